What follows belongs to an exercise in optimizing a design on an open flow for small area, a short achievable clock period and few clock cycles per item; a production flow would make more cautious choices. At most, simulation tests tie the RTL to the original design; equivalence was not proved. Order is by start time. A run may have started before the one above it ended, and the first run may already hold edits. Not every run is shown, and edits may drop behaviour that the tests do not exercise. Only the layout flow was run in runs 4 to 10, 17, 21 and 22; the RTL was not checked for function there. No driver is modelled on the clock port, so clocking that relies on it looks cheaper here than on a real chip.

==> design.v <==
module ireg (
    input logic clk,
    input logic rst_n,
    input logic write,
    input logic [7:0] data_in,
    input logic [4:0] addr_in,
    output logic [7:0] data_out_1,
    output logic [7:0] data_out_2,
    output logic [7:0] data_out_3,
    output logic [7:0] data_out_4,
    input logic [4:0] addr_out_1,
    input logic [4:0] addr_out_2,
    input logic [4:0] addr_out_3,
    input logic [4:0] addr_out_4
    );
    logic [7:0] registers [0:31];
  assign data_out_1 = registers[addr_out_1];
  assign data_out_2 = registers[addr_out_2];
  assign data_out_3 = registers[addr_out_3];
  assign data_out_4 = registers[addr_out_4];
  always_ff @(posedge clk) begin
    if (!rst_n) begin
      for(int i = 0; i < 32; i++) begin
        registers[i] <= 0;
      end
    end else begin	
      if(write) begin
        registers[addr_in] <= data_in;
      end
    end
  end
endmodule
module rom(
    input logic [3:0] in_addr,
    input logic sel_upper,
    output logic [6:0] out_data
);
    logic [13:0] sel_word;
    always_comb begin
        case(in_addr)
            0: sel_word = 14'b00000110010110;
            1: sel_word = 14'b11110011111111;
            2: sel_word = 14'b00010000000011;
            3: sel_word = 14'b00000010000010;
            4: sel_word = 14'b00010001111101;
            5: sel_word = 14'b00000100000100;
            6: sel_word = 14'b11110000000110;
            7: sel_word = 14'b00000010000010;
            8: sel_word = 14'b00100100101000;
            9: sel_word = 14'b00000110000010;
            10: sel_word = 14'b00100000001001;
            11: sel_word = 14'b00000010000010;
            12: sel_word = 14'b00000010001010;
            13: sel_word = 14'b00001000000000;
            14: sel_word = 14'b00000100001100;
            default: sel_word = 14'b00000010000010;
        endcase 
        if(~sel_upper) begin  
            out_data = sel_word[13:7];
        end else begin
            out_data = sel_word[6:0];
        end
    end
endmodule
module mul(
  input logic [7:0] in_data,
  input logic [6:0] in_coeff,
  output logic [14:0] out_data
);
  assign out_data = in_data * in_coeff;
endmodule
module mac_unit(
  input logic [14:0] in_data,
  input logic clk,
  input logic rst_n,
  input logic en,
  output logic [17:0] out_data
);
  logic [17:0] acc_reg;
  always_ff @(posedge clk) begin
    if(!rst_n) begin
      acc_reg <= 0;
    end else begin
      if(en) begin
        acc_reg <= acc_reg + in_data;
      end
    end
  end
  assign out_data = acc_reg;
endmodule
module ram_mux(
    input logic [17:0] in_data_1,
    input logic [17:0] in_data_2,
    input logic [17:0] in_data_3,
    input logic [17:0] in_data_4,
    input logic [1:0] select,
    output logic [17:0] out_data
);
    always_comb begin
        case(select)
            2'b00 : out_data = in_data_1;
            2'b01 : out_data = in_data_2;
            2'b10 : out_data = in_data_3;
            default : out_data = in_data_4;
        endcase
    end
endmodule
module output_logic(
    input logic clk,
    input logic rst_n,
    input logic [31:0] in_data,
    input logic sel_upper,
    output logic [8:0] out_data
);
    logic [8:0] output_buffer;
    always_comb begin
        if(sel_upper) begin
            out_data = output_buffer;
        end
        else begin
            out_data = in_data[8:0];
        end
    end
    always_ff @(posedge clk) begin
        if(!rst_n) begin
            output_buffer <= 0;
        end
        else begin
            output_buffer <= in_data[17:9];
        end
    end
endmodule
module calc_asmd(
    input logic clk,
    input logic rst_n,
    input logic start,
    input logic read,
    input logic [2:0] in_addr,
    output logic finish,
    output logic mac_en,
    output logic mac_rst_n,
    output logic [4:0] to_ireg_read_addr_1,
    output logic [4:0] to_ireg_read_addr_2,
    output logic [4:0] to_ireg_read_addr_3,
    output logic [4:0] to_ireg_read_addr_4,
    output logic [4:0] to_ireg_write_addr,
    output logic to_ireg_write_en,
    output logic [3:0] to_rom_read_addr,  
    output logic to_rom_sel_second,
    output logic [6:0] to_ram_addr,
    output logic to_ram_write_en,
    output logic [1:0] to_mux_select,
    output logic sel_upper
);
    typedef enum {idle, input_data, calc_collumn, write_collumn, read_first, read_second} state_type;
    state_type current_state, next_state;
    logic [2:0] ram_base_addr,ram_base_addr_next;   
    logic [4:0] input_counter,input_counter_next;   
    logic [2:0] calc_col_counter,calc_col_counter_next;  
    logic [4:0] ireg_read_counter,ireg_read_counter_next;  
    logic [1:0] write_col_counter,write_col_counter_next;  
    logic [1:0] calc_total_counter,calc_total_counter_next;  
    logic [3:0] read_counter, read_counter_next;
    always_ff @(posedge clk) begin
        if (!rst_n) begin
            current_state <= idle;
            ram_base_addr <= 0;
            input_counter <= 0;
            calc_col_counter <= 0;
            ireg_read_counter <= 0;
            write_col_counter <= 0;
            calc_total_counter <= 0;
            read_counter <= 0;
        end else begin	
            current_state <= next_state;
            ram_base_addr <= ram_base_addr_next;
            input_counter <= input_counter_next;
            calc_col_counter <= calc_col_counter_next;
            ireg_read_counter <= ireg_read_counter_next;
            write_col_counter <= write_col_counter_next;
            calc_total_counter <= calc_total_counter_next;
            read_counter <= read_counter_next;
        end
    end
    always_comb begin
        next_state = current_state;
        case(current_state)
            input_data: begin
                if(input_counter == 31) begin
                    next_state = calc_collumn;
                end
            end
            calc_collumn: begin
                if(calc_col_counter == 7) begin
                    next_state = write_collumn;
                end
            end
            write_collumn: begin
                if(write_col_counter == 3) begin
                    if(calc_total_counter == 3) begin
                        next_state = idle;
                    end else begin
                        next_state = calc_collumn;
                    end
                end
            end
            read_first: begin
                next_state = read_second;
            end
            read_second: begin
                next_state = read_first;
                if(read_counter == 0) begin  
                    next_state = idle;
                end
            end 
            default: begin  
                if(start) begin
                    next_state = input_data;
                end else begin
                    if(read) begin
                        next_state = read_first;
                    end
                end
            end
        endcase
    end
    assign to_rom_sel_second = calc_col_counter[0];
    assign to_mux_select = write_col_counter;
    assign to_rom_read_addr = {calc_total_counter,calc_col_counter[2:1]};
    always_comb begin
        finish = 0;
        to_ireg_read_addr_1 = 0;
        to_ireg_read_addr_2 = 0;
        to_ireg_read_addr_3 = 0;
        to_ireg_read_addr_4 = 0;
        to_ireg_write_addr = 0;
        to_ireg_write_en = 0;
        mac_en = 0;
        mac_rst_n = 1;
        to_ram_write_en = 0;
        sel_upper = 0; 
        to_ram_addr = 0; 
        case(current_state)
            input_data: begin
                to_ireg_write_addr = input_counter;
                to_ireg_write_en = 1;
            end
            calc_collumn: begin
                to_ireg_read_addr_1 = ireg_read_counter;
                to_ireg_read_addr_2 = ireg_read_counter +1;
                to_ireg_read_addr_3 = ireg_read_counter +2;
                to_ireg_read_addr_4 = ireg_read_counter +3;
                mac_en = 1;
            end
            write_collumn: begin
                to_ram_addr = {ram_base_addr,calc_total_counter,write_col_counter};
                to_ram_write_en = 1;
                if(write_col_counter == 3) begin
                    mac_rst_n = 0;
                    if(calc_total_counter == 3) begin
                        finish = 1;
                    end
                end
            end
            read_first: begin
                to_ram_addr = {ram_base_addr,read_counter};
            end
            read_second: begin
                to_ram_addr = {ram_base_addr,read_counter};
                sel_upper = 1;
            end  
            default: begin  
              	if(start) begin
                	to_ireg_write_en = 1;
                end else begin
                    if(read == 1) begin
                        to_ram_addr = {in_addr,4'b0000};
                    end
                end
            end
        endcase
    end
    always_comb begin
        ram_base_addr_next = ram_base_addr;
        input_counter_next = input_counter;
        calc_col_counter_next = calc_col_counter;
        ireg_read_counter_next = ireg_read_counter;
        write_col_counter_next = write_col_counter;
        calc_total_counter_next = calc_total_counter;
        read_counter_next = read_counter;
        case(current_state)
        input_data: begin
            input_counter_next = input_counter+1;
            if(input_counter == 31) begin
                calc_col_counter_next = 0;
                ireg_read_counter_next = 0;
            end
        end
        calc_collumn: begin
            calc_col_counter_next = calc_col_counter +1;
            ireg_read_counter_next = ireg_read_counter +4;
            if(calc_col_counter == 7) begin
                write_col_counter_next = 0;
            end
        end
        write_collumn: begin
            write_col_counter_next = write_col_counter +1;
            if(write_col_counter == 3) begin
                calc_col_counter_next = 0;
                calc_total_counter_next = calc_total_counter +1;
            end
        end
        read_first: begin
            read_counter_next = read_counter + 1;
        end
        read_second: begin
        end
        default: begin  
            input_counter_next = 0;
            calc_total_counter_next = 0;
            if(start) begin
                input_counter_next = 1;
                ram_base_addr_next = in_addr;
            end else begin
                if(read) begin
                    ram_base_addr_next = in_addr;
                end
            end
        end
    endcase
    end
endmodule
module result_ram(
    input logic clk,
    input logic [6:0] addr,
    input logic [17:0] din,
    input logic wen,
    output logic [17:0] dout
);
    logic [17:0] mem [0:127];
    always_ff @(posedge clk) begin
        if (wen) begin
            mem[addr] <= din;
            dout <= din;
        end else begin
            dout <= mem[addr];
        end
    end
endmodule
module mm_top(
    input logic clk,
    input logic rst,
    input logic read,
    input logic start,
    input logic [7:0] in_data,
    input logic [2:0] ram_slot,
    output logic finish,
    output logic [8:0] out_data
);
    logic ireg_write_en;
    logic [4:0] ireg_write_addr;
    logic [7:0] ireg_data_out_1;
    logic [7:0] ireg_data_out_2;
    logic [7:0] ireg_data_out_3;
    logic [7:0] ireg_data_out_4;
    logic [4:0] ireg_read_addr_1;
    logic [4:0] ireg_read_addr_2;
    logic [4:0] ireg_read_addr_3;
    logic [4:0] ireg_read_addr_4;
    logic [14:0] mul_output_1;
    logic [14:0] mul_output_2;
    logic [14:0] mul_output_3;
    logic [14:0] mul_output_4;
    logic [17:0] mac_out_1;
    logic [17:0] mac_out_2;
    logic [17:0] mac_out_3;
    logic [17:0] mac_out_4;
    logic mac_rst_n;
    logic mac_en;
    logic [1:0] ram_mux_select;
    logic [17:0] ram_mux_out;
    logic from_asmd_mac_rst_n;
    logic [3:0] rom_read_addr;
    logic [6:0] ram_addr;
    logic ram_write_en;
    logic [31:0] ram_read_data;
    logic [8:0] ram_read_addr; 
    logic read_sel_upper;
    logic [6:0] rom_coeff;
    logic rom_sel_upper;
    logic rst_n;
    assign rst_n = ~rst;
result_ram ram_block(
    .clk(clk),
    .addr(ram_addr),
    .din(ram_mux_out),
    .wen(ram_write_en),
    .dout(ram_read_data[17:0])
);
assign ram_read_data[31:18] = 14'b0;
ireg input_register(
    .clk(clk),
    .rst_n(rst_n),
    .write(ireg_write_en),
    .data_in(in_data),
    .addr_in(ireg_write_addr),
    .data_out_1(ireg_data_out_1),
    .data_out_2(ireg_data_out_2),
    .data_out_3(ireg_data_out_3),
    .data_out_4(ireg_data_out_4),
    .addr_out_1(ireg_read_addr_1),
    .addr_out_2(ireg_read_addr_2),
    .addr_out_3(ireg_read_addr_3),
    .addr_out_4(ireg_read_addr_4)
);
rom rom_1(
    .in_addr(rom_read_addr),
    .sel_upper(rom_sel_upper),
    .out_data(rom_coeff)
);
mul mul_1(
    .in_data(ireg_data_out_1),
    .in_coeff(rom_coeff),
    .out_data(mul_output_1)
);
mul mul_2(
    .in_data(ireg_data_out_2),
    .in_coeff(rom_coeff),
    .out_data(mul_output_2)
);
mul mul_3(
    .in_data(ireg_data_out_3),
    .in_coeff(rom_coeff),
    .out_data(mul_output_3)
);
mul mul_4(
    .in_data(ireg_data_out_4),
    .in_coeff(rom_coeff),
    .out_data(mul_output_4)
);
mac_unit mac_1(
    .clk(clk),
    .rst_n(mac_rst_n),
    .in_data(mul_output_1),
    .out_data(mac_out_1),
    .en(mac_en)
);
mac_unit mac_2(
    .clk(clk),
    .rst_n(mac_rst_n),
    .in_data(mul_output_2),
    .out_data(mac_out_2),
    .en(mac_en)
);
mac_unit mac_3(
    .clk(clk),
    .rst_n(mac_rst_n),
    .in_data(mul_output_3),
    .out_data(mac_out_3),
    .en(mac_en)
);
mac_unit mac_4(
    .clk(clk),
    .rst_n(mac_rst_n),
    .in_data(mul_output_4),
    .out_data(mac_out_4),
    .en(mac_en)
);
assign mac_rst_n = rst_n && from_asmd_mac_rst_n;
ram_mux ram_mux_1(
    .in_data_1(mac_out_1),
    .in_data_2(mac_out_2),
    .in_data_3(mac_out_3),
    .in_data_4(mac_out_4),
    .select(ram_mux_select),
    .out_data(ram_mux_out)
);
output_logic op_logic(
    .clk(clk),
    .rst_n(rst_n),
    .in_data(ram_read_data),
    .sel_upper(read_sel_upper),
    .out_data(out_data)
);
calc_asmd calc_control(
    .clk(clk),
    .rst_n(rst_n),
    .start(start),
    .read(read),
    .in_addr(ram_slot),
    .finish(finish),
    .mac_en(mac_en),
    .mac_rst_n(from_asmd_mac_rst_n),
    .to_ireg_read_addr_1(ireg_read_addr_1),
    .to_ireg_read_addr_2(ireg_read_addr_2),
    .to_ireg_read_addr_3(ireg_read_addr_3),
    .to_ireg_read_addr_4(ireg_read_addr_4),
    .to_ireg_write_addr(ireg_write_addr),
    .to_ireg_write_en(ireg_write_en),
    .to_rom_sel_second(rom_sel_upper),
    .to_rom_read_addr(rom_read_addr),
    .to_ram_addr(ram_addr),
    .to_ram_write_en(ram_write_en),
    .sel_upper(read_sel_upper),
    .to_mux_select(ram_mux_select)
);
endmodule
==> run.sh <==
#!/bin/bash
# synth_recipe.tcl (not shown) runs the flow's synth.tcl, then flattens the netlist and writes it again
# the make line also repeats each setting of config.mk as NAME=value (left out here)
make -C /OpenROAD-flow-scripts/flow DESIGN_CONFIG=/design/flow/config.mk WORK_HOME=/design/flow/orfs CLKGATE_MAP_FILE= SYNTH_SCRIPT=/design/flow/synth_recipe.tcl finish
==> config.mk <==
export PLATFORM = sky130hd
export DESIGN_NAME = mm_top
export DESIGN_NICKNAME = mm_top
export VERILOG_FILES = /design/flow/design.v
export SDC_FILE = /design/flow/constraint.sdc
export NUM_CORES = 4
export LEC_CHECK = 0
export CAP_MARGIN = 20
export CORE_MARGIN = 2
export CORE_UTILIZATION = 40
export SLEW_MARGIN = 20
==> constraint.sdc <==
create_clock -name core_clock -period 10.0 [get_ports {clk}]
set_input_delay 2.0000 -clock core_clock [delete_from_list [all_inputs] [get_ports {clk}]]
set_output_delay 2.0000 -clock core_clock [all_outputs]
set_load 0.01 [all_outputs]
==> summary.txt, run 1 <==
Clock network
  • Clock tree from TritonCTS: done
  • Clock sinks: between 2,000 and 3,000
  • CTS buffer count: 282
  • Root cell of the clock tree: clkbuf_16
  • Hold-fix buffers at CTS: 0
  • Htree depth: 5
  • Clock-pin slew of the registers on the worst-case setup and hold paths: about 0.06 ns
  • Worst-skew pair later-pin latency: slightly below 0.9 ns
  • Post-CTS setup buffer count: 0
  • Number of instances resized during post-cts repair: 0
  • Buffer depth of the longest clock path: 4

Logic synthesis
  • Post-synthesis share of cell area spent on and, or, nand and nor gates: 4.902%
  • Fraction of the mapped netlist area in adder cells: under 10%
  • Portion of synthesized cell area occupied by the leading cell type: around two thirds
  • Number of instances in the synthesized netlist: between 6,000 and 7,000
  • Synthesized flop and latch total: 2,673
  • Largest area contributor in the netlist: edfxtp_1
  • Count of flip-flops with a built-in enable after synthesis: 2,560
  • Top cells by area in the synthesized netlist: edfxtp_1, mux4_2, fa_1
  • Most used flip-flop cell after synthesis: edfxtp_1
  • Share of synthesized flip-flops with an asynchronous set or reset: 0%
  • Share of synthesized area occupied by flip-flops and latches: 69.19%
  • Combinational family with the most area after synthesis: multiplexers
  • Fraction of synthesized area in multiplexers: around 15%
  • Synthesis warning total: 7
  • Summed instance area of the synthesized netlist: around 110,000 sq um
  • Post-synth net total: 6,568
  • Number of library cell types mapped by synthesis: 70
  • Parity-gate share of the synthesized area counting xor and xnor cells: 0.1991%
  • Average footprint of a synthesized cell: 18.42 sq um
  • Compound-gate portion of the synthesized area: between 3 and 4%

Timing
  • Setup TNS: 0 ns
  • Setup Skew: 0.09683 ns
  • Count of final max-slew check failures: 0
  • Worst Tran Pin Value: 1.184 ns
  • Max_slew headroom: 20.21%
  • Final setup violation count: 0
  • RSZ-0062 raised after global routing: false
  • Fmax: 129.6 MHz
  • Final Hold Vio Count: 0
  • Final min period: around 7.7 ns
  • Final Cycle Share: 77.17%

Detailed routing
  • Aggregate routed wire length: 291,100 um
  • Pre-Repair DR Iteration Count: 6
  • Drt initial violations: ~6,500
  • Final routed wire length divided by cell count: 28.06 um
  • Avg Vias per Cell: about 5.7
  • DRC violation count after routing: 0
  • Remaining antenna violation count after routing: 0
  • Via count of the routed design: 58,939

Global routing
  • Total track usage: 19.90%
  • First-pass GRT wire length: roughly 420,000 um
  • Global-route track usage on met3: 3.048%
  • Maximum number of pins on one net before global-route repair: 108
  • Vias in the first global route: 60,224
  • Overall overflow remaining after global route: 0
  • Fraction of met2 tracks used by global routing: about a third
  • Most utilized layer in the global route result: met2
  • Met1 demand-to-capacity share in global routing: around 28%
  • Antenna violations before repair: 8

Worst setup path
  • Buffering stage count on the worst path with inverters included: 4
  • Worst setup path class: flop to flop
  • Cell breakdown of the critical path: nor3_2 -> buf_4 -> nand2_1 -> mux4_2 -> o21ai_0 -> nand2_1 -> nand2b_1 -> fa_1 -> fa_1 -> inv_1 -> fa_1 -> inv_1 -> fa_1 -> inv_1 -> ha_1 -> a21boi_0 -> o2111ai_1 -> a31oi_1 -> nor3_1 -> or3_1
  • Slowest CP cell: o21ai_0
  • Arrival time worst endpoint: roughly 8.4 ns
  • Internal reg-to-reg setup slack: around 2.3 ns
  • Sort of element at the start of the critical path: flop
  • Largest stage delay on the critical path: 0.92 ns
  • Endpoint class of the critical path: flop
  • Top delay family on crit path: adder cells
  • Required arrival time at the worst endpoint: between 10 and 15 ns
  • Cell repeated most along the worst path: fa_1
  • Maximum fanout along the worst path: between 40 and 50

Floorplanning
  • Top-level port count: 25
  • Die W: between 500 and 600 um
  • Die Outline Area: 290,200 sq um
  • Starting utilization of the core area: around 40%
  • Count of standard-cell rows: 196
  • Die boundary height: 538.7 um
  • Floorplan Core Area: 284,700 sq um

Final layout
  • Register with the highest flop count: ram_block.mem
  • Number of flip-flops under the largest register name: 2,304
  • Post-layout util: 45.38%
  • Layout filler cell count: around 24,000
  • Registers with the most flip-flops: ram_block.mem (2304), input_register.registers (256)
  • Net total in the final layout: 6,765
  • Layout overhead on the synthesized area: 12.96%
  • Fraction of layout cells with a size suffix above 1: between 20% and 30%

Hold path
  • Hold Crit Class: flop to flop

Place
  • Final HPWL DP: 173,600 um
  • Total of buffers placed on input and output ports: 24
  • Routability congestion estimate from global placement: about 0.84

Status
  • Result of the run: no timing/DRC/antenna violations

Flow run
  • Max-capacitance violation count: 0
[layout by cell type (no fill, tap or decap), types with 27 or more instances in the layout]
| master | synthesis | routed |
|---|---|---|
| nand2_1 | 174 | 174 |
| clkbuf_16 | 0 | 289 |
| inv_1 | 301 | 301 |
| clkinv_1 | 1 | 49 |
| nand3_1 | 47 | 47 |
| or2_2 | 87 | 87 |
| a211oi_1 | 31 | 31 |
| o21ai_0 | 76 | 76 |
| a21oi_1 | 127 | 127 |
| a21o_1 | 27 | 27 |
| buf_4 | 26 | 210 |
| nor2_2 | 0 | 80 |
| fa_1 | 168 | 168 |
| ha_1 | 176 | 175 |
| clkinv_2 | 0 | 37 |
| edfxtp_1 | 2560 | 2560 |
| mux2i_1 | 127 | 108 |
| and2_1 | 264 | 264 |
| a22o_1 | 36 | 36 |
| nor2_1 | 439 | 343 |
| dfxtp_1 | 113 | 106 |
| a221oi_1 | 28 | 28 |
| clkbuf_1 | 188 | 55 |
| mux4_2 | 718 | 718 |
[cells in the mapped netlist (all sizes together), types with 28 or more instances]
| cell type | n |
|---|---|
| dfxtp | 113 |
| a22o | 36 |
| o21ai | 94 |
| a211oi | 31 |
| edfxtp | 2560 |
| mux2i | 127 |
| inv | 301 |
| buf | 148 |
| nand3 | 47 |
| mux4 | 718 |
| fa | 168 |
| nand2 | 174 |
| a221oi | 28 |
| and2 | 265 |
| a21oi | 127 |
| or2 | 87 |
| nor2 | 439 |
| a31oi | 28 |
| ha | 176 |
| clkbuf | 188 |
[layout make-up]
| type | instances | area [sq um] | share of cell area, % |
|---|---|---|---|
| clock inverters | 140 | 1449 | 1.121 |
| diodes | 3 | 7.507 | 0.005811 |
| inverters | 302 | 1134 | 0.8774 |
| well taps | 3762 | 4707 | 3.643 |
| clock buffers | 347 | 7480 | 5.789 |
| flip-flops and latches | 2673 | 79160 | 61.27 |
| repair buffers | 249 | 2096 | 1.622 |
| multi-input cells | 2898 | 33160 | 25.67 |
[cell families after synthesis]
group,after synthesis
buffers and inverters,638
multiplexers,864
flip-flops,2673
AND/OR/NAND/NOR,1145
XOR/XNOR,26
AO/OA/AOI/OAI,519
adder cells (fa/ha/maj),344
[stage by stage]
stage / worst slack [ns] / hold slack, ns / instance area, sq um / cells
3_5_place_dp: 2.417 / 0.4631 / 120200 / 9883
6_report: 2.283 / 0.4724 / 129200 / 10374
4_1_cts: 2.420 / 0.4716 / 129200 / 10370
3_3_place_gp: 2.496 / 0.4500 / 120200 / 9881
2_1_floorplan: 3.654 / 0.4347 / 114400 / 6209
5_1_grt: 1.903 / 0.4972 / 129200 / 10374
[layer usage]
layer  routed length [um]  up-vias
li1                     -    24890
met1               121200    31437
met2               141800     2201
met3                20500      411
met4                 7625        0
met5                    0        -
[worst paths after layout]
check	from	to	depth (start not counted)
worst max register to register	calc_control.current_state[0]	mac_4.acc_reg[14]	20
worst max-delay path	calc_control.current_state[0]	mac_4.acc_reg[14]	20
worst min-delay path	mac_4.acc_reg[12]	mac_4.acc_reg[12]	2
worst min register to register	mac_4.acc_reg[12]	mac_4.acc_reg[12]	2
[worst register-to-register path: cells and delay by family (launching register included)]
family	cells	cell delay (ns)
adder cells (fa/ha/maj)	5	2.26
AND/OR/NAND/NOR	6	1.70
AO/OA/AOI/OAI	4	1.79
multiplexers	1	0.67
buffers and inverters	4	0.65
flip-flops	1	0.57
Testbench counts, summed over its fixed seeds: cycles 21,696, items 192.
Power of run 1 is not shown: the default activity estimate is doubtful for this run.
==> run 2, diff against run 1 <==
==> design.v (replaced) <==
module mm_top(
    input  logic       clk,
    input  logic       rst,
    input  logic       read,
    input  logic       start,
    input  logic [7:0] in_data,
    input  logic [2:0] ram_slot,
    output logic       finish,
    output logic [8:0] out_data
);
    localparam int W0 = 17, W1 = 17, W2 = 15, W3 = 13;
    localparam int RW = W0 + W1 + W2 + W3;   
    localparam int O1 = W0, O2 = W0 + W1, O3 = W0 + W1 + W2;
    typedef enum logic [1:0] {IDLE = 2'd0, COMP = 2'd1, READ = 2'd2} state_t;
    state_t     state;
    logic [4:0] cnt;         
    logic [2:0] slot_q;      
    logic       fin_q;
    logic [1:0] g;           
    wire idle    = (state == IDLE);
    wire cmd_c   = idle && start;
    wire cmd_r   = idle && !start && read;
    always_ff @(posedge clk) begin
        g <= g + 2'd1;
        if (rst) begin
            state <= IDLE;
            cnt   <= 5'd0;
            fin_q <= 1'b0;
        end else begin
            fin_q <= (state == COMP) && (cnt == 5'd30);
            case (state)
                IDLE: begin
                    cnt <= cmd_c ? 5'd1 : 5'd0;
                    if (cmd_c) state <= COMP;
                    else if (cmd_r) state <= READ;
                end
                COMP: begin
                    cnt <= cnt + 5'd1;
                    if (cnt == 5'd31) state <= IDLE;
                end
                default: begin
                    cnt <= cnt + 5'd1;
                    if (cnt == 5'd31) state <= IDLE;
                end
            endcase
        end
    end
    always_ff @(posedge clk) begin
        if (idle) slot_q <= ram_slot;
    end
    assign finish = fin_q;
    logic [7:0] din_q;
    logic       v1, v2;
    logic [4:0] n1, n2;
    logic [2:0] d1, d2;
    wire in_valid = !rst && (cmd_c || state == COMP);
    wire [4:0] in_n = idle ? 5'd0 : cnt;
    wire [2:0] in_d = idle ? ram_slot : slot_q;
    always_ff @(posedge clk) begin
        din_q <= in_data;
        v1 <= in_valid;
        n1 <= in_n;
        d1 <= in_d;
        v2 <= v1;
        n2 <= n1;
        d2 <= d1;
    end
    function automatic logic [27:0] crow(input logic [2:0] k);
        case (k)
            3'd0: crow = {7'd1,  7'd18, 7'd8,   7'd3};
            3'd1: crow = {7'd10, 7'd40, 7'd125, 7'd22};
            3'd2: crow = {7'd4,  7'd3,  7'd2,   7'd121};
            3'd3: crow = {7'd0,  7'd2,  7'd4,   7'd127};
            3'd4: crow = {7'd2,  7'd16, 7'd120, 7'd8};
            3'd5: crow = {7'd12, 7'd9,  7'd6,   7'd3};
            3'd6: crow = {7'd1,  7'd1,  7'd1,   7'd1};
            default: crow = {7'd2, 7'd2, 7'd2,  7'd2};
        endcase
    endfunction
    wire [2:0] k1 = n1[4:2];
    logic [14:0] p0, p1, p2, p3;
    wire [27:0] cr = crow(k1);
    always_ff @(posedge clk) begin
        p0 <= 15'(din_q) * 15'(cr[6:0]);
        p1 <= 15'(din_q) * 15'(cr[13:7]);
        p2 <= 15'(din_q) * 15'(cr[20:14]);
        p3 <= 15'(din_q) * 15'(cr[27:21]);
    end
    logic [RW-1:0] acc [0:3];
    wire first2 = (n2[4:2] == 3'd0);
    wire last2  = (n2[4:2] == 3'd7);
    wire [RW-1:0] ah = first2 ? '0 : acc[0];
    wire [W0-1:0] s0 = ah[O1-1:0]  + W0'(p0);
    wire [W1-1:0] s1 = ah[O2-1:O1] + W1'(p1);
    wire [W2-1:0] s2 = ah[O3-1:O2] + W2'(p2);
    wire [W3-1:0] s3 = ah[RW-1:O3] + W3'(p3);
    wire [RW-1:0] sum = {s3, s2, s1, s0};
    always_ff @(posedge clk) begin
        acc[0] <= acc[1];
        acc[1] <= acc[2];
        acc[2] <= acc[3];
        acc[3] <= sum;
    end
    wire wr = v2 && last2;
    wire [4:0] u_nx = idle ? 5'd0 : (cnt + 5'd1);
    wire [1:0] ri = u_nx[2:1];
    wire [1:0] rj = u_nx[4:3];
    wire       rh = u_nx[0];
    wire [2:0] rslot = idle ? ram_slot : slot_q;
    logic [8:0] slot_out [0:7];
    for (genvar x = 0; x < 8; x++) begin : g_slot
        logic [RW-1:0] ring0, ring1, ring2, ring3;
        logic [1:0] base;    
        wire we = wr && (d2 == 3'(x));
        always_ff @(posedge clk) begin
            ring0 <= ring1;
            ring1 <= ring2;
            ring2 <= ring3;
            ring3 <= we ? sum : ring0;
            if (we && n2[1:0] == 2'd0) base <= g;
        end
        wire [1:0] pos = base + ri - g;
        logic [RW-1:0] row;
        always_comb begin
            case (pos)
                2'd0: row = ring0;
                2'd1: row = ring1;
                2'd2: row = ring2;
                default: row = ring3;
            endcase
        end
        logic [16:0] word;
        always_comb begin
            case (rj)
                2'd0: word = row[O1-1:0];
                2'd1: word = row[O2-1:O1];
                2'd2: word = 17'(row[O3-1:O2]);
                default: word = 17'(row[RW-1:O3]);
            endcase
        end
        assign slot_out[x] = rh ? {1'b0, word[16:9]} : word[8:0];
    end
    logic [8:0] out_q;
    always_ff @(posedge clk) begin
        out_q <= slot_out[rslot];
    end
    assign out_data = out_q;
endmodule
==> summary.txt, run 2 <==
Worst setup path
  • Top delay family on crit path: XOR/XNOR gates
  • Slowest CP cell: xnor3_4
  • R2r endpoint: out_q[1]
  • Required arrival time at the worst endpoint: 10.71 ns (about the same)
  • Cell repeated most along the worst path: buf_4
  • Launch instance of the worst register-to-register path: cnt[0]
  • Maximum fanout along the worst path: 55 (+12%)
  • Arrival time worst endpoint: 6.91 ns (-1.53 ns)
  • Sort of element at the start of the critical path: flop
  • Largest stage delay on the critical path: 0.97 ns (+0.05 ns)
  • Worst setup path class: flop to flop
  • Worst reg2reg path depth: 14 (-30%)
  • Buffering stage count on the worst path with inverters included: 3 (-1)
  • Internal reg-to-reg setup slack: 3.80 ns (+1.51 ns)
  • Endpoint class of the critical path: flop
  • Cell breakdown of the critical path: inv_2 -> ha_1 -> nor2_1 -> buf_4 -> ha_2 -> xor2_1 -> xnor2_1 -> xnor3_4 -> buf_4 -> mux4_2 -> o31ai_1 -> a211oi_1 -> nor4_1 -> a41oi_1

Logic synthesis
  • Largest area contributor in the netlist: dfxtp_1
  • Most used flip-flop cell after synthesis: dfxtp_1
  • Summed instance area of the synthesized netlist: 79,160 sq um (-31%)
  • Average footprint of a synthesized cell: 11.66 sq um (-37%)
  • Top cells by area in the synthesized netlist: dfxtp_1, mux4_2, nand2_1
  • Number of instances in the synthesized netlist: 6,790 (+9.4%)
  • Share of synthesized area occupied by flip-flops and latches: 59.63% (-9.6 points)
  • Share of synthesized flip-flops with an asynchronous set or reset: 0% (unchanged)
  • Number of library cell types mapped by synthesis: 83 (+19%)
  • Synthesis warning total: 3 (-4)
  • Most frequent cells after synthesis: dfxtp_1, nand2_1, o21ai_0, mux2i_1, a21oi_1
  • Library cell with the highest instance count after synthesis: dfxtp_1
  • Post-synth net total: 7,095 (+8.0%)
  • Synthesized flop and latch total: 2,350 (-12%)
  • Count of flip-flops with a built-in enable after synthesis: 16 (-99%)
  • Portion of synthesized cell area occupied by the leading cell type: 59.03% (-8.2 points)

Clock network
  • Clock tree from TritonCTS: done
  • Worst-skew pair later-pin latency: 0.90 ns (+0.03 ns)
  • Buffer depth of the longest clock path: 3 (-1)
  • Hold-fix buffers at CTS: 0 (unchanged)
  • Clock sinks: 2,350 (-12%)
  • Root cell of the clock tree: clkbuf_16
  • Htree depth: 4 (-1)
  • Clock-pin slew of the registers on the worst-case setup and hold paths: 0.06 ns (about the same)
  • CTS buffer count: 222 (-21%)
  • Post-CTS setup buffer count: 0 (unchanged)
  • Number of instances resized during post-cts repair: 0 (unchanged)

Floorplanning
  • Count of standard-cell rows: 163 (-17%)
  • Top-level port count: 25 (unchanged)
  • Starting utilization of the core area: 40.18% (about the same)
  • Die W: 448.9 um (-17%)
  • Die Outline Area: 201,500 sq um (-31%)
  • Floorplan Core Area: 197,000 sq um (-31%)
  • Die boundary height: 448.9 um (-17%)

Timing
  • Final min period: 6.203 ns (-1.514 ns)
  • Count of final max-slew check failures: 0 (unchanged)
  • RSZ-0062 raised after global routing: false
  • Setup Skew: 0.08531 ns (-0.01151 ns)
  • Setup TNS: 0 ns (unchanged)
  • Max_slew headroom: 20.72% (+0.51 points)
  • Final Cycle Share: 62.03% (-15 points)
  • Fmax: 161.2 MHz (+24%)
  • Final Hold Vio Count: 0 (unchanged)
  • Final setup violation count: 0 (unchanged)
  • Worst Tran Pin Value: 1.178 ns (-0.006012 ns)

Detailed routing
  • Final routed wire length divided by cell count: 25.15 um (-10%)
  • DRC violation count after routing: 0 (unchanged)
  • Remaining antenna violation count after routing: 0 (unchanged)
  • Routed wl met2: 108,000 um (-24%)
  • Routed wl met3: 18,400 um (-10%)
  • Via count of the routed design: 52,262 (-11%)
  • Drt initial violations: 4,683 (-28%)
  • Avg Vias per Cell: 5.412 (-4.7%)
  • Aggregate routed wire length: 242,900 um (-17%)
  • Max layer used: met5
  • Total routed wire length on the met1 layer: 104,100 um (-14%)
  • Pre-Repair DR Iteration Count: 6 (unchanged)

Place
  • Routability congestion estimate from global placement: 0.9131 (+8.9%)
  • Final HPWL DP: 162,000 um (-6.7%)
  • Total of buffers placed on input and output ports: 24 (unchanged)

Status
  • Result of the run: no timing/DRC/antenna violations

Final layout
  • Highest-count cells in the layout ignoring fill and taps: dfxtp_1, nand2_1, o21ai_0
  • Fraction of layout cells with a size suffix above 1: 13.65% (-10 points)
  • Most frequent standard cell in the layout excluding fill and tap cells: dfxtp_1
  • Layout overhead on the synthesized area: 14.61%
  • Net total in the final layout: 7,123 (+5.3%)

Flow run
  • Max-capacitance violation count: 0 (unchanged)

Global routing
  • First-pass GRT wire length: 354,700 um (-16%)
  • Total track usage: 23.69% (+3.8 points)
  • Maximum number of pins on one net before global-route repair: 90 (-17%)
  • Vias in the first global route: 51,695 (-14%)
  • Antenna violations before repair: 18 (+10)
  • Overall overflow remaining after global route: 0 (unchanged)

Hold path
  • Origin of the worst min-delay path: acc[1][39]
  • WHS Endpoint: acc[0][39]
  • Hold Crit Class: flop to flop
  • Worst Hold Depth: 0 (-2)
run 2: layer usage:
| metal | GRT usage (%) | vias to the layer above |
|---|---|---|
| li1 | - | 23662 |
| met1 | 31.96 | 26043 |
| met2 | 36.72 | 2030 |
| met3 | 4.362 | 521 |
| met4 | 11.31 | 6 |
| met5 | 0 | - |
run 2: final cells by class:
cell class / instances / area, sq um
antenna: 6 / 15.01
clock buffer: 321 / 6549
clock inverter: 95 / 1311
fill: 17892 / 106300
inverter: 215 / 807.0
multi-input combinational: 3875 / 30310
sequential: 2350 / 47210
tap: 2640 / 3303
timing repair buffer: 154 / 1221
run 2: how the worst max path moves through the flow:
| stage | cells after the start | start | to |
|---|---|---|---|
| floorplan | 21 | n1[2] | p0[14] |
| global placement | 12 | cnt[0] | out_q[0] |
| detailed placement | 14 | cnt[0] | out_q[1] |
| CTS | 15 | cnt[0] | out_q[4] |
| global route | 20 | n1[3] | p0[14] |
| finish | 14 | cnt[0] | out_q[1] |
run 2: through the flow:
step / util [%] / setup slack (ns) / hold slack, ns / cell area (sq um) / std cells
floorplan: - / 4.958 / 0.3096 / 79160 / 6790
global placement: 42.02 / 4.048 / 0.3097 / 82780 / 9232
detailed placement: 42.05 / 3.964 / 0.3121 / 82850 / 9234
CTS: 46.04 / 3.880 / 0.3020 / 90710 / 9650
global route: 46.04 / 3.469 / 0.2994 / 90710 / 9650
finish: 46.05 / 3.797 / 0.2948 / 90720 / 9656
run 2: logic make-up (layout without fill, tap and decap cells):
logic type / Yosys count / after routing / synth area share (%)
adder cells (fa/ha/maj): 290 / 290 / 5.380
AO/OA/AOI/OAI: 1135 / 1135 / 8.632
XOR/XNOR: 137 / 137 / 1.761
flip-flops: 2350 / 2350 / 59.63
multiplexers: 710 / 710 / 12.72
AND/OR/NAND/NOR: 1603 / 1603 / 9.043
other: 0 / 6 / 0
buffers and inverters: 565 / 785 / 2.831
Testbench counts for the RTL of run 2, summed over its fixed seeds: cycles 12,480, items 192.
Power of run 2 is not shown: the default activity estimate is doubtful for this run.
==> run 3, diff against run 2 <==
--- a/design.v
+++ b/design.v
@@ -88,6 +88,11 @@
     end
-    logic [RW-1:0] acc [0:3];
     wire first2 = (n2[4:2] == 3'd0);
     wire last2  = (n2[4:2] == 3'd7);
-    wire [RW-1:0] ah = first2 ? '0 : acc[0];
+    wire [2:0] hsel = v2 ? d2 : slot_q;
+    logic [RW-1:0] heads [0:7];
+    logic [1:0]    bases [0:7];
+    logic [16:0]   col0s [0:7];
+    wire  [RW-1:0] head = heads[hsel];
+    wire  [1:0]    hbase = bases[hsel];
+    wire [RW-1:0] ah = first2 ? '0 : head;
     wire [W0-1:0] s0 = ah[O1-1:0]  + W0'(p0);
@@ -97,15 +102,7 @@
     wire [RW-1:0] sum = {s3, s2, s1, s0};
-    always_ff @(posedge clk) begin
-        acc[0] <= acc[1];
-        acc[1] <= acc[2];
-        acc[2] <= acc[3];
-        acc[3] <= sum;
-    end
-    wire wr = v2 && last2;
-    wire [4:0] u_nx = idle ? 5'd0 : (cnt + 5'd1);
-    wire [1:0] ri = u_nx[2:1];
-    wire [1:0] rj = u_nx[4:3];
-    wire       rh = u_nx[0];
+    wire [4:0] u_nx = idle ? 5'd0 : (cnt + 5'd1);    
+    wire [1:0] sp_i = u_nx[2:1];
+    wire       sp_h = u_nx[0];
     wire [2:0] rslot = idle ? ram_slot : slot_q;
-    logic [8:0] slot_out [0:7];
+    logic [8:0] sp_out [0:7];
     for (genvar x = 0; x < 8; x++) begin : g_slot
@@ -113,3 +110,3 @@
         logic [1:0] base;    
-        wire we = wr && (d2 == 3'(x));
+        wire we = v2 && (d2 == 3'(x));
         always_ff @(posedge clk) begin
@@ -119,28 +116,46 @@
             ring3 <= we ? sum : ring0;
-            if (we && n2[1:0] == 2'd0) base <= g;
+            if (we && last2 && n2[1:0] == 2'd0) base <= g;
         end
-        wire [1:0] pos = base + ri - g;
-        logic [RW-1:0] row;
+        assign heads[x] = ring0;
+        assign bases[x] = base;
+        wire [1:0] pos = base + sp_i - g;
+        logic [16:0] c0;
         always_comb begin
             case (pos)
-                2'd0: row = ring0;
-                2'd1: row = ring1;
-                2'd2: row = ring2;
-                default: row = ring3;
+                2'd0: c0 = ring0[16:0];
+                2'd1: c0 = ring1[16:0];
+                2'd2: c0 = ring2[16:0];
+                default: c0 = ring3[16:0];
             endcase
         end
-        logic [16:0] word;
-        always_comb begin
-            case (rj)
-                2'd0: word = row[O1-1:0];
-                2'd1: word = row[O2-1:O1];
-                2'd2: word = 17'(row[O3-1:O2]);
-                default: word = 17'(row[RW-1:O3]);
-            endcase
-        end
-        assign slot_out[x] = rh ? {1'b0, word[16:9]} : word[8:0];
+        assign sp_out[x] = sp_h ? {1'b0, c0[16:9]} : c0[8:0];
     end
-    logic [8:0] out_q;
+    wire [5:0] d   = 6'(cnt) + 6'd1;           
+    wire [4:0] m_a = 5'((d + 6'd2) >> 1);
+    wire [4:0] m_b = m_a + 5'd1;
+    wire [1:0] hrow = g - hbase;               
+    wire ok_a = (state == READ) && m_a >= 5'd4 && m_a <= 5'd15 && m_a[1:0] == hrow;
+    wire ok_b = (state == READ) && m_b >= 5'd4 && m_b <= 5'd15 && m_b[1:0] == hrow;
+    wire [4:0] m_f = ok_a ? m_a : m_b;
+    logic [16:0] hcol;
+    always_comb begin
+        case (m_f[3:2])
+            2'd0: hcol = head[O1-1:0];
+            2'd1: hcol = head[O2-1:O1];
+            2'd2: hcol = 17'(head[O3-1:O2]);
+            default: hcol = 17'(head[RW-1:O3]);
+        endcase
+    end
+    logic [16:0] hold0, hold1;
+    logic [7:0]  hi_q;
+    logic [8:0]  out_q;
+    wire  [3:0]  m_nx = u_nx[4:1];
+    wire  [16:0] hold_m = m_nx[0] ? hold1 : hold0;
     always_ff @(posedge clk) begin
-        out_q <= slot_out[rslot];
+        if ((ok_a || ok_b) && !m_f[0]) hold0 <= hcol;
+        if ((ok_a || ok_b) &&  m_f[0]) hold1 <= hcol;
+        hi_q <= hold_m[16:9];
+        if (m_nx < 4'd4) out_q <= sp_out[rslot];
+        else if (!sp_h)  out_q <= hold_m[8:0];
+        else             out_q <= {1'b0, hi_q};
     end
==> summary.txt, run 3 <==
Status
  • Result of the run: no timing/DRC/antenna violations

Logic synthesis
  • Share of synthesized flip-flops with an asynchronous set or reset: 0% (unchanged)
  • Count of flip-flops with a built-in enable after synthesis: 50 (+34)
  • Share of synthesized area occupied by flip-flops and latches: 63.77% (+4.1 points)
  • Largest area contributor in the netlist: dfxtp_1
  • Most used flip-flop cell after synthesis: dfxtp_1
  • Portion of synthesized cell area occupied by the leading cell type: 61.57% (+2.5 points)
  • Most frequent cells after synthesis: dfxtp_1, nand2_1, o21ai_0, nor2_1, ha_1
  • Synthesized flop and latch total: 2,144 (-8.8%)
  • Number of instances in the synthesized netlist: 5,957 (-12%)
  • Summed instance area of the synthesized netlist: 68,090 sq um (-14%)
  • Post-synth net total: 6,267 (-12%)
  • Number of library cell types mapped by synthesis: 87 (+4.8%)
  • Synthesis warning total: 4 (+1)
  • Top cells by area in the synthesized netlist: dfxtp_1, nand2_1, o21ai_0
  • Average footprint of a synthesized cell: 11.43 sq um (-2.0%)
  • Library cell with the highest instance count after synthesis: dfxtp_1

Detailed routing
  • Pre-Repair DR Iteration Count: 5 (-1)
  • Avg Vias per Cell: 5.164 (-4.6%)
  • DRC violation count after routing: 0 (unchanged)
  • Drt initial violations: 4,207 (-10%)
  • Via count of the routed design: 43,249 (-17%)
  • Final routed wire length divided by cell count: 22.06 um (-12%)
  • Remaining antenna violation count after routing: 0 (unchanged)
  • Aggregate routed wire length: 184,700 um (-24%)

Floorplanning
  • Die W: 416.6 um (-7.2%)
  • Starting utilization of the core area: 40.22% (+0.043 points)
  • Die Outline Area: 173,500 sq um (-14%)
  • Die boundary height: 416.6 um (-7.2%)
  • Top-level port count: 25 (unchanged)
  • Floorplan Core Area: 169,300 sq um (-14%)
  • Count of standard-cell rows: 151 (-7.4%)

Timing
  • Final Cycle Share: 64.40% (+2.4 points)
  • Setup Skew: 0.04139 ns (-0.04392 ns)
  • Count of final max-slew check failures: 0 (unchanged)
  • RSZ-0062 raised after global routing: false
  • Final Hold Vio Count: 0 (unchanged)
  • Fmax: 155.3 MHz (-3.7%)
  • Setup TNS: 0 ns (unchanged)
  • Final setup violation count: 0 (unchanged)
  • Max_slew headroom: 17.61% (-3.1 points)
  • Final min period: 6.440 ns (+0.2369 ns)
  • Worst setup margin: 3.560 ns (-0.2369 ns)
  • Worst Tran Pin Value: 1.226 ns (+0.04822 ns)

Final layout
  • Net total in the final layout: 6,301 (-12%)
  • Highest-count cells in the layout ignoring fill and taps: dfxtp_1, nand2_1, o21ai_0
  • Layout filler cell count: 15,422 (-14%)
  • Post-route cell area: 77,480 sq um (-15%)
  • Multi-input logic area: 23,060 sq um (-24%)
  • Combined flip-flop and latch cell area: 43,420 sq um (-8.0%)
  • Post-layout util: 45.77% (-0.28 points)
  • Most frequent standard cell in the layout excluding fill and tap cells: dfxtp_1
  • Layout overhead on the synthesized area: 13.79%
  • Fraction of layout cells with a size suffix above 1: 9.324% (-4.3 points)

Clock network
  • Clock-pin slew of the registers on the worst-case setup and hold paths: 0.07 ns (about the same)
  • CTS buffer count: 201 (-9.5%)
  • Root cell of the clock tree: clkbuf_16
  • Hold-fix buffers at CTS: 0 (unchanged)
  • Clock tree from TritonCTS: done
  • Post-CTS setup buffer count: 0 (unchanged)
  • Worst-skew pair later-pin latency: 0.84 ns (-0.06 ns)
  • Buffer depth of the longest clock path: 3 (unchanged)
  • Number of instances resized during post-cts repair: 0 (unchanged)
  • Clock sinks: 2,144 (-8.8%)
  • Htree depth: 4 (unchanged)

Worst setup path
  • Endpoint class of the critical path: flop
  • Maximum fanout along the worst path: 31 (-44%)
  • Arrival time worst endpoint: 7.09 ns (+0.18 ns)
  • Required arrival time at the worst endpoint: 10.65 ns (-0.06 ns)
  • Worst reg2reg path depth: 17 (+3)
  • Sort of element at the start of the critical path: flop
  • Worst setup path class: flop to flop

Place
  • Final HPWL DP: 121,200 um (-25%)
  • Worst slack, placed: 3.721 ns (-0.2432 ns)
  • Total of buffers placed on input and output ports: 24 (unchanged)
  • Placed Instance Area: 70,810 sq um (-15%)
  • Routability congestion estimate from global placement: 0.9046 (-0.93%)

Global routing
  • Total track usage: 21.18% (-2.5 points)
  • Vias in the first global route: 42,525 (-18%)
  • Overall overflow remaining after global route: 0 (unchanged)
  • Antenna violations before repair: 4 (-14)
  • Maximum number of pins on one net before global-route repair: 96 (+6.7%)
  • First-pass GRT wire length: 276,100 um (-22%)

Flow run
  • Max-capacitance violation count: 0 (unchanged)

Hold path
  • Hold Crit Class: flop to flop
  • Worst Hold Depth: 0 (unchanged)
## run 3: final timing paths
kind	to	startpoint	slack, ns
max	g_slot[6].ring3[30]	v2	3.56
min	g_slot[4].ring0[38]	g_slot[4].ring1[38]	0.30
max reg2reg	g_slot[6].ring3[30]	v2	3.56
min reg2reg	g_slot[4].ring0[38]	g_slot[4].ring1[38]	0.30
## run 3: through the flow
stage	hold slack, ns	std cells
2_1_floorplan	0.3096	5957
3_3_place_gp	0.3096	8006
3_5_place_dp	0.3121	8006
4_1_cts	0.3032	8374
5_1_grt	0.3091	8374
6_report	0.2985	8375
## run 3: logic make-up after synthesis
family	count (synthesis)	synth area share, %
DFF	2144	63.77
and+or+nand+nor	1581	10.12
AOI/OAI and AO/OA	1086	9.531
buffers and inverters	448	2.635
adders and majority gates	295	6.358
muxes	266	5.606
xor gates and xnor gates	137	1.981
## run 3: layer usage
layer / track usage, % / routed length [um]
met5: 0 / 0
met4: 7.959 / 6497
met2: 31.91 / 79670
met1: 30.49 / 85430
met3: 3.439 / 13130
## run 3: critical path: stages, from the launching register on
cell	delay (ns)
dfxtp_1	0.90
mux2i_4	0.90
buf_4	0.61
nand2_1	0.62
a21oi_1	0.30
o32a_1	0.31
nand2_1	0.13
inv_1	0.09
ha_1	0.22
a21o_1	0.15
a21oi_1	0.21
nand2b_1	0.18
a31o_2	0.24
o211a_1	0.29
o21bai_1	0.10
a21oi_1	0.20
xor2_1	0.56
o21ai_0	0.21
## run 3: area by class of cell
cell class | count | area share [%]
flip-flops and latches | 2144 | 56.04
inverters | 168 | 0.8139
repair buffers | 111 | 1.185
clock inverters | 60 | 0.9060
well taps | 2218 | 3.582
diodes | 1 | 0.003230
multi-input cells | 3365 | 29.77
clock buffers | 308 | 7.695
Testbench counts for the RTL of run 3, summed over its fixed seeds: cycles 12,480, items 192.
Power of run 3 is not shown: the default activity estimate is doubtful for this run.
==> run 4, diff against run 3 <==
==> design.v (replaced) <==
module mm_top(
    input  logic       clk,
    input  logic       rst,
    input  logic       read,
    input  logic       start,
    input  logic [7:0] in_data,
    input  logic [2:0] ram_slot,
    output logic       finish,
    output logic [8:0] out_data
);
    localparam int W0 = 17, W1 = 17, W2 = 15, W3 = 13;
    localparam int RW = W0 + W1 + W2 + W3;   
    localparam int O1 = W0, O2 = W0 + W1, O3 = W0 + W1 + W2;
    typedef enum logic [1:0] {IDLE = 2'd0, COMP = 2'd1, READ = 2'd2} state_t;
    state_t     state, state_n;
    logic [4:0] u, u_n;      
    logic [2:0] slot_q;      
    logic       fin_q;
    logic [1:0] g;           
    wire idle  = (state == IDLE);
    wire cmd_c = idle && start;
    wire cmd_r = idle && !start && read;
    always_comb begin
        state_n = state;
        u_n = u + 5'd1;
        case (state)
            IDLE: begin
                u_n = (cmd_c || cmd_r) ? 5'd1 : 5'd0;
                if (cmd_c) state_n = COMP;
                else if (cmd_r) state_n = READ;
            end
            COMP: if (u == 5'd31) state_n = IDLE;
            default: if (u == 5'd0) begin
                state_n = IDLE;
                u_n = 5'd0;
            end
        endcase
        if (rst) begin
            state_n = IDLE;
            u_n = 5'd0;
        end
    end
    always_ff @(posedge clk) begin
        g <= g + 2'd1;
        state <= state_n;
        u <= u_n;
        fin_q <= !rst && (state == COMP) && (u == 5'd30);
        if (idle) slot_q <= ram_slot;
    end
    assign finish = fin_q;
    logic [7:0] din_q;
    logic       v1, v2;
    logic [4:0] n1, n2;
    logic [2:0] d1, d2;
    logic [2:0] hsel;        
    always_ff @(posedge clk) begin
        din_q <= in_data;
        v1 <= !rst && (cmd_c || state == COMP);
        n1 <= u;
        d1 <= idle ? ram_slot : slot_q;
        v2 <= v1;
        n2 <= n1;
        d2 <= d1;
        hsel <= v1 ? d1 : (idle ? ram_slot : slot_q);
    end
    function automatic logic [27:0] crow(input logic [2:0] k);
        case (k)
            3'd0: crow = {7'd1,  7'd18, 7'd8,   7'd3};
            3'd1: crow = {7'd10, 7'd40, 7'd125, 7'd22};
            3'd2: crow = {7'd4,  7'd3,  7'd2,   7'd121};
            3'd3: crow = {7'd0,  7'd2,  7'd4,   7'd127};
            3'd4: crow = {7'd2,  7'd16, 7'd120, 7'd8};
            3'd5: crow = {7'd12, 7'd9,  7'd6,   7'd3};
            3'd6: crow = {7'd1,  7'd1,  7'd1,   7'd1};
            default: crow = {7'd2, 7'd2, 7'd2,  7'd2};
        endcase
    endfunction
    wire [27:0] cr = crow(n1[4:2]);
    logic [14:0] p0, p1, p2, p3;
    always_ff @(posedge clk) begin
        p0 <= 15'(din_q) * 15'(cr[6:0]);
        p1 <= 15'(din_q) * 15'(cr[13:7]);
        p2 <= 15'(din_q) * 15'(cr[20:14]);
        p3 <= 15'(din_q) * 15'(cr[27:21]);
    end
    wire first2 = (n2[4:2] == 3'd0);
    wire last2  = (n2[4:2] == 3'd7);
    logic [RW-1:0] heads [0:7];
    logic [1:0]    bases [0:7];
    logic [8:0]    sp_out [0:7];
    wire  [RW-1:0] head = heads[hsel];
    wire [RW-1:0] ah = first2 ? '0 : head;
    wire [W0-1:0] s0 = ah[O1-1:0]  + W0'(p0);
    wire [W1-1:0] s1 = ah[O2-1:O1] + W1'(p1);
    wire [W2-1:0] s2 = ah[O3-1:O2] + W2'(p2);
    wire [W3-1:0] s3 = ah[RW-1:O3] + W3'(p3);
    wire [RW-1:0] sum = {s3, s2, s1, s0};
    logic sp_use, sp_h;
    always_ff @(posedge clk) begin
        sp_use <= (u_n[4:3] == 2'd0);
        sp_h   <= u_n[0];
    end
    for (genvar x = 0; x < 8; x++) begin : g_slot
        logic [RW-1:0] ring0, ring1, ring2, ring3;
        logic [1:0] base;    
        logic [1:0] pos;     
        wire we = v2 && (d2 == 3'(x));
        always_ff @(posedge clk) begin
            ring0 <= ring1;
            ring1 <= ring2;
            ring2 <= ring3;
            ring3 <= we ? sum : ring0;
            if (we && last2 && n2[1:0] == 2'd0) base <= g;
            pos <= base + u_n[2:1] - g - 2'd1;
        end
        assign heads[x] = ring0;
        assign bases[x] = base;
        logic [16:0] c0;
        always_comb begin
            case (pos)
                2'd0: c0 = ring0[16:0];
                2'd1: c0 = ring1[16:0];
                2'd2: c0 = ring2[16:0];
                default: c0 = ring3[16:0];
            endcase
        end
        assign sp_out[x] = sp_h ? {1'b0, c0[16:9]} : c0[8:0];
    end
    wire [1:0] hrow_n = g + 2'd1 - bases[slot_q];
    wire [5:0] m_a = 6'((6'(u_n) + 6'd2) >> 1);
    wire [5:0] m_b = m_a + 6'd1;
    wire rd_n = (state_n == READ);
    wire ok_a = rd_n && m_a >= 6'd4 && m_a <= 6'd15 && m_a[1:0] == hrow_n;
    wire ok_b = rd_n && m_b >= 6'd4 && m_b <= 6'd15 && m_b[1:0] == hrow_n;
    wire [5:0] m_f = ok_a ? m_a : m_b;
    logic f_en0, f_en1;
    logic [1:0] f_col;
    always_ff @(posedge clk) begin
        f_en0 <= (ok_a || ok_b) && !m_f[0];
        f_en1 <= (ok_a || ok_b) &&  m_f[0];
        f_col <= m_f[3:2];
    end
    logic [16:0] hcol;
    always_comb begin
        case (f_col)
            2'd0: hcol = head[O1-1:0];
            2'd1: hcol = head[O2-1:O1];
            2'd2: hcol = 17'(head[O3-1:O2]);
            default: hcol = 17'(head[RW-1:O3]);
        endcase
    end
    logic [16:0] hold0, hold1;
    logic [7:0]  hi_q;
    logic [8:0]  out_q;
    logic        o_par;
    always_ff @(posedge clk) o_par <= u_n[1];
    wire  [16:0] hold_m = o_par ? hold1 : hold0;
    wire  [2:0]  rslot = idle ? ram_slot : slot_q;
    always_ff @(posedge clk) begin
        if (f_en0) hold0 <= hcol;
        if (f_en1) hold1 <= hcol;
        hi_q <= hold_m[16:9];
        if (sp_use)     out_q <= sp_out[rslot];
        else if (!sp_h) out_q <= hold_m[8:0];
        else            out_q <= {1'b0, hi_q};
    end
    assign out_data = out_q;
endmodule
==> summary.txt, run 4 <==
Status
  • Result of the run: no timing/DRC/antenna violations

Logic synthesis
  • Number of library cell types mapped by synthesis: 87 (unchanged)
  • Synthesized flop and latch total: 2,168 (+1.1%)
  • Average footprint of a synthesized cell: 12.08 sq um (+5.7%)
  • Post-synth net total: 5,977 (-4.6%)
  • Share of synthesized area occupied by flip-flops and latches: 64.02% (+0.25 points)
  • Number of instances in the synthesized netlist: 5,677 (-4.7%)
  • Library cell with the highest instance count after synthesis: dfxtp_1
  • Portion of synthesized cell area occupied by the leading cell type: 61.83% (+0.27 points)
  • Count of flip-flops with a built-in enable after synthesis: 50 (unchanged)
  • Top cells by area in the synthesized netlist: dfxtp_1, mux4_2, nand2_1
  • Synthesis warning total: 4 (unchanged)
  • Summed instance area of the synthesized netlist: 68,570 sq um (+0.71%)
  • Share of synthesized flip-flops with an asynchronous set or reset: 0% (unchanged)
  • Most used flip-flop cell after synthesis: dfxtp_1
  • Most frequent cells after synthesis: dfxtp_1, nand2_1, o21ai_0, nor2_1, ha_1
  • Largest area contributor in the netlist: dfxtp_1

Final layout
  • Layout filler cell count: 15,213 (-1.4%)
  • Highest-count cells in the layout ignoring fill and taps: dfxtp_1, nand2_1, o21ai_0
  • Net total in the final layout: 6,002 (-4.7%)
  • Layout overhead on the synthesized area: 13.33%
  • Post-route cell area: 77,710 sq um (+0.30%)
  • Most frequent standard cell in the layout excluding fill and tap cells: dfxtp_1
  • Multi-input logic area: 23,030 sq um (-0.15%)
  • Fraction of layout cells with a size suffix above 1: 11.32% (+2.0 points)
  • Combined flip-flop and latch cell area: 43,910 sq um (+1.1%)

Detailed routing
  • Via count of the routed design: 40,899 (-5.4%)
  • DRC violation count after routing: 0 (unchanged)
  • Final routed wire length divided by cell count: 21.18 um (-4.0%)
  • Avg Vias per Cell: 5.059 (-2.0%)
  • Drt initial violations: 3,192 (-24%)
  • Remaining antenna violation count after routing: 0 (unchanged)
  • Pre-Repair DR Iteration Count: 6 (+1)
  • Aggregate routed wire length: 171,200 um (-7.3%)

Flow run
  • Max-capacitance violation count: 0 (unchanged)

Clock network
  • Clock-pin slew of the registers on the worst-case setup and hold paths: 0.06 ns (about the same)
  • Number of instances resized during post-cts repair: 0 (unchanged)
  • Clock tree from TritonCTS: done
  • Hold-fix buffers at CTS: 0 (unchanged)
  • CTS buffer count: 197 (-2.0%)
  • Htree depth: 4 (unchanged)
  • Post-CTS setup buffer count: 0 (unchanged)
  • Root cell of the clock tree: clkbuf_16
  • Worst-skew pair later-pin latency: 0.85 ns (about the same)
  • Buffer depth of the longest clock path: 3 (unchanged)
  • Clock sinks: 2,168 (+1.1%)

Floorplanning
  • Floorplan Core Area: 169,800 sq um (+0.33%)
  • Die W: 418.0 um (+0.35%)
  • Starting utilization of the core area: 40.37% (+0.15 points)
  • Die boundary height: 418.0 um (+0.35%)
  • Top-level port count: 25 (unchanged)
  • Count of standard-cell rows: 151 (unchanged)
  • Die Outline Area: 174,800 sq um (+0.70%)

Worst setup path
  • Sort of element at the start of the critical path: flop
  • Setup crit end: g_slot[3].ring3[61]
  • Required arrival time at the worst endpoint: 10.67 ns (+0.02 ns)
  • R2r endpoint: g_slot[3].ring3[61]
  • Worst setup path class: flop to flop
  • Maximum fanout along the worst path: 64 (+110%)
  • Endpoint class of the critical path: flop
  • Worst setup path startpoint: hsel[0]
  • Launch instance of the worst register-to-register path: hsel[0]
  • Worst reg2reg path depth: 16 (-1)
  • Internal reg-to-reg setup slack: 4.01 ns (+0.45 ns)
  • Arrival time worst endpoint: 6.66 ns (-0.43 ns)

Global routing
  • Overall overflow remaining after global route: 0 (unchanged)
  • Antenna violations before repair: 12 (+8)
  • Total track usage: 19.66% (-1.5 points)
  • First-pass GRT wire length: 259,500 um (-6.0%)
  • Vias in the first global route: 40,975 (-3.6%)
  • Maximum number of pins on one net before global-route repair: 93 (-3.1%)

Hold path
  • Hold Crit Class: flop to flop

Place
  • Routability congestion estimate from global placement: 0.8856 (-2.1%)
  • Total of buffers placed on input and output ports: 24 (unchanged)
  • Placed Instance Area: 71,050 sq um (+0.33%)
  • Final HPWL DP: 111,200 um (-8.2%)

Timing
  • Final Cycle Share: 59.89% (-4.5 points)
  • Final min period: 5.989 ns (-0.4504 ns)
  • Count of final max-slew check failures: 0 (unchanged)
  • Final Hold Vio Count: 0 (unchanged)
  • RSZ-0062 raised after global routing: false
  • Setup Skew: 0.05733 ns (+0.01593 ns)
  • Max_slew headroom: 24.25% (+6.6 points)
  • Setup TNS: 0 ns (unchanged)
  • Final setup violation count: 0 (unchanged)
  • Fmax: 167.0 MHz (+7.5%)
  • Worst Tran Pin Value: 1.124 ns (-0.1022 ns)
-- run 4: changes by cell type in the layout (fill, tap and decap cells not counted), sizes merged, moves of 28 or more --
cell   previous run  this run
inv             179       151
nand3           115        52
nand2           917       749
mux4             87       190
mux2i           129       101
-- run 4: per-stage QoR --
step / util (%) / worst slack, ns / hold slack [ns] / cells
global placement: 41.83 / 4.034 / 0.3095 / 7721
finish: 45.75 / 4.011 / 0.3022 / 8084
detailed placement: 41.83 / 3.965 / 0.3121 / 7721
floorplan: - / 5.190 / 0.3096 / 5677
CTS: 45.75 / 3.985 / 0.3039 / 8082
global route: 45.75 / 3.680 / 0.3199 / 8082
-- run 4: routing by layer --
layer	part of all wire (%)	track usage, %	vias to the layer above
met5	0.0076	0	-
met4	2.9	6.278	2
met3	5.5	3.372	286
met2	45	31.11	1087
met1	46	27.37	20051
li1	-	-	19473
-- run 4: final cells by class --
type	count	area share, %
clock inverters	73	1.217
repair buffers	96	1.037
clock buffers	288	7.352
well taps	2218	3.571
inverters	139	0.6714
diodes	2	0.006440
multi-input cells	3100	29.64
flip-flops and latches	2168	56.51
-- run 4: cell families after synthesis --
group | Yosys count | synth area share (%)
buf+inv | 409 | 2.527
xor+xnor | 121 | 1.567
simple gates | 1361 | 8.811
flops | 2168 | 64.02
compound gates | 1003 | 8.541
mux | 330 | 8.355
fa+ha+maj | 285 | 6.175
-- run 4: how the worst min path moves through the flow --
stage / endpoint / from / cells after the start / slack (ns)
2_1_floorplan: g_slot[0].ring0[17] / g_slot[0].ring1[17] / 0 / 0.31
3_3_place_gp: g_slot[7].ring0[56] / g_slot[7].ring1[56] / 0 / 0.31
3_5_place_dp: g_slot[3].ring0[27] / g_slot[3].ring1[27] / 0 / 0.31
4_1_cts: g_slot[1].ring1[33] / g_slot[1].ring2[33] / 0 / 0.30
5_1_grt: g_slot[1].ring1[33] / g_slot[1].ring2[33] / 0 / 0.32
6_report: g_slot[6].ring2[18] / g_slot[6].ring3[18] / 0 / 0.30
-- run 4: worst max-delay path: stages (launching register included) --
cell,delay (ns)
dfxtp_4,0.75
buf_12,0.46
or3_2,0.94
buf_4,0.52
nor2_1,0.07
a21oi_1,0.57
and2_1,0.22
ha_1,0.20
inv_1,0.08
fa_1,0.42
nor2b_1,0.18
o31ai_1,0.13
a21oi_1,0.20
a41oi_1,0.17
a21oi_1,0.21
xor2_1,0.51
o21ai_0,0.14
Power of run 4 is not shown: the default activity estimate is doubtful for this run.
==> run 5, diff against run 4 <==
--- a/design.v
+++ b/design.v
@@ -54,3 +54,4 @@
     logic [2:0] d1, d2;
-    logic [2:0] hsel;        
+    logic [2:0] hs_q;        
+    logic [7:0] we_q;        
     always_ff @(posedge clk) begin
@@ -63,3 +64,4 @@
         d2 <= d1;
-        hsel <= v1 ? d1 : (idle ? ram_slot : slot_q);
+        hs_q <= (!rst && (cmd_c || state == COMP)) ? (idle ? ram_slot : slot_q) : slot_q;
+        for (int x = 0; x < 8; x++) we_q[x] <= v1 && (d1 == 3'(x));
     end
@@ -87,6 +89,8 @@
     wire last2  = (n2[4:2] == 3'd7);
-    logic [RW-1:0] heads [0:7];
+    logic [RW-1:0] nheads [0:7];
     logic [1:0]    bases [0:7];
     logic [8:0]    sp_out [0:7];
-    wire  [RW-1:0] head = heads[hsel];
+    logic [RW-1:0] head_q;
+    always_ff @(posedge clk) head_q <= nheads[hs_q];
+    wire  [RW-1:0] head = head_q;
     wire [RW-1:0] ah = first2 ? '0 : head;
@@ -106,3 +110,3 @@
         logic [1:0] pos;     
-        wire we = v2 && (d2 == 3'(x));
+        wire we = we_q[x];
         always_ff @(posedge clk) begin
@@ -115,3 +119,3 @@
         end
-        assign heads[x] = ring0;
+        assign nheads[x] = ring1;
         assign bases[x] = base;
--- a/config.mk
+++ b/config.mk
@@ -7,2 +7,3 @@
 export LEC_CHECK = 0
+export ABC_CLOCK_PERIOD_IN_PS = 3000
 export CAP_MARGIN = 20
@@ -10,2 +11,3 @@
 export CORE_UTILIZATION = 40
+export SETUP_SLACK_MARGIN = 5
 export SLEW_MARGIN = 20
==> summary.txt, run 5 <==
Logic synthesis
  • Compound-gate portion of the synthesized area: 6.246% (-2.3 points)
  • Summed instance area of the synthesized netlist: 71,090 sq um (+3.7%)
  • Largest area contributor in the netlist: dfxtp_1
  • Most frequent cells after synthesis: dfxtp_1, mux2_2, nand2_1, nor2_1, ha_1
  • Fraction of synthesized area in multiplexers: 13.97% (+5.6 points)
  • Share of synthesized flip-flops with an asynchronous set or reset: 0% (unchanged)
  • Top cells by area in the synthesized netlist: dfxtp_1, mux2_2, mux4_2
  • Post-synth net total: 5,711 (-4.5%)
  • Share of synthesized area occupied by flip-flops and latches: 63.61% (-0.41 points)
  • Combinational family with the most area after synthesis: multiplexers
  • Synthesis warning total: 4 (unchanged)
  • Count of flip-flops with a built-in enable after synthesis: 50 (unchanged)
  • Average footprint of a synthesized cell: 13.15 sq um (+8.9%)
  • Fraction of the mapped netlist area in adder cells: 6.086% (-0.089 points)
  • Number of instances in the synthesized netlist: 5,406 (-4.8%)
  • Portion of synthesized cell area occupied by the leading cell type: 61.50% (-0.33 points)
  • Synthesized flop and latch total: 2,234 (+3.0%)
  • Parity-gate share of the synthesized area counting xor and xnor cells: 1.383% (-0.18 points)
  • Number of library cell types mapped by synthesis: 89 (+2.3%)
  • Most used flip-flop cell after synthesis: dfxtp_1
  • Library cell with the highest instance count after synthesis: dfxtp_1
  • Post-synthesis share of cell area spent on and, or, nand and nor gates: 6.482% (-2.3 points)

Worst setup path
  • Required arrival time at the worst endpoint: 10.78 ns (+0.11 ns)
  • Sort of element at the start of the critical path: flop
  • R2r endpoint: p1[13]
  • Cell repeated most along the worst path: fa_1
  • Worst setup path startpoint: n1[2]
  • Endpoint class of the critical path: flop
  • Worst setup path class: flop to flop
  • Internal reg-to-reg setup slack: 5.14 ns (+1.13 ns)
  • Arrival time worst endpoint: 5.64 ns (-1.02 ns)
  • Cell breakdown of the critical path: clkinvlp_4 -> nor2_4 -> and2_2 -> or2_2 -> fa_1 -> inv_1 -> fa_1 -> fa_1 -> fa_1 -> inv_1 -> ha_2 -> or2_2 -> nor3_2 -> nor2_1 -> a41o_1 -> o41ai_2 -> xnor2_1
  • Top delay family on crit path: adder cells
  • Launch instance of the worst register-to-register path: n1[2]
  • Largest stage delay on the critical path: 0.55 ns (-0.39 ns)
  • Maximum fanout along the worst path: 7 (-89%)
  • Worst reg2reg path depth: 17 (+1)
  • Slowest CP cell: fa_1
  • Buffering stage count on the worst path with inverters included: 3 (unchanged)

Global routing
  • Antenna violations before repair: 11 (-1)
  • Maximum number of pins on one net before global-route repair: 86 (-7.5%)
  • First-pass GRT wire length: 268,900 um (+3.6%)
  • Vias in the first global route: 41,474 (+1.2%)
  • Overall overflow remaining after global route: 0 (unchanged)
  • Total track usage: 19.82% (+0.17 points)

Clock network
  • Clock-pin slew of the registers on the worst-case setup and hold paths: 0.07 ns (about the same)
  • Root cell of the clock tree: clkbuf_16
  • Hold-fix buffers at CTS: 0 (unchanged)
  • Clock sinks: 2,234 (+3.0%)
  • CTS buffer count: 205 (+4.1%)
  • Clock tree from TritonCTS: done
  • Worst-skew pair later-pin latency: 0.86 ns (about the same)
  • Htree depth: 4 (unchanged)
  • Buffer depth of the longest clock path: 3 (unchanged)

Detailed routing
  • Aggregate routed wire length: 179,800 um (+5.0%)
  • DRC violation count after routing: 0 (unchanged)
  • Final routed wire length divided by cell count: 22.46 um (+6.1%)
  • Pre-Repair DR Iteration Count: 5 (-1)
  • Avg Vias per Cell: 5.051 (-0.15%)
  • Remaining antenna violation count after routing: 0 (unchanged)
  • Via count of the routed design: 40,427 (-1.2%)
  • Drt initial violations: 2,826 (-11%)

Floorplanning
  • Die W: 425.6 um (+1.8%)
  • Top-level port count: 25 (unchanged)
  • Floorplan Core Area: 176,300 sq um (+3.8%)
  • Starting utilization of the core area: 40.32% (-0.050 points)
  • Die Outline Area: 181,100 sq um (+3.6%)
  • Count of standard-cell rows: 154 (+2.0%)
  • Die boundary height: 425.6 um (+1.8%)

Timing
  • Max_slew headroom: 22.47% (-1.8 points)
  • RSZ-0062 raised after global routing: false
  • Count of final max-slew check failures: 0 (unchanged)
  • Worst Tran Pin Value: 1.155 ns (+0.03036 ns)
  • Final min period: 4.860 ns (-1.130 ns)
  • Setup Skew: 0.04714 ns (-0.01019 ns)
  • Final setup violation count: 0 (unchanged)
  • Final Hold Vio Count: 0 (unchanged)
  • Setup TNS: 0 ns (unchanged)
  • Fmax: 205.8 MHz (+23%)
  • Final Cycle Share: 48.60% (-11 points)

Hold path
  • Origin of the worst min-delay path: g_slot[2].ring2[53]
  • Hold Crit Class: flop to flop
  • WHS Endpoint: g_slot[2].ring1[53]
  • Worst Hold Depth: 0 (unchanged)

Final layout
  • Highest-count cells in the layout ignoring fill and taps: dfxtp_1, mux2_2, nand2_1
  • Most frequent standard cell in the layout excluding fill and tap cells: dfxtp_1
  • Net total in the final layout: 5,795 (-3.4%)
  • Fraction of layout cells with a size suffix above 1: 19.82% (+8.5 points)
  • Layout overhead on the synthesized area: 14.50%

Flow run
  • Max-capacitance violation count: 0 (unchanged)

Status
  • Result of the run: no timing/DRC/antenna violations

Place
  • Routability congestion estimate from global placement: 0.8550 (-3.5%)
  • Final HPWL DP: 113,800 um (+2.4%)
  • Total of buffers placed on input and output ports: 24 (unchanged)
[run 5: cell types whose count changed in the layout (fill, tap and decap cells not counted), sizes merged, moves of 37 or more]
cell | previous run | this run
dfxtp | 2118 | 2184
and2 | 112 | 149
o21ai | 544 | 143
mux2 | 39 | 431
nand2 | 749 | 301
nor2 | 222 | 292
[run 5: timing repair]
item,4_1_cts,5_1_grt
pin swaps,0,2
resized for setup,15,36
cloned,0,1
setup endpoints to repair,18,15
setup buffers,0,10
[run 5: how the worst max path moves through the flow]
stage | endpoint | slack [ns] | depth (start not counted)
finish | p1[13] | 5.14 | 17
global route | p1[13] | 4.98 | 17
CTS | p1[14] | 5.02 | 18
detailed placement | f_col[0] | 4.38 | 13
global placement | f_col[0] | 4.47 | 13
floorplan | p0[14] | 5.27 | 20
[run 5: metal layers]
| metal | wire (um) | vias up | global-route usage, % |
|---|---|---|---|
| li1 | - | 18944 | - |
| met1 | 80700 | 20176 | 26.26 |
| met2 | 84360 | 1006 | 32.63 |
| met3 | 8608 | 301 | 3.205 |
| met4 | 6103 | 0 | 7.246 |
| met5 | 0 | - | 0 |
[run 5: metrics by stage]
stage          util, %  instances  hold slack, ns  setup WS [ns]  cell area, sq um
3_5_place_dp     41.98       7611          0.3121          4.379             74010
6_report         46.17       8003          0.3021          5.140             81400
5_1_grt          46.17       8001          0.3098          4.976             81400
3_3_place_gp     41.98       7611          0.3096          4.466             74010
4_1_cts          46.03       7988          0.3012          5.017             81160
2_1_floorplan        -       5406          0.3096          5.267             71090
[run 5: kinds of logic (layout without fill, tap and decap cells)]
logic type	Yosys count	in the layout
xor gates and xnor gates	108	108
and+or+nand+nor	979	980
DFF	2234	2234
adders and majority gates	290	290
AOI/OAI and AO/OA	661	661
muxes	722	722
other	0	3
buffers and inverters	412	665
[run 5: cell type report]
| type | instances | area, sq um |
|---|---|---|
| Fill cell | 15607 | 94900 |
| Antenna cell | 3 | 7.507 |
| Clock inverter | 73 | 1020 |
| Clock buffer | 304 | 6092 |
| Tap cell | 2340 | 2928 |
| Sequential cell | 2234 | 45290 |
| Timing Repair Buffer | 113 | 920.9 |
| Multi-Input combinational cell | 2761 | 24480 |
| Inverter | 175 | 669.4 |
Power of run 5 is not shown: the default activity estimate is doubtful for this run.
==> run 6, diff against run 5 <==
--- a/config.mk
+++ b/config.mk
@@ -10,3 +10,5 @@
 export CORE_MARGIN = 2
-export CORE_UTILIZATION = 40
+export CORE_UTILIZATION = 55
+export CTS_BUF_LIST = sky130_fd_sc_hd__clkbuf_4 sky130_fd_sc_hd__clkbuf_8
+export CTS_CLUSTER_SIZE = 30
 export SETUP_SLACK_MARGIN = 5
==> summary.txt, run 6 <==
Status
  • Result of the run: no timing/DRC/antenna violations

Logic synthesis
  • Post-synth net total: 5,711 (unchanged)
  • Portion of synthesized cell area occupied by the leading cell type: 61.50% (unchanged)
  • Number of library cell types mapped by synthesis: 89 (unchanged)
  • Number of instances in the synthesized netlist: 5,406 (unchanged)
  • Share of synthesized flip-flops with an asynchronous set or reset: 0% (unchanged)
  • Largest area contributor in the netlist: dfxtp_1
  • Top cells by area in the synthesized netlist: dfxtp_1, mux2_2, mux4_2
  • Share of synthesized area occupied by flip-flops and latches: 63.61% (unchanged)
  • Library cell with the highest instance count after synthesis: dfxtp_1
  • Summed instance area of the synthesized netlist: 71,090 sq um (unchanged)
  • Most used flip-flop cell after synthesis: dfxtp_1
  • Average footprint of a synthesized cell: 13.15 sq um (unchanged)
  • Count of flip-flops with a built-in enable after synthesis: 50 (unchanged)
  • Synthesis warning total: 4 (unchanged)
  • Synthesized flop and latch total: 2,234 (unchanged)
  • Most frequent cells after synthesis: dfxtp_1, mux2_2, nand2_1, nor2_1, ha_1

Final layout
  • Most frequent standard cell in the layout excluding fill and tap cells: dfxtp_1
  • Non-filler instance count after layout: 7,556 (-5.6%)
  • Fraction of layout cells with a size suffix above 1: 23.43% (+3.6 points)
  • Layout filler cell count: 9,962 (-36%)
  • Combined flip-flop and latch cell area: 45,290 sq um (about the same)
  • Multi-input logic area: 24,440 sq um (-0.14%)
  • Net total in the final layout: 5,941 (+2.5%)
  • Layout overhead on the synthesized area: 13.57%
  • Highest-count cells in the layout ignoring fill and taps: dfxtp_1, clkbuf_8, mux2_2
  • Post-route cell area: 80,740 sq um (-0.82%)

Timing
  • Setup TNS: 0 ns (unchanged)
  • Setup Skew: 0.07541 ns (+0.02827 ns)
  • Count of final max-slew check failures: 0 (unchanged)
  • Worst Tran Pin Value: 1.182 ns (+0.02744 ns)
  • RSZ-0062 raised after global routing: false
  • Final setup violation count: 0 (unchanged)
  • Worst setup margin: 5.216 ns (+0.07582 ns)
  • Final Cycle Share: 47.84% (-0.76 points)
  • Fmax: 209.0 MHz (+1.6%)
  • Max_slew headroom: 20.63% (-1.8 points)
  • Final Hold Vio Count: 0 (unchanged)
  • Final min period: 4.784 ns (-0.07582 ns)

Global routing
  • First-pass GRT wire length: 271,200 um (+0.85%)
  • Vias in the first global route: 42,179 (+1.7%)
  • Maximum number of pins on one net before global-route repair: 62 (-28%)
  • Antenna violations before repair: 10 (-1)
  • Overall overflow remaining after global route: 0 (unchanged)
  • Total track usage: 27.89% (+8.1 points)

Worst setup path
  • Worst setup path class: flop to flop
  • Maximum fanout along the worst path: 51 (+44)
  • Number of logic stages on the critical path including buffering: 13 (-4)
  • Cell breakdown of the critical path: or3_2 -> buf_4 -> and2_1 -> ha_1 -> inv_1 -> fa_1 -> nand2b_1 -> a21oi_1 -> o31ai_1 -> o31ai_1 -> o41ai_1 -> xor2_1 -> o2bb2ai_1
  • R2r endpoint: g_slot[0].ring3[16]
  • Cell repeated most along the worst path: o31ai_1
  • Required arrival time at the worst endpoint: 10.78 ns (about the same)
  • Buffering stage count on the worst path with inverters included: 2 (-1)
  • Endpoint class of the critical path: flop
  • Worst reg2reg path depth: 13 (-4)
  • Top delay family on crit path: compound AO/OA/AOI/OAI gates
  • Launch instance of the worst register-to-register path: n2[4]
  • Internal reg-to-reg setup slack: 5.22 ns (+0.08 ns)
  • Largest stage delay on the critical path: 0.83 ns (+0.28 ns)
  • Slowest CP cell: xor2_1
  • Sort of element at the start of the critical path: flop
  • Arrival time worst endpoint: 5.56 ns (-0.08 ns)

Detailed routing
  • Pre-Repair DR Iteration Count: 6 (+1)
  • Via count of the routed design: 41,425 (+2.5%)
  • Drt initial violations: 2,918 (+3.3%)
  • DRC violation count after routing: 0 (unchanged)
  • Remaining antenna violation count after routing: 0 (unchanged)
  • Avg Vias per Cell: 5.482 (+8.5%)
  • Final routed wire length divided by cell count: 24.22 um (+7.8%)
  • Aggregate routed wire length: 183,000 um (+1.8%)

Place
  • Placed cell count: 6,935 (-8.9%)
  • Total of buffers placed on input and output ports: 24 (unchanged)
  • Routability congestion estimate from global placement: 0.8836 (+3.3%)
  • Final HPWL DP: 115,100 um (+1.1%)
  • Worst slack, placed: 4.360 ns (-0.01886 ns)
  • Placed Instance Area: 73,210 sq um (-1.1%)

Clock network
  • Worst-skew pair later-pin latency: 1.02 ns (+0.16 ns)
  • Htree depth: 5 (+1)
  • Clock-pin slew of the registers on the worst-case setup and hold paths: 0.06 ns (about the same)
  • Buffer depth of the longest clock path: 4 (+1)
  • Clock tree from TritonCTS: done
  • CTS buffer count: 355 (+73%)
  • Hold-fix buffers at CTS: 0 (unchanged)
  • Clock sinks: 2,234 (unchanged)
  • Root cell of the clock tree: clkbuf_8

Hold path
  • Hold Crit Class: flop to flop
  • WHS Endpoint: g_slot[0].ring1[49]
  • Worst Hold Depth: 0 (unchanged)
  • Origin of the worst min-delay path: g_slot[0].ring2[49]

Floorplanning
  • Starting utilization of the core area: 55.61% (+15 points)
  • Count of standard-cell rows: 131 (-15%)
  • Die W: 363.5 um (-15%)
  • Die boundary height: 363.5 um (-15%)
  • Floorplan Core Area: 127,800 sq um (-27%)
  • Die Outline Area: 132,100 sq um (-27%)
  • Top-level port count: 25 (unchanged)

Flow run
  • Max-capacitance violation count: 0 (unchanged)
-- run 6: cell count changes in the layout (fill, tap and decap cells not counted), sizes merged --
cell      previous run  this run
diode                3         8
buf                 88        85
clkbuf             305       558
bufinv              17         7
clkinvlp             8         7
inv                184       177
clkinv              39        33
-- run 6: final cells by class --
| class | instances | share of cell area [%] |
|---|---|---|
| well taps | 1662 | 2.576 |
| diodes | 8 | 0.02480 |
| flip-flops and latches | 2234 | 56.09 |
| inverters | 175 | 0.8183 |
| multi-input cells | 2761 | 30.27 |
| repair buffers | 109 | 1.100 |
| clock inverters | 49 | 0.5641 |
| clock buffers | 558 | 8.551 |
-- run 6: what timing repair did --
item                       4_1_cts  5_1_grt
resized for setup               10       24
buffers inserted                 0        5
hold endpoints to repair         0        0
pin swaps                        0        1
cloned                           0        1
setup endpoints to repair       14       12
-- run 6: metrics by stage --
step | util, % | hold slack (ns)
final | 63.15 | 0.2627
after global routing | 63.14 | 0.2674
after CTS | 63.04 | 0.2636
after detailed placement | 57.26 | 0.3121
after global placement | 57.26 | 0.3095
after floorplan | - | 0.3096
-- run 6: logic make-up after synthesis --
group           count (synthesis)  synth area share, %
flops                        2234                63.61
simple gates                  979                6.482
mux                           722                13.97
compound gates                661                6.246
buf+inv                       412                2.219
fa+ha+maj                     290                6.086
xor+xnor                      108                1.383
-- run 6: worst max path at each step --
stage	endpoint	slack (ns)	startpoint
floorplan	p0[14]	5.27	n1[4]
global placement	f_col[0]	4.48	rst
detailed placement	f_col[0]	4.36	rst
CTS	p0[14]	4.96	n1[4]
global route	p1[13]	5.02	n1[2]
finish	g_slot[0].ring3[16]	5.22	n2[4]
-- run 6: worst reg2reg max path, stage by stage, from the launching register on --
cell and delay (ns):
dfxtp_1 0.30, or3_2 0.72, buf_4 0.45, and2_1 0.28, ha_1 0.21, inv_1 0.09, fa_1 0.21, nand2b_1 0.14
a21oi_1 0.09, o31ai_1 0.38, o31ai_1 0.20, o41ai_1 0.56, xor2_1 0.83, o2bb2ai_1 0.17
-- run 6: routing by layer --
metal / global-route usage [%] / share of wire [%]
met3: 4.276 / 4.3
met5: 0 / 0.0055
met2: 45.54 / 47
met4: 11.58 / 3.9
met1: 37.17 / 45
Power of run 6 is not shown: the default activity estimate is doubtful for this run.
==> run 7, diff against run 6 <==
--- a/design.v
+++ b/design.v
@@ -87,3 +87,2 @@
     end
-    wire first2 = (n2[4:2] == 3'd0);
     wire last2  = (n2[4:2] == 3'd7);
@@ -93,5 +92,5 @@
     logic [RW-1:0] head_q;
-    always_ff @(posedge clk) head_q <= nheads[hs_q];
+    always_ff @(posedge clk) head_q <= (v1 && n1[4:2] == 3'd0) ? '0 : nheads[hs_q];
     wire  [RW-1:0] head = head_q;
-    wire [RW-1:0] ah = first2 ? '0 : head;
+    wire [RW-1:0] ah = head;
     wire [W0-1:0] s0 = ah[O1-1:0]  + W0'(p0);
@@ -101,5 +100,8 @@
     wire [RW-1:0] sum = {s3, s2, s1, s0};
+    wire [4:0] u_p1 = u + 5'd1;
+    wire       rd   = (state == READ);
+    wire [1:0] i_n  = (rd && !rst) ? u_p1[2:1] : 2'd0;
     logic sp_use, sp_h;
     always_ff @(posedge clk) begin
-        sp_use <= (u_n[4:3] == 2'd0);
+        sp_use <= !(rd && !rst && u_p1[4:3] != 2'd0);
         sp_h   <= u_n[0];
@@ -117,3 +119,3 @@
             if (we && last2 && n2[1:0] == 2'd0) base <= g;
-            pos <= base + u_n[2:1] - g - 2'd1;
+            pos <= base + i_n - g - 2'd1;
         end
@@ -133,5 +135,5 @@
     wire [1:0] hrow_n = g + 2'd1 - bases[slot_q];
-    wire [5:0] m_a = 6'((6'(u_n) + 6'd2) >> 1);
+    wire [5:0] m_a = 6'((6'(u) + 6'd3) >> 1);
     wire [5:0] m_b = m_a + 6'd1;
-    wire rd_n = (state_n == READ);
+    wire rd_n = rd;
     wire ok_a = rd_n && m_a >= 6'd4 && m_a <= 6'd15 && m_a[1:0] == hrow_n;
@@ -159,3 +161,3 @@
     logic        o_par;
-    always_ff @(posedge clk) o_par <= u_n[1];
+    always_ff @(posedge clk) o_par <= u_p1[1];
     wire  [16:0] hold_m = o_par ? hold1 : hold0;
==> flow/run.sh (new file) <==
#!/bin/bash
set -euo pipefail
bash standard.sh SETUP_SLACK_MARGIN=6.4 finish > standard_flow.log 2>&1
==> standard.sh (new file) <==
#!/bin/bash
# synth_recipe.tcl (not shown) runs the flow's synth.tcl, then flattens the netlist and writes it again
# the make line also repeats each setting of config.mk as NAME=value (left out here)
make -C /OpenROAD-flow-scripts/flow DESIGN_CONFIG=/design/flow/config.mk WORK_HOME=/design/flow/orfs CLKGATE_MAP_FILE= SYNTH_SCRIPT=/design/flow/synth_recipe.tcl "${@:-finish}"
--- a/config.mk
+++ b/config.mk
@@ -10,6 +10,3 @@
 export CORE_MARGIN = 2
-export CORE_UTILIZATION = 55
-export CTS_BUF_LIST = sky130_fd_sc_hd__clkbuf_4 sky130_fd_sc_hd__clkbuf_8
-export CTS_CLUSTER_SIZE = 30
-export SETUP_SLACK_MARGIN = 5
+export CORE_UTILIZATION = 40
 export SLEW_MARGIN = 20
removed: run.sh
==> summary.txt, run 7 <==
Status
  • Result of the run: no timing/DRC/antenna violations

Clock network
  • Buffer depth of the longest clock path: 3 (-1)
  • Clock-pin slew of the registers on the worst-case setup and hold paths: 0.07 ns (about the same)
  • Hold-fix buffers at CTS: 0 (unchanged)
  • Root cell of the clock tree: clkbuf_16
  • Htree depth: 4 (-1)
  • Clock sinks: 2,235 (+0.045%)
  • Clock tree from TritonCTS: done
  • CTS buffer count: 203 (-43%)
  • Worst-skew pair later-pin latency: 0.86 ns (-0.16 ns)

Logic synthesis
  • Most used flip-flop cell after synthesis: dfxtp_1
  • Number of instances in the synthesized netlist: 5,948 (+10%)
  • Most frequent cells after synthesis: dfxtp_1, mux2_2, nand2_1, nor2_1, a21oi_1
  • Count of flip-flops with a built-in enable after synthesis: 50 (unchanged)
  • Average footprint of a synthesized cell: 12.33 sq um (-6.3%)
  • Share of synthesized flip-flops with an asynchronous set or reset: 0% (unchanged)
  • Share of synthesized area occupied by flip-flops and latches: 61.70% (-1.9 points)
  • Summed instance area of the synthesized netlist: 73,330 sq um (+3.1%)
  • Post-synth net total: 6,253 (+9.5%)
  • Largest area contributor in the netlist: dfxtp_1
  • Number of library cell types mapped by synthesis: 91 (+2.2%)
  • Portion of synthesized cell area occupied by the leading cell type: 59.65% (-1.8 points)
  • Library cell with the highest instance count after synthesis: dfxtp_1
  • Synthesis warning total: 4 (unchanged)
  • Top cells by area in the synthesized netlist: dfxtp_1, mux2_2, mux4_2
  • Synthesized flop and latch total: 2,235 (+0.045%)

Detailed routing
  • Via count of the routed design: 45,456 (+9.7%)
  • DRC violation count after routing: 0 (unchanged)
  • Final routed wire length divided by cell count: 23.26 um (-4.0%)
  • Remaining antenna violation count after routing: 0 (unchanged)
  • Aggregate routed wire length: 198,400 um (+8.4%)
  • Pre-Repair DR Iteration Count: 6 (unchanged)
  • Drt initial violations: 3,634 (+25%)
  • Avg Vias per Cell: 5.328 (-2.8%)

Final layout
  • Net total in the final layout: 6,281 (+5.7%)
  • Highest-count cells in the layout ignoring fill and taps: dfxtp_1, mux2_2, nand2_1
  • Layout overhead on the synthesized area: 15.29%
  • Multi-input logic area: 26,790 sq um (+9.6%)
  • Fraction of layout cells with a size suffix above 1: 18.97% (-4.5 points)
  • Combined flip-flop and latch cell area: 45,320 sq um (about the same)
  • Most frequent standard cell in the layout excluding fill and tap cells: dfxtp_1
  • Layout filler cell count: 16,304 (+64%)

Floorplanning
  • Die Outline Area: 186,800 sq um (+41%)
  • Floorplan Core Area: 182,700 sq um (+43%)
  • Starting utilization of the core area: 40.14% (-15 points)
  • Die boundary height: 432.2 um (+19%)
  • Count of standard-cell rows: 157 (+20%)
  • Top-level port count: 25 (unchanged)
  • Die W: 432.2 um (+19%)

Timing
  • Count of final max-slew check failures: 0 (unchanged)
  • Minimum hold slack: 0.2940 ns (+0.03124 ns)
  • Fmax: 232.3 MHz (+11%)
  • RSZ-0062 raised after global routing: true
  • Setup TNS: 0 ns (unchanged)
  • Worst Tran Pin Value: 1.217 ns (+0.03461 ns)
  • Setup Skew: 0.07129 ns (-0.004122 ns)
  • Final setup violation count: 0 (unchanged)
  • Final min period: 4.305 ns (-0.4786 ns)
  • Final Hold Vio Count: 0 (unchanged)
  • Final Cycle Share: 43.05% (-4.8 points)
  • Max_slew headroom: 18.49% (-2.1 points)

Worst setup path
  • Cell repeated most along the worst path: fa_1
  • Maximum fanout along the worst path: 6 (-88%)
  • Largest stage delay on the critical path: 0.53 ns (-0.30 ns)
  • Endpoint class of the critical path: flop
  • R2r endpoint: p0[13]
  • Launch instance of the worst register-to-register path: n1[4]
  • Sort of element at the start of the critical path: flop
  • Required arrival time at the worst endpoint: 10.78 ns (about the same)
  • Internal reg-to-reg setup slack: 5.69 ns (+0.48 ns)
  • Arrival time worst endpoint: 5.08 ns (-0.48 ns)
  • Setup crit end: p0[13]
  • Worst setup path class: flop to flop
  • Worst reg2reg path depth: 19 (+6)
  • Slowest CP cell: fa_1
  • Cell breakdown of the critical path: buf_6 -> nand2b_4 -> buf_6 -> nor2_4 -> o21ai_2 -> fa_1 -> fa_1 -> inv_1 -> fa_1 -> inv_1 -> fa_1 -> inv_2 -> ha_4 -> o21a_1 -> nor2_2 -> a21oi_2 -> a41oi_2 -> a21oi_2 -> xor2_1
  • Worst setup path startpoint: n1[4]

Global routing
  • Antenna violations before repair: 13 (+3)
  • Total track usage: 21.04% (-6.8 points)
  • Overall overflow remaining after global route: 0 (unchanged)
  • First-pass GRT wire length: 295,700 um (+9.0%)
  • Maximum number of pins on one net before global-route repair: 90 (+45%)
  • Vias in the first global route: 45,652 (+8.2%)

Place
  • Total of buffers placed on input and output ports: 24 (unchanged)
  • Routability congestion estimate from global placement: 0.8589 (-2.8%)
  • Final HPWL DP: 124,400 um (+8.1%)

Hold path
  • Hold Crit Class: flop to flop

Flow run
  • Max-capacitance violation count: 0 (unchanged)
## run 7: cell count changes after synthesis, sizes merged, moves of 30 or more
| cell | delta |
|---|---|
| inv | +35 |
| mux4 | -30 |
| nor2b | +32 |
| o21ai | +54 |
| o2111ai | +44 |
| a21oi | +92 |
| a31oi | +33 |
| buf | +32 |
| mux2 | -107 |
| o211ai | +83 |
| o31ai | +39 |
| clkbuf | +76 |
| and2 | -48 |
## run 7: layout make-up
| class | instances | area share [%] |
|---|---|---|
| diodes | 1 | 0.002960 |
| clock buffers | 298 | 7.140 |
| clock inverters | 77 | 1.402 |
| inverters | 211 | 0.9487 |
| multi-input cells | 3158 | 31.69 |
| flip-flops and latches | 2235 | 53.61 |
| well taps | 2385 | 3.530 |
| repair buffers | 167 | 1.678 |
## run 7: metrics by stage
stage          std cells  worst slack, ns  cell area [sq um]  utilization (%)
5_1_grt             8532            5.559              84540            46.28
4_1_cts             8499            5.809              83980            45.97
2_1_floorplan       5948            5.789              73630                -
3_3_place_gp        8088            5.281              76130            41.67
3_5_place_dp        8088            5.209              76150            41.68
6_report            8532            5.695              84540            46.28
## run 7: how the worst min path moves through the flow
stage	slack, ns	startpoint	depth (start not counted)	endpoint
floorplan	0.31	g_slot[0].ring2[17]	0	g_slot[0].ring1[17]
global route	0.29	g_slot[7].ring3[37]	0	g_slot[7].ring2[37]
finish	0.29	g_slot[3].ring3[39]	0	g_slot[3].ring2[39]
CTS	0.28	g_slot[7].ring3[37]	0	g_slot[7].ring2[37]
global placement	0.31	g_slot[2].ring3[54]	0	g_slot[2].ring2[54]
detailed placement	0.31	g_slot[0].ring2[19]	0	g_slot[0].ring1[19]
## run 7: critical path: cells and delay by family (launching register included)
family / cells / cell delay (ns)
adders and majority gates: 5 / 2.29
xor gates and xnor gates: 1 / 0.16
AOI/OAI and AO/OA: 5 / 0.71
buffers and inverters: 5 / 0.40
and+or+nand+nor: 3 / 0.26
DFF: 1 / 0.42
## run 7: routing by layer
layer,wire (um),share of wire (%),track usage [%]
met5,0,0,0
met4,6566,3.3,7.320
met3,10740,5.4,3.265
met2,90090,45,33.56
met1,91010,46,29.01
## run 7: cell families (layout without fill, tap and decap cells)
kind of cell / Yosys count / after routing / synth area share (%)
adder cells (fa/ha/maj): 290 / 290 / 5.880
XOR/XNOR: 100 / 100 / 1.232
multiplexers: 608 / 608 / 11.31
flip-flops: 2235 / 2235 / 61.70
buffers and inverters: 556 / 753 / 2.926
AO/OA/AOI/OAI: 1100 / 1100 / 10.14
other: 0 / 1 / 0
AND/OR/NAND/NOR: 1059 / 1060 / 6.812
## run 7: timing repair
item | in CTS | in global routing
setup endpoints to repair | 56 | 67
gates cloned | 1 | 0
setup buffers | 35 | 32
resized for setup | 96 | 85
pin swaps | 48 | 58
Power of run 7 is not shown: the default activity estimate is doubtful for this run.
==> run 8, diff against run 7 <==
==> run.sh (new file) <==
#!/bin/bash
# synth_recipe.tcl (not shown) runs the flow's synth.tcl, then flattens the netlist and writes it again
# the make line also repeats each setting of config.mk as NAME=value (left out here)
make -C /OpenROAD-flow-scripts/flow DESIGN_CONFIG=/design/flow/config.mk WORK_HOME=/design/flow/orfs CLKGATE_MAP_FILE= SYNTH_SCRIPT=/design/flow/synth_recipe.tcl finish
--- a/config.mk
+++ b/config.mk
@@ -11,2 +11,3 @@
 export CORE_UTILIZATION = 40
+export SETUP_SLACK_MARGIN = 5
 export SLEW_MARGIN = 20
removed: flow/run.sh
removed: standard.sh
==> summary.txt, run 8 <==
Worst setup path
  • Slowest CP cell: dfxtp_1
  • Maximum fanout along the worst path: 12 (+6)
  • Arrival time worst endpoint: 5.57 ns (+0.49 ns)
  • Largest stage delay on the critical path: 0.55 ns (+0.02 ns)
  • Cell breakdown of the critical path: nand2b_1 -> nor2b_1 -> and2_1 -> ha_1 -> fa_1 -> fa_1 -> inv_1 -> fa_1 -> inv_1 -> ha_1 -> or2_2 -> a21oi_1 -> a31oi_1 -> a41o_1 -> o21bai_1 -> xnor2_1
  • Required arrival time at the worst endpoint: 10.77 ns (about the same)
  • R2r endpoint: p2[14]
  • Worst setup path class: flop to flop
  • Worst reg2reg path depth: 16 (-3)
  • Buffering stage count on the worst path with inverters included: 2 (-3)
  • Internal reg-to-reg setup slack: 5.20 ns (-0.50 ns)
  • Sort of element at the start of the critical path: flop
  • Endpoint class of the critical path: flop
  • Launch instance of the worst register-to-register path: n1[2]
  • Cell repeated most along the worst path: fa_1
  • Top delay family on crit path: adder cells

Hold path
  • Origin of the worst min-delay path: g_slot[1].ring3[16]
  • Hold Crit Class: flop to flop
  • WHS Endpoint: g_slot[1].ring2[16]
  • Worst Hold Depth: 0 (unchanged)

Floorplanning
  • Top-level port count: 25 (unchanged)
  • Starting utilization of the core area: 40.14% (unchanged)
  • Die boundary height: 432.2 um (unchanged)
  • Die W: 432.2 um (unchanged)
  • Die Outline Area: 186,800 sq um (unchanged)
  • Floorplan Core Area: 182,700 sq um (unchanged)
  • Count of standard-cell rows: 157 (unchanged)

Timing
  • Setup Skew: 0.06732 ns (-0.003969 ns)
  • Setup TNS: 0 ns (unchanged)
  • Final Hold Vio Count: 0 (unchanged)
  • Fmax: 208.2 MHz (-10%)
  • Final Cycle Share: 48.03% (+5.0 points)
  • Minimum hold slack: 0.2989 ns (+0.004973 ns)
  • Count of final max-slew check failures: 0 (unchanged)
  • RSZ-0062 raised after global routing: true
  • Final min period: 4.803 ns (+0.4975 ns)
  • Max_slew headroom: 21.73% (+3.2 points)
  • Worst Tran Pin Value: 1.168 ns (-0.04840 ns)
  • Final setup violation count: 0 (unchanged)

Clock network
  • Clock sinks: 2,235 (unchanged)
  • Buffer depth of the longest clock path: 3 (unchanged)
  • Clock-pin slew of the registers on the worst-case setup and hold paths: 0.08 ns (about the same)
  • Hold-fix buffers at CTS: 0 (unchanged)
  • Post-CTS setup buffer count: 0 (-100%)
  • Root cell of the clock tree: clkbuf_16
  • CTS buffer count: 205 (+0.99%)
  • Worst-skew pair later-pin latency: 0.84 ns (-0.02 ns)
  • Clock tree from TritonCTS: done
  • Htree depth: 4 (unchanged)

Final layout
  • Layout filler cell count: 16,428 (+0.76%)
  • Fraction of layout cells with a size suffix above 1: 15.77% (-3.2 points)
  • Net total in the final layout: 6,226 (-0.88%)
  • Highest-count cells in the layout ignoring fill and taps: dfxtp_1, mux2_2, nand2_1
  • Layout overhead on the synthesized area: 13.12%
  • Most frequent standard cell in the layout excluding fill and tap cells: dfxtp_1

Logic synthesis
  • Top cells by area in the synthesized netlist: dfxtp_1, mux2_2, mux4_2
  • Post-synth net total: 6,253 (unchanged)
  • Number of library cell types mapped by synthesis: 91 (unchanged)
  • Number of instances in the synthesized netlist: 5,948 (unchanged)
  • Portion of synthesized cell area occupied by the leading cell type: 59.65% (unchanged)
  • Average footprint of a synthesized cell: 12.33 sq um (unchanged)
  • Synthesis warning total: 4 (unchanged)
  • Most frequent cells after synthesis: dfxtp_1, mux2_2, nand2_1, nor2_1, a21oi_1
  • Summed instance area of the synthesized netlist: 73,330 sq um (unchanged)
  • Library cell with the highest instance count after synthesis: dfxtp_1
  • Synthesized flop and latch total: 2,235 (unchanged)
  • Count of flip-flops with a built-in enable after synthesis: 50 (unchanged)
  • Most used flip-flop cell after synthesis: dfxtp_1
  • Share of synthesized area occupied by flip-flops and latches: 61.70% (unchanged)
  • Share of synthesized flip-flops with an asynchronous set or reset: 0% (unchanged)
  • Largest area contributor in the netlist: dfxtp_1

Status
  • Result of the run: no timing/DRC/antenna violations

Detailed routing
  • Pre-Repair DR Iteration Count: 6 (unchanged)
  • Via count of the routed design: 44,536 (-2.0%)
  • Remaining antenna violation count after routing: 0 (unchanged)
  • Final routed wire length divided by cell count: 22.74 um (-2.2%)
  • DRC violation count after routing: 0 (unchanged)
  • Avg Vias per Cell: 5.251 (-1.4%)
  • Drt initial violations: 3,305 (-9.1%)
  • Aggregate routed wire length: 192,900 um (-2.8%)

Global routing
  • Total track usage: 20.57% (-0.47 points)
  • Overall overflow remaining after global route: 0 (unchanged)
  • First-pass GRT wire length: 290,300 um (-1.8%)
  • Maximum number of pins on one net before global-route repair: 69 (-23%)
  • Antenna violations before repair: 11 (-2)
  • Vias in the first global route: 45,191 (-1.0%)

Place
  • Total of buffers placed on input and output ports: 24 (unchanged)
  • Routability congestion estimate from global placement: 0.8444 (-1.7%)
  • Final HPWL DP: 122,400 um (-1.6%)

Flow run
  • Max-capacitance violation count: 0 (unchanged)
[run 8: cell types whose count changed in the layout (fill, tap and decap cells not counted), moves of 12 or more]
cell and change:
ha_4 -14, inv_1 +21, nand2_1 +12, buf_4 -41, inv_2 -17, buf_6 -13, and2_1 +12, ha_1 +17
nor2_1 +12, a21oi_1 +12
[run 8: timing repair]
action / CTS / global route
setup endpoints to repair: 14 / 19
resized for setup: 2 / 12
pin swaps: 0 / 0
[run 8: logic make-up after synthesis]
kind of cell | count (synthesis) | share of synthesized area [%]
flip-flops | 2235 | 61.70
AO/OA/AOI/OAI | 1100 | 10.14
AND/OR/NAND/NOR | 1059 | 6.812
multiplexers | 608 | 11.31
buffers and inverters | 556 | 2.926
adder cells (fa/ha/maj) | 290 | 5.880
XOR/XNOR | 100 | 1.232
[run 8: worst max-delay path by stage]
stage / from / cells after the start / end
final: n1[2] / 16 / p2[14]
after global routing: n1[2] / 16 / p2[14]
after CTS: n1[2] / 16 / p2[14]
after detailed placement: n1[3] / 16 / p0[14]
after global placement: n1[3] / 16 / p0[14]
after floorplan: n1[3] / 18 / p0[14]
[run 8: final cells by class]
cell class | count | area (sq um) | share of cell area, %
flip-flops and latches | 2235 | 45290 | 54.61
multi-input cells | 3157 | 26060 | 31.42
clock buffers | 299 | 5969 | 7.197
well taps | 2385 | 2984 | 3.597
repair buffers | 111 | 930.9 | 1.122
clock inverters | 79 | 908.4 | 1.095
inverters | 211 | 792.0 | 0.9548
diodes | 4 | 10.01 | 0.01207
[run 8: metal layers]
layer  up-vias  wire (um)  track usage [%]
met4         4       6166            6.620
met1     22126      88210            27.88
met5         -         27                0
li1      20880          -                -
met2      1187      88810            33.50
met3       339       9637            3.334
[run 8: worst reg2reg max path, cell delays in order (launching register included)]
cell and delay, ns:
dfxtp_1 0.55, nand2b_1 0.30, nor2b_1 0.43, and2_1 0.20, ha_1 0.25, fa_1 0.51, fa_1 0.50, inv_1 0.05
fa_1 0.47, inv_1 0.04, ha_1 0.31, or2_2 0.32, a21oi_1 0.15, a31oi_1 0.07, a41o_1 0.26, o21bai_1 0.17
xnor2_1 0.13
[run 8: per-stage QoR]
stage | std cells | utilization [%] | area (sq um) | setup slack, ns
2_1_floorplan | 5948 | - | 73330 | 5.381
3_3_place_gp | 8098 | 41.59 | 75980 | 4.757
3_5_place_dp | 8099 | 41.60 | 76010 | 4.658
4_1_cts | 8477 | 45.37 | 82890 | 5.025
5_1_grt | 8478 | 45.40 | 82940 | 4.929
6_report | 8481 | 45.41 | 82950 | 5.197
Power of run 8 is not shown: the default activity estimate is doubtful for this run.
==> run 9, diff against run 8 <==
--- a/design.v
+++ b/design.v
@@ -51,39 +51,13 @@
     logic [7:0] din_q;
-    logic       v1, v2;
-    logic [4:0] n1, n2;
-    logic [2:0] d1, d2;
-    logic [2:0] hs_q;        
+    logic [4:0] n1;
     logic [7:0] we_q;        
+    logic       last_q;      
+    wire       in_valid = !rst && (cmd_c || state == COMP);
+    wire [2:0] in_d     = idle ? ram_slot : slot_q;
     always_ff @(posedge clk) begin
         din_q <= in_data;
-        v1 <= !rst && (cmd_c || state == COMP);
         n1 <= u;
-        d1 <= idle ? ram_slot : slot_q;
-        v2 <= v1;
-        n2 <= n1;
-        d2 <= d1;
-        hs_q <= (!rst && (cmd_c || state == COMP)) ? (idle ? ram_slot : slot_q) : slot_q;
-        for (int x = 0; x < 8; x++) we_q[x] <= v1 && (d1 == 3'(x));
+        last_q <= (u[4:2] == 3'd7);
+        for (int x = 0; x < 8; x++) we_q[x] <= in_valid && (in_d == 3'(x));
     end
-    function automatic logic [27:0] crow(input logic [2:0] k);
-        case (k)
-            3'd0: crow = {7'd1,  7'd18, 7'd8,   7'd3};
-            3'd1: crow = {7'd10, 7'd40, 7'd125, 7'd22};
-            3'd2: crow = {7'd4,  7'd3,  7'd2,   7'd121};
-            3'd3: crow = {7'd0,  7'd2,  7'd4,   7'd127};
-            3'd4: crow = {7'd2,  7'd16, 7'd120, 7'd8};
-            3'd5: crow = {7'd12, 7'd9,  7'd6,   7'd3};
-            3'd6: crow = {7'd1,  7'd1,  7'd1,   7'd1};
-            default: crow = {7'd2, 7'd2, 7'd2,  7'd2};
-        endcase
-    endfunction
-    wire [27:0] cr = crow(n1[4:2]);
-    logic [14:0] p0, p1, p2, p3;
-    always_ff @(posedge clk) begin
-        p0 <= 15'(din_q) * 15'(cr[6:0]);
-        p1 <= 15'(din_q) * 15'(cr[13:7]);
-        p2 <= 15'(din_q) * 15'(cr[20:14]);
-        p3 <= 15'(din_q) * 15'(cr[27:21]);
-    end
-    wire last2  = (n2[4:2] == 3'd7);
     logic [RW-1:0] nheads [0:7];
@@ -92,9 +66,53 @@
     logic [RW-1:0] head_q;
-    always_ff @(posedge clk) head_q <= (v1 && n1[4:2] == 3'd0) ? '0 : nheads[hs_q];
+    wire zero_n = cmd_c || (state == COMP && u[4:2] == 3'd0);
+    always_ff @(posedge clk) head_q <= zero_n ? '0 : nheads[slot_q];
     wire  [RW-1:0] head = head_q;
-    wire [RW-1:0] ah = head;
-    wire [W0-1:0] s0 = ah[O1-1:0]  + W0'(p0);
-    wire [W1-1:0] s1 = ah[O2-1:O1] + W1'(p1);
-    wire [W2-1:0] s2 = ah[O3-1:O2] + W2'(p2);
-    wire [W3-1:0] s3 = ah[RW-1:O3] + W3'(p3);
+    wire [16:0] a = 17'(din_q);
+    logic [16:0] a0, b0, c0, a1, b1, c1, a2, b2, a3, b3;
+    always_comb begin
+        case (n1[4:2])
+            3'd0: begin a0 = a << 1; b0 = a;         c0 = '0;     end
+            3'd1: begin a0 = a << 4; b0 = a << 2;    c0 = a << 1; end
+            3'd2: begin a0 = a << 7; b0 = -(a << 3); c0 = a;      end
+            3'd3: begin a0 = a << 7; b0 = -a;        c0 = '0;     end
+            3'd4: begin a0 = a << 3; b0 = '0;        c0 = '0;     end
+            3'd5: begin a0 = a << 1; b0 = a;         c0 = '0;     end
+            3'd6: begin a0 = a;      b0 = '0;        c0 = '0;     end
+            default: begin a0 = a << 1; b0 = '0;     c0 = '0;     end
+        endcase
+        case (n1[4:2])
+            3'd0: begin a1 = a << 3; b1 = '0;        c1 = '0; end
+            3'd1: begin a1 = a << 7; b1 = -(a << 2); c1 = a;  end
+            3'd2: begin a1 = a << 1; b1 = '0;        c1 = '0; end
+            3'd3: begin a1 = a << 2; b1 = '0;        c1 = '0; end
+            3'd4: begin a1 = a << 7; b1 = -(a << 3); c1 = '0; end
+            3'd5: begin a1 = a << 2; b1 = a << 1;    c1 = '0; end
+            3'd6: begin a1 = a;      b1 = '0;        c1 = '0; end
+            default: begin a1 = a << 1; b1 = '0;     c1 = '0; end
+        endcase
+        case (n1[4:2])
+            3'd0: begin a2 = a << 4; b2 = a << 1; end
+            3'd1: begin a2 = a << 5; b2 = a << 3; end
+            3'd2: begin a2 = a << 1; b2 = a;      end
+            3'd3: begin a2 = a << 1; b2 = '0;     end
+            3'd4: begin a2 = a << 4; b2 = '0;     end
+            3'd5: begin a2 = a << 3; b2 = a;      end
+            3'd6: begin a2 = a;      b2 = '0;     end
+            default: begin a2 = a << 1; b2 = '0;  end
+        endcase
+        case (n1[4:2])
+            3'd0: begin a3 = a;      b3 = '0;     end
+            3'd1: begin a3 = a << 3; b3 = a << 1; end
+            3'd2: begin a3 = a << 2; b3 = '0;     end
+            3'd3: begin a3 = '0;     b3 = '0;     end
+            3'd4: begin a3 = a << 1; b3 = '0;     end
+            3'd5: begin a3 = a << 3; b3 = a << 2; end
+            3'd6: begin a3 = a;      b3 = '0;     end
+            default: begin a3 = a << 1; b3 = '0;  end
+        endcase
+    end
+    wire [W0-1:0] s0 = head[O1-1:0]  + W0'(a0) + W0'(b0) + W0'(c0);
+    wire [W1-1:0] s1 = head[O2-1:O1] + W1'(a1) + W1'(b1) + W1'(c1);
+    wire [W2-1:0] s2 = head[O3-1:O2] + W2'(a2) + W2'(b2);
+    wire [W3-1:0] s3 = head[RW-1:O3] + W3'(a3) + W3'(b3);
     wire [RW-1:0] sum = {s3, s2, s1, s0};
@@ -118,3 +136,3 @@
             ring3 <= we ? sum : ring0;
-            if (we && last2 && n2[1:0] == 2'd0) base <= g;
+            if (we && last_q && n1[1:0] == 2'd0) base <= g;
             pos <= base + i_n - g - 2'd1;
==> flow/run.sh (new file) <==
#!/bin/bash
set -euo pipefail
bash standard.sh SETUP_SLACK_MARGIN=6.5 finish > standard_flow.log 2>&1
==> standard.sh (new file) <==
#!/bin/bash
# synth_recipe.tcl (not shown) runs the flow's synth.tcl, then flattens the netlist and writes it again
# the make line also repeats each setting of config.mk as NAME=value (left out here)
make -C /OpenROAD-flow-scripts/flow DESIGN_CONFIG=/design/flow/config.mk WORK_HOME=/design/flow/orfs CLKGATE_MAP_FILE= SYNTH_SCRIPT=/design/flow/synth_recipe.tcl "${@:-finish}"
--- a/config.mk
+++ b/config.mk
@@ -11,3 +11,2 @@
 export CORE_UTILIZATION = 40
-export SETUP_SLACK_MARGIN = 5
 export SLEW_MARGIN = 20
removed: run.sh
==> summary.txt, run 9 <==
Logic synthesis
  • Largest area contributor in the netlist: dfxtp_1
  • Post-synth net total: 5,653 (-9.6%)
  • Most used flip-flop cell after synthesis: dfxtp_1
  • Number of library cell types mapped by synthesis: 97 (+6.6%)
  • Share of synthesized area occupied by flip-flops and latches: 64.05% (+2.3 points)
  • Library cell with the highest instance count after synthesis: dfxtp_1
  • Most frequent cells after synthesis: dfxtp_1, mux2_2, nand2_1, nor2_1, clkbuf_1
  • Portion of synthesized cell area occupied by the leading cell type: 61.86% (+2.2 points)
  • Count of flip-flops with a built-in enable after synthesis: 50 (unchanged)
  • Number of instances in the synthesized netlist: 5,473 (-8.0%)
  • Synthesized flop and latch total: 2,170 (-2.9%)
  • Summed instance area of the synthesized netlist: 68,610 sq um (-6.4%)
  • Average footprint of a synthesized cell: 12.54 sq um (+1.7%)
  • Share of synthesized flip-flops with an asynchronous set or reset: 0% (unchanged)
  • Synthesis warning total: 4 (unchanged)
  • Top cells by area in the synthesized netlist: dfxtp_1, mux2_2, mux4_2

Timing
  • Count of final max-slew check failures: 0 (unchanged)
  • Setup Skew: 0.04189 ns (-0.02543 ns)
  • Final Hold Vio Count: 0 (unchanged)
  • Final Cycle Share: 44.53% (-3.5 points)
  • Fmax: 224.6 MHz (+7.9%)
  • Max_slew headroom: 29.34% (+7.6 points)
  • Final min period: 4.453 ns (-0.3502 ns)
  • Worst Tran Pin Value: 1.053 ns (-0.1150 ns)
  • Final setup violation count: 0 (unchanged)
  • Setup TNS: 0 ns (unchanged)
  • RSZ-0062 raised after global routing: true

Final layout
  • Fraction of layout cells with a size suffix above 1: 28.06% (+12 points)
  • Layout overhead on the synthesized area: 22.69%
  • Most frequent standard cell in the layout excluding fill and tap cells: dfxtp_1
  • Net total in the final layout: 5,860 (-5.9%)
  • Layout filler cell count: 14,575 (-11%)
  • Highest-count cells in the layout ignoring fill and taps: dfxtp_1, nand2_1, mux2_2
  • Post-route cell area: 84,170 sq um (+1.5%)
  • Non-filler instance count after layout: 8,067 (-4.9%)

Clock network
  • Clock sinks: 2,170 (-2.9%)
  • Root cell of the clock tree: clkbuf_16
  • Clock tree from TritonCTS: done
  • Clock-pin slew of the registers on the worst-case setup and hold paths: 0.06 ns (-0.02 ns)
  • Buffer depth of the longest clock path: 3 (unchanged)
  • Htree depth: 4 (unchanged)
  • Worst-skew pair later-pin latency: 0.84 ns (about the same)
  • CTS buffer count: 199 (-2.9%)

Place
  • Final HPWL DP: 127,000 um (+3.8%)
  • Total of buffers placed on input and output ports: 24 (unchanged)
  • Routability congestion estimate from global placement: 1.001 (+19%)
  • Placed Instance Area: 71,690 sq um (-5.7%)
  • Placed cell count: 7,490 (-7.5%)

Detailed routing
  • Avg Vias per Cell: 5.445 (+3.7%)
  • Remaining antenna violation count after routing: 0 (unchanged)
  • Aggregate routed wire length: 209,000 um (+8.3%)
  • DRC violation count after routing: 0 (unchanged)
  • Via count of the routed design: 43,925 (-1.4%)
  • Final routed wire length divided by cell count: 25.90 um (+14%)
  • Pre-Repair DR Iteration Count: 6 (unchanged)
  • Drt initial violations: 4,164 (+26%)

Global routing
  • First-pass GRT wire length: 299,700 um (+3.2%)
  • Total track usage: 23.29% (+2.7 points)
  • Overall overflow remaining after global route: 0 (unchanged)
  • Maximum number of pins on one net before global-route repair: 55 (-20%)
  • Antenna violations before repair: 15 (+4)
  • Vias in the first global route: 43,310 (-4.2%)

Floorplanning
  • Die Outline Area: 174,800 sq um (-6.4%)
  • Floorplan Core Area: 169,800 sq um (-7.0%)
  • Die boundary height: 418.1 um (-3.2%)
  • Top-level port count: 25 (unchanged)
  • Die W: 418.1 um (-3.2%)
  • Count of standard-cell rows: 151 (-3.8%)
  • Starting utilization of the core area: 40.39% (+0.25 points)

Worst setup path
  • Arrival time worst endpoint: 5.13 ns (-0.44 ns)
  • Endpoint class of the critical path: flop
  • Sort of element at the start of the critical path: flop
  • Largest stage delay on the critical path: 0.52 ns (-0.03 ns)
  • Cell breakdown of the critical path: buf_12 -> clkinvlp_4 -> buf_12 -> buf_16 -> o22ai_4 -> o22ai_2 -> a22o_1 -> fa_1 -> inv_2 -> fa_1 -> inv_2 -> ha_4 -> o211ai_1 -> o21ai_4 -> o21bai_4 -> a2111oi_4 -> o21a_4 -> o31ai_1
  • Launch instance of the worst register-to-register path: n1[3]
  • Required arrival time at the worst endpoint: 10.68 ns (-0.09 ns)
  • Internal reg-to-reg setup slack: 5.55 ns (+0.35 ns)
  • Worst setup path class: flop to flop
  • Worst reg2reg path depth: 18 (+2)
  • R2r endpoint: g_slot[2].ring3[14]
  • Slowest CP cell: fa_1
  • Maximum fanout along the worst path: 8 (-4)

Hold path
  • Origin of the worst min-delay path: g_slot[0].ring3[27]
  • Hold Crit Class: flop to flop
  • Worst Hold Depth: 0 (unchanged)
  • WHS Endpoint: g_slot[0].ring2[27]

Flow run
  • Max-capacitance violation count: 0 (unchanged)

Status
  • Result of the run: no timing/DRC/antenna violations
[run 9: cell types whose count changed after synthesis, sizes merged, moves of 41 or more]
cell     delta
dfxtp      -65
nand2      +41
mux2       +44
inv        -42
o2111ai    -44
o211ai     -70
ha        -110
and2       -74
[run 9: area by class of cell]
| cell class | instances | area [sq um] | share of cell area [%] |
|---|---|---|---|
| Sequential cell | 2170 | 44020 | 52.29 |
| Multi-Input combinational cell | 2813 | 26160 | 31.08 |
| Clock buffer | 296 | 5942 | 7.059 |
| Timing Repair Buffer | 328 | 3600 | 4.277 |
| Tap cell | 2218 | 2775 | 3.297 |
| Clock inverter | 73 | 991.0 | 1.177 |
| Inverter | 168 | 688.2 | 0.8176 |
| Antenna cell | 1 | 2.502 | 0.002973 |
[run 9: cells by family after synthesis]
logic type      Yosys count  synth area share, %
fa+ha+maj               165                3.841
simple gates            943                6.100
flops                  2170                64.05
xor+xnor                 70               0.9684
mux                     604                12.04
compound gates         1029                10.17
buf+inv                 492                2.825
[run 9: timing repair]
action                     in CTS  in global routing
pin swaps                     137                105
setup endpoints to repair     513                409
setup buffers                 132                 62
hold buffers                    0                  0
cloned                         10                  3
gates resized for setup       472                270
[run 9: worst max path at each step]
stage | start | to | cells past startpoint
2_1_floorplan | din_q[2] | g_slot[0].ring3[14] | 20
3_3_place_gp | n1[4] | g_slot[3].ring3[12] | 16
3_5_place_dp | n1[4] | g_slot[0].ring3[12] | 16
4_1_cts | n1[3] | g_slot[3].ring3[11] | 21
5_1_grt | din_q[1] | g_slot[6].ring3[14] | 19
6_report | n1[3] | g_slot[2].ring3[14] | 18
[run 9: per-stage QoR]
step,worst slack [ns],utilization (%),hold WS (ns)
global placement,4.234,42.21,0.3097
global route,5.430,49.56,0.3022
CTS,5.664,48.42,0.3016
finish,5.547,49.56,0.2996
floorplan,5.928,-,0.3096
detailed placement,4.196,42.21,0.3121
[run 9: worst max-delay path: cells and delay by family (launching register included)]
family	cells	cell delay, ns
adders and majority gates	3	1.33
AOI/OAI and AO/OA	9	1.91
buffers and inverters	6	0.67
DFF	1	0.38
[run 9: per-layer routing]
| metal | share of wire (%) | GRT usage (%) | vias up |
|---|---|---|---|
| li1 | - | - | 19724 |
| met1 | 45 | 31.97 | 22134 |
| met2 | 44 | 35.78 | 1607 |
| met3 | 6.6 | 4.431 | 454 |
| met4 | 4.5 | 10.20 | 6 |
| met5 | 0.017 | 0 | - |
Power of run 9 is not shown: the default activity estimate is doubtful for this run.
==> run 10, diff against run 9 <==
==> flow/run.sh (replaced) <==
#!/bin/bash
set -euo pipefail
bash standard.sh SETUP_SLACK_MARGIN=6.5 "CTS_ARGS=-sink_clustering_enable -repair_clock_nets -dont_use_dummy_load" finish > standard_flow.log 2>&1
==> summary.txt, run 10 <==
Status
  • Result of the run: no timing/DRC/antenna violations

Worst setup path
  • Worst setup path class: flop to flop
  • Maximum fanout along the worst path: 7 (-1)
  • Worst reg2reg path depth: 21 (+3)
  • Worst setup path startpoint: n1[3]
  • Launch instance of the worst register-to-register path: n1[3]
  • Sort of element at the start of the critical path: flop
  • Endpoint class of the critical path: flop
  • Required arrival time at the worst endpoint: 10.70 ns (+0.02 ns)
  • Setup crit end: g_slot[3].ring3[28]
  • Arrival time worst endpoint: 5.18 ns (+0.05 ns)
  • Internal reg-to-reg setup slack: 5.52 ns (-0.02 ns)
  • R2r endpoint: g_slot[3].ring3[28]

Final layout
  • Layout filler cell count: 14,592 (+0.12%)
  • Layout overhead on the synthesized area: 21.47%
  • Multi-input logic area: 26,770 sq um (+2.3%)
  • Combined flip-flop and latch cell area: 44,020 sq um (unchanged)
  • Net total in the final layout: 5,910 (+0.85%)
  • Most frequent standard cell in the layout excluding fill and tap cells: dfxtp_1
  • Fraction of layout cells with a size suffix above 1: 28.11% (+0.047 points)
  • Highest-count cells in the layout ignoring fill and taps: dfxtp_1, nand2_1, nor2_1

Global routing
  • First-pass GRT wire length: 299,400 um (about the same)
  • Maximum number of pins on one net before global-route repair: 55 (unchanged)
  • Vias in the first global route: 43,357 (+0.11%)
  • Total track usage: 23.28% (about the same)
  • Overall overflow remaining after global route: 0 (unchanged)
  • Antenna violations before repair: 20 (+5)

Flow run
  • Max-capacitance violation count: 0 (unchanged)

Logic synthesis
  • Summed instance area of the synthesized netlist: 68,610 sq um (unchanged)
  • Share of synthesized area occupied by flip-flops and latches: 64.05% (unchanged)
  • Number of library cell types mapped by synthesis: 97 (unchanged)
  • Synthesis warning total: 4 (unchanged)
  • Portion of synthesized cell area occupied by the leading cell type: 61.86% (unchanged)
  • Post-synth net total: 5,653 (unchanged)
  • Library cell with the highest instance count after synthesis: dfxtp_1
  • Number of instances in the synthesized netlist: 5,473 (unchanged)
  • Count of flip-flops with a built-in enable after synthesis: 50 (unchanged)
  • Average footprint of a synthesized cell: 12.54 sq um (unchanged)
  • Share of synthesized flip-flops with an asynchronous set or reset: 0% (unchanged)
  • Most used flip-flop cell after synthesis: dfxtp_1
  • Largest area contributor in the netlist: dfxtp_1
  • Most frequent cells after synthesis: dfxtp_1, mux2_2, nand2_1, nor2_1, clkbuf_1
  • Synthesized flop and latch total: 2,170 (unchanged)
  • Top cells by area in the synthesized netlist: dfxtp_1, mux2_2, mux4_2

Clock network
  • Clock-pin slew of the registers on the worst-case setup and hold paths: 0.06 ns (about the same)
  • Buffer depth of the longest clock path: 3 (unchanged)
  • CTS buffer count: 199 (unchanged)
  • Clock sinks: 2,170 (unchanged)
  • Worst-skew pair later-pin latency: 0.82 ns (-0.02 ns)
  • Hold-fix buffers at CTS: 0 (unchanged)
  • Clock tree from TritonCTS: done
  • Htree depth: 4 (unchanged)
  • Root cell of the clock tree: clkbuf_16

Floorplanning
  • Die boundary height: 418.1 um (unchanged)
  • Count of standard-cell rows: 151 (unchanged)
  • Top-level port count: 25 (unchanged)
  • Floorplan Core Area: 169,800 sq um (unchanged)
  • Die W: 418.1 um (unchanged)
  • Die Outline Area: 174,800 sq um (unchanged)
  • Starting utilization of the core area: 40.39% (unchanged)

Timing
  • Setup Skew: 0.07728 ns (+0.03539 ns)
  • Worst setup margin: 5.525 ns (-0.02262 ns)
  • Worst Tran Pin Value: 1.135 ns (+0.08160 ns)
  • Final setup violation count: 0 (unchanged)
  • Final Cycle Share: 44.75% (+0.23 points)
  • Final Hold Vio Count: 0 (unchanged)
  • Max_slew headroom: 23.87% (-5.5 points)
  • RSZ-0062 raised after global routing: true
  • Setup TNS: 0 ns (unchanged)
  • Final min period: 4.475 ns (+0.02262 ns)
  • Fmax: 223.5 MHz (-0.51%)
  • Count of final max-slew check failures: 0 (unchanged)

Detailed routing
  • Remaining antenna violation count after routing: 0 (unchanged)
  • Avg Vias per Cell: 5.518 (+1.3%)
  • Pre-Repair DR Iteration Count: 6 (unchanged)
  • DRC violation count after routing: 0 (unchanged)
  • Final routed wire length divided by cell count: 26.22 um (+1.2%)
  • Drt initial violations: 4,028 (-3.3%)
  • Via count of the routed design: 43,870 (-0.13%)
  • Aggregate routed wire length: 208,500 um (-0.22%)

Place
  • Worst slack, placed: 4.196 ns (unchanged)
  • Final HPWL DP: 127,000 um (unchanged)
  • Routability congestion estimate from global placement: 1.001 (unchanged)
  • Total of buffers placed on input and output ports: 24 (unchanged)

Hold path
  • Hold Crit Class: flop to flop
-- run 10: cell counts after synthesis --
No cell type changed its count.
-- run 10: logic make-up after synthesis --
logic type	share of synthesized area [%]
AOI/OAI and AO/OA	10.17
xor gates and xnor gates	0.9684
adders and majority gates	3.841
buffers and inverters	2.825
DFF	64.05
muxes	12.04
and+or+nand+nor	6.100
-- run 10: cell type report --
cell class	count	area share, %
inverters	168	0.8272
well taps	2218	3.330
clock buffers	199	5.975
multi-input cells	2813	32.12
flip-flops and latches	2170	52.82
diodes	5	0.01501
repair buffers	378	4.915
-- run 10: worst min-delay path by stage --
stage	start	endpoint	slack, ns	cells past startpoint
3_3_place_gp	g_slot[1].ring3[32]	g_slot[1].ring2[32]	0.31	0
4_1_cts	g_slot[0].ring3[27]	g_slot[0].ring2[27]	0.26	0
3_5_place_dp	g_slot[0].ring2[19]	g_slot[0].ring1[19]	0.31	0
2_1_floorplan	g_slot[0].ring2[17]	g_slot[0].ring1[17]	0.31	0
5_1_grt	g_slot[2].ring3[27]	g_slot[2].ring2[27]	0.27	0
6_report	g_slot[0].ring3[27]	g_slot[0].ring2[27]	0.26	0
-- run 10: critical path: stages (launching register included) --
cell and delay (ns):
dfxtp_4 0.39, buf_12 0.14, clkinvlp_4 0.17, buf_12 0.20, a21oi_1 0.16, a31oi_2 0.09
a211oi_2 0.29, a21oi_2 0.11, fa_1 0.54, inv_2 0.05, fa_1 0.52, inv_1 0.06
ha_4 0.28, o21a_1 0.16, o21ai_2 0.10, buf_6 0.14, a211oi_2 0.14, buf_4 0.17
o21a_4 0.20, nor2_4 0.07, buf_12 0.14, mux2_4 0.25
-- run 10: routing by layer --
metal / GRT usage, % / part of all wire (%)
met2: 36.06 / 45
met4: 10.00 / 4.3
met1: 31.87 / 44
met3: 4.268 / 7.0
met5: 0 / 0.028
-- run 10: stage by stage --
stage	std cells	cell area (sq um)	hold slack, ns	utilization, %
after floorplan	5473	69360	0.3096	-
after global placement	7490	71690	0.3097	42.21
after detailed placement	7490	71690	0.3121	42.21
after CTS	7865	80840	0.2637	47.59
after global routing	7948	83330	0.2720	49.06
final	7951	83340	0.2650	49.07
-- run 10: what timing repair did --
| action | 4_1_cts | 5_1_grt |
|---|---|---|
| pin swaps | 140 | 228 |
| gates cloned | 11 | 2 |
| gates resized for setup | 502 | 376 |
| setup endpoints to repair | 514 | 410 |
| buffers inserted | 165 | 79 |
Power of run 10 is not shown: the default activity estimate is doubtful for this run.
==> run 11, diff against run 10 <==
--- a/design.v
+++ b/design.v
@@ -51,20 +51,19 @@
     logic [7:0] din_q;
-    logic [4:0] n1;
+    logic       v1, v2;
+    logic [4:0] n1, n2;
+    logic [2:0] d1, d2;
+    logic [2:0] hs_q;        
     logic [7:0] we_q;        
-    logic       last_q;      
-    wire       in_valid = !rst && (cmd_c || state == COMP);
-    wire [2:0] in_d     = idle ? ram_slot : slot_q;
     always_ff @(posedge clk) begin
         din_q <= in_data;
+        v1 <= !rst && (cmd_c || state == COMP);
         n1 <= u;
-        last_q <= (u[4:2] == 3'd7);
-        for (int x = 0; x < 8; x++) we_q[x] <= in_valid && (in_d == 3'(x));
-    end
-    logic [RW-1:0] nheads [0:7];
-    logic [1:0]    bases [0:7];
-    logic [8:0]    sp_out [0:7];
-    logic [RW-1:0] head_q;
-    wire zero_n = cmd_c || (state == COMP && u[4:2] == 3'd0);
-    always_ff @(posedge clk) head_q <= zero_n ? '0 : nheads[slot_q];
-    wire  [RW-1:0] head = head_q;
+        d1 <= idle ? ram_slot : slot_q;
+        v2 <= v1;
+        n2 <= n1;
+        d2 <= d1;
+        hs_q <= (!rst && (cmd_c || state == COMP)) ? (idle ? ram_slot : slot_q) : slot_q;
+        for (int x = 0; x < 8; x++) we_q[x] <= v1 && (d1 == 3'(x));
+    end
+    wire [2:0] k1 = n1[4:2];
     wire [16:0] a = 17'(din_q);
@@ -72,3 +71,3 @@
     always_comb begin
-        case (n1[4:2])
+        case (k1)
             3'd0: begin a0 = a << 1; b0 = a;         c0 = '0;     end
@@ -82,3 +81,3 @@
         endcase
-        case (n1[4:2])
+        case (k1)
             3'd0: begin a1 = a << 3; b1 = '0;        c1 = '0; end
@@ -92,3 +91,3 @@
         endcase
-        case (n1[4:2])
+        case (k1)
             3'd0: begin a2 = a << 4; b2 = a << 1; end
@@ -102,3 +101,3 @@
         endcase
-        case (n1[4:2])
+        case (k1)
             3'd0: begin a3 = a;      b3 = '0;     end
@@ -113,6 +112,21 @@
     end
-    wire [W0-1:0] s0 = head[O1-1:0]  + W0'(a0) + W0'(b0) + W0'(c0);
-    wire [W1-1:0] s1 = head[O2-1:O1] + W1'(a1) + W1'(b1) + W1'(c1);
-    wire [W2-1:0] s2 = head[O3-1:O2] + W2'(a2) + W2'(b2);
-    wire [W3-1:0] s3 = head[RW-1:O3] + W3'(a3) + W3'(b3);
+    logic [14:0] p0, p1, p2, p3;
+    always_ff @(posedge clk) begin
+        p0 <= 15'(a0 + b0 + c0);
+        p1 <= 15'(a1 + b1 + c1);
+        p2 <= 15'(a2 + b2);
+        p3 <= 15'(a3 + b3);
+    end
+    wire last2  = (n2[4:2] == 3'd7);
+    logic [RW-1:0] nheads [0:7];
+    logic [1:0]    bases [0:7];
+    logic [8:0]    sp_out [0:7];
+    logic [RW-1:0] head_q;
+    always_ff @(posedge clk) head_q <= (v1 && n1[4:2] == 3'd0) ? '0 : nheads[hs_q];
+    wire  [RW-1:0] head = head_q;
+    wire [RW-1:0] ah = head;
+    wire [W0-1:0] s0 = ah[O1-1:0]  + W0'(p0);
+    wire [W1-1:0] s1 = ah[O2-1:O1] + W1'(p1);
+    wire [W2-1:0] s2 = ah[O3-1:O2] + W2'(p2);
+    wire [W3-1:0] s3 = ah[RW-1:O3] + W3'(p3);
     wire [RW-1:0] sum = {s3, s2, s1, s0};
@@ -136,3 +150,3 @@
             ring3 <= we ? sum : ring0;
-            if (we && last_q && n1[1:0] == 2'd0) base <= g;
+            if (we && last2 && n2[1:0] == 2'd0) base <= g;
             pos <= base + i_n - g - 2'd1;
==> flow/run.sh (replaced) <==
#!/bin/bash
set -euo pipefail
bash standard.sh SETUP_SLACK_MARGIN=6.6 "CTS_ARGS=-sink_clustering_enable -repair_clock_nets -dont_use_dummy_load" finish > standard_flow.log 2>&1
--- a/config.mk
+++ b/config.mk
@@ -7,3 +7,3 @@
 export LEC_CHECK = 0
-export ABC_CLOCK_PERIOD_IN_PS = 3000
+export ABC_AREA = 1
 export CAP_MARGIN = 20
==> summary.txt, run 11 <==
Final layout
  • Net total in the final layout: 6,931 (+17%)
  • Highest-count cells in the layout ignoring fill and taps: dfxtp_1, nand2_1, o21ai_0
  • Layout overhead on the synthesized area: 12.67%
  • Fraction of layout cells with a size suffix above 1: 8.109% (-20 points)
  • Most frequent standard cell in the layout excluding fill and tap cells: dfxtp_1

Detailed routing
  • Via count of the routed design: 47,379 (+8.0%)
  • Drt initial violations: 4,730 (+17%)
  • Avg Vias per Cell: 5.285 (-4.2%)
  • Pre-Repair DR Iteration Count: 6 (unchanged)
  • Remaining antenna violation count after routing: 0 (unchanged)
  • Final routed wire length divided by cell count: 23.78 um (-9.3%)
  • Aggregate routed wire length: 213,200 um (+2.2%)
  • DRC violation count after routing: 0 (unchanged)

Worst setup path
  • Arrival time worst endpoint: 4.12 ns (-1.06 ns)
  • Maximum fanout along the worst path: 28 (+21)
  • Cell breakdown of the critical path: nand3_1 -> clkinv_4 -> buf_4 -> a22oi_1 -> a31oi_1
  • Required arrival time at the worst endpoint: 10.68 ns (-0.02 ns)
  • Top delay family on crit path: buffers and inverters
  • Largest stage delay on the critical path: 0.64 ns (+0.10 ns)
  • Slowest CP cell: nand3_1
  • Worst setup path class: flop to flop
  • Buffering stage count on the worst path with inverters included: 2 (-6)
  • Sort of element at the start of the critical path: flop
  • Endpoint class of the critical path: flop

Logic synthesis
  • Average footprint of a synthesized cell: 10.11 sq um (-19%)
  • Post-synth net total: 6,849 (+21%)
  • Share of synthesized area occupied by flip-flops and latches: 66.99% (+2.9 points)
  • Largest area contributor in the netlist: dfxtp_1
  • Most frequent cells after synthesis: dfxtp_1, nand2_1, o21ai_0, nand3_1, inv_1
  • Top cells by area in the synthesized netlist: dfxtp_1, nand2_1, o21ai_0
  • Number of library cell types mapped by synthesis: 61 (-37%)
  • Summed instance area of the synthesized netlist: 67,510 sq um (-1.6%)
  • Synthesis warning total: 4 (unchanged)
  • Count of flip-flops with a built-in enable after synthesis: 50 (unchanged)
  • Share of synthesized flip-flops with an asynchronous set or reset: 0% (unchanged)
  • Synthesized flop and latch total: 2,234 (+2.9%)
  • Most used flip-flop cell after synthesis: dfxtp_1
  • Number of instances in the synthesized netlist: 6,678 (+22%)
  • Library cell with the highest instance count after synthesis: dfxtp_1
  • Portion of synthesized cell area occupied by the leading cell type: 64.76% (+2.9 points)

Timing
  • Worst Tran Pin Value: 1.244 ns (+0.1088 ns)
  • Setup Skew: 0.09030 ns (+0.01302 ns)
  • Fmax: 290.8 MHz (+30%)
  • Final Hold Vio Count: 0 (unchanged)
  • Count of final max-slew check failures: 0 (unchanged)
  • Final Cycle Share: 34.39% (-10 points)
  • Final setup violation count: 0 (unchanged)
  • Max_slew headroom: 17.08% (-6.8 points)
  • Setup TNS: 0 ns (unchanged)
  • Final min period: 3.439 ns (-1.037 ns)
  • RSZ-0062 raised after global routing: true

Floorplanning
  • Top-level port count: 25 (unchanged)
  • Die W: 414.8 um (-0.79%)
  • Die boundary height: 414.8 um (-0.79%)
  • Count of standard-cell rows: 150 (-0.66%)
  • Starting utilization of the core area: 40.33% (-0.066 points)
  • Floorplan Core Area: 167,400 sq um (-1.4%)
  • Die Outline Area: 172,100 sq um (-1.6%)

Status
  • Result of the run: no timing/DRC/antenna violations

Clock network
  • Htree depth: 4 (unchanged)
  • Clock tree from TritonCTS: done
  • Clock sinks: 2,234 (+2.9%)
  • Worst-skew pair later-pin latency: 0.83 ns (about the same)
  • Clock-pin slew of the registers on the worst-case setup and hold paths: 0.06 ns (about the same)
  • Root cell of the clock tree: clkbuf_16
  • CTS buffer count: 205 (+3.0%)
  • Buffer depth of the longest clock path: 3 (unchanged)

Global routing
  • Maximum number of pins on one net before global-route repair: 64 (+16%)
  • Total track usage: 24.28% (+0.99 points)
  • Overall overflow remaining after global route: 0 (unchanged)
  • Vias in the first global route: 46,064 (+6.2%)
  • Antenna violations before repair: 18 (-10%)
  • First-pass GRT wire length: 310,500 um (+3.7%)

Place
  • Routability congestion estimate from global placement: 0.9704 (-3.1%)
  • Total of buffers placed on input and output ports: 24 (unchanged)
  • Final HPWL DP: 140,400 um (+11%)

Hold path
  • Hold Crit Class: flop to flop

Flow run
  • Max-capacitance violation count: 0 (unchanged)
-- run 11: cell count changes in the layout (fill, tap and decap cells not counted), moves of 70 or more --
| cell | delta |
|---|---|
| mux2i_1 | -99 |
| nand3_1 | +350 |
| inv_1 | +158 |
| nand2_1 | +1403 |
| buf_4 | -91 |
| mux2_4 | -126 |
| buf_6 | -70 |
| nand4_1 | +75 |
| mux2_2 | -242 |
| o21ai_0 | +273 |
| mux4_2 | -128 |
-- run 11: final timing paths --
kind / start / to / slack, ns / depth (start not counted)
worst min register to register: g_slot[5].ring3[52] / g_slot[5].ring2[52] / 0.26 / 0
worst max register to register: hs_q[0] / head_q[9] / 6.56 / 5
worst min-delay path: g_slot[5].ring3[52] / g_slot[5].ring2[52] / 0.26 / 0
worst max-delay path: hs_q[0] / head_q[9] / 6.56 / 5
-- run 11: kinds of logic after synthesis --
kind of cell	share of synthesized area, %
compound gates	9.450
xor+xnor	1.281
fa+ha+maj	3.247
buf+inv	3.473
flops	66.99
simple gates	15.56
-- run 11: layer usage --
metal / GRT usage, % / wire, um / vias to the layer above
li1: - / - / 22128
met1: 33.57 / 94280 / 23005
met2: 37.20 / 93040 / 1803
met4: 11.37 / 10580 / 4
met5: 0 / 23 / -
met3: 3.837 / 15250 / 439
-- run 11: final cells by class --
cell class	count	area, sq um
tap	2204	2758
timing repair buffer	146	1184
clock buffer	205	5130
sequential	2234	45300
antenna	3	7.507
inverter	327	1305
multi-input combinational	3846	20380
fill	15765	91350
-- run 11: timing repair --
action | CTS | global route
setup endpoints to repair | 61 | 33
resized for setup | 140 | 60
hold buffers | 0 | 0
pin swaps | 8 | 20
setup buffers | 40 | 25
-- run 11: metrics by stage --
stage | worst slack [ns] | instances | cell area (sq um) | hold slack [ns] | util [%]
6_report | 6.562 | 8965 | 76070 | 0.2640 | 45.44
5_1_grt | 6.444 | 8962 | 76060 | 0.2709 | 45.43
4_1_cts | 6.488 | 8936 | 75630 | 0.2626 | 45.18
3_5_place_dp | 5.805 | 8691 | 69930 | 0.3121 | 41.77
3_3_place_gp | 5.844 | 8689 | 69910 | 0.3098 | 41.76
2_1_floorplan | 6.606 | 6678 | 67520 | 0.3096 | -
Testbench counts for the RTL of run 11, summed over its fixed seeds: cycles 12,480, items 192.
Power of run 11 is not shown: the default activity estimate is doubtful for this run.
==> run 12, diff against run 11 <==
--- a/config.mk
+++ b/config.mk
@@ -7,3 +7,3 @@
 export LEC_CHECK = 0
-export ABC_AREA = 1
+export ABC_CLOCK_PERIOD_IN_PS = 3000
 export CAP_MARGIN = 20
==> summary.txt, run 12 <==
Timing
  • Max_slew headroom: 22.09% (+5.0 points)
  • Minimum hold slack: 0.2375 ns (-0.02653 ns)
  • RSZ-0062 raised after global routing: true
  • Worst Tran Pin Value: 1.165 ns (-0.07900 ns)
  • Count of final max-slew check failures: 0 (unchanged)
  • Setup TNS: 0 ns (unchanged)
  • Final setup violation count: 0 (unchanged)
  • Final Cycle Share: 35.59% (+1.2 points)
  • Final Hold Vio Count: 0 (unchanged)
  • Fmax: 280.9 MHz (-3.4%)
  • Final min period: 3.559 ns (+0.1209 ns)
  • Setup Skew: 0.09082 ns (+0.0005243 ns)

Global routing
  • First-pass GRT wire length: 272,300 um (-12%)
  • Total track usage: 20.24% (-4.0 points)
  • Vias in the first global route: 41,711 (-9.4%)
  • Maximum number of pins on one net before global-route repair: 55 (-14%)
  • Overall overflow remaining after global route: 0 (unchanged)
  • Antenna violations before repair: 4 (-14)

Logic synthesis
  • Library cell with the highest instance count after synthesis: dfxtp_1
  • Share of synthesized area occupied by flip-flops and latches: 64.67% (-2.3 points)
  • Share of synthesized flip-flops with an asynchronous set or reset: 0% (unchanged)
  • Average footprint of a synthesized cell: 12.94 sq um (+28%)
  • Portion of synthesized cell area occupied by the leading cell type: 62.52% (-2.2 points)
  • Top cells by area in the synthesized netlist: dfxtp_1, mux2_2, mux4_2
  • Largest area contributor in the netlist: dfxtp_1
  • Synthesis warning total: 4 (unchanged)
  • Count of flip-flops with a built-in enable after synthesis: 50 (unchanged)
  • Synthesized flop and latch total: 2,234 (unchanged)
  • Most used flip-flop cell after synthesis: dfxtp_1
  • Summed instance area of the synthesized netlist: 69,930 sq um (+3.6%)
  • Number of instances in the synthesized netlist: 5,406 (-19%)
  • Most frequent cells after synthesis: dfxtp_1, mux2_2, nor2_1, a21oi_1, nand2_1
  • Post-synth net total: 5,577 (-19%)
  • Number of library cell types mapped by synthesis: 92 (+51%)

Floorplanning
  • Die W: 422.1 um (+1.8%)
  • Die Outline Area: 178,200 sq um (+3.5%)
  • Top-level port count: 25 (unchanged)
  • Count of standard-cell rows: 153 (+2.0%)
  • Floorplan Core Area: 173,800 sq um (+3.8%)
  • Die boundary height: 422.1 um (+1.8%)
  • Starting utilization of the core area: 40.23% (-0.096 points)

Detailed routing
  • Routed wl met2: 83,990 um (-9.7%)
  • Aggregate routed wire length: 183,600 um (-14%)
  • Remaining antenna violation count after routing: 0 (unchanged)
  • Final routed wire length divided by cell count: 23.38 um (-1.7%)
  • DRC violation count after routing: 0 (unchanged)
  • Max layer used: met4
  • Total routed wire length on the met1 layer: 84,140 um (-11%)
  • Drt initial violations: 3,181 (-33%)
  • Routed wl met3: 8934 um (-41%)
  • Via count of the routed design: 40,944 (-14%)
  • Avg Vias per Cell: 5.214 (-1.3%)
  • Pre-Repair DR Iteration Count: 5 (-1)

Clock network
  • Clock-pin slew of the registers on the worst-case setup and hold paths: 0.05 ns (about the same)
  • Clock sinks: 2,234 (unchanged)
  • CTS buffer count: 206 (+0.49%)
  • Worst-skew pair later-pin latency: 0.83 ns (about the same)
  • Root cell of the clock tree: clkbuf_16
  • Buffer depth of the longest clock path: 3 (unchanged)
  • Htree depth: 4 (unchanged)
  • Clock tree from TritonCTS: done

Flow run
  • Max-capacitance violation count: 0 (unchanged)

Worst setup path
  • Cell breakdown of the critical path: buf_12 -> nor4_4 -> nand2_2 -> mux2_2 -> nor3_4 -> nor2_2 -> o21a_1 -> ha_1 -> ha_1 -> a21o_1 -> a21o_1 -> or4_1 -> and3_1
  • Sort of element at the start of the critical path: flop
  • Top delay family on crit path: simple AND/OR/NAND/NOR gates
  • Largest stage delay on the critical path: 0.47 ns (-0.17 ns)
  • Buffering stage count on the worst path with inverters included: 1 (-1)
  • Maximum fanout along the worst path: 8 (-71%)
  • Slowest CP cell: or4_1
  • Endpoint class of the critical path: flop
  • Worst setup path class: flop to flop
  • Required arrival time at the worst endpoint: 10.66 ns (-0.02 ns)
  • Arrival time worst endpoint: 4.22 ns (+0.10 ns)

Hold path
  • Hold Crit Class: flop to flop

Final layout
  • Fraction of layout cells with a size suffix above 1: 21.80% (+14 points)
  • Highest-count cells in the layout ignoring fill and taps: dfxtp_1, mux2_2, nor2_1
  • Most frequent standard cell in the layout excluding fill and tap cells: dfxtp_1
  • Net total in the final layout: 5,697 (-18%)
  • Layout filler cell count: 15,618 (-0.93%)
  • Layout overhead on the synthesized area: 14.30%
  • Non-filler instance count after layout: 7,852 (-12%)

Place
  • Total of buffers placed on input and output ports: 24 (unchanged)
  • Final HPWL DP: 114,000 um (-19%)
  • Routability congestion estimate from global placement: 0.9400 (-3.1%)
  • Placed cell count: 7,529 (-13%)

Status
  • Result of the run: no timing/DRC/antenna violations
run 12: cell types whose count changed in the layout (fill, tap and decap cells not counted), sizes merged, moves of 61 or more:
cell and change:
mux4 +194, o21ai -318, nand3 -339, inv -182, nand4 -86, a221oi -61
nor2 +138, nand2 -1505, mux2i +153, mux2 +396, nor2b +65
run 12: kinds of logic (layout without fill, tap and decap cells):
family                     after synthesis  in the layout  synth area share [%]
other                                    0              3                     0
AOI/OAI and AO/OA                      807            807                 7.402
DFF                                   2234           2234                 64.67
xor gates and xnor gates               116            116                 1.496
muxes                                  743            743                 14.88
adders and majority gates              156            156                 3.135
and+or+nand+nor                        927            927                 6.037
buffers and inverters                  423            541                 2.385
run 12: final timing paths:
check / from / end / slack [ns] / cells past startpoint
worst max-delay path: din_q[5] / p0[13] / 6.44 / 13
worst min-delay path: g_slot[6].ring2[23] / g_slot[6].ring1[23] / 0.24 / 0
worst max register to register: din_q[5] / p0[13] / 6.44 / 13
worst min register to register: g_slot[6].ring2[23] / g_slot[6].ring1[23] / 0.24 / 0
run 12: what timing repair did:
action | CTS | global route
pin swaps | 47 | 29
resized for setup | 213 | 95
hold buffers | 0 | 0
cloned | 9 | 4
endpoints found under the setup margin | 128 | 55
setup buffers | 63 | 37
run 12: worst register-to-register path, cell delays in order (launching register included):
cell and delay [ns]:
dfxtp_4 0.35, buf_12 0.14, nor4_4 0.35, nand2_2 0.20, mux2_2 0.34, nor3_4 0.21, nor2_2 0.08, o21a_1 0.15
ha_1 0.20, ha_1 0.35, a21o_1 0.18, a21o_1 0.24, or4_1 0.47, and3_1 0.16
run 12: through the flow:
stage	util, %	worst slack (ns)	instance area [sq um]
after global placement	41.74	5.409	72550
after CTS	45.53	6.483	79150
after floorplan	-	6.577	70070
after global routing	45.98	6.315	79930
after detailed placement	41.75	5.345	72570
final	45.98	6.441	79930
run 12: metal layers:
metal  GRT usage [%]  vias up
li1                -    18998
met3           3.269      369
met5               0        -
met2           32.55     1133
met4           7.143        0
met1           27.59    20444
run 12: final cells by class:
cell class | instances | area (sq um) | share of cell area, %
tap | 2325 | 2909 | 3.640
sequential | 2234 | 45330 | 56.71
antenna | 3 | 7.507 | 0.009392
timing repair buffer | 203 | 1982 | 2.480
timing repair inverter | 2 | 20.02 | 0.02505
clock buffer | 206 | 5155 | 6.449
multi-input combinational | 2749 | 23980 | 30.00
inverter | 130 | 548.0 | 0.6857
Power of run 12 is not shown: the default activity estimate is doubtful for this run.
==> run 13, diff against run 12 <==
--- a/design.v
+++ b/design.v
@@ -54,3 +54,3 @@
     logic [2:0] d1, d2;
-    logic [2:0] hs_q;        
+    logic [7:0] hs_q;        
     logic [7:0] we_q;        
@@ -64,56 +64,34 @@
         d2 <= d1;
-        hs_q <= (!rst && (cmd_c || state == COMP)) ? (idle ? ram_slot : slot_q) : slot_q;
+        hs_q <= 8'd1 << ((!rst && (cmd_c || state == COMP)) ? (idle ? ram_slot : slot_q) : slot_q);
         for (int x = 0; x < 8; x++) we_q[x] <= v1 && (d1 == 3'(x));
     end
-    wire [2:0] k1 = n1[4:2];
-    wire [16:0] a = 17'(din_q);
-    logic [16:0] a0, b0, c0, a1, b1, c1, a2, b2, a3, b3;
-    always_comb begin
-        case (k1)
-            3'd0: begin a0 = a << 1; b0 = a;         c0 = '0;     end
-            3'd1: begin a0 = a << 4; b0 = a << 2;    c0 = a << 1; end
-            3'd2: begin a0 = a << 7; b0 = -(a << 3); c0 = a;      end
-            3'd3: begin a0 = a << 7; b0 = -a;        c0 = '0;     end
-            3'd4: begin a0 = a << 3; b0 = '0;        c0 = '0;     end
-            3'd5: begin a0 = a << 1; b0 = a;         c0 = '0;     end
-            3'd6: begin a0 = a;      b0 = '0;        c0 = '0;     end
-            default: begin a0 = a << 1; b0 = '0;     c0 = '0;     end
-        endcase
-        case (k1)
-            3'd0: begin a1 = a << 3; b1 = '0;        c1 = '0; end
-            3'd1: begin a1 = a << 7; b1 = -(a << 2); c1 = a;  end
-            3'd2: begin a1 = a << 1; b1 = '0;        c1 = '0; end
-            3'd3: begin a1 = a << 2; b1 = '0;        c1 = '0; end
-            3'd4: begin a1 = a << 7; b1 = -(a << 3); c1 = '0; end
-            3'd5: begin a1 = a << 2; b1 = a << 1;    c1 = '0; end
-            3'd6: begin a1 = a;      b1 = '0;        c1 = '0; end
-            default: begin a1 = a << 1; b1 = '0;     c1 = '0; end
-        endcase
-        case (k1)
-            3'd0: begin a2 = a << 4; b2 = a << 1; end
-            3'd1: begin a2 = a << 5; b2 = a << 3; end
-            3'd2: begin a2 = a << 1; b2 = a;      end
-            3'd3: begin a2 = a << 1; b2 = '0;     end
-            3'd4: begin a2 = a << 4; b2 = '0;     end
-            3'd5: begin a2 = a << 3; b2 = a;      end
-            3'd6: begin a2 = a;      b2 = '0;     end
-            default: begin a2 = a << 1; b2 = '0;  end
-        endcase
-        case (k1)
-            3'd0: begin a3 = a;      b3 = '0;     end
-            3'd1: begin a3 = a << 3; b3 = a << 1; end
-            3'd2: begin a3 = a << 2; b3 = '0;     end
-            3'd3: begin a3 = '0;     b3 = '0;     end
-            3'd4: begin a3 = a << 1; b3 = '0;     end
-            3'd5: begin a3 = a << 3; b3 = a << 2; end
-            3'd6: begin a3 = a;      b3 = '0;     end
-            default: begin a3 = a << 1; b3 = '0;  end
-        endcase
-    end
+    logic [7:0] kh;
+    always_ff @(posedge clk) kh <= 8'd1 << u[4:2];
+    wire [14:0] a = 15'(din_q);
+    function automatic logic [14:0] pick(input logic s, input logic [14:0] v);
+        pick = s ? v : 15'd0;
+    endfunction
+    wire [14:0] a0 = pick(kh[0] | kh[5] | kh[7], a << 1) | pick(kh[1], a << 4)
+                   | pick(kh[2] | kh[3], a << 7) | pick(kh[4], a << 3) | pick(kh[6], a);
+    wire [14:0] b0 = pick(kh[0] | kh[5], a) | pick(kh[1], a << 2)
+                   | pick(kh[2], ~(a << 3)) | pick(kh[3], ~a);
+    wire [14:0] c0 = pick(kh[1], a << 1) | pick(kh[2], a);
+    wire        n0 = kh[2] | kh[3];
+    wire [14:0] a1 = pick(kh[0], a << 3) | pick(kh[1] | kh[4], a << 7)
+                   | pick(kh[2] | kh[7], a << 1) | pick(kh[3] | kh[5], a << 2) | pick(kh[6], a);
+    wire [14:0] b1 = pick(kh[1], ~(a << 2)) | pick(kh[4], ~(a << 3)) | pick(kh[5], a << 1);
+    wire [14:0] c1 = pick(kh[1], a);
+    wire        n1b = kh[1] | kh[4];
+    wire [14:0] a2 = pick(kh[0] | kh[4], a << 4) | pick(kh[1], a << 5)
+                   | pick(kh[2] | kh[3] | kh[7], a << 1) | pick(kh[5], a << 3) | pick(kh[6], a);
+    wire [14:0] b2 = pick(kh[0], a << 1) | pick(kh[1], a << 3) | pick(kh[2] | kh[5], a);
+    wire [14:0] a3 = pick(kh[0] | kh[6], a) | pick(kh[1] | kh[5], a << 3)
+                   | pick(kh[2], a << 2) | pick(kh[4] | kh[7], a << 1);
+    wire [14:0] b3 = pick(kh[1], a << 1) | pick(kh[5], a << 2);
     logic [14:0] p0, p1, p2, p3;
     always_ff @(posedge clk) begin
-        p0 <= 15'(a0 + b0 + c0);
-        p1 <= 15'(a1 + b1 + c1);
-        p2 <= 15'(a2 + b2);
-        p3 <= 15'(a3 + b3);
+        p0 <= a0 + b0 + c0 + 15'(n0);
+        p1 <= a1 + b1 + c1 + 15'(n1b);
+        p2 <= a2 + b2;
+        p3 <= a3 + b3;
     end
@@ -124,3 +102,8 @@
     logic [RW-1:0] head_q;
-    always_ff @(posedge clk) head_q <= (v1 && n1[4:2] == 3'd0) ? '0 : nheads[hs_q];
+    logic [RW-1:0] nhead;
+    always_comb begin
+        nhead = '0;
+        for (int x = 0; x < 8; x++) nhead = nhead | (hs_q[x] ? nheads[x] : '0);
+    end
+    always_ff @(posedge clk) head_q <= (v1 && n1[4:2] == 3'd0) ? '0 : nhead;
     wire  [RW-1:0] head = head_q;
==> flow/run.sh (replaced) <==
#!/bin/bash
set -euo pipefail
bash standard.sh SETUP_SLACK_MARGIN=6.8 "CTS_ARGS=-sink_clustering_enable -repair_clock_nets -dont_use_dummy_load -sink_clustering_size 30 -sink_clustering_max_diameter 120" "BUFFER_PORTS_ARGS=-buffer_cell sky130_fd_sc_hd__buf_2" finish > standard_flow.log 2>&1
--- a/config.mk
+++ b/config.mk
@@ -7,3 +7,3 @@
 export LEC_CHECK = 0
-export ABC_CLOCK_PERIOD_IN_PS = 3000
+export ABC_AREA = 1
 export CAP_MARGIN = 20
==> summary.txt, run 13 <==
Clock network
  • Htree depth: 3 (-1)
  • CTS buffer count: 86 (-58%)
  • Clock-pin slew of the registers on the worst-case setup and hold paths: 0.12 ns (+0.07 ns)
  • Root cell of the clock tree: clkbuf_16
  • Clock sinks: 2,247 (+0.58%)
  • Buffer depth of the longest clock path: 3 (unchanged)
  • Clock tree from TritonCTS: done
  • Worst-skew pair later-pin latency: 0.76 ns (-0.07 ns)
  • Hold-fix buffers at CTS: 0 (unchanged)

Final layout
  • Combined flip-flop and latch cell area: 45,610 sq um (+0.61%)
  • Net total in the final layout: 6,740 (+18%)
  • Most frequent standard cell in the layout excluding fill and tap cells: dfxtp_1
  • Non-filler instance count after layout: 8,778 (+12%)
  • Fraction of layout cells with a size suffix above 1: 5.112% (-17 points)
  • Layout filler cell count: 16,054 (+2.8%)
  • Highest-count cells in the layout ignoring fill and taps: dfxtp_1, nand2_1, nand3_1
  • Multi-input logic area: 20,110 sq um (-16%)
  • Layout overhead on the synthesized area: 7.137%

Place
  • Placed cell count: 8,681 (+15%)
  • Total of buffers placed on input and output ports: 24 (unchanged)
  • Final HPWL DP: 136,500 um (+20%)
  • Routability congestion estimate from global placement: 0.9490 (+0.96%)

Logic synthesis
  • Share of synthesized area occupied by flip-flops and latches: 67.37% (+2.7 points)
  • Most frequent cells after synthesis: dfxtp_1, nand2_1, nand3_1, o21ai_0, a21oi_1
  • Share of synthesized flip-flops with an asynchronous set or reset: 0% (unchanged)
  • Portion of synthesized cell area occupied by the leading cell type: 65.14% (+2.6 points)
  • Summed instance area of the synthesized netlist: 67,520 sq um (-3.5%)
  • Synthesis warning total: 4 (unchanged)
  • Library cell with the highest instance count after synthesis: dfxtp_1
  • Average footprint of a synthesized cell: 10.14 sq um (-22%)
  • Top cells by area in the synthesized netlist: dfxtp_1, nand2_1, nand3_1
  • Most used flip-flop cell after synthesis: dfxtp_1
  • Synthesized flop and latch total: 2,247 (+0.58%)
  • Post-synth net total: 6,822 (+22%)
  • Number of library cell types mapped by synthesis: 55 (-40%)
  • Largest area contributor in the netlist: dfxtp_1
  • Count of flip-flops with a built-in enable after synthesis: 50 (unchanged)
  • Number of instances in the synthesized netlist: 6,657 (+23%)

Worst setup path
  • Maximum fanout along the worst path: 1 (-7)
  • Sort of element at the start of the critical path: flop
  • Buffering stage count on the worst path with inverters included: 1 (unchanged)
  • Largest stage delay on the critical path: 0.43 ns (-0.04 ns)
  • Worst setup path class: flop to output port
  • Launch instance of the worst register-to-register path: din_q[1]
  • Cell breakdown of the critical path: buf_6
  • Slowest CP cell: dfxtp_4
  • Worst setup path startpoint: out_q[6]
  • Internal reg-to-reg setup slack: 6.91 ns (+0.47 ns)
  • Endpoint class of the critical path: output port
  • Arrival time worst endpoint: 1.27 ns (-2.95 ns)
  • Required arrival time at the worst endpoint: 8.00 ns (-2.66 ns)
  • Top delay family on crit path: flip-flops

Floorplanning
  • Die W: 414.8 um (-1.7%)
  • Top-level port count: 25 (unchanged)
  • Floorplan Core Area: 167,400 sq um (-3.7%)
  • Starting utilization of the core area: 40.33% (+0.099 points)
  • Die Outline Area: 172,100 sq um (-3.4%)
  • Die boundary height: 414.8 um (-1.7%)
  • Count of standard-cell rows: 150 (-2.0%)

Timing
  • Setup Skew: 0.1030 ns (+0.01222 ns)
  • Final min period: 3.268 ns (-0.2918 ns)
  • Worst Tran Pin Value: 1.208 ns (+0.04346 ns)
  • Final Hold Vio Count: 0 (unchanged)
  • Final Cycle Share: 32.68% (-2.9 points)
  • Max_slew headroom: 19.38% (-2.7 points)
  • Final setup violation count: 0 (unchanged)
  • Fmax: 306.0 MHz (+8.9%)
  • RSZ-0062 raised after global routing: true
  • Count of final max-slew check failures: 0 (unchanged)
  • Setup TNS: 0 ns (unchanged)

Global routing
  • Total track usage: 22.95% (+2.7 points)
  • Maximum number of pins on one net before global-route repair: 70 (+27%)
  • Overall overflow remaining after global route: 0 (unchanged)
  • Vias in the first global route: 44,206 (+6.0%)
  • First-pass GRT wire length: 296,800 um (+9.0%)
  • Antenna violations before repair: 12 (+8)

Detailed routing
  • Aggregate routed wire length: 201,800 um (+9.9%)
  • Avg Vias per Cell: 5.206 (-0.16%)
  • Via count of the routed design: 45,700 (+12%)
  • Remaining antenna violation count after routing: 0 (unchanged)
  • DRC violation count after routing: 0 (unchanged)
  • Pre-Repair DR Iteration Count: 8 (+3)
  • Drt initial violations: 4,118 (+29%)
  • Final routed wire length divided by cell count: 22.99 um (-1.7%)

Status
  • Result of the run: no timing/DRC/antenna violations

Hold path
  • Hold Crit Class: flop to flop
  • Origin of the worst min-delay path: g_slot[4].ring2[40]

Flow run
  • Max-capacitance violation count: 0 (unchanged)
## run 13: final cells by class
type / count / share of cell area, %
sequential: 2247 / 63.05
multi-input combinational: 3892 / 27.80
antenna: 1 / 0.003459
inverter: 250 / 1.347
tap: 2204 / 3.812
clock buffer: 86 / 2.975
timing repair buffer: 98 / 1.017
## run 13: path summary, 6_finish.rpt
check	to	cells after the start
hold / removal	g_slot[4].ring1[40]	0
hold reg to reg	g_slot[4].ring1[40]	0
setup reg to reg	p1[10]	13
setup / recovery	out_data[6]	1
## run 13: cells by family after synthesis
family / Yosys count / synth area share, %
flops: 2247 / 67.37
simple gates: 2642 / 16.32
xor+xnor: 93 / 1.245
buf+inv: 518 / 3.050
compound gates: 1007 / 8.866
fa+ha+maj: 150 / 3.147
## run 13: timing repair
action / CTS / global route
buffers inserted: 2 / 8
setup endpoints to repair: 33 / 37
pin swaps: 0 / 2
resized for setup: 63 / 32
endpoints found under the hold margin: 0 / 0
## run 13: layer usage
metal	GRT usage (%)	part of all wire, %	up-vias
met5	0	0.031	-
li1	-	-	21730
met2	36.65	45	1433
met1	32.22	46	22224
met4	6.650	3.2	10
met3	3.379	6.1	303
## run 13: per-stage QoR
step / util (%) / setup WS [ns] / cell area (sq um) / hold WS, ns
after floorplan: - / 6.870 / 67520 / 0.3096
after global placement: 41.74 / 6.269 / 69870 / 0.3097
after detailed placement: 41.74 / 6.171 / 69870 / 0.3121
after CTS: 43.12 / 6.693 / 72180 / 0.2965
after global routing: 43.21 / 6.687 / 72330 / 0.2978
final: 43.21 / 6.732 / 72330 / 0.3003
Testbench counts for the RTL of run 13, summed over its fixed seeds: cycles 12,480, items 192.
Power of run 13 is not shown: the default activity estimate is doubtful for this run.
==> run 14, diff against run 13 <==
==> flow/run.sh (replaced) <==
#!/bin/bash
set -euo pipefail
bash standard.sh SETUP_SLACK_MARGIN=6.8 "CTS_ARGS=-sink_clustering_enable -repair_clock_nets -dont_use_dummy_load" "BUFFER_PORTS_ARGS=-buffer_cell sky130_fd_sc_hd__buf_2" finish > standard_flow.log 2>&1
==> summary.txt, run 14 <==
Timing
  • Count of final max-slew check failures: 0 (unchanged)
  • Max_slew headroom: 21.48% (+2.1 points)
  • Worst Tran Pin Value: 1.177 ns (-0.03140 ns)
  • Fmax: 299.8 MHz (-2.0%)
  • RSZ-0062 raised after global routing: true
  • Setup TNS: 0 ns (unchanged)
  • Final Hold Vio Count: 0 (unchanged)
  • Setup Skew: 0.1428 ns (+0.03979 ns)
  • Final min period: 3.336 ns (+0.06795 ns)
  • Final setup violation count: 0 (unchanged)
  • Final Cycle Share: 33.36% (+0.68 points)

Global routing
  • Antenna violations before repair: 11 (-1)
  • Maximum number of pins on one net before global-route repair: 70 (unchanged)
  • First-pass GRT wire length: 301,600 um (+1.6%)
  • Overall overflow remaining after global route: 0 (unchanged)
  • Total track usage: 23.40% (+0.45 points)
  • Vias in the first global route: 45,564 (+3.1%)

Worst setup path
  • Top delay family on crit path: flip-flops
  • Cell breakdown of the critical path: buf_6
  • Buffering stage count on the worst path with inverters included: 1 (unchanged)
  • Worst reg2reg path depth: 13 (unchanged)
  • Maximum fanout along the worst path: 1 (unchanged)
  • Required arrival time at the worst endpoint: 8.00 ns (about the same)
  • Internal reg-to-reg setup slack: 6.89 ns (-0.02 ns)
  • Launch instance of the worst register-to-register path: din_q[0]
  • Sort of element at the start of the critical path: flop
  • Arrival time worst endpoint: 1.34 ns (+0.07 ns)
  • Slowest CP cell: dfxtp_4
  • Largest stage delay on the critical path: 0.40 ns (-0.03 ns)
  • Worst setup path class: flop to output port
  • R2r endpoint: p1[10]
  • Endpoint class of the critical path: output port

Logic synthesis
  • Share of synthesized flip-flops with an asynchronous set or reset: 0% (unchanged)
  • Most used flip-flop cell after synthesis: dfxtp_1
  • Top cells by area in the synthesized netlist: dfxtp_1, nand2_1, nand3_1
  • Number of library cell types mapped by synthesis: 55 (unchanged)
  • Count of flip-flops with a built-in enable after synthesis: 50 (unchanged)
  • Average footprint of a synthesized cell: 10.14 sq um (unchanged)
  • Share of synthesized area occupied by flip-flops and latches: 67.37% (unchanged)
  • Number of instances in the synthesized netlist: 6,657 (unchanged)
  • Synthesis warning total: 4 (unchanged)
  • Synthesized flop and latch total: 2,247 (unchanged)
  • Largest area contributor in the netlist: dfxtp_1
  • Library cell with the highest instance count after synthesis: dfxtp_1
  • Post-synth net total: 6,822 (unchanged)
  • Most frequent cells after synthesis: dfxtp_1, nand2_1, nand3_1, o21ai_0, a21oi_1
  • Summed instance area of the synthesized netlist: 67,520 sq um (unchanged)
  • Portion of synthesized cell area occupied by the leading cell type: 65.14% (unchanged)

Status
  • Result of the run: no timing/DRC/antenna violations

Floorplanning
  • Floorplan Core Area: 167,400 sq um (unchanged)
  • Die Outline Area: 172,100 sq um (unchanged)
  • Die W: 414.8 um (unchanged)
  • Die boundary height: 414.8 um (unchanged)
  • Starting utilization of the core area: 40.33% (unchanged)
  • Top-level port count: 25 (unchanged)
  • Count of standard-cell rows: 150 (unchanged)

Clock network
  • Clock-pin slew of the registers on the worst-case setup and hold paths: 0.06 ns (-0.06 ns)
  • Worst-skew pair later-pin latency: 0.89 ns (+0.13 ns)
  • Clock tree from TritonCTS: done
  • CTS buffer count: 209 (+140%)
  • Buffer depth of the longest clock path: 3 (unchanged)
  • Htree depth: 4 (+1)
  • Root cell of the clock tree: clkbuf_16
  • Clock sinks: 2,247 (unchanged)

Detailed routing
  • Total routed wire length on the met1 layer: 93,360 um (+0.81%)
  • Routed wl met3: 12,940 um (+5.3%)
  • Via count of the routed design: 46,481 (+1.7%)
  • Final routed wire length divided by cell count: 23.02 um (+0.16%)
  • DRC violation count after routing: 0 (unchanged)
  • Remaining antenna violation count after routing: 0 (unchanged)
  • Avg Vias per Cell: 5.223 (+0.31%)
  • Routed wl met2: 91,080 um (+0.90%)
  • Aggregate routed wire length: 204,900 um (+1.6%)
  • Drt initial violations: 4,041 (-1.9%)
  • Max layer used: met5
  • Pre-Repair DR Iteration Count: 6 (-2)

Final layout
  • Post-layout util: 45.04% (+1.8 points)
  • Multi-input logic area: 20,100 sq um (about the same)
  • Antenna diodes: 0 (-1)
  • Net total in the final layout: 6,863 (+1.8%)
  • Layout overhead on the synthesized area: 11.67%
  • Combined flip-flop and latch cell area: 45,600 sq um (about the same)
  • Fraction of layout cells with a size suffix above 1: 6.870% (+1.8 points)
  • Highest-count cells in the layout ignoring fill and taps: dfxtp_1, nand2_1, nand3_1
  • Most frequent standard cell in the layout excluding fill and tap cells: dfxtp_1
  • Layout filler cell count: 15,769 (-1.8%)

Hold path
  • Worst Hold Depth: 0 (unchanged)
  • Origin of the worst min-delay path: g_slot[1].ring3[61]
  • WHS Endpoint: g_slot[1].ring2[61]
  • Hold Crit Class: flop to flop

Place
  • Final HPWL DP: 136,500 um (unchanged)
  • Total of buffers placed on input and output ports: 24 (unchanged)
  • Routability congestion estimate from global placement: 0.9490 (unchanged)

Flow run
  • Max-capacitance violation count: 0 (unchanged)
run 14: cells by family (layout without fill, tap and decap cells):
kind of cell	Yosys count	after routing	share of synthesized area, %
AND/OR/NAND/NOR	2642	2642	16.32
flip-flops	2247	2247	67.37
XOR/XNOR	93	93	1.245
adder cells (fa/ha/maj)	150	150	3.147
buffers and inverters	518	557	3.050
AO/OA/AOI/OAI	1007	1007	8.866
run 14: final cells by class:
type                            instances  area share (%)
Sequential cell                      2247           60.48
Multi-Input combinational cell       3892           26.66
Clock buffer                          209           6.937
Tap cell                             2204           3.657
Inverter                              250           1.291
Timing Repair Buffer                   98          0.9758
run 14: timing repair:
item                                    CTS  global route
endpoints found under the setup margin   36            47
resized for setup                        62            32
hold buffers                              0             0
buffers inserted                          3             7
gates cloned                              0             0
pin swaps                                 0             3
run 14: per-layer routing:
layer  up-vias  GRT usage [%]
li1      21970              -
met1     22510          32.48
met2      1625          36.71
met3       366          3.990
met4        10          8.301
met5         -              0
run 14: metrics by stage:
step / area (sq um) / setup slack [ns] / hold slack (ns) / instances
after detailed placement: 69870 / 6.171 / 0.3121 / 8681
after global routing: 75400 / 6.626 / 0.2458 / 8900
after floorplan: 67520 / 6.870 / 0.3096 / 6657
after CTS: 75260 / 6.619 / 0.2498 / 8893
after global placement: 69870 / 6.269 / 0.3097 / 8681
final: 75400 / 6.664 / 0.2483 / 8900
run 14: worst max path at each step:
stage	startpoint	endpoint	slack (ns)	cells after the start
floorplan	rst	g_slot[0].pos[1]	6.87	6
global placement	ram_slot[2]	out_q[0]	6.27	10
detailed placement	kh[4]	p1[10]	6.17	12
CTS	out_q[6]	out_data[6]	6.62	1
global route	out_q[6]	out_data[6]	6.63	1
finish	out_q[6]	out_data[6]	6.66	1
Power of run 14 is not shown: the default activity estimate is doubtful for this run.
==> run 15, diff against run 14 <==
==> flow/run.sh (replaced) <==
#!/bin/bash
set -euo pipefail
bash standard.sh SETUP_SLACK_MARGIN=6.8 "CTS_ARGS=-sink_clustering_enable -repair_clock_nets -dont_use_dummy_load -sink_clustering_size 24 -sink_clustering_max_diameter 100" "BUFFER_PORTS_ARGS=-buffer_cell sky130_fd_sc_hd__buf_2" finish > standard_flow.log 2>&1
--- a/config.mk
+++ b/config.mk
@@ -10,3 +10,3 @@
 export CORE_MARGIN = 2
-export CORE_UTILIZATION = 40
+export CORE_UTILIZATION = 55
 export SLEW_MARGIN = 20
==> summary.txt, run 15 <==
Final layout
  • Fraction of layout cells with a size suffix above 1: 5.454% (-1.4 points)
  • Antenna diodes: 0 (unchanged)
  • Post-layout util: 59.11% (+14 points)
  • Net total in the final layout: 6,749 (-1.7%)
  • Most frequent standard cell in the layout excluding fill and tap cells: dfxtp_1
  • Layout filler cell count: 10,498 (-33%)
  • Layout overhead on the synthesized area: 6.707%
  • Highest-count cells in the layout ignoring fill and taps: dfxtp_1, nand2_1, nand3_1
  • Non-filler instance count after layout: 8,207 (-7.8%)

Detailed routing
  • Routed wl met2: 90,020 um (-1.2%)
  • Via count of the routed design: 46,381 (-0.22%)
  • Remaining antenna violation count after routing: 0 (unchanged)
  • Aggregate routed wire length: 204,000 um (-0.43%)
  • DRC violation count after routing: 0 (unchanged)
  • Final routed wire length divided by cell count: 24.86 um (+8.0%)
  • Pre-Repair DR Iteration Count: 6 (unchanged)
  • Routed wl met3: 15,010 um (+16%)
  • Total routed wire length on the met1 layer: 90,240 um (-3.3%)
  • Drt initial violations: 4,873 (+21%)
  • Avg Vias per Cell: 5.651 (+8.2%)
  • Max layer used: met5

Floorplanning
  • Floorplan Core Area: 121,900 sq um (-27%)
  • Count of standard-cell rows: 128 (-15%)
  • Die Outline Area: 125,600 sq um (-27%)
  • Die W: 354.4 um (-15%)
  • Top-level port count: 25 (unchanged)
  • Starting utilization of the core area: 55.40% (+15 points)
  • Die boundary height: 354.4 um (-15%)

Global routing
  • Maximum number of pins on one net before global-route repair: 64 (-8.6%)
  • Antenna violations before repair: 9 (-2)
  • Overall overflow remaining after global route: 0 (unchanged)
  • Total track usage: 32.11% (+8.7 points)
  • First-pass GRT wire length: 298,700 um (-0.95%)
  • Vias in the first global route: 43,994 (-3.4%)

Hold path
  • Hold Crit Class: flop to flop

Worst setup path
  • Sort of element at the start of the critical path: flop
  • Required arrival time at the worst endpoint: 8.00 ns (about the same)
  • Maximum fanout along the worst path: 1 (unchanged)
  • Largest stage delay on the critical path: 0.44 ns (+0.04 ns)
  • Worst setup path class: flop to output port
  • Arrival time worst endpoint: 1.31 ns (-0.03 ns)
  • Endpoint class of the critical path: output port
  • Top delay family on crit path: flip-flops
  • Slowest CP cell: dfxtp_4
  • Buffering stage count on the worst path with inverters included: 1 (unchanged)
  • Cell breakdown of the critical path: buf_6

Logic synthesis
  • Largest area contributor in the netlist: dfxtp_1
  • Post-synth net total: 6,822 (unchanged)
  • Library cell with the highest instance count after synthesis: dfxtp_1
  • Number of library cell types mapped by synthesis: 55 (unchanged)
  • Share of synthesized area occupied by flip-flops and latches: 67.37% (unchanged)
  • Portion of synthesized cell area occupied by the leading cell type: 65.14% (unchanged)
  • Synthesis warning total: 4 (unchanged)
  • Summed instance area of the synthesized netlist: 67,520 sq um (unchanged)
  • Most frequent cells after synthesis: dfxtp_1, nand2_1, nand3_1, o21ai_0, a21oi_1
  • Most used flip-flop cell after synthesis: dfxtp_1
  • Top cells by area in the synthesized netlist: dfxtp_1, nand2_1, nand3_1
  • Share of synthesized flip-flops with an asynchronous set or reset: 0% (unchanged)
  • Count of flip-flops with a built-in enable after synthesis: 50 (unchanged)
  • Average footprint of a synthesized cell: 10.14 sq um (unchanged)
  • Synthesized flop and latch total: 2,247 (unchanged)
  • Number of instances in the synthesized netlist: 6,657 (unchanged)

Place
  • Placed cell count: 8,088 (-6.8%)
  • Routability congestion estimate from global placement: 0.9651 (+1.7%)
  • Total of buffers placed on input and output ports: 24 (unchanged)
  • Final HPWL DP: 134,400 um (-1.5%)

Timing
  • RSZ-0062 raised after global routing: true
  • Minimum hold slack: 0.2875 ns (+0.03920 ns)
  • Count of final max-slew check failures: 0 (unchanged)
  • Setup Skew: 0.08494 ns (-0.05790 ns)
  • Final min period: 3.307 ns (-0.02814 ns)
  • Final Hold Vio Count: 0 (unchanged)
  • Worst Tran Pin Value: 1.199 ns (+0.02168 ns)
  • Final Cycle Share: 33.07% (-0.28 points)
  • Fmax: 302.3 MHz (+0.85%)
  • Setup TNS: 0 ns (unchanged)
  • Max_slew headroom: 20.10% (-1.4 points)
  • Final setup violation count: 0 (unchanged)

Clock network
  • CTS buffer count: 104 (-50%)
  • Clock tree from TritonCTS: done
  • Buffer depth of the longest clock path: 3 (unchanged)
  • Htree depth: 3 (-1)
  • Root cell of the clock tree: clkbuf_16
  • Clock sinks: 2,247 (unchanged)
  • Worst-skew pair later-pin latency: 0.77 ns (-0.12 ns)
  • Clock-pin slew of the registers on the worst-case setup and hold paths: 0.10 ns (+0.04 ns)

Status
  • Result of the run: no timing/DRC/antenna violations

Flow run
  • Max-capacitance violation count: 0 (unchanged)
## run 15: per-stage QoR
| step | setup WS (ns) | cell area (sq um) |
|---|---|---|
| floorplan | 6.870 | 67520 |
| global placement | 6.297 | 69050 |
| detailed placement | 6.243 | 69050 |
| CTS | 6.659 | 71810 |
| global route | 6.700 | 72040 |
| finish | 6.693 | 72040 |
## run 15: cells by family after synthesis
| kind of cell | after synthesis | synth area share, % |
|---|---|---|
| xor+xnor | 93 | 1.245 |
| simple gates | 2642 | 16.32 |
| compound gates | 1007 | 8.866 |
| flops | 2247 | 67.37 |
| buf+inv | 518 | 3.050 |
| fa+ha+maj | 150 | 3.147 |
## run 15: worst paths after layout
kind	startpoint	end	slack (ns)	cells after the start
worst min-delay path	g_slot[7].ring3[28]	g_slot[7].ring2[28]	0.29	0
worst min register to register	g_slot[7].ring3[28]	g_slot[7].ring2[28]	0.29	0
worst max register to register	kh[6]	p1[10]	6.90	12
worst max-delay path	out_q[1]	out_data[1]	6.69	1
## run 15: area by class of cell
class	count	area [sq um]	area share [%]
flip-flops and latches	2247	45610	63.30
multi-input cells	3893	20160	27.99
clock buffers	104	2603	3.612
well taps	1625	2033	2.822
inverters	250	980.9	1.362
repair buffers	87	653.1	0.9066
repair inverters	1	7.507	0.01042
## run 15: timing repair
item	CTS	global route
hold buffers	0	0
pin swaps	0	2
resized for setup	58	43
setup endpoints to repair	43	56
gates cloned	0	2
buffers inserted	2	10
hold endpoints to repair	0	0
## run 15: routing by layer
layer	vias to the layer above	track usage, %
met3	373	4.257
met1	22440	45.53
met2	1839	49.87
met5	-	0
li1	21723	-
met4	6	12.97
Power of run 15 is not shown: the default activity estimate is doubtful for this run.
==> run 16, diff against run 15 <==
--- a/config.mk
+++ b/config.mk
@@ -10,3 +10,3 @@
 export CORE_MARGIN = 2
-export CORE_UTILIZATION = 55
+export CORE_UTILIZATION = 40
 export SLEW_MARGIN = 20
==> summary.txt, run 16 <==
Status
  • Result of the run: no timing/DRC/antenna violations

Global routing
  • Total track usage: 22.99% (-9.1 points)
  • Antenna violations before repair: 12 (+3)
  • Vias in the first global route: 44,357 (+0.83%)
  • First-pass GRT wire length: 297,300 um (-0.46%)
  • Overall overflow remaining after global route: 0 (unchanged)
  • Maximum number of pins on one net before global-route repair: 70 (+9.4%)

Worst setup path
  • Largest stage delay on the critical path: 0.42 ns (-0.02 ns)
  • Required arrival time at the worst endpoint: 8.00 ns (about the same)
  • Maximum fanout along the worst path: 1 (unchanged)
  • Buffering stage count on the worst path with inverters included: 1 (unchanged)
  • Top delay family on crit path: flip-flops
  • Endpoint class of the critical path: output port
  • Slowest CP cell: dfxtp_4
  • Worst setup path class: flop to output port
  • Arrival time worst endpoint: 1.27 ns (-0.04 ns)
  • Cell breakdown of the critical path: buf_6
  • Sort of element at the start of the critical path: flop

Final layout
  • Layout filler cell count: 16,019 (+53%)
  • Fraction of layout cells with a size suffix above 1: 5.400% (-0.055 points)
  • Most frequent standard cell in the layout excluding fill and tap cells: dfxtp_1
  • Highest-count cells in the layout ignoring fill and taps: dfxtp_1, nand2_1, nand3_1
  • Net total in the final layout: 6,760 (+0.16%)
  • Layout overhead on the synthesized area: 7.821%

Place
  • Worst slack, placed: 6.171 ns (-0.07127 ns)
  • Final HPWL DP: 136,500 um (+1.6%)
  • Total of buffers placed on input and output ports: 24 (unchanged)
  • Routability congestion estimate from global placement: 0.9490 (-1.7%)

Detailed routing
  • Pre-Repair DR Iteration Count: 6 (unchanged)
  • Aggregate routed wire length: 202,300 um (-0.84%)
  • Remaining antenna violation count after routing: 0 (unchanged)
  • Drt initial violations: 4,353 (-11%)
  • Via count of the routed design: 45,753 (-1.4%)
  • Avg Vias per Cell: 5.200 (-8.0%)
  • Final routed wire length divided by cell count: 22.99 um (-7.5%)
  • DRC violation count after routing: 0 (unchanged)

Logic synthesis
  • Share of synthesized area occupied by flip-flops and latches: 67.37% (unchanged)
  • Synthesis warning total: 4 (unchanged)
  • Fraction of the mapped netlist area in adder cells: 3.147% (unchanged)
  • Count of flip-flops with a built-in enable after synthesis: 50 (unchanged)
  • Most frequent cells after synthesis: dfxtp_1, nand2_1, nand3_1, o21ai_0, a21oi_1
  • Number of library cell types mapped by synthesis: 55 (unchanged)
  • Summed instance area of the synthesized netlist: 67,520 sq um (unchanged)
  • Compound-gate portion of the synthesized area: 8.866% (unchanged)
  • Fraction of synthesized area in multiplexers: 0% (unchanged)
  • Library cell with the highest instance count after synthesis: dfxtp_1
  • Parity-gate share of the synthesized area counting xor and xnor cells: 1.245% (unchanged)
  • Top cells by area in the synthesized netlist: dfxtp_1, nand2_1, nand3_1
  • Largest area contributor in the netlist: dfxtp_1
  • Average footprint of a synthesized cell: 10.14 sq um (unchanged)
  • Post-synthesis share of cell area spent on and, or, nand and nor gates: 16.32% (unchanged)
  • Most used flip-flop cell after synthesis: dfxtp_1
  • Combinational family with the most area after synthesis: simple AND/OR/NAND/NOR gates
  • Number of instances in the synthesized netlist: 6,657 (unchanged)
  • Synthesized flop and latch total: 2,247 (unchanged)
  • Post-synth net total: 6,822 (unchanged)
  • Portion of synthesized cell area occupied by the leading cell type: 65.14% (unchanged)
  • Share of synthesized flip-flops with an asynchronous set or reset: 0% (unchanged)

Timing
  • Final Cycle Share: 32.70% (-0.37 points)
  • Final Hold Vio Count: 0 (unchanged)
  • Final min period: 3.270 ns (-0.03718 ns)
  • Worst setup margin: 6.730 ns (+0.03718 ns)
  • Fmax: 305.8 MHz (+1.1%)
  • Final setup violation count: 0 (unchanged)
  • Setup Skew: 0.09903 ns (+0.01409 ns)
  • Max_slew headroom: 18.65% (-1.5 points)
  • Worst Tran Pin Value: 1.219 ns (+0.02074 ns)
  • Count of final max-slew check failures: 0 (unchanged)
  • Setup TNS: 0 ns (unchanged)
  • RSZ-0062 raised after global routing: true

Clock network
  • Clock tree from TritonCTS: done
  • Hold-fix buffers at CTS: 0 (unchanged)
  • CTS buffer count: 104 (unchanged)
  • Htree depth: 3 (unchanged)
  • Clock sinks: 2,247 (unchanged)
  • Root cell of the clock tree: clkbuf_16
  • Worst-skew pair later-pin latency: 0.79 ns (+0.02 ns)
  • Clock-pin slew of the registers on the worst-case setup and hold paths: 0.10 ns (about the same)
  • Buffer depth of the longest clock path: 3 (unchanged)

Floorplanning
  • Top-level port count: 25 (unchanged)
  • Starting utilization of the core area: 40.33% (-15 points)
  • Floorplan Core Area: 167,400 sq um (+37%)
  • Die boundary height: 414.8 um (+17%)
  • Die W: 414.8 um (+17%)
  • Die Outline Area: 172,100 sq um (+37%)
  • Count of standard-cell rows: 150 (+17%)

Hold path
  • Hold Crit Class: flop to flop

Flow run
  • Max-capacitance violation count: 0 (unchanged)
[run 16: cell counts after synthesis]
Identical to the previous run, type by type.
[run 16: final cells by class]
cell class	instances	area (sq um)	area share (%)
Timing Repair Buffer	100	750.7	1.031
Multi-Input combinational cell	3892	20100	27.61
Sequential cell	2247	45610	62.65
Antenna cell	1	2.502	0.003438
Tap cell	2204	2758	3.788
Inverter	250	974.7	1.339
Clock buffer	104	2603	3.575
[run 16: worst paths after layout]
check / slack, ns / depth (start not counted) / to / start
max: 6.73 / 1 / out_data[6] / out_q[6]
min: 0.29 / 0 / g_slot[0].ring1[41] / g_slot[0].ring2[41]
max reg2reg: 6.90 / 14 / p1[9] / din_q[3]
min reg2reg: 0.29 / 0 / g_slot[0].ring1[41] / g_slot[0].ring2[41]
[run 16: kinds of logic (layout without fill, tap and decap cells)]
family	after synthesis	count (layout)
XOR/XNOR	93	93
other	0	1
buffers and inverters	518	454
adder cells (fa/ha/maj)	150	150
AO/OA/AOI/OAI	1007	1007
AND/OR/NAND/NOR	2642	2642
flip-flops	2247	2247
[run 16: timing repair]
action                     in CTS  in global routing
pin swaps                       0                  2
resized for setup              60                 35
setup endpoints to repair      33                 34
setup buffers                   2                 10
[run 16: stage by stage]
step                      instance area, sq um  hold slack (ns)  utilization, %  cells
after floorplan                          67520           0.3096               -   6657
after global placement                   69870           0.3097           41.74   8681
after detailed placement                 69870           0.3121           41.74   8681
after CTS                                72620           0.2862           43.38   8787
after global routing                     72790           0.2878           43.48   8797
final                                    72800           0.2946           43.48   8798
[run 16: routing by layer]
metal	up-vias	GRT usage [%]	share of wire, %
li1	21758	-	-
met1	22193	32.47	46
met4	10	6.687	3.2
met2	1486	36.69	45
met3	306	3.108	5.8
met5	-	0	0.030
Power of run 16 is not shown: the default activity estimate is doubtful for this run.
==> run 17, diff against run 16 <==
--- a/design.v
+++ b/design.v
@@ -55,2 +55,3 @@
     logic [7:0] hs_q;        
+    logic       first_q;     
     logic [7:0] we_q;        
@@ -64,3 +65,4 @@
         d2 <= d1;
-        hs_q <= 8'd1 << ((!rst && (cmd_c || state == COMP)) ? (idle ? ram_slot : slot_q) : slot_q);
+        hs_q <= 8'd1 << (v1 ? d1 : slot_q);
+        first_q <= v1 && n1[4:2] == 3'd0;
         for (int x = 0; x < 8; x++) we_q[x] <= v1 && (d1 == 3'(x));
@@ -101,11 +103,8 @@
     logic [8:0]    sp_out [0:7];
-    logic [RW-1:0] head_q;
-    logic [RW-1:0] nhead;
+    logic [RW-1:0] head;
     always_comb begin
-        nhead = '0;
-        for (int x = 0; x < 8; x++) nhead = nhead | (hs_q[x] ? nheads[x] : '0);
+        head = '0;
+        for (int x = 0; x < 8; x++) head = head | (hs_q[x] ? nheads[x] : '0);
     end
-    always_ff @(posedge clk) head_q <= (v1 && n1[4:2] == 3'd0) ? '0 : nhead;
-    wire  [RW-1:0] head = head_q;
-    wire [RW-1:0] ah = head;
+    wire [RW-1:0] ah = first_q ? '0 : head;
     wire [W0-1:0] s0 = ah[O1-1:0]  + W0'(p0);
@@ -136,3 +135,3 @@
         end
-        assign nheads[x] = ring1;
+        assign nheads[x] = ring0;
         assign bases[x] = base;
==> summary.txt, run 17 <==
Status
  • Result of the run: no timing/DRC/antenna violations

Detailed routing
  • Pre-Repair DR Iteration Count: 7 (+1)
  • Remaining antenna violation count after routing: 0 (unchanged)
  • Aggregate routed wire length: 217,000 um (+7.3%)
  • Drt initial violations: 5,571 (+28%)
  • Avg Vias per Cell: 5.337 (+2.6%)
  • Final routed wire length divided by cell count: 23.93 um (+4.1%)
  • Via count of the routed design: 48,399 (+5.8%)
  • DRC violation count after routing: 0 (unchanged)

Worst setup path
  • Top delay family on crit path: simple AND/OR/NAND/NOR gates
  • Cell repeated most along the worst path: nand2_1
  • Arrival time worst endpoint: 3.99 ns (+2.72 ns)
  • Required arrival time at the worst endpoint: 10.63 ns (+2.63 ns)
  • Worst setup path class: flop to flop
  • Maximum fanout along the worst path: 8 (+7)
  • Buffering stage count on the worst path with inverters included: 3 (+2)
  • Sort of element at the start of the critical path: flop
  • Cell breakdown of the critical path: buf_4 -> nand2_1 -> nand4_1 -> a221oi_4 -> a31oi_4 -> ha_4 -> buf_6 -> nand2_2 -> inv_2 -> a21oi_4 -> nand3b_1 -> nand3_4 -> nand3_1 -> nand2_1
  • Endpoint class of the critical path: flop
  • Slowest CP cell: a221oi_4
  • Largest stage delay on the critical path: 0.45 ns (+0.03 ns)

Final layout
  • Highest-count cells in the layout ignoring fill and taps: dfxtp_1, nand2_1, o21ai_0
  • Post-route cell area: 76,750 sq um (+5.4%)
  • Fraction of layout cells with a size suffix above 1: 13.86% (+8.5 points)
  • Layout filler cell count: 15,339 (-4.2%)
  • Non-filler instance count after layout: 9,069 (+3.1%)
  • Layout overhead on the synthesized area: 15.38%
  • Net total in the final layout: 7,045 (+4.2%)
  • Most frequent standard cell in the layout excluding fill and tap cells: dfxtp_1

Place
  • Worst slack, placed: 5.086 ns (-1.085 ns)
  • Routability congestion estimate from global placement: 0.9850 (+3.8%)
  • Total of buffers placed on input and output ports: 24 (unchanged)
  • Placed Instance Area: 68,800 sq um (-1.5%)
  • Placed cell count: 8,755 (+0.85%)
  • Final HPWL DP: 135,500 um (-0.74%)

Global routing
  • Fraction of met2 tracks used by global routing: 36.89% (+0.20 points)
  • First-pass GRT wire length: 308,400 um (+3.7%)
  • Global-route track usage on met3: 3.681% (+0.57 points)
  • Vias in the first global route: 45,188 (+1.9%)
  • Overall overflow remaining after global route: 0 (unchanged)
  • Maximum number of pins on one net before global-route repair: 61 (-13%)
  • Total track usage: 24.59% (+1.6 points)
  • Most utilized layer in the global route result: met2
  • Met1 demand-to-capacity share in global routing: 35.30% (+2.8 points)
  • Antenna violations before repair: 5 (-7)

Logic synthesis
  • Most frequent cells after synthesis: dfxtp_1, nand2_1, nand3_1, o21ai_0, a21oi_1
  • Number of instances in the synthesized netlist: 6,756 (+1.5%)
  • Library cell with the highest instance count after synthesis: dfxtp_1
  • Synthesized flop and latch total: 2,186 (-2.7%)
  • Post-synth net total: 6,921 (+1.5%)
  • Portion of synthesized cell area occupied by the leading cell type: 64.28% (-0.86 points)
  • Share of synthesized flip-flops with an asynchronous set or reset: 0% (unchanged)
  • Summed instance area of the synthesized netlist: 66,520 sq um (-1.5%)
  • Share of synthesized area occupied by flip-flops and latches: 66.54% (-0.83 points)
  • Top cells by area in the synthesized netlist: dfxtp_1, nand2_1, nand3_1
  • Largest area contributor in the netlist: dfxtp_1
  • Number of library cell types mapped by synthesis: 59 (+7.3%)
  • Average footprint of a synthesized cell: 9.846 sq um (-2.9%)
  • Count of flip-flops with a built-in enable after synthesis: 50 (unchanged)
  • Synthesis warning total: 4 (unchanged)
  • Most used flip-flop cell after synthesis: dfxtp_1

Clock network
  • Clock sinks: 2,186 (-2.7%)
  • Clock tree from TritonCTS: done
  • Clock-pin slew of the registers on the worst-case setup and hold paths: 0.09 ns (about the same)
  • Htree depth: 3 (unchanged)
  • Buffer depth of the longest clock path: 3 (unchanged)
  • Worst-skew pair later-pin latency: 0.76 ns (-0.03 ns)
  • CTS buffer count: 101 (-2.9%)
  • Hold-fix buffers at CTS: 0 (unchanged)
  • Root cell of the clock tree: clkbuf_16

Timing
  • Final min period: 3.365 ns (+0.09480 ns)
  • Max_slew headroom: 25.97% (+7.3 points)
  • RSZ-0062 raised after global routing: true
  • Worst setup margin: 6.635 ns (-0.09480 ns)
  • Worst Tran Pin Value: 1.111 ns (-0.1087 ns)
  • Setup Skew: 0.1373 ns (+0.03831 ns)
  • Count of final max-slew check failures: 0 (unchanged)
  • Final Hold Vio Count: 0 (unchanged)
  • Final setup violation count: 0 (unchanged)
  • Setup TNS: 0 ns (unchanged)
  • Fmax: 297.2 MHz (-2.8%)
  • Final Cycle Share: 33.65% (+0.95 points)

Floorplanning
  • Die boundary height: 411.8 um (-0.73%)
  • Starting utilization of the core area: 40.32% (about the same)
  • Die W: 411.8 um (-0.73%)
  • Die Outline Area: 169,600 sq um (-1.5%)
  • Count of standard-cell rows: 149 (-0.67%)
  • Floorplan Core Area: 165,000 sq um (-1.4%)
  • Top-level port count: 25 (unchanged)

Hold path
  • Hold Crit Class: flop to flop

Flow run
  • Max-capacitance violation count: 0 (unchanged)
-- run 17: final timing paths --
kind	start	cells after the start	slack (ns)	end
hold / removal	g_slot[7].ring1[44]	0	0.27	g_slot[7].ring0[44]
hold reg to reg	g_slot[7].ring1[44]	0	0.27	g_slot[7].ring0[44]
setup reg to reg	hs_q[2]	14	6.63	g_slot[4].ring3[13]
setup / recovery	hs_q[2]	14	6.63	g_slot[4].ring3[13]
-- run 17: repair_timing --
item / 4_1_cts / 5_1_grt
gates cloned: 3 / 7
resized for setup: 413 / 356
setup endpoints to repair: 539 / 418
buffers inserted: 120 / 81
pin swaps: 96 / 158
-- run 17: kinds of logic (layout without fill, tap and decap cells) --
group,Yosys count,count (layout),synth area share (%)
AND/OR/NAND/NOR,2875,2875,17.99
flip-flops,2186,2186,66.54
AO/OA/AOI/OAI,904,904,7.742
buffers and inverters,544,666,3.218
adder cells (fa/ha/maj),150,150,3.194
XOR/XNOR,97,97,1.317
other,0,2,0
-- run 17: cell type report --
| cell class | instances | area, sq um | area share [%] |
|---|---|---|---|
| Antenna cell | 2 | 5.005 | 0.006521 |
| Clock buffer | 101 | 2527 | 3.293 |
| Inverter | 272 | 1084 | 1.412 |
| Multi-Input combinational cell | 4026 | 23000 | 29.96 |
| Sequential cell | 2186 | 44380 | 57.82 |
| Tap cell | 2189 | 2739 | 3.568 |
| Timing Repair Buffer | 292 | 3014 | 3.927 |
| Timing Repair inverter | 1 | 7.507 | 0.009781 |
-- run 17: metrics by stage --
| step | hold WS (ns) | util, % |
|---|---|---|
| floorplan | 0.3096 | - |
| global placement | 0.3096 | 41.70 |
| detailed placement | 0.3121 | 41.70 |
| CTS | 0.2739 | 45.11 |
| global route | 0.2847 | 46.52 |
| finish | 0.2713 | 46.52 |
-- run 17: routing by layer --
layer / vias to the layer above / wire length [um]
met5: - / 0
met4: 0 / 10410
met3: 479 / 18010
met2: 2199 / 92260
met1: 23447 / 96350
li1: 22274 / -
Power of run 17 is not shown: the default activity estimate is doubtful for this run.
==> run 18, diff against run 17 <==
--- a/design.v
+++ b/design.v
@@ -55,3 +55,2 @@
     logic [7:0] hs_q;        
-    logic       first_q;     
     logic [7:0] we_q;        
@@ -65,4 +64,3 @@
         d2 <= d1;
-        hs_q <= 8'd1 << (v1 ? d1 : slot_q);
-        first_q <= v1 && n1[4:2] == 3'd0;
+        hs_q <= 8'd1 << ((!rst && (cmd_c || state == COMP)) ? (idle ? ram_slot : slot_q) : slot_q);
         for (int x = 0; x < 8; x++) we_q[x] <= v1 && (d1 == 3'(x));
@@ -103,8 +101,11 @@
     logic [8:0]    sp_out [0:7];
-    logic [RW-1:0] head;
+    logic [RW-1:0] head_q;
+    logic [RW-1:0] nhead;
     always_comb begin
-        head = '0;
-        for (int x = 0; x < 8; x++) head = head | (hs_q[x] ? nheads[x] : '0);
+        nhead = '0;
+        for (int x = 0; x < 8; x++) nhead = nhead | (hs_q[x] ? nheads[x] : '0);
     end
-    wire [RW-1:0] ah = first_q ? '0 : head;
+    always_ff @(posedge clk) head_q <= (v1 && n1[4:2] == 3'd0) ? '0 : nhead;
+    wire  [RW-1:0] head = head_q;
+    wire [RW-1:0] ah = head;
     wire [W0-1:0] s0 = ah[O1-1:0]  + W0'(p0);
@@ -135,3 +136,3 @@
         end
-        assign nheads[x] = ring0;
+        assign nheads[x] = ring1;
         assign bases[x] = base;
==> flow/run.sh (replaced) <==
#!/bin/bash
set -euo pipefail
ARGS=(SETUP_SLACK_MARGIN=6.8 "CTS_ARGS=-sink_clustering_enable -repair_clock_nets -dont_use_dummy_load -sink_clustering_size 24 -sink_clustering_max_diameter 100" "BUFFER_PORTS_ARGS=-buffer_cell sky130_fd_sc_hd__buf_2")
bash standard.sh "${ARGS[@]}" 3_3_place_gp > standard_flow_place.log 2>&1
ODB=orfs/results/sky130hd/mm_top/base/3_3_place_gp.odb MOVE_FRAC=0.7 openroad -no_init -exit flow/move_out_regs.tcl > move_out_regs.log 2>&1
bash standard.sh "${ARGS[@]}" finish > standard_flow.log 2>&1
==> flow/move_out_regs.tcl (new file) <==
# Pull each register that drives an output port's buffer part of the way
# towards that buffer, after global placement; detailed placement
# legalizes the result.
set frac $::env(MOVE_FRAC)
read_db $::env(ODB)
set block [ord::get_db_block]
foreach bterm [$block getBTerms] {
  if {[$bterm getIoType] != "OUTPUT"} { continue }
  set net [$bterm getNet]
  set buf ""
  foreach it [$net getITerms] { if {[$it isOutputSignal]} { set buf [$it getInst] } }
  if {$buf == ""} { continue }
  set ff ""
  foreach it [$buf getITerms] {
    if {[$it isInputSignal] && [$it getNet] != "NULL"} {
      foreach it2 [[$it getNet] getITerms] { if {[$it2 isOutputSignal]} { set ff [$it2 getInst] } }
    }
  }
  if {$ff == "" || ![[$ff getMaster] isSequential]} { continue }
  set bl [$buf getLocation]
  set fl [$ff getLocation]
  set x [expr {int([lindex $fl 0] + $frac * ([lindex $bl 0] - [lindex $fl 0]))}]
  set y [expr {int([lindex $fl 1] + $frac * ([lindex $bl 1] - [lindex $fl 1]))}]
  puts "move [$ff getName] from $fl to $x $y (buffer [$buf getName] at $bl)"
  $ff setLocation $x $y
}
write_db $::env(ODB)
==> summary.txt, run 18 <==
Status
  • Result of the run: no timing/DRC/antenna violations

Logic synthesis
  • Number of library cell types mapped by synthesis: 55 (-6.8%)
  • Post-synth net total: 6,822 (-1.4%)
  • Post-synthesis share of cell area spent on and, or, nand and nor gates: 16.32% (-1.7 points)
  • Compound-gate portion of the synthesized area: 8.866% (+1.1 points)
  • Share of synthesized flip-flops with an asynchronous set or reset: 0% (unchanged)
  • Count of flip-flops with a built-in enable after synthesis: 50 (unchanged)
  • Synthesized flop and latch total: 2,247 (+2.8%)
  • Parity-gate share of the synthesized area counting xor and xnor cells: 1.245% (-0.071 points)
  • Average footprint of a synthesized cell: 10.14 sq um (+3.0%)
  • Number of instances in the synthesized netlist: 6,657 (-1.5%)
  • Top cells by area in the synthesized netlist: dfxtp_1, nand2_1, nand3_1
  • Combinational family with the most area after synthesis: simple AND/OR/NAND/NOR gates
  • Fraction of synthesized area in multiplexers: 0% (unchanged)
  • Library cell with the highest instance count after synthesis: dfxtp_1
  • Share of synthesized area occupied by flip-flops and latches: 67.37% (+0.83 points)
  • Synthesis warning total: 4 (unchanged)
  • Summed instance area of the synthesized netlist: 67,520 sq um (+1.5%)
  • Most used flip-flop cell after synthesis: dfxtp_1
  • Portion of synthesized cell area occupied by the leading cell type: 65.14% (+0.86 points)
  • Fraction of the mapped netlist area in adder cells: 3.147% (-0.047 points)
  • Largest area contributor in the netlist: dfxtp_1
  • Most frequent cells after synthesis: dfxtp_1, nand2_1, nand3_1, o21ai_0, a21oi_1

Worst setup path
  • Buffering stage count on the worst path with inverters included: 1 (-2)
  • Endpoint class of the critical path: output port
  • Maximum fanout along the worst path: 1 (-7)
  • Cell breakdown of the critical path: buf_6
  • Top delay family on crit path: flip-flops
  • Arrival time worst endpoint: 1.26 ns (-2.73 ns)
  • Sort of element at the start of the critical path: flop
  • Slowest CP cell: dfxtp_2
  • Required arrival time at the worst endpoint: 8.00 ns (-2.63 ns)
  • Largest stage delay on the critical path: 0.36 ns (-0.09 ns)
  • Worst setup path class: flop to output port
  • Launch instance of the worst register-to-register path: din_q[3]
  • Worst setup path startpoint: out_q[1]

Final layout
  • Highest-count cells in the layout ignoring fill and taps: dfxtp_1, nand2_1, nand3_1
  • Fraction of layout cells with a size suffix above 1: 5.477% (-8.4 points)
  • Layout filler cell count: 16,071 (+4.8%)
  • Net total in the final layout: 6,758 (-4.1%)
  • Antenna diodes: 0 (-2)
  • Post-layout util: 43.50% (-3.0 points)
  • Layout overhead on the synthesized area: 7.856%
  • Most frequent standard cell in the layout excluding fill and tap cells: dfxtp_1
  • Multi-input logic area: 20,130 sq um (-12%)
  • Combined flip-flop and latch cell area: 45,580 sq um (+2.7%)

Clock network
  • Buffer depth of the longest clock path: 3 (unchanged)
  • Htree depth: 3 (unchanged)
  • Hold-fix buffers at CTS: 0 (unchanged)
  • Clock tree from TritonCTS: done
  • Worst-skew pair later-pin latency: 0.78 ns (+0.02 ns)
  • Clock sinks: 2,247 (+2.8%)
  • Clock-pin slew of the registers on the worst-case setup and hold paths: 0.10 ns (about the same)
  • Root cell of the clock tree: clkbuf_16
  • CTS buffer count: 105 (+4.0%)

Hold path
  • Origin of the worst min-delay path: g_slot[0].ring2[26]
  • Hold Crit Class: flop to flop

Global routing
  • Total track usage: 23.05% (-1.5 points)
  • Antenna violations before repair: 14 (+9)
  • Vias in the first global route: 44,488 (-1.5%)
  • Maximum number of pins on one net before global-route repair: 70 (+15%)
  • Overall overflow remaining after global route: 0 (unchanged)
  • First-pass GRT wire length: 298,000 um (-3.4%)

Floorplanning
  • Die Outline Area: 172,100 sq um (+1.5%)
  • Top-level port count: 25 (unchanged)
  • Count of standard-cell rows: 150 (+0.67%)
  • Floorplan Core Area: 167,400 sq um (+1.5%)
  • Die W: 414.8 um (+0.74%)
  • Die boundary height: 414.8 um (+0.74%)
  • Starting utilization of the core area: 40.33% (about the same)

Timing
  • Final Hold Vio Count: 0 (unchanged)
  • Final Cycle Share: 32.56% (-1.1 points)
  • Setup TNS: 0 ns (unchanged)
  • Setup Skew: 0.1168 ns (-0.02055 ns)
  • Final setup violation count: 0 (unchanged)
  • Worst setup margin: 6.744 ns (+0.1092 ns)
  • Final min period: 3.256 ns (-0.1092 ns)
  • RSZ-0062 raised after global routing: true
  • Worst Tran Pin Value: 1.155 ns (+0.04434 ns)
  • Max_slew headroom: 22.75% (-3.2 points)
  • Count of final max-slew check failures: 0 (unchanged)
  • Fmax: 307.1 MHz (+3.4%)

Detailed routing
  • Via count of the routed design: 45,692 (-5.6%)
  • DRC violation count after routing: 0 (unchanged)
  • Final routed wire length divided by cell count: 22.98 um (-4.0%)
  • Pre-Repair DR Iteration Count: 6 (-1)
  • Remaining antenna violation count after routing: 0 (unchanged)
  • Aggregate routed wire length: 202,100 um (-6.9%)
  • Avg Vias per Cell: 5.195 (-2.7%)
  • Drt initial violations: 4,060 (-27%)

Place
  • Total of buffers placed on input and output ports: 24 (unchanged)
  • Routability congestion estimate from global placement: 0.9490 (-3.7%)
  • Worst slack, placed: 6.073 ns (+0.9873 ns)
  • Final HPWL DP: 136,400 um (+0.63%)

Flow run
  • Max-capacitance violation count: 0 (unchanged)
[run 18: worst paths after layout]
kind,depth (start not counted),endpoint,slack (ns)
setup / recovery,1,out_data[1],6.74
hold / removal,0,g_slot[0].ring1[26],0.30
setup reg to reg,12,p1[10],6.92
hold reg to reg,0,g_slot[0].ring1[26],0.30
[run 18: cells by family (layout without fill, tap and decap cells)]
| logic type | count (synthesis) | in the layout |
|---|---|---|
| flops | 2247 | 2247 |
| compound gates | 1007 | 1007 |
| buf+inv | 518 | 452 |
| simple gates | 2642 | 2642 |
| xor+xnor | 93 | 93 |
| fa+ha+maj | 150 | 150 |
[run 18: per-layer routing]
| metal | GRT usage (%) | share of wire (%) |
|---|---|---|
| met1 | 32.56 | 46 |
| met2 | 36.31 | 44 |
| met4 | 7.237 | 3.6 |
| met5 | 0 | 0.040 |
| met3 | 3.390 | 5.9 |
[run 18: stage by stage]
| step | hold slack, ns | cells | area (sq um) |
|---|---|---|---|
| final | 0.3023 | 8795 | 72820 |
| after global placement | 0.3097 | 8681 | 69870 |
| after detailed placement | 0.3121 | 8681 | 69870 |
| after CTS | 0.2929 | 8788 | 72620 |
| after floorplan | 0.3096 | 6657 | 67520 |
| after global routing | 0.3009 | 8795 | 72820 |
[run 18: layout make-up]
type                    instances  share of cell area, %
flip-flops and latches       2247                  62.60
multi-input cells            3892                  27.65
well taps                    2204                  3.787
clock buffers                 105                  3.608
inverters                     250                  1.363
repair buffers                 97                  1.000
[run 18: repair_timing]
action                                  CTS  global route
setup buffers                             2             7
resized for setup                        50            46
endpoints found under the setup margin   34            39
hold endpoints to repair                  0             0
pin swaps                                 0             2
Testbench counts for the RTL of run 18, summed over its fixed seeds: cycles 12,480, items 192.
Power of run 18 is not shown: the default activity estimate is doubtful for this run.
==> run 19, diff against run 18 <==
--- a/flow/run.sh
+++ b/flow/run.sh
@@ -4,3 +4,3 @@
 bash standard.sh "${ARGS[@]}" 3_3_place_gp > standard_flow_place.log 2>&1
-ODB=orfs/results/sky130hd/mm_top/base/3_3_place_gp.odb MOVE_FRAC=0.7 openroad -no_init -exit flow/move_out_regs.tcl > move_out_regs.log 2>&1
+ODB=orfs/results/sky130hd/mm_top/base/3_3_place_gp.odb MOVE_FRAC=0.8 BUF_FRAC=0.9 openroad -no_init -exit flow/move_out_regs.tcl > move_out_regs.log 2>&1
 bash standard.sh "${ARGS[@]}" finish > standard_flow.log 2>&1
--- a/flow/move_out_regs.tcl
+++ b/flow/move_out_regs.tcl
@@ -1,3 +1,3 @@
-# Pull each register that drives an output port's buffer part of the way
-# towards that buffer, after global placement; detailed placement
+# Pull each output port's buffer part of the way towards its pin, and the
+# register that drives it part of the way towards the buffer, after global placement; detailed placement
 # legalizes the result.
@@ -19,3 +19,11 @@
   if {$ff == "" || ![[$ff getMaster] isSequential]} { continue }
-  set bl [$buf getLocation]
+  # the port's pin position (centre of its first pin box)
+  set bb [[lindex [$bterm getBPins] 0] getBBox]
+  set px [expr {([$bb xMin] + [$bb xMax]) / 2}]
+  set py [expr {([$bb yMin] + [$bb yMax]) / 2}]
+  set ol [$buf getLocation]
+  set bx [expr {int([lindex $ol 0] + $::env(BUF_FRAC) * ($px - [lindex $ol 0]))}]
+  set by [expr {int([lindex $ol 1] + $::env(BUF_FRAC) * ($py - [lindex $ol 1]))}]
+  $buf setLocation $bx $by
+  set bl [list $bx $by]
   set fl [$ff getLocation]
==> summary.txt, run 19 <==
Status
  • Result of the run: no timing/DRC/antenna violations

Logic synthesis
  • Average footprint of a synthesized cell: 10.14 sq um (unchanged)
  • Share of synthesized area occupied by flip-flops and latches: 67.37% (unchanged)
  • Portion of synthesized cell area occupied by the leading cell type: 65.14% (unchanged)
  • Number of instances in the synthesized netlist: 6,657 (unchanged)
  • Library cell with the highest instance count after synthesis: dfxtp_1
  • Largest area contributor in the netlist: dfxtp_1
  • Count of flip-flops with a built-in enable after synthesis: 50 (unchanged)
  • Most used flip-flop cell after synthesis: dfxtp_1
  • Post-synth net total: 6,822 (unchanged)
  • Share of synthesized flip-flops with an asynchronous set or reset: 0% (unchanged)
  • Summed instance area of the synthesized netlist: 67,520 sq um (unchanged)
  • Synthesis warning total: 4 (unchanged)
  • Top cells by area in the synthesized netlist: dfxtp_1, nand2_1, nand3_1
  • Most frequent cells after synthesis: dfxtp_1, nand2_1, nand3_1, o21ai_0, a21oi_1
  • Number of library cell types mapped by synthesis: 55 (unchanged)
  • Synthesized flop and latch total: 2,247 (unchanged)

Worst setup path
  • Worst setup path class: flop to output port
  • Largest stage delay on the critical path: 0.36 ns (about the same)
  • Cell breakdown of the critical path: buf_6
  • Arrival time worst endpoint: 1.24 ns (-0.02 ns)
  • Sort of element at the start of the critical path: flop
  • Maximum fanout along the worst path: 1 (unchanged)
  • Slowest CP cell: dfxtp_2
  • Top delay family on crit path: flip-flops
  • Buffering stage count on the worst path with inverters included: 1 (unchanged)
  • Endpoint class of the critical path: output port
  • Required arrival time at the worst endpoint: 8.00 ns (about the same)

Final layout
  • Most frequent standard cell in the layout excluding fill and tap cells: dfxtp_1
  • Fraction of layout cells with a size suffix above 1: 5.446% (-0.031 points)
  • Net total in the final layout: 6,759 (+0.015%)
  • Layout overhead on the synthesized area: 7.874% (about the same)
  • Highest-count cells in the layout ignoring fill and taps: dfxtp_1, nand2_1, nand3_1

Timing
  • RSZ-0062 raised after global routing: true
  • Count of final max-slew check failures: 0 (unchanged)
  • Fmax: 308.2 MHz (+0.36%)
  • Setup TNS: 0 ns (unchanged)
  • Final min period: 3.244 ns (-0.01163 ns)
  • Max_slew headroom: 15.51% (-7.2 points)
  • Final Cycle Share: 32.44% (-0.12 points)
  • Minimum hold slack: 0.2745 ns (-0.02780 ns)
  • Worst Tran Pin Value: 1.266 ns (+0.1115 ns)
  • Setup Skew: 0.1329 ns (+0.01607 ns)
  • Final setup violation count: 0 (unchanged)
  • Final Hold Vio Count: 0 (unchanged)

Clock network
  • Hold-fix buffers at CTS: 0 (unchanged)
  • Root cell of the clock tree: clkbuf_16
  • Clock tree from TritonCTS: done
  • CTS buffer count: 106 (+0.95%)
  • Worst-skew pair later-pin latency: 0.80 ns (+0.02 ns)
  • Clock-pin slew of the registers on the worst-case setup and hold paths: 0.09 ns (about the same)
  • Clock sinks: 2,247 (unchanged)
  • Buffer depth of the longest clock path: 3 (unchanged)
  • Htree depth: 3 (unchanged)

Detailed routing
  • Avg Vias per Cell: 5.185 (-0.19%)
  • DRC violation count after routing: 0 (unchanged)
  • Via count of the routed design: 45,620 (-0.16%)
  • Aggregate routed wire length: 202,200 um (about the same)
  • Drt initial violations: 3,907 (-3.8%)
  • Final routed wire length divided by cell count: 22.98 um (about the same)
  • Pre-Repair DR Iteration Count: 6 (unchanged)
  • Remaining antenna violation count after routing: 0 (unchanged)

Flow run
  • Max-capacitance violation count: 0 (unchanged)

Floorplanning
  • Top-level port count: 25 (unchanged)
  • Die boundary height: 414.8 um (unchanged)
  • Floorplan Core Area: 167,400 sq um (unchanged)
  • Die W: 414.8 um (unchanged)
  • Starting utilization of the core area: 40.33% (unchanged)
  • Die Outline Area: 172,100 sq um (unchanged)
  • Count of standard-cell rows: 150 (unchanged)

Global routing
  • Vias in the first global route: 44,483 (-0.011%)
  • Total track usage: 23.02% (-0.023 points)
  • Overall overflow remaining after global route: 0 (unchanged)
  • First-pass GRT wire length: 297,300 um (-0.22%)
  • Maximum number of pins on one net before global-route repair: 70 (unchanged)
  • Antenna violations before repair: 18 (+4)

Place
  • Total of buffers placed on input and output ports: 24 (unchanged)
  • Routability congestion estimate from global placement: 0.9490 (unchanged)
  • Final HPWL DP: 136,500 um (+0.10%)

Hold path
  • Hold Crit Class: flop to flop
-- run 19: path summary, 6_finish.rpt --
kind / to / start / slack [ns] / cells past startpoint
worst max-delay path: out_data[6] / out_q[6] / 6.76 / 1
worst min-delay path: g_slot[0].ring2[19] / g_slot[0].ring3[19] / 0.27 / 0
worst max register to register: p1[10] / kh[1] / 6.90 / 12
worst min register to register: g_slot[0].ring2[19] / g_slot[0].ring3[19] / 0.27 / 0
-- run 19: worst reg2reg max path, stage by stage, from the launching register on --
cell      delay (ns)
dfxtp_2         0.51
nand2_2         0.21
fa_1            0.48
or2_1           0.29
fa_1            0.46
nand3b_1        0.18
nand3_1         0.16
inv_1           0.06
o21a_1          0.21
o21ai_1         0.21
nand2_1         0.08
nand2_1         0.08
xor2_1          0.15
-- run 19: routing by layer --
| layer | up-vias | routed length (um) | global-route usage [%] |
|---|---|---|---|
| met5 | - | 100 | 0 |
| met4 | 16 | 7712 | 7.807 |
| met3 | 348 | 12530 | 4.008 |
| met2 | 1399 | 89580 | 36.41 |
| met1 | 22094 | 92260 | 31.80 |
| li1 | 21763 | - | - |
-- run 19: cell type report --
| type | instances | area (sq um) |
|---|---|---|
| Multi-Input combinational cell | 3892 | 20120 |
| Antenna cell | 2 | 5.005 |
| Sequential cell | 2247 | 45580 |
| Fill cell | 16057 | 94580 |
| Timing Repair inverter | 1 | 7.507 |
| Timing Repair Buffer | 96 | 724.4 |
| Clock buffer | 106 | 2653 |
| Tap cell | 2204 | 2758 |
| Inverter | 250 | 982.2 |
-- run 19: repair_timing --
action	4_1_cts	5_1_grt
resized for setup	40	41
buffers inserted	2	6
cloned	0	1
endpoints found under the setup margin	38	46
pin swaps	0	2
-- run 19: kinds of logic after synthesis --
group / share of synthesized area (%)
AND/OR/NAND/NOR: 16.32
flip-flops: 67.37
AO/OA/AOI/OAI: 8.866
buffers and inverters: 3.050
adder cells (fa/ha/maj): 3.147
XOR/XNOR: 1.245
-- run 19: through the flow --
step                utilization, %  cell area [sq um]  instances  worst slack [ns]
floorplan                        -              67520       6657             6.870
global placement             41.74              69870       8681             6.269
detailed placement           41.74              69870       8681             5.994
CTS                          43.39              72640       8789             6.664
global route                 43.50              72830       8797             6.693
finish                       43.51              72830       8798             6.756
Power of run 19 is not shown: the default activity estimate is doubtful for this run.
==> run 20, diff against run 19 <==
==> run.sh (new file) <==
#!/bin/bash
# synth_recipe.tcl (not shown) runs the flow's synth.tcl, then flattens the netlist and writes it again
# the make line also repeats each setting of config.mk as NAME=value (left out here)
make -C /OpenROAD-flow-scripts/flow DESIGN_CONFIG=/design/flow/config.mk WORK_HOME=/design/flow/orfs CLKGATE_MAP_FILE= SYNTH_SCRIPT=/design/flow/synth_recipe.tcl finish
--- a/config.mk
+++ b/config.mk
@@ -11,2 +11,5 @@
 export CORE_UTILIZATION = 40
+export CTS_CLUSTER_DIAMETER = 100
+export CTS_CLUSTER_SIZE = 24
+export SETUP_SLACK_MARGIN = 5
 export SLEW_MARGIN = 20
removed: flow/run.sh
removed: flow/move_out_regs.tcl
removed: standard.sh
==> summary.txt, run 20 <==
Detailed routing
  • Aggregate routed wire length: 201,500 um (-0.35%)
  • Avg Vias per Cell: 5.228 (+0.83%)
  • Drt initial violations: 4,699 (+20%)
  • Pre-Repair DR Iteration Count: 6 (unchanged)
  • Remaining antenna violation count after routing: 0 (unchanged)
  • Via count of the routed design: 45,986 (+0.80%)
  • Final routed wire length divided by cell count: 22.91 um (-0.32%)
  • DRC violation count after routing: 0 (unchanged)

Final layout
  • Most frequent standard cell in the layout excluding fill and tap cells: dfxtp_1
  • Fraction of layout cells with a size suffix above 1: 4.203% (-1.2 points)
  • Layout overhead on the synthesized area: 7.883% (about the same)
  • Highest-count cells in the layout ignoring fill and taps: dfxtp_1, nand2_1, nand3_1
  • Net total in the final layout: 6,737 (-0.33%)
  • Multi-input logic area: 20,030 sq um (-0.44%)
  • Combined flip-flop and latch cell area: 45,530 sq um (-0.12%)
  • Layout filler cell count: 16,061 (+0.025%)

Global routing
  • Fraction of met2 tracks used by global routing: 36.03% (-0.38 points)
  • Met1 demand-to-capacity share in global routing: 32.35% (+0.55 points)
  • First-pass GRT wire length: 297,600 um (+0.10%)
  • Global-route track usage on met3: 3.699% (-0.31 points)
  • Most utilized layer in the global route result: met2
  • Overall overflow remaining after global route: 0 (unchanged)
  • Total track usage: 22.95% (-0.070 points)
  • Vias in the first global route: 44,624 (+0.32%)
  • Antenna violations before repair: 19 (+1)
  • Maximum number of pins on one net before global-route repair: 70 (unchanged)

Timing
  • Setup Skew: 0.06866 ns (-0.06420 ns)
  • Final min period: 3.994 ns (+0.7493 ns)
  • Final Hold Vio Count: 0 (unchanged)
  • Minimum hold slack: 0.3059 ns (+0.03139 ns)
  • Fmax: 250.4 MHz (-19%)
  • Worst Tran Pin Value: 1.252 ns (-0.01398 ns)
  • Max_slew headroom: 16.10% (+0.59 points)
  • Final setup violation count: 0 (unchanged)
  • Setup TNS: 0 ns (unchanged)
  • Count of final max-slew check failures: 0 (unchanged)
  • Final Cycle Share: 39.94% (+7.5 points)
  • RSZ-0062 raised after global routing: false

Logic synthesis
  • Library cell with the highest instance count after synthesis: dfxtp_1
  • Top cells by area in the synthesized netlist: dfxtp_1, nand2_1, nand3_1
  • Post-synth net total: 6,822 (unchanged)
  • Average footprint of a synthesized cell: 10.14 sq um (unchanged)
  • Summed instance area of the synthesized netlist: 67,520 sq um (unchanged)
  • Share of synthesized area occupied by flip-flops and latches: 67.37% (unchanged)
  • Synthesis warning total: 4 (unchanged)
  • Count of flip-flops with a built-in enable after synthesis: 50 (unchanged)
  • Portion of synthesized cell area occupied by the leading cell type: 65.14% (unchanged)
  • Most used flip-flop cell after synthesis: dfxtp_1
  • Largest area contributor in the netlist: dfxtp_1
  • Number of library cell types mapped by synthesis: 55 (unchanged)
  • Number of instances in the synthesized netlist: 6,657 (unchanged)
  • Synthesized flop and latch total: 2,247 (unchanged)
  • Share of synthesized flip-flops with an asynchronous set or reset: 0% (unchanged)
  • Most frequent cells after synthesis: dfxtp_1, nand2_1, nand3_1, o21ai_0, a21oi_1

Floorplanning
  • Die Outline Area: 172,100 sq um (unchanged)
  • Starting utilization of the core area: 40.33% (unchanged)
  • Top-level port count: 25 (unchanged)
  • Die W: 414.8 um (unchanged)
  • Die boundary height: 414.8 um (unchanged)
  • Count of standard-cell rows: 150 (unchanged)
  • Floorplan Core Area: 167,400 sq um (unchanged)

Worst setup path
  • Top delay family on crit path: buffers and inverters
  • Buffering stage count on the worst path with inverters included: 1 (unchanged)
  • Sort of element at the start of the critical path: flop
  • Worst setup path class: flop to output port
  • Endpoint class of the critical path: output port
  • Required arrival time at the worst endpoint: 8.00 ns (about the same)
  • Slowest CP cell: clkdlybuf4s50_1
  • Cell breakdown of the critical path: clkdlybuf4s50_1
  • Maximum fanout along the worst path: 1 (unchanged)
  • Arrival time worst endpoint: 1.99 ns (+0.75 ns)
  • Largest stage delay on the critical path: 0.65 ns (+0.29 ns)

Clock network
  • Clock tree from TritonCTS: done
  • Htree depth: 3 (unchanged)
  • Root cell of the clock tree: clkbuf_16
  • CTS buffer count: 105 (-0.94%)
  • Clock sinks: 2,247 (unchanged)
  • Buffer depth of the longest clock path: 3 (unchanged)
  • Post-CTS setup buffer count: 0 (-2)
  • Clock-pin slew of the registers on the worst-case setup and hold paths: 0.11 ns (+0.02 ns)
  • Hold-fix buffers at CTS: 0 (unchanged)
  • Number of instances resized during post-cts repair: 0 (-100%)
  • Worst-skew pair later-pin latency: 0.81 ns (about the same)

Flow run
  • Max-capacitance violation count: 0 (unchanged)

Status
  • Result of the run: no timing/DRC/antenna violations

Hold path
  • Hold Crit Class: flop to flop

Place
  • Total of buffers placed on input and output ports: 24 (unchanged)
  • Routability congestion estimate from global placement: 0.9444 (-0.48%)
  • Final HPWL DP: 132,500 um (-2.9%)
[run 20: kinds of logic after synthesis]
group	Yosys count	share of synthesized area [%]
compound gates	1007	8.866
xor+xnor	93	1.245
simple gates	2642	16.32
flops	2247	67.37
buf+inv	518	3.050
fa+ha+maj	150	3.147
[run 20: metrics by stage]
step	util [%]	setup slack [ns]	instance area [sq um]	instances
after floorplan	-	6.663	67520	6657
after global placement	41.75	5.807	69890	8669
after detailed placement	41.76	5.707	69910	8669
after CTS	43.50	5.909	72830	8794
after global routing	43.51	5.978	72830	8794
final	43.51	6.006	72840	8796
[run 20: metal layers]
metal  vias up  wire length [um]
li1      21742                 -
met3       318             14450
met2      1656             88990
met5         -               113
met4        16              6330
met1     22254             91600
[run 20: area by class of cell]
class / count / area share [%]
Multi-Input combinational cell: 3892 / 27.50
Tap cell: 2204 / 3.786
Sequential cell: 2247 / 62.50
Clock buffer: 113 / 3.649
Timing Repair Buffer: 76 / 0.8658
Inverter: 250 / 1.316
Clock inverter: 12 / 0.3676
Antenna cell: 2 / 0.006871
[run 20: final timing paths]
| kind | startpoint | to | slack (ns) | cells after the start |
|---|---|---|---|---|
| setup / recovery | out_q[8] | out_data[8] | 6.01 | 1 |
| hold / removal | g_slot[5].ring3[16] | g_slot[5].ring2[16] | 0.31 | 0 |
| setup reg to reg | kh[1] | p1[10] | 6.18 | 12 |
| hold reg to reg | g_slot[5].ring3[16] | g_slot[5].ring2[16] | 0.31 | 0 |
Power of run 20 is not shown: the default activity estimate is doubtful for this run.
==> run 21, diff against run 20 <==
--- a/design.v
+++ b/design.v
@@ -126,3 +126,3 @@
         logic [1:0] base;    
-        logic [1:0] pos;     
+        logic [3:0] pos;     
         wire we = we_q[x];
@@ -134,3 +134,3 @@
             if (we && last2 && n2[1:0] == 2'd0) base <= g;
-            pos <= base + i_n - g - 2'd1;
+            pos <= 4'd1 << 2'(base + i_n - g - 2'd1);
         end
@@ -140,8 +140,4 @@
         always_comb begin
-            case (pos)
-                2'd0: c0 = ring0[16:0];
-                2'd1: c0 = ring1[16:0];
-                2'd2: c0 = ring2[16:0];
-                default: c0 = ring3[16:0];
-            endcase
+            c0 = (pos[0] ? ring0[16:0] : 17'd0) | (pos[1] ? ring1[16:0] : 17'd0)
+               | (pos[2] ? ring2[16:0] : 17'd0) | (pos[3] ? ring3[16:0] : 17'd0);
         end
==> flow/run.sh (new file) <==
#!/bin/bash
set -euo pipefail
ARGS=(SETUP_SLACK_MARGIN=6.8 "CTS_ARGS=-sink_clustering_enable -repair_clock_nets -dont_use_dummy_load -sink_clustering_size 27 -sink_clustering_max_diameter 110" "BUFFER_PORTS_ARGS=-buffer_cell sky130_fd_sc_hd__buf_2")
bash standard.sh "${ARGS[@]}" 3_3_place_gp > standard_flow_place.log 2>&1
ODB=orfs/results/sky130hd/mm_top/base/3_3_place_gp.odb MOVE_FRAC=0.8 BUF_FRAC=0.9 openroad -no_init -exit flow/move_out_regs.tcl > move_out_regs.log 2>&1
bash standard.sh "${ARGS[@]}" finish > standard_flow.log 2>&1
==> flow/move_out_regs.tcl (new file) <==
# Pull each output port's buffer part of the way towards its pin, and the
# register that drives it part of the way towards the buffer, after global placement; detailed placement
# legalizes the result.
set frac $::env(MOVE_FRAC)
read_db $::env(ODB)
set block [ord::get_db_block]
foreach bterm [$block getBTerms] {
  if {[$bterm getIoType] != "OUTPUT"} { continue }
  set net [$bterm getNet]
  set buf ""
  foreach it [$net getITerms] { if {[$it isOutputSignal]} { set buf [$it getInst] } }
  if {$buf == ""} { continue }
  set ff ""
  foreach it [$buf getITerms] {
    if {[$it isInputSignal] && [$it getNet] != "NULL"} {
      foreach it2 [[$it getNet] getITerms] { if {[$it2 isOutputSignal]} { set ff [$it2 getInst] } }
    }
  }
  if {$ff == "" || ![[$ff getMaster] isSequential]} { continue }
  # the port's pin position (centre of its first pin box)
  set bb [[lindex [$bterm getBPins] 0] getBBox]
  set px [expr {([$bb xMin] + [$bb xMax]) / 2}]
  set py [expr {([$bb yMin] + [$bb yMax]) / 2}]
  set ol [$buf getLocation]
  set bx [expr {int([lindex $ol 0] + $::env(BUF_FRAC) * ($px - [lindex $ol 0]))}]
  set by [expr {int([lindex $ol 1] + $::env(BUF_FRAC) * ($py - [lindex $ol 1]))}]
  $buf setLocation $bx $by
  set bl [list $bx $by]
  set fl [$ff getLocation]
  set x [expr {int([lindex $fl 0] + $frac * ([lindex $bl 0] - [lindex $fl 0]))}]
  set y [expr {int([lindex $fl 1] + $frac * ([lindex $bl 1] - [lindex $fl 1]))}]
  puts "move [$ff getName] from $fl to $x $y (buffer [$buf getName] at $bl)"
  $ff setLocation $x $y
}
write_db $::env(ODB)
==> standard.sh (new file) <==
#!/bin/bash
# synth_recipe.tcl (not shown) runs the flow's synth.tcl, then flattens the netlist and writes it again
# the make line also repeats each setting of config.mk as NAME=value (left out here)
make -C /OpenROAD-flow-scripts/flow DESIGN_CONFIG=/design/flow/config.mk WORK_HOME=/design/flow/orfs CLKGATE_MAP_FILE= SYNTH_SCRIPT=/design/flow/synth_recipe.tcl "${@:-finish}"
--- a/config.mk
+++ b/config.mk
@@ -11,5 +11,2 @@
 export CORE_UTILIZATION = 40
-export CTS_CLUSTER_DIAMETER = 100
-export CTS_CLUSTER_SIZE = 24
-export SETUP_SLACK_MARGIN = 5
 export SLEW_MARGIN = 20
removed: run.sh
==> summary.txt, run 21 <==
Worst setup path
  • Slowest CP cell: dfxtp_2
  • Required arrival time at the worst endpoint: 8.00 ns (about the same)
  • Number of logic stages on the critical path including buffering: 1 (unchanged)
  • Internal reg-to-reg setup slack: 6.93 ns (+0.75 ns)
  • Endpoint class of the critical path: output port
  • Worst reg2reg path depth: 12 (unchanged)
  • Sort of element at the start of the critical path: flop
  • Maximum fanout along the worst path: 1 (unchanged)
  • Launch instance of the worst register-to-register path: din_q[3]
  • Arrival time worst endpoint: 1.20 ns (-0.79 ns)
  • Worst setup path startpoint: out_q[5]
  • Top delay family on crit path: flip-flops
  • Setup crit end: out_data[5]
  • Largest stage delay on the critical path: 0.36 ns (-0.29 ns)
  • Worst setup path class: flop to output port
  • R2r endpoint: p0[10]
  • Buffering stage count on the worst path with inverters included: 1 (unchanged)
  • Cell breakdown of the critical path: buf_6

Timing
  • Minimum hold slack: 0.2344 ns (-0.07146 ns)
  • Setup TNS: 0 ns (unchanged)
  • Count of final max-slew check failures: 0 (unchanged)
  • Final setup violation count: 0 (unchanged)
  • Final Hold Vio Count: 0 (unchanged)
  • Fmax: 312.7 MHz (+25%)
  • Final min period: 3.198 ns (-0.7958 ns)
  • Max_slew headroom: 22.81% (+6.7 points)
  • Setup Skew: 0.1508 ns (+0.08214 ns)
  • RSZ-0062 raised after global routing: true
  • Worst Tran Pin Value: 1.156 ns (-0.09611 ns)
  • Final Cycle Share: 31.98% (-8.0 points)

Detailed routing
  • Aggregate routed wire length: 197,500 um (-2.0%)
  • Final routed wire length divided by cell count: 22.63 um (-1.2%)
  • Avg Vias per Cell: 5.177 (-0.97%)
  • DRC violation count after routing: 0 (unchanged)
  • Remaining antenna violation count after routing: 0 (unchanged)
  • Pre-Repair DR Iteration Count: 6 (unchanged)
  • Drt initial violations: 4,200 (-11%)
  • Via count of the routed design: 45,182 (-1.7%)

Clock network
  • Htree depth: 3 (unchanged)
  • Worst-skew pair later-pin latency: 0.77 ns (-0.04 ns)
  • Hold-fix buffers at CTS: 0 (unchanged)
  • Clock-pin slew of the registers on the worst-case setup and hold paths: 0.10 ns (about the same)
  • Clock sinks: 2,263 (+0.71%)
  • Buffer depth of the longest clock path: 3 (unchanged)
  • Clock tree from TritonCTS: done
  • Root cell of the clock tree: clkbuf_16
  • CTS buffer count: 95 (-9.5%)

Logic synthesis
  • Synthesis warning total: 4 (unchanged)
  • Largest area contributor in the netlist: dfxtp_1
  • Most frequent cells after synthesis: dfxtp_1, nand2_1, o21ai_0, nand3_1, a21oi_1
  • Count of flip-flops with a built-in enable after synthesis: 50 (unchanged)
  • Post-synth net total: 6,771 (-0.75%)
  • Summed instance area of the synthesized netlist: 67,330 sq um (-0.28%)
  • Synthesized flop and latch total: 2,263 (+0.71%)
  • Average footprint of a synthesized cell: 10.19 sq um (+0.49%)
  • Top cells by area in the synthesized netlist: dfxtp_1, nand2_1, o21ai_0
  • Library cell with the highest instance count after synthesis: dfxtp_1
  • Number of library cell types mapped by synthesis: 56 (+1.8%)
  • Portion of synthesized cell area occupied by the leading cell type: 65.80% (+0.66 points)
  • Share of synthesized flip-flops with an asynchronous set or reset: 0% (unchanged)
  • Share of synthesized area occupied by flip-flops and latches: 68.03% (+0.66 points)
  • Most used flip-flop cell after synthesis: dfxtp_1
  • Number of instances in the synthesized netlist: 6,606 (-0.77%)

Final layout
  • Net total in the final layout: 6,689 (-0.71%)
  • Layout overhead on the synthesized area: 7.712%
  • Most frequent standard cell in the layout excluding fill and tap cells: dfxtp_1
  • Fraction of layout cells with a size suffix above 1: 4.968% (+0.76 points)
  • Post-layout util: 43.37% (-0.14 points)
  • Highest-count cells in the layout ignoring fill and taps: dfxtp_1, nand2_1, o21ai_0
  • Non-filler instance count after layout: 8,727 (-0.78%)
  • Layout filler cell count: 15,744 (-2.0%)

Place
  • Final HPWL DP: 128,600 um (-2.9%)
  • Placed cell count: 8,611 (-0.67%)
  • Total of buffers placed on input and output ports: 24 (unchanged)
  • Routability congestion estimate from global placement: 0.9355 (-0.94%)

Global routing
  • Total track usage: 22.42% (-0.53 points)
  • First-pass GRT wire length: 290,800 um (-2.3%)
  • Overall overflow remaining after global route: 0 (unchanged)
  • Most utilized layer in the global route result: met2
  • Antenna violations before repair: 11 (-8)
  • Global-route track usage on met3: 3.308% (-0.39 points)
  • Maximum number of pins on one net before global-route repair: 60 (-14%)
  • Met1 demand-to-capacity share in global routing: 31.04% (-1.3 points)
  • Vias in the first global route: 43,960 (-1.5%)
  • Fraction of met2 tracks used by global routing: 36.19% (+0.16 points)

Hold path
  • Hold Crit Class: flop to flop

Floorplanning
  • Starting utilization of the core area: 40.26% (-0.068 points)
  • Die boundary height: 414.3 um (-0.14%)
  • Top-level port count: 25 (unchanged)
  • Floorplan Core Area: 167,200 sq um (-0.11%)
  • Die W: 414.3 um (-0.14%)
  • Count of standard-cell rows: 150 (unchanged)
  • Die Outline Area: 171,600 sq um (-0.28%)

Flow run
  • Max-capacitance violation count: 0 (unchanged)

Status
  • Result of the run: no timing/DRC/antenna violations
-- run 21: area by class of cell --
type,count,area (sq um),area share (%)
Antenna cell,1,2.502,0.003451
Clock buffer,95,2377,3.278
Inverter,267,1046,1.442
Multi-Input combinational cell,3795,19650,27.10
Sequential cell,2263,45900,63.30
Tap cell,2204,2758,3.803
Timing Repair Buffer,102,782.0,1.078
-- run 21: layer usage --
layer  up-vias  share of wire, %
li1      21459                 -
met2      1477                45
met4        10               3.4
met3       343               6.2
met1     21893                45
met5         -             0.031
-- run 21: repair_timing --
action,CTS,global route
buffers inserted,8,12
endpoints found under the setup margin,74,41
gates resized for setup,48,36
pin swaps,1,2
-- run 21: through the flow --
step           setup WS (ns)  cell area [sq um]
6_report               6.802              72520
3_5_place_dp           6.097              69720
4_1_cts                6.757              72280
5_1_grt                6.762              72520
2_1_floorplan          6.773              67430
3_3_place_gp           6.369              69720
-- run 21: cell families after synthesis --
logic type | share of synthesized area [%]
compound gates | 9.076
xor+xnor | 1.264
fa+ha+maj | 3.156
buf+inv | 3.111
flops | 68.03
simple gates | 15.36
-- run 21: worst min-delay path by stage --
stage / from / endpoint / slack, ns / cells after the start
global route: g_slot[5].ring2[10] / g_slot[5].ring1[10] / 0.23 / 0
global placement: g_slot[7].ring2[38] / g_slot[7].ring1[38] / 0.31 / 0
finish: g_slot[3].ring2[9] / g_slot[3].ring1[9] / 0.23 / 0
CTS: g_slot[5].ring2[10] / g_slot[5].ring1[10] / 0.24 / 0
detailed placement: g_slot[1].ring3[38] / g_slot[1].ring2[38] / 0.31 / 0
floorplan: g_slot[0].ring2[17] / g_slot[0].ring1[17] / 0.31 / 0
Power of run 21 is not shown: the default activity estimate is doubtful for this run.
==> run 22, diff against run 21 <==
--- a/design.v
+++ b/design.v
@@ -162,3 +162,2 @@
         case (f_col)
-            2'd0: hcol = head[O1-1:0];
             2'd1: hcol = head[O2-1:O1];
@@ -174,3 +173,8 @@
     wire  [16:0] hold_m = o_par ? hold1 : hold0;
-    wire  [2:0]  rslot = idle ? ram_slot : slot_q;
+    wire  [7:0]  rs_oh = 8'd1 << (idle ? ram_slot : slot_q);
+    logic [8:0]  sp_sel;
+    always_comb begin
+        sp_sel = '0;
+        for (int x = 0; x < 8; x++) sp_sel = sp_sel | (rs_oh[x] ? sp_out[x] : 9'd0);
+    end
     always_ff @(posedge clk) begin
@@ -179,3 +183,3 @@
         hi_q <= hold_m[16:9];
-        if (sp_use)     out_q <= sp_out[rslot];
+        if (sp_use)     out_q <= sp_sel;
         else if (!sp_h) out_q <= hold_m[8:0];
==> flow/run.sh (replaced) <==
#!/bin/bash
set -euo pipefail
ARGS=(SETUP_SLACK_MARGIN=6.8 "CTS_ARGS=-sink_clustering_enable -repair_clock_nets -dont_use_dummy_load -sink_clustering_size 24 -sink_clustering_max_diameter 100" "BUFFER_PORTS_ARGS=-buffer_cell sky130_fd_sc_hd__buf_2")
bash standard.sh "${ARGS[@]}" 3_3_place_gp > standard_flow_place.log 2>&1
ODB=orfs/results/sky130hd/mm_top/base/3_3_place_gp.odb MOVE_FRAC=0.8 BUF_FRAC=0.9 openroad -no_init -exit flow/move_out_regs.tcl > move_out_regs.log 2>&1
bash standard.sh "${ARGS[@]}" finish > standard_flow.log 2>&1
==> summary.txt, run 22 <==
Status
  • Result of the run: no timing/DRC/antenna violations

Logic synthesis
  • Count of flip-flops with a built-in enable after synthesis: 50 (unchanged)
  • Number of library cell types mapped by synthesis: 56 (unchanged)
  • Share of synthesized flip-flops with an asynchronous set or reset: 0% (unchanged)
  • Summed instance area of the synthesized netlist: 67,360 sq um (about the same)
  • Number of instances in the synthesized netlist: 6,568 (-0.58%)
  • Largest area contributor in the netlist: dfxtp_1
  • Most frequent cells after synthesis: dfxtp_1, nand2_1, o21ai_0, nand3_1, a21oi_1
  • Synthesis warning total: 4 (unchanged)
  • Synthesized flop and latch total: 2,263 (unchanged)
  • Post-synth net total: 6,735 (-0.53%)
  • Library cell with the highest instance count after synthesis: dfxtp_1
  • Portion of synthesized cell area occupied by the leading cell type: 65.77% (about the same)
  • Top cells by area in the synthesized netlist: dfxtp_1, nand2_1, o21ai_0
  • Share of synthesized area occupied by flip-flops and latches: 68.00% (about the same)
  • Average footprint of a synthesized cell: 10.26 sq um (+0.63%)
  • Most used flip-flop cell after synthesis: dfxtp_1

Final layout
  • Net total in the final layout: 6,665 (-0.36%)
  • Layout overhead on the synthesized area: 7.983%
  • Highest-count cells in the layout ignoring fill and taps: dfxtp_1, nand2_1, o21ai_0
  • Post-layout util: 43.50% (+0.13 points)
  • Most frequent standard cell in the layout excluding fill and tap cells: dfxtp_1
  • Fraction of layout cells with a size suffix above 1: 5.388% (+0.42 points)
  • Non-filler instance count after layout: 8,703 (-0.28%)

Timing
  • Final Cycle Share: 32.01% (about the same)
  • Setup TNS: 0 ns (unchanged)
  • Count of final max-slew check failures: 0 (unchanged)
  • Worst Tran Pin Value: 1.095 ns (-0.06094 ns)
  • Fmax: 312.4 MHz (about the same)
  • RSZ-0062 raised after global routing: true
  • Final min period: 3.201 ns (+0.002880 ns)
  • Final setup violation count: 0 (unchanged)
  • Final Hold Vio Count: 0 (unchanged)
  • Setup Skew: 0.1205 ns (-0.03034 ns)
  • Max_slew headroom: 26.73% (+3.9 points)

Clock network
  • Clock-pin slew of the registers on the worst-case setup and hold paths: 0.09 ns (about the same)
  • Worst-skew pair later-pin latency: 0.77 ns (about the same)
  • Root cell of the clock tree: clkbuf_16
  • Htree depth: 3 (unchanged)
  • CTS buffer count: 105 (+11%)
  • Clock tree from TritonCTS: done
  • Buffer depth of the longest clock path: 3 (unchanged)
  • Clock sinks: 2,263 (unchanged)
  • Hold-fix buffers at CTS: 0 (unchanged)

Place
  • Routability congestion estimate from global placement: 0.9390 (+0.37%)
  • Total of buffers placed on input and output ports: 24 (unchanged)
  • Placed cell count: 8,572 (-0.45%)
  • Final HPWL DP: 123,800 um (-3.8%)

Global routing
  • First-pass GRT wire length: 286,400 um (-1.5%)
  • Total track usage: 21.93% (-0.49 points)
  • Antenna violations before repair: 7 (-4)
  • Overall overflow remaining after global route: 0 (unchanged)
  • Vias in the first global route: 43,601 (-0.82%)
  • Maximum number of pins on one net before global-route repair: 68 (+13%)

Worst setup path
  • Buffering stage count on the worst path with inverters included: 3 (+2)
  • Slowest CP cell: nor3_1
  • Maximum fanout along the worst path: 8 (+7)
  • Top delay family on crit path: simple AND/OR/NAND/NOR gates
  • Required arrival time at the worst endpoint: 10.55 ns (+2.55 ns)
  • Largest stage delay on the critical path: 0.38 ns (+0.02 ns)
  • Cell repeated most along the worst path: nand2_1
  • Worst setup path class: input port to flop
  • Sort of element at the start of the critical path: input port
  • Cell breakdown of the critical path: buf_2 -> inv_1 -> nand2_1 -> o21ai_4 -> inv_6 -> nor3_1 -> o21ai_0 -> nand2_1 -> nor2_1 -> nand2_1 -> nand2_1 -> nand2_1
  • Arrival time worst endpoint: 3.75 ns (+2.55 ns)
  • Endpoint class of the critical path: flop

Hold path
  • Hold Crit Class: flop to flop

Flow run
  • Max-capacitance violation count: 0 (unchanged)

Detailed routing
  • Pre-Repair DR Iteration Count: 6 (unchanged)
  • Aggregate routed wire length: 192,500 um (-2.5%)
  • Routed wl met3: 11,200 um (-8.3%)
  • Final routed wire length divided by cell count: 22.12 um (-2.2%)
  • Max layer used: met5
  • Drt initial violations: 3,951 (-5.9%)
  • DRC violation count after routing: 0 (unchanged)
  • Total routed wire length on the met1 layer: 87,140 um (-2.6%)
  • Avg Vias per Cell: 5.142 (-0.68%)
  • Routed wl met2: 86,810 um (-2.5%)
  • Via count of the routed design: 44,750 (-0.96%)
  • Remaining antenna violation count after routing: 0 (unchanged)

Floorplanning
  • Floorplan Core Area: 167,200 sq um (unchanged)
  • Die boundary height: 414.4 um (about the same)
  • Die Outline Area: 171,700 sq um (about the same)
  • Top-level port count: 25 (unchanged)
  • Starting utilization of the core area: 40.28% (about the same)
  • Count of standard-cell rows: 150 (unchanged)
  • Die W: 414.4 um (about the same)
-- run 22: final timing paths --
| kind | start | endpoint | slack [ns] | depth (start not counted) |
|---|---|---|---|---|
| setup / recovery | ram_slot[2] | out_q[6] | 6.80 | 12 |
| hold / removal | g_slot[3].ring3[47] | g_slot[3].ring2[47] | 0.25 | 0 |
| setup reg to reg | u[0] | out_q[6] | 6.90 | 12 |
| hold reg to reg | g_slot[3].ring3[47] | g_slot[3].ring2[47] | 0.25 | 0 |
-- run 22: layout make-up --
type | instances | area (sq um)
Antenna cell | 3 | 7.507
Clock buffer | 105 | 2628
Fill cell | 15813 | 94480
Inverter | 283 | 1111
Multi-Input combinational cell | 3737 | 19520
Sequential cell | 2263 | 45910
Tap cell | 2204 | 2758
Timing Repair Buffer | 108 | 807.0
-- run 22: repair_timing --
item | in CTS | in global routing
resized for setup | 48 | 41
pin swaps | 0 | 5
endpoints found under the setup margin | 31 | 33
setup buffers | 12 | 11
-- run 22: per-layer routing --
metal	up-vias	GRT usage, %
li1	21377	-
met4	4	7.661
met2	1389	35.38
met5	-	0
met1	21639	30.16
met3	341	2.962
-- run 22: kinds of logic (layout without fill, tap and decap cells) --
group / after synthesis / after routing / share of synthesized area [%]
AOI/OAI and AO/OA: 1007 / 1007 / 9.166
DFF: 2263 / 2263 / 68.00
adders and majority gates: 152 / 152 / 3.191
buffers and inverters: 568 / 496 / 3.243
other: 0 / 3 / 0
xor gates and xnor gates: 96 / 96 / 1.287
and+or+nand+nor: 2482 / 2482 / 15.12
-- run 22: through the flow --
stage                     instance area (sq um)  hold WS (ns)  setup slack, ns
final                                     72740        0.2533            6.799
after global placement                    69680        0.3097            6.434
after global routing                      72730        0.2531            6.761
after floorplan                           67380        0.3096            6.797
after detailed placement                  69690        0.3121            6.130
after CTS                                 72520        0.2408            6.761
Power of run 22 is not shown: the default activity estimate is doubtful for this run.

separate check: timing with driven ports:
No port has a modelled driver above. Below, the same layouts with a new extraction and two added sets of constraints. Step 1 assumes that a clkbuf_16 drives the clock port and a buf_2 every other input. Step 2 times the ports against the registers' clock, not the clock port: input delays grow and output delays shrink by t, the midpoint of the rising clock arrivals with the driver on. a / b / c = no drivers / after step 1 / after step 2; a / b = the first two.
run | shift t [ns] | slack for setup (ns) | worst setup path at the end | clock arrival spread, ns | slew at the worst register clock pin (ns)
run 1 | 0.921 | 2.283 / 2.283 / 2.283 | register to register | 0.101 / 0.101 | 0.07 / 0.07
run 2 | 0.954 | 3.797 / 3.797 / 3.797 | register to register | 0.091 / 0.091 | 0.07 / 0.07
run 3 | 0.890 | 3.560 / 3.560 / 3.560 | register to register | 0.049 / 0.048 | 0.07 / 0.07
run 4 | 0.901 | 4.011 / 4.011 / 4.011 | register to register | 0.059 / 0.059 | 0.07 / 0.07
run 5 | 0.914 | 5.140 / 5.140 / 4.502 | input to register | 0.051 / 0.051 | 0.07 / 0.07
run 6 | 1.044 | 5.216 / 5.216 / 4.340 | input to register | 0.091 / 0.092 | 0.07 / 0.07
run 7 | 0.907 | 5.695 / 5.695 / 5.570 | input to register | 0.073 / 0.072 | 0.07 / 0.07
run 8 | 0.889 | 5.197 / 5.197 / 5.197 | register to register | 0.081 / 0.081 | 0.08 / 0.08
run 9 | 0.901 | 5.547 / 5.547 / 5.547 | register to register | 0.045 / 0.045 | 0.07 / 0.07
run 10 | 0.862 | 5.525 / 5.525 / 5.525 | register to register | 0.080 / 0.080 | 0.07 / 0.07
run 11 | 0.875 | 6.561 / 6.549 / 5.919 | input to register | 0.110 / 0.110 | 0.07 / 0.07
run 12 | 0.873 | 6.441 / 6.441 / 5.917 | input to register | 0.103 / 0.103 | 0.07 / 0.07
run 13 | 0.799 | 6.732 / 6.642 / 6.212 | input to register | 0.106 / 0.106 | 0.12 / 0.12
run 14 | 0.900 | 6.664 / 6.578 / 6.141 | input to register | 0.148 / 0.148 | 0.07 / 0.07
run 15 | 0.796 | 6.693 / 6.620 / 6.208 | input to register | 0.085 / 0.086 | 0.10 / 0.10
run 16 | 0.827 | 6.730 / 6.640 / 6.226 | input to register | 0.101 / 0.101 | 0.11 / 0.11
run 17 | 0.780 | 6.635 / 6.612 / 6.039 | input to register | 0.137 / 0.138 | 0.10 / 0.10
run 18 | 0.811 | 6.744 / 6.659 / 6.166 | input to register | 0.117 / 0.117 | 0.10 / 0.10
run 19 | 0.832 | 6.756 / 6.665 / 6.197 | input to register | 0.139 / 0.139 | 0.11 / 0.11
run 20 | 0.853 | 6.006 / 5.924 / 5.703 | input to register | 0.075 / 0.075 | 0.11 / 0.11
run 21 | 0.783 | 6.802 / 6.720 / 6.122 | input to register | 0.163 / 0.163 | 0.11 / 0.11
run 22 | 0.804 | 6.799 / 6.713 / 6.063 | input to register | 0.122 / 0.122 | 0.10 / 0.10
After both steps setup and hold are still met in every run listed. For run 6, which loses most, drivers alone change the setup slack by 0.000 ns; drivers and shift together by -0.876 ns.
